This design comes from an exercise in tuning for small area, a short achievable clock period and few clock cycles on the open sky130 flow, not from production work. RTL that was checked went through simulation tests only; none was proved equivalent to the original. Order is by start time. A run may have started before the one above it ended, and the first run may already hold edits. Not every run is shown, and edits may drop behaviour that the tests do not exercise. Only the layout flow was run in run 3; the RTL was not checked for function there.

===== flow/run.sh =====
#!/bin/bash
# synth_recipe.tcl (not shown) runs the flow's synth.tcl, then flattens the netlist and writes it again
# the make line also repeats each setting of config.mk as NAME=value (left out here)
make -C /OpenROAD-flow-scripts/flow DESIGN_CONFIG=/design/flow/config.mk WORK_HOME=/design/flow/orfs CLKGATE_MAP_FILE= SYNTH_SCRIPT=/design/flow/synth_recipe.tcl finish

===== flow/config.mk =====
export PLATFORM = sky130hd
export DESIGN_NAME = ValuEngine
export DESIGN_NICKNAME = ValuEngine
export VERILOG_FILES = /design/flow/design.v
export SDC_FILE = /design/flow/constraint.sdc
export NUM_CORES = 8
export LEC_CHECK = 0
export CAP_MARGIN = 20
export CORE_MARGIN = 2
export CORE_UTILIZATION = 35
export PLACE_DENSITY = 0.55
export SETUP_SLACK_MARGIN = 0.4
export SLEW_MARGIN = 20

===== flow/constraint.sdc =====
create_clock -name core_clock -period 18.0 [get_ports {clk}]
set_input_delay 3.6000 -clock core_clock [delete_from_list [all_inputs] [get_ports {clk}]]
set_output_delay 3.6000 -clock core_clock [all_outputs]
set_load 0.01 [all_outputs]

===== flow/design.v =====
`timescale 1ns/1ps
module ValuEngine (
  input  wire          io_slots_0_valid,
  input  wire [3:0]    io_slots_0_opcode,
  input  wire [10:0]   io_slots_0_destBase,
  input  wire [10:0]   io_slots_0_src1Base,
  input  wire [10:0]   io_slots_0_src2Base,
  input  wire [10:0]   io_slots_0_src3Base,
  input  wire          io_valid,
  input  wire [31:0]   io_operandA_0_0,
  input  wire [31:0]   io_operandA_0_1,
  input  wire [31:0]   io_operandA_0_2,
  input  wire [31:0]   io_operandA_0_3,
  input  wire [31:0]   io_operandA_0_4,
  input  wire [31:0]   io_operandA_0_5,
  input  wire [31:0]   io_operandA_0_6,
  input  wire [31:0]   io_operandA_0_7,
  input  wire [31:0]   io_operandB_0_0,
  input  wire [31:0]   io_operandB_0_1,
  input  wire [31:0]   io_operandB_0_2,
  input  wire [31:0]   io_operandB_0_3,
  input  wire [31:0]   io_operandB_0_4,
  input  wire [31:0]   io_operandB_0_5,
  input  wire [31:0]   io_operandB_0_6,
  input  wire [31:0]   io_operandB_0_7,
  input  wire [31:0]   io_operandC_0_0,
  input  wire [31:0]   io_operandC_0_1,
  input  wire [31:0]   io_operandC_0_2,
  input  wire [31:0]   io_operandC_0_3,
  input  wire [31:0]   io_operandC_0_4,
  input  wire [31:0]   io_operandC_0_5,
  input  wire [31:0]   io_operandC_0_6,
  input  wire [31:0]   io_operandC_0_7,
  output wire          io_writeReqs_0_0_valid,
  output wire [10:0]   io_writeReqs_0_0_payload_addr,
  output wire [31:0]   io_writeReqs_0_0_payload_data,
  output wire          io_writeReqs_0_1_valid,
  output wire [10:0]   io_writeReqs_0_1_payload_addr,
  output wire [31:0]   io_writeReqs_0_1_payload_data,
  output wire          io_writeReqs_0_2_valid,
  output wire [10:0]   io_writeReqs_0_2_payload_addr,
  output wire [31:0]   io_writeReqs_0_2_payload_data,
  output wire          io_writeReqs_0_3_valid,
  output wire [10:0]   io_writeReqs_0_3_payload_addr,
  output wire [31:0]   io_writeReqs_0_3_payload_data,
  output wire          io_writeReqs_0_4_valid,
  output wire [10:0]   io_writeReqs_0_4_payload_addr,
  output wire [31:0]   io_writeReqs_0_4_payload_data,
  output wire          io_writeReqs_0_5_valid,
  output wire [10:0]   io_writeReqs_0_5_payload_addr,
  output wire [31:0]   io_writeReqs_0_5_payload_data,
  output wire          io_writeReqs_0_6_valid,
  output wire [10:0]   io_writeReqs_0_6_payload_addr,
  output wire [31:0]   io_writeReqs_0_6_payload_data,
  output wire          io_writeReqs_0_7_valid,
  output wire [10:0]   io_writeReqs_0_7_payload_addr,
  output wire [31:0]   io_writeReqs_0_7_payload_data,
  input  wire          clk,
  input  wire          reset
);
  wire                unsignedDivider_9_io_start;
  wire       [31:0]   unsignedDivider_9_io_dividend;
  wire                unsignedDivider_10_io_start;
  wire       [31:0]   unsignedDivider_10_io_dividend;
  wire                unsignedDivider_11_io_start;
  wire       [31:0]   unsignedDivider_11_io_dividend;
  wire                unsignedDivider_12_io_start;
  wire       [31:0]   unsignedDivider_12_io_dividend;
  wire                unsignedDivider_13_io_start;
  wire       [31:0]   unsignedDivider_13_io_dividend;
  wire                unsignedDivider_14_io_start;
  wire       [31:0]   unsignedDivider_14_io_dividend;
  wire                unsignedDivider_15_io_start;
  wire       [31:0]   unsignedDivider_15_io_dividend;
  wire                unsignedDivider_16_io_start;
  wire       [31:0]   unsignedDivider_16_io_dividend;
  wire                unsignedDivider_9_io_done;
  wire                unsignedDivider_9_io_busy;
  wire       [31:0]   unsignedDivider_9_io_quotient;
  wire       [31:0]   unsignedDivider_9_io_remainder;
  wire                unsignedDivider_10_io_done;
  wire                unsignedDivider_10_io_busy;
  wire       [31:0]   unsignedDivider_10_io_quotient;
  wire       [31:0]   unsignedDivider_10_io_remainder;
  wire                unsignedDivider_11_io_done;
  wire                unsignedDivider_11_io_busy;
  wire       [31:0]   unsignedDivider_11_io_quotient;
  wire       [31:0]   unsignedDivider_11_io_remainder;
  wire                unsignedDivider_12_io_done;
  wire                unsignedDivider_12_io_busy;
  wire       [31:0]   unsignedDivider_12_io_quotient;
  wire       [31:0]   unsignedDivider_12_io_remainder;
  wire                unsignedDivider_13_io_done;
  wire                unsignedDivider_13_io_busy;
  wire       [31:0]   unsignedDivider_13_io_quotient;
  wire       [31:0]   unsignedDivider_13_io_remainder;
  wire                unsignedDivider_14_io_done;
  wire                unsignedDivider_14_io_busy;
  wire       [31:0]   unsignedDivider_14_io_quotient;
  wire       [31:0]   unsignedDivider_14_io_remainder;
  wire                unsignedDivider_15_io_done;
  wire                unsignedDivider_15_io_busy;
  wire       [31:0]   unsignedDivider_15_io_quotient;
  wire       [31:0]   unsignedDivider_15_io_remainder;
  wire                unsignedDivider_16_io_done;
  wire                unsignedDivider_16_io_busy;
  wire       [31:0]   unsignedDivider_16_io_quotient;
  wire       [31:0]   unsignedDivider_16_io_remainder;
  wire       [31:0]   _zz_io_dividend;
  wire       [31:0]   _zz_io_dividend_1;
  wire       [63:0]   _zz__zz_io_writeReqs_0_0_payload_data_1;
  wire       [0:0]    _zz__zz_io_writeReqs_0_0_payload_data_1_1;
  wire       [0:0]    _zz__zz_io_writeReqs_0_0_payload_data_1_2;
  wire       [63:0]   _zz__zz_io_writeReqs_0_0_payload_data_1_3;
  wire       [63:0]   _zz__zz_io_writeReqs_0_0_payload_data_1_4;
  wire       [63:0]   _zz__zz_io_writeReqs_0_0_payload_data_1_5;
  wire       [10:0]   _zz_io_writeReqs_0_0_payload_addr_1;
  wire       [31:0]   _zz_io_dividend_2;
  wire       [31:0]   _zz_io_dividend_3;
  wire       [63:0]   _zz__zz_io_writeReqs_0_1_payload_data_1;
  wire       [0:0]    _zz__zz_io_writeReqs_0_1_payload_data_1_1;
  wire       [0:0]    _zz__zz_io_writeReqs_0_1_payload_data_1_2;
  wire       [63:0]   _zz__zz_io_writeReqs_0_1_payload_data_1_3;
  wire       [63:0]   _zz__zz_io_writeReqs_0_1_payload_data_1_4;
  wire       [63:0]   _zz__zz_io_writeReqs_0_1_payload_data_1_5;
  wire       [10:0]   _zz_io_writeReqs_0_1_payload_addr_1;
  wire       [31:0]   _zz_io_dividend_4;
  wire       [31:0]   _zz_io_dividend_5;
  wire       [63:0]   _zz__zz_io_writeReqs_0_2_payload_data_1;
  wire       [0:0]    _zz__zz_io_writeReqs_0_2_payload_data_1_1;
  wire       [0:0]    _zz__zz_io_writeReqs_0_2_payload_data_1_2;
  wire       [63:0]   _zz__zz_io_writeReqs_0_2_payload_data_1_3;
  wire       [63:0]   _zz__zz_io_writeReqs_0_2_payload_data_1_4;
  wire       [63:0]   _zz__zz_io_writeReqs_0_2_payload_data_1_5;
  wire       [10:0]   _zz_io_writeReqs_0_2_payload_addr_1;
  wire       [31:0]   _zz_io_dividend_6;
  wire       [31:0]   _zz_io_dividend_7;
  wire       [63:0]   _zz__zz_io_writeReqs_0_3_payload_data_1;
  wire       [0:0]    _zz__zz_io_writeReqs_0_3_payload_data_1_1;
  wire       [0:0]    _zz__zz_io_writeReqs_0_3_payload_data_1_2;
  wire       [63:0]   _zz__zz_io_writeReqs_0_3_payload_data_1_3;
  wire       [63:0]   _zz__zz_io_writeReqs_0_3_payload_data_1_4;
  wire       [63:0]   _zz__zz_io_writeReqs_0_3_payload_data_1_5;
  wire       [10:0]   _zz_io_writeReqs_0_3_payload_addr_1;
  wire       [31:0]   _zz_io_dividend_8;
  wire       [31:0]   _zz_io_dividend_9;
  wire       [63:0]   _zz__zz_io_writeReqs_0_4_payload_data_1;
  wire       [0:0]    _zz__zz_io_writeReqs_0_4_payload_data_1_1;
  wire       [0:0]    _zz__zz_io_writeReqs_0_4_payload_data_1_2;
  wire       [63:0]   _zz__zz_io_writeReqs_0_4_payload_data_1_3;
  wire       [63:0]   _zz__zz_io_writeReqs_0_4_payload_data_1_4;
  wire       [63:0]   _zz__zz_io_writeReqs_0_4_payload_data_1_5;
  wire       [10:0]   _zz_io_writeReqs_0_4_payload_addr_1;
  wire       [31:0]   _zz_io_dividend_10;
  wire       [31:0]   _zz_io_dividend_11;
  wire       [63:0]   _zz__zz_io_writeReqs_0_5_payload_data_1;
  wire       [0:0]    _zz__zz_io_writeReqs_0_5_payload_data_1_1;
  wire       [0:0]    _zz__zz_io_writeReqs_0_5_payload_data_1_2;
  wire       [63:0]   _zz__zz_io_writeReqs_0_5_payload_data_1_3;
  wire       [63:0]   _zz__zz_io_writeReqs_0_5_payload_data_1_4;
  wire       [63:0]   _zz__zz_io_writeReqs_0_5_payload_data_1_5;
  wire       [10:0]   _zz_io_writeReqs_0_5_payload_addr_1;
  wire       [31:0]   _zz_io_dividend_12;
  wire       [31:0]   _zz_io_dividend_13;
  wire       [63:0]   _zz__zz_io_writeReqs_0_6_payload_data_1;
  wire       [0:0]    _zz__zz_io_writeReqs_0_6_payload_data_1_1;
  wire       [0:0]    _zz__zz_io_writeReqs_0_6_payload_data_1_2;
  wire       [63:0]   _zz__zz_io_writeReqs_0_6_payload_data_1_3;
  wire       [63:0]   _zz__zz_io_writeReqs_0_6_payload_data_1_4;
  wire       [63:0]   _zz__zz_io_writeReqs_0_6_payload_data_1_5;
  wire       [10:0]   _zz_io_writeReqs_0_6_payload_addr_1;
  wire       [31:0]   _zz_io_dividend_14;
  wire       [31:0]   _zz_io_dividend_15;
  wire       [63:0]   _zz__zz_io_writeReqs_0_7_payload_data_1;
  wire       [0:0]    _zz__zz_io_writeReqs_0_7_payload_data_1_1;
  wire       [0:0]    _zz__zz_io_writeReqs_0_7_payload_data_1_2;
  wire       [63:0]   _zz__zz_io_writeReqs_0_7_payload_data_1_3;
  wire       [63:0]   _zz__zz_io_writeReqs_0_7_payload_data_1_4;
  wire       [63:0]   _zz__zz_io_writeReqs_0_7_payload_data_1_5;
  wire       [10:0]   _zz_io_writeReqs_0_7_payload_addr_1;
  wire                _zz_io_writeReqs_0_0_valid;
  reg        [10:0]   _zz_io_writeReqs_0_0_payload_addr;
  reg        [1:0]    _zz_io_writeReqs_0_0_payload_data;
  wire                _zz_io_writeReqs_0_0_valid_1;
  wire                when_ValuEngine_l72;
  wire                when_ValuEngine_l74;
  reg        [31:0]   _zz_io_writeReqs_0_0_payload_data_1;
  reg        [10:0]   _zz_io_writeReqs_0_1_payload_addr;
  reg        [1:0]    _zz_io_writeReqs_0_1_payload_data;
  wire                _zz_io_writeReqs_0_1_valid;
  wire                when_ValuEngine_l72_1;
  wire                when_ValuEngine_l74_1;
  reg        [31:0]   _zz_io_writeReqs_0_1_payload_data_1;
  reg        [10:0]   _zz_io_writeReqs_0_2_payload_addr;
  reg        [1:0]    _zz_io_writeReqs_0_2_payload_data;
  wire                _zz_io_writeReqs_0_2_valid;
  wire                when_ValuEngine_l72_2;
  wire                when_ValuEngine_l74_2;
  reg        [31:0]   _zz_io_writeReqs_0_2_payload_data_1;
  reg        [10:0]   _zz_io_writeReqs_0_3_payload_addr;
  reg        [1:0]    _zz_io_writeReqs_0_3_payload_data;
  wire                _zz_io_writeReqs_0_3_valid;
  wire                when_ValuEngine_l72_3;
  wire                when_ValuEngine_l74_3;
  reg        [31:0]   _zz_io_writeReqs_0_3_payload_data_1;
  reg        [10:0]   _zz_io_writeReqs_0_4_payload_addr;
  reg        [1:0]    _zz_io_writeReqs_0_4_payload_data;
  wire                _zz_io_writeReqs_0_4_valid;
  wire                when_ValuEngine_l72_4;
  wire                when_ValuEngine_l74_4;
  reg        [31:0]   _zz_io_writeReqs_0_4_payload_data_1;
  reg        [10:0]   _zz_io_writeReqs_0_5_payload_addr;
  reg        [1:0]    _zz_io_writeReqs_0_5_payload_data;
  wire                _zz_io_writeReqs_0_5_valid;
  wire                when_ValuEngine_l72_5;
  wire                when_ValuEngine_l74_5;
  reg        [31:0]   _zz_io_writeReqs_0_5_payload_data_1;
  reg        [10:0]   _zz_io_writeReqs_0_6_payload_addr;
  reg        [1:0]    _zz_io_writeReqs_0_6_payload_data;
  wire                _zz_io_writeReqs_0_6_valid;
  wire                when_ValuEngine_l72_6;
  wire                when_ValuEngine_l74_6;
  reg        [31:0]   _zz_io_writeReqs_0_6_payload_data_1;
  reg        [10:0]   _zz_io_writeReqs_0_7_payload_addr;
  reg        [1:0]    _zz_io_writeReqs_0_7_payload_data;
  wire                _zz_io_writeReqs_0_7_valid;
  wire                when_ValuEngine_l72_7;
  wire                when_ValuEngine_l74_7;
  reg        [31:0]   _zz_io_writeReqs_0_7_payload_data_1;
  assign _zz_io_dividend = (_zz_io_dividend_1 - 32'h00000001);
  assign _zz_io_dividend_1 = (io_operandA_0_0 + io_operandB_0_0);
  assign _zz__zz_io_writeReqs_0_0_payload_data_1 = (io_operandA_0_0 * io_operandB_0_0);
  assign _zz__zz_io_writeReqs_0_0_payload_data_1_1 = (io_operandA_0_0 < io_operandB_0_0);
  assign _zz__zz_io_writeReqs_0_0_payload_data_1_2 = (io_operandA_0_0 == io_operandB_0_0);
  assign _zz__zz_io_writeReqs_0_0_payload_data_1_3 = (_zz__zz_io_writeReqs_0_0_payload_data_1_4 + _zz__zz_io_writeReqs_0_0_payload_data_1_5);
  assign _zz__zz_io_writeReqs_0_0_payload_data_1_4 = (io_operandA_0_0 * io_operandB_0_0);
  assign _zz__zz_io_writeReqs_0_0_payload_data_1_5 = {32'd0, io_operandC_0_0};
  assign _zz_io_writeReqs_0_0_payload_addr_1 = (io_slots_0_destBase + 11'h0);
  assign _zz_io_dividend_2 = (_zz_io_dividend_3 - 32'h00000001);
  assign _zz_io_dividend_3 = (io_operandA_0_1 + io_operandB_0_1);
  assign _zz__zz_io_writeReqs_0_1_payload_data_1 = (io_operandA_0_1 * io_operandB_0_1);
  assign _zz__zz_io_writeReqs_0_1_payload_data_1_1 = (io_operandA_0_1 < io_operandB_0_1);
  assign _zz__zz_io_writeReqs_0_1_payload_data_1_2 = (io_operandA_0_1 == io_operandB_0_1);
  assign _zz__zz_io_writeReqs_0_1_payload_data_1_3 = (_zz__zz_io_writeReqs_0_1_payload_data_1_4 + _zz__zz_io_writeReqs_0_1_payload_data_1_5);
  assign _zz__zz_io_writeReqs_0_1_payload_data_1_4 = (io_operandA_0_1 * io_operandB_0_1);
  assign _zz__zz_io_writeReqs_0_1_payload_data_1_5 = {32'd0, io_operandC_0_1};
  assign _zz_io_writeReqs_0_1_payload_addr_1 = (io_slots_0_destBase + 11'h001);
  assign _zz_io_dividend_4 = (_zz_io_dividend_5 - 32'h00000001);
  assign _zz_io_dividend_5 = (io_operandA_0_2 + io_operandB_0_2);
  assign _zz__zz_io_writeReqs_0_2_payload_data_1 = (io_operandA_0_2 * io_operandB_0_2);
  assign _zz__zz_io_writeReqs_0_2_payload_data_1_1 = (io_operandA_0_2 < io_operandB_0_2);
  assign _zz__zz_io_writeReqs_0_2_payload_data_1_2 = (io_operandA_0_2 == io_operandB_0_2);
  assign _zz__zz_io_writeReqs_0_2_payload_data_1_3 = (_zz__zz_io_writeReqs_0_2_payload_data_1_4 + _zz__zz_io_writeReqs_0_2_payload_data_1_5);
  assign _zz__zz_io_writeReqs_0_2_payload_data_1_4 = (io_operandA_0_2 * io_operandB_0_2);
  assign _zz__zz_io_writeReqs_0_2_payload_data_1_5 = {32'd0, io_operandC_0_2};
  assign _zz_io_writeReqs_0_2_payload_addr_1 = (io_slots_0_destBase + 11'h002);
  assign _zz_io_dividend_6 = (_zz_io_dividend_7 - 32'h00000001);
  assign _zz_io_dividend_7 = (io_operandA_0_3 + io_operandB_0_3);
  assign _zz__zz_io_writeReqs_0_3_payload_data_1 = (io_operandA_0_3 * io_operandB_0_3);
  assign _zz__zz_io_writeReqs_0_3_payload_data_1_1 = (io_operandA_0_3 < io_operandB_0_3);
  assign _zz__zz_io_writeReqs_0_3_payload_data_1_2 = (io_operandA_0_3 == io_operandB_0_3);
  assign _zz__zz_io_writeReqs_0_3_payload_data_1_3 = (_zz__zz_io_writeReqs_0_3_payload_data_1_4 + _zz__zz_io_writeReqs_0_3_payload_data_1_5);
  assign _zz__zz_io_writeReqs_0_3_payload_data_1_4 = (io_operandA_0_3 * io_operandB_0_3);
  assign _zz__zz_io_writeReqs_0_3_payload_data_1_5 = {32'd0, io_operandC_0_3};
  assign _zz_io_writeReqs_0_3_payload_addr_1 = (io_slots_0_destBase + 11'h003);
  assign _zz_io_dividend_8 = (_zz_io_dividend_9 - 32'h00000001);
  assign _zz_io_dividend_9 = (io_operandA_0_4 + io_operandB_0_4);
  assign _zz__zz_io_writeReqs_0_4_payload_data_1 = (io_operandA_0_4 * io_operandB_0_4);
  assign _zz__zz_io_writeReqs_0_4_payload_data_1_1 = (io_operandA_0_4 < io_operandB_0_4);
  assign _zz__zz_io_writeReqs_0_4_payload_data_1_2 = (io_operandA_0_4 == io_operandB_0_4);
  assign _zz__zz_io_writeReqs_0_4_payload_data_1_3 = (_zz__zz_io_writeReqs_0_4_payload_data_1_4 + _zz__zz_io_writeReqs_0_4_payload_data_1_5);
  assign _zz__zz_io_writeReqs_0_4_payload_data_1_4 = (io_operandA_0_4 * io_operandB_0_4);
  assign _zz__zz_io_writeReqs_0_4_payload_data_1_5 = {32'd0, io_operandC_0_4};
  assign _zz_io_writeReqs_0_4_payload_addr_1 = (io_slots_0_destBase + 11'h004);
  assign _zz_io_dividend_10 = (_zz_io_dividend_11 - 32'h00000001);
  assign _zz_io_dividend_11 = (io_operandA_0_5 + io_operandB_0_5);
  assign _zz__zz_io_writeReqs_0_5_payload_data_1 = (io_operandA_0_5 * io_operandB_0_5);
  assign _zz__zz_io_writeReqs_0_5_payload_data_1_1 = (io_operandA_0_5 < io_operandB_0_5);
  assign _zz__zz_io_writeReqs_0_5_payload_data_1_2 = (io_operandA_0_5 == io_operandB_0_5);
  assign _zz__zz_io_writeReqs_0_5_payload_data_1_3 = (_zz__zz_io_writeReqs_0_5_payload_data_1_4 + _zz__zz_io_writeReqs_0_5_payload_data_1_5);
  assign _zz__zz_io_writeReqs_0_5_payload_data_1_4 = (io_operandA_0_5 * io_operandB_0_5);
  assign _zz__zz_io_writeReqs_0_5_payload_data_1_5 = {32'd0, io_operandC_0_5};
  assign _zz_io_writeReqs_0_5_payload_addr_1 = (io_slots_0_destBase + 11'h005);
  assign _zz_io_dividend_12 = (_zz_io_dividend_13 - 32'h00000001);
  assign _zz_io_dividend_13 = (io_operandA_0_6 + io_operandB_0_6);
  assign _zz__zz_io_writeReqs_0_6_payload_data_1 = (io_operandA_0_6 * io_operandB_0_6);
  assign _zz__zz_io_writeReqs_0_6_payload_data_1_1 = (io_operandA_0_6 < io_operandB_0_6);
  assign _zz__zz_io_writeReqs_0_6_payload_data_1_2 = (io_operandA_0_6 == io_operandB_0_6);
  assign _zz__zz_io_writeReqs_0_6_payload_data_1_3 = (_zz__zz_io_writeReqs_0_6_payload_data_1_4 + _zz__zz_io_writeReqs_0_6_payload_data_1_5);
  assign _zz__zz_io_writeReqs_0_6_payload_data_1_4 = (io_operandA_0_6 * io_operandB_0_6);
  assign _zz__zz_io_writeReqs_0_6_payload_data_1_5 = {32'd0, io_operandC_0_6};
  assign _zz_io_writeReqs_0_6_payload_addr_1 = (io_slots_0_destBase + 11'h006);
  assign _zz_io_dividend_14 = (_zz_io_dividend_15 - 32'h00000001);
  assign _zz_io_dividend_15 = (io_operandA_0_7 + io_operandB_0_7);
  assign _zz__zz_io_writeReqs_0_7_payload_data_1 = (io_operandA_0_7 * io_operandB_0_7);
  assign _zz__zz_io_writeReqs_0_7_payload_data_1_1 = (io_operandA_0_7 < io_operandB_0_7);
  assign _zz__zz_io_writeReqs_0_7_payload_data_1_2 = (io_operandA_0_7 == io_operandB_0_7);
  assign _zz__zz_io_writeReqs_0_7_payload_data_1_3 = (_zz__zz_io_writeReqs_0_7_payload_data_1_4 + _zz__zz_io_writeReqs_0_7_payload_data_1_5);
  assign _zz__zz_io_writeReqs_0_7_payload_data_1_4 = (io_operandA_0_7 * io_operandB_0_7);
  assign _zz__zz_io_writeReqs_0_7_payload_data_1_5 = {32'd0, io_operandC_0_7};
  assign _zz_io_writeReqs_0_7_payload_addr_1 = (io_slots_0_destBase + 11'h007);
  UnsignedDivider_8 unsignedDivider_9 (
    .io_start     (unsignedDivider_9_io_start          ),  
    .io_dividend  (unsignedDivider_9_io_dividend[31:0] ),  
    .io_divisor   (io_operandB_0_0[31:0]               ),  
    .io_done      (unsignedDivider_9_io_done           ),  
    .io_busy      (unsignedDivider_9_io_busy           ),  
    .io_quotient  (unsignedDivider_9_io_quotient[31:0] ),  
    .io_remainder (unsignedDivider_9_io_remainder[31:0]),  
    .clk          (clk                                 ),  
    .reset        (reset                               )   
  );
  UnsignedDivider_8 unsignedDivider_10 (
    .io_start     (unsignedDivider_10_io_start          ),  
    .io_dividend  (unsignedDivider_10_io_dividend[31:0] ),  
    .io_divisor   (io_operandB_0_1[31:0]                ),  
    .io_done      (unsignedDivider_10_io_done           ),  
    .io_busy      (unsignedDivider_10_io_busy           ),  
    .io_quotient  (unsignedDivider_10_io_quotient[31:0] ),  
    .io_remainder (unsignedDivider_10_io_remainder[31:0]),  
    .clk          (clk                                  ),  
    .reset        (reset                                )   
  );
  UnsignedDivider_8 unsignedDivider_11 (
    .io_start     (unsignedDivider_11_io_start          ),  
    .io_dividend  (unsignedDivider_11_io_dividend[31:0] ),  
    .io_divisor   (io_operandB_0_2[31:0]                ),  
    .io_done      (unsignedDivider_11_io_done           ),  
    .io_busy      (unsignedDivider_11_io_busy           ),  
    .io_quotient  (unsignedDivider_11_io_quotient[31:0] ),  
    .io_remainder (unsignedDivider_11_io_remainder[31:0]),  
    .clk          (clk                                  ),  
    .reset        (reset                                )   
  );
  UnsignedDivider_8 unsignedDivider_12 (
    .io_start     (unsignedDivider_12_io_start          ),  
    .io_dividend  (unsignedDivider_12_io_dividend[31:0] ),  
    .io_divisor   (io_operandB_0_3[31:0]                ),  
    .io_done      (unsignedDivider_12_io_done           ),  
    .io_busy      (unsignedDivider_12_io_busy           ),  
    .io_quotient  (unsignedDivider_12_io_quotient[31:0] ),  
    .io_remainder (unsignedDivider_12_io_remainder[31:0]),  
    .clk          (clk                                  ),  
    .reset        (reset                                )   
  );
  UnsignedDivider_8 unsignedDivider_13 (
    .io_start     (unsignedDivider_13_io_start          ),  
    .io_dividend  (unsignedDivider_13_io_dividend[31:0] ),  
    .io_divisor   (io_operandB_0_4[31:0]                ),  
    .io_done      (unsignedDivider_13_io_done           ),  
    .io_busy      (unsignedDivider_13_io_busy           ),  
    .io_quotient  (unsignedDivider_13_io_quotient[31:0] ),  
    .io_remainder (unsignedDivider_13_io_remainder[31:0]),  
    .clk          (clk                                  ),  
    .reset        (reset                                )   
  );
  UnsignedDivider_8 unsignedDivider_14 (
    .io_start     (unsignedDivider_14_io_start          ),  
    .io_dividend  (unsignedDivider_14_io_dividend[31:0] ),  
    .io_divisor   (io_operandB_0_5[31:0]                ),  
    .io_done      (unsignedDivider_14_io_done           ),  
    .io_busy      (unsignedDivider_14_io_busy           ),  
    .io_quotient  (unsignedDivider_14_io_quotient[31:0] ),  
    .io_remainder (unsignedDivider_14_io_remainder[31:0]),  
    .clk          (clk                                  ),  
    .reset        (reset                                )   
  );
  UnsignedDivider_8 unsignedDivider_15 (
    .io_start     (unsignedDivider_15_io_start          ),  
    .io_dividend  (unsignedDivider_15_io_dividend[31:0] ),  
    .io_divisor   (io_operandB_0_6[31:0]                ),  
    .io_done      (unsignedDivider_15_io_done           ),  
    .io_busy      (unsignedDivider_15_io_busy           ),  
    .io_quotient  (unsignedDivider_15_io_quotient[31:0] ),  
    .io_remainder (unsignedDivider_15_io_remainder[31:0]),  
    .clk          (clk                                  ),  
    .reset        (reset                                )   
  );
  UnsignedDivider_8 unsignedDivider_16 (
    .io_start     (unsignedDivider_16_io_start          ),  
    .io_dividend  (unsignedDivider_16_io_dividend[31:0] ),  
    .io_divisor   (io_operandB_0_7[31:0]                ),  
    .io_done      (unsignedDivider_16_io_done           ),  
    .io_busy      (unsignedDivider_16_io_busy           ),  
    .io_quotient  (unsignedDivider_16_io_quotient[31:0] ),  
    .io_remainder (unsignedDivider_16_io_remainder[31:0]),  
    .clk          (clk                                  ),  
    .reset        (reset                                )   
  );
  assign _zz_io_writeReqs_0_0_valid = (io_slots_0_valid && io_valid);
  assign _zz_io_writeReqs_0_0_valid_1 = (((io_slots_0_opcode == 4'b1010) || (io_slots_0_opcode == 4'b1011)) || (io_slots_0_opcode == 4'b1100));
  assign unsignedDivider_9_io_start = ((_zz_io_writeReqs_0_0_valid && _zz_io_writeReqs_0_0_valid_1) && (! unsignedDivider_9_io_busy));
  assign unsignedDivider_9_io_dividend = ((io_slots_0_opcode == 4'b1100) ? _zz_io_dividend : io_operandA_0_0);
  assign when_ValuEngine_l72 = (io_slots_0_opcode == 4'b1010);
  assign when_ValuEngine_l74 = (io_slots_0_opcode == 4'b1011);
  always @(*) begin
    _zz_io_writeReqs_0_0_payload_data_1 = 32'h0;
    case(io_slots_0_opcode)
      4'b0000 : begin
        _zz_io_writeReqs_0_0_payload_data_1 = (io_operandA_0_0 + io_operandB_0_0);
      end
      4'b0001 : begin
        _zz_io_writeReqs_0_0_payload_data_1 = (io_operandA_0_0 - io_operandB_0_0);
      end
      4'b0010 : begin
        _zz_io_writeReqs_0_0_payload_data_1 = _zz__zz_io_writeReqs_0_0_payload_data_1[31:0];
      end
      4'b0011 : begin
        _zz_io_writeReqs_0_0_payload_data_1 = (io_operandA_0_0 ^ io_operandB_0_0);
      end
      4'b0100 : begin
        _zz_io_writeReqs_0_0_payload_data_1 = (io_operandA_0_0 & io_operandB_0_0);
      end
      4'b0101 : begin
        _zz_io_writeReqs_0_0_payload_data_1 = (io_operandA_0_0 | io_operandB_0_0);
      end
      4'b0110 : begin
        _zz_io_writeReqs_0_0_payload_data_1 = (io_operandA_0_0 <<< io_operandB_0_0[4 : 0]);
      end
      4'b0111 : begin
        _zz_io_writeReqs_0_0_payload_data_1 = (io_operandA_0_0 >>> io_operandB_0_0[4 : 0]);
      end
      4'b1000 : begin
        _zz_io_writeReqs_0_0_payload_data_1 = {31'd0, _zz__zz_io_writeReqs_0_0_payload_data_1_1};
      end
      4'b1001 : begin
        _zz_io_writeReqs_0_0_payload_data_1 = {31'd0, _zz__zz_io_writeReqs_0_0_payload_data_1_2};
      end
      4'b1101 : begin
        _zz_io_writeReqs_0_0_payload_data_1 = io_operandC_0_0;
      end
      4'b1110 : begin
        _zz_io_writeReqs_0_0_payload_data_1 = _zz__zz_io_writeReqs_0_0_payload_data_1_3[31:0];
      end
      default : begin
      end
    endcase
  end
  assign io_writeReqs_0_0_valid = (unsignedDivider_9_io_done || (_zz_io_writeReqs_0_0_valid && (! _zz_io_writeReqs_0_0_valid_1)));
  assign io_writeReqs_0_0_payload_addr = (unsignedDivider_9_io_done ? _zz_io_writeReqs_0_0_payload_addr : _zz_io_writeReqs_0_0_payload_addr_1);
  assign io_writeReqs_0_0_payload_data = (unsignedDivider_9_io_done ? ((_zz_io_writeReqs_0_0_payload_data == 2'b00) ? unsignedDivider_9_io_remainder : unsignedDivider_9_io_quotient) : _zz_io_writeReqs_0_0_payload_data_1);
  assign _zz_io_writeReqs_0_1_valid = (((io_slots_0_opcode == 4'b1010) || (io_slots_0_opcode == 4'b1011)) || (io_slots_0_opcode == 4'b1100));
  assign unsignedDivider_10_io_start = ((_zz_io_writeReqs_0_0_valid && _zz_io_writeReqs_0_1_valid) && (! unsignedDivider_10_io_busy));
  assign unsignedDivider_10_io_dividend = ((io_slots_0_opcode == 4'b1100) ? _zz_io_dividend_2 : io_operandA_0_1);
  assign when_ValuEngine_l72_1 = (io_slots_0_opcode == 4'b1010);
  assign when_ValuEngine_l74_1 = (io_slots_0_opcode == 4'b1011);
  always @(*) begin
    _zz_io_writeReqs_0_1_payload_data_1 = 32'h0;
    case(io_slots_0_opcode)
      4'b0000 : begin
        _zz_io_writeReqs_0_1_payload_data_1 = (io_operandA_0_1 + io_operandB_0_1);
      end
      4'b0001 : begin
        _zz_io_writeReqs_0_1_payload_data_1 = (io_operandA_0_1 - io_operandB_0_1);
      end
      4'b0010 : begin
        _zz_io_writeReqs_0_1_payload_data_1 = _zz__zz_io_writeReqs_0_1_payload_data_1[31:0];
      end
      4'b0011 : begin
        _zz_io_writeReqs_0_1_payload_data_1 = (io_operandA_0_1 ^ io_operandB_0_1);
      end
      4'b0100 : begin
        _zz_io_writeReqs_0_1_payload_data_1 = (io_operandA_0_1 & io_operandB_0_1);
      end
      4'b0101 : begin
        _zz_io_writeReqs_0_1_payload_data_1 = (io_operandA_0_1 | io_operandB_0_1);
      end
      4'b0110 : begin
        _zz_io_writeReqs_0_1_payload_data_1 = (io_operandA_0_1 <<< io_operandB_0_1[4 : 0]);
      end
      4'b0111 : begin
        _zz_io_writeReqs_0_1_payload_data_1 = (io_operandA_0_1 >>> io_operandB_0_1[4 : 0]);
      end
      4'b1000 : begin
        _zz_io_writeReqs_0_1_payload_data_1 = {31'd0, _zz__zz_io_writeReqs_0_1_payload_data_1_1};
      end
      4'b1001 : begin
        _zz_io_writeReqs_0_1_payload_data_1 = {31'd0, _zz__zz_io_writeReqs_0_1_payload_data_1_2};
      end
      4'b1101 : begin
        _zz_io_writeReqs_0_1_payload_data_1 = io_operandC_0_0;
      end
      4'b1110 : begin
        _zz_io_writeReqs_0_1_payload_data_1 = _zz__zz_io_writeReqs_0_1_payload_data_1_3[31:0];
      end
      default : begin
      end
    endcase
  end
  assign io_writeReqs_0_1_valid = (unsignedDivider_10_io_done || (_zz_io_writeReqs_0_0_valid && (! _zz_io_writeReqs_0_1_valid)));
  assign io_writeReqs_0_1_payload_addr = (unsignedDivider_10_io_done ? _zz_io_writeReqs_0_1_payload_addr : _zz_io_writeReqs_0_1_payload_addr_1);
  assign io_writeReqs_0_1_payload_data = (unsignedDivider_10_io_done ? ((_zz_io_writeReqs_0_1_payload_data == 2'b00) ? unsignedDivider_10_io_remainder : unsignedDivider_10_io_quotient) : _zz_io_writeReqs_0_1_payload_data_1);
  assign _zz_io_writeReqs_0_2_valid = (((io_slots_0_opcode == 4'b1010) || (io_slots_0_opcode == 4'b1011)) || (io_slots_0_opcode == 4'b1100));
  assign unsignedDivider_11_io_start = ((_zz_io_writeReqs_0_0_valid && _zz_io_writeReqs_0_2_valid) && (! unsignedDivider_11_io_busy));
  assign unsignedDivider_11_io_dividend = ((io_slots_0_opcode == 4'b1100) ? _zz_io_dividend_4 : io_operandA_0_2);
  assign when_ValuEngine_l72_2 = (io_slots_0_opcode == 4'b1010);
  assign when_ValuEngine_l74_2 = (io_slots_0_opcode == 4'b1011);
  always @(*) begin
    _zz_io_writeReqs_0_2_payload_data_1 = 32'h0;
    case(io_slots_0_opcode)
      4'b0000 : begin
        _zz_io_writeReqs_0_2_payload_data_1 = (io_operandA_0_2 + io_operandB_0_2);
      end
      4'b0001 : begin
        _zz_io_writeReqs_0_2_payload_data_1 = (io_operandA_0_2 - io_operandB_0_2);
      end
      4'b0010 : begin
        _zz_io_writeReqs_0_2_payload_data_1 = _zz__zz_io_writeReqs_0_2_payload_data_1[31:0];
      end
      4'b0011 : begin
        _zz_io_writeReqs_0_2_payload_data_1 = (io_operandA_0_2 ^ io_operandB_0_2);
      end
      4'b0100 : begin
        _zz_io_writeReqs_0_2_payload_data_1 = (io_operandA_0_2 & io_operandB_0_2);
      end
      4'b0101 : begin
        _zz_io_writeReqs_0_2_payload_data_1 = (io_operandA_0_2 | io_operandB_0_2);
      end
      4'b0110 : begin
        _zz_io_writeReqs_0_2_payload_data_1 = (io_operandA_0_2 <<< io_operandB_0_2[4 : 0]);
      end
      4'b0111 : begin
        _zz_io_writeReqs_0_2_payload_data_1 = (io_operandA_0_2 >>> io_operandB_0_2[4 : 0]);
      end
      4'b1000 : begin
        _zz_io_writeReqs_0_2_payload_data_1 = {31'd0, _zz__zz_io_writeReqs_0_2_payload_data_1_1};
      end
      4'b1001 : begin
        _zz_io_writeReqs_0_2_payload_data_1 = {31'd0, _zz__zz_io_writeReqs_0_2_payload_data_1_2};
      end
      4'b1101 : begin
        _zz_io_writeReqs_0_2_payload_data_1 = io_operandC_0_0;
      end
      4'b1110 : begin
        _zz_io_writeReqs_0_2_payload_data_1 = _zz__zz_io_writeReqs_0_2_payload_data_1_3[31:0];
      end
      default : begin
      end
    endcase
  end
  assign io_writeReqs_0_2_valid = (unsignedDivider_11_io_done || (_zz_io_writeReqs_0_0_valid && (! _zz_io_writeReqs_0_2_valid)));
  assign io_writeReqs_0_2_payload_addr = (unsignedDivider_11_io_done ? _zz_io_writeReqs_0_2_payload_addr : _zz_io_writeReqs_0_2_payload_addr_1);
  assign io_writeReqs_0_2_payload_data = (unsignedDivider_11_io_done ? ((_zz_io_writeReqs_0_2_payload_data == 2'b00) ? unsignedDivider_11_io_remainder : unsignedDivider_11_io_quotient) : _zz_io_writeReqs_0_2_payload_data_1);
  assign _zz_io_writeReqs_0_3_valid = (((io_slots_0_opcode == 4'b1010) || (io_slots_0_opcode == 4'b1011)) || (io_slots_0_opcode == 4'b1100));
  assign unsignedDivider_12_io_start = ((_zz_io_writeReqs_0_0_valid && _zz_io_writeReqs_0_3_valid) && (! unsignedDivider_12_io_busy));
  assign unsignedDivider_12_io_dividend = ((io_slots_0_opcode == 4'b1100) ? _zz_io_dividend_6 : io_operandA_0_3);
  assign when_ValuEngine_l72_3 = (io_slots_0_opcode == 4'b1010);
  assign when_ValuEngine_l74_3 = (io_slots_0_opcode == 4'b1011);
  always @(*) begin
    _zz_io_writeReqs_0_3_payload_data_1 = 32'h0;
    case(io_slots_0_opcode)
      4'b0000 : begin
        _zz_io_writeReqs_0_3_payload_data_1 = (io_operandA_0_3 + io_operandB_0_3);
      end
      4'b0001 : begin
        _zz_io_writeReqs_0_3_payload_data_1 = (io_operandA_0_3 - io_operandB_0_3);
      end
      4'b0010 : begin
        _zz_io_writeReqs_0_3_payload_data_1 = _zz__zz_io_writeReqs_0_3_payload_data_1[31:0];
      end
      4'b0011 : begin
        _zz_io_writeReqs_0_3_payload_data_1 = (io_operandA_0_3 ^ io_operandB_0_3);
      end
      4'b0100 : begin
        _zz_io_writeReqs_0_3_payload_data_1 = (io_operandA_0_3 & io_operandB_0_3);
      end
      4'b0101 : begin
        _zz_io_writeReqs_0_3_payload_data_1 = (io_operandA_0_3 | io_operandB_0_3);
      end
      4'b0110 : begin
        _zz_io_writeReqs_0_3_payload_data_1 = (io_operandA_0_3 <<< io_operandB_0_3[4 : 0]);
      end
      4'b0111 : begin
        _zz_io_writeReqs_0_3_payload_data_1 = (io_operandA_0_3 >>> io_operandB_0_3[4 : 0]);
      end
      4'b1000 : begin
        _zz_io_writeReqs_0_3_payload_data_1 = {31'd0, _zz__zz_io_writeReqs_0_3_payload_data_1_1};
      end
      4'b1001 : begin
        _zz_io_writeReqs_0_3_payload_data_1 = {31'd0, _zz__zz_io_writeReqs_0_3_payload_data_1_2};
      end
      4'b1101 : begin
        _zz_io_writeReqs_0_3_payload_data_1 = io_operandC_0_0;
      end
      4'b1110 : begin
        _zz_io_writeReqs_0_3_payload_data_1 = _zz__zz_io_writeReqs_0_3_payload_data_1_3[31:0];
      end
      default : begin
      end
    endcase
  end
  assign io_writeReqs_0_3_valid = (unsignedDivider_12_io_done || (_zz_io_writeReqs_0_0_valid && (! _zz_io_writeReqs_0_3_valid)));
  assign io_writeReqs_0_3_payload_addr = (unsignedDivider_12_io_done ? _zz_io_writeReqs_0_3_payload_addr : _zz_io_writeReqs_0_3_payload_addr_1);
  assign io_writeReqs_0_3_payload_data = (unsignedDivider_12_io_done ? ((_zz_io_writeReqs_0_3_payload_data == 2'b00) ? unsignedDivider_12_io_remainder : unsignedDivider_12_io_quotient) : _zz_io_writeReqs_0_3_payload_data_1);
  assign _zz_io_writeReqs_0_4_valid = (((io_slots_0_opcode == 4'b1010) || (io_slots_0_opcode == 4'b1011)) || (io_slots_0_opcode == 4'b1100));
  assign unsignedDivider_13_io_start = ((_zz_io_writeReqs_0_0_valid && _zz_io_writeReqs_0_4_valid) && (! unsignedDivider_13_io_busy));
  assign unsignedDivider_13_io_dividend = ((io_slots_0_opcode == 4'b1100) ? _zz_io_dividend_8 : io_operandA_0_4);
  assign when_ValuEngine_l72_4 = (io_slots_0_opcode == 4'b1010);
  assign when_ValuEngine_l74_4 = (io_slots_0_opcode == 4'b1011);
  always @(*) begin
    _zz_io_writeReqs_0_4_payload_data_1 = 32'h0;
    case(io_slots_0_opcode)
      4'b0000 : begin
        _zz_io_writeReqs_0_4_payload_data_1 = (io_operandA_0_4 + io_operandB_0_4);
      end
      4'b0001 : begin
        _zz_io_writeReqs_0_4_payload_data_1 = (io_operandA_0_4 - io_operandB_0_4);
      end
      4'b0010 : begin
        _zz_io_writeReqs_0_4_payload_data_1 = _zz__zz_io_writeReqs_0_4_payload_data_1[31:0];
      end
      4'b0011 : begin
        _zz_io_writeReqs_0_4_payload_data_1 = (io_operandA_0_4 ^ io_operandB_0_4);
      end
      4'b0100 : begin
        _zz_io_writeReqs_0_4_payload_data_1 = (io_operandA_0_4 & io_operandB_0_4);
      end
      4'b0101 : begin
        _zz_io_writeReqs_0_4_payload_data_1 = (io_operandA_0_4 | io_operandB_0_4);
      end
      4'b0110 : begin
        _zz_io_writeReqs_0_4_payload_data_1 = (io_operandA_0_4 <<< io_operandB_0_4[4 : 0]);
      end
      4'b0111 : begin
        _zz_io_writeReqs_0_4_payload_data_1 = (io_operandA_0_4 >>> io_operandB_0_4[4 : 0]);
      end
      4'b1000 : begin
        _zz_io_writeReqs_0_4_payload_data_1 = {31'd0, _zz__zz_io_writeReqs_0_4_payload_data_1_1};
      end
      4'b1001 : begin
        _zz_io_writeReqs_0_4_payload_data_1 = {31'd0, _zz__zz_io_writeReqs_0_4_payload_data_1_2};
      end
      4'b1101 : begin
        _zz_io_writeReqs_0_4_payload_data_1 = io_operandC_0_0;
      end
      4'b1110 : begin
        _zz_io_writeReqs_0_4_payload_data_1 = _zz__zz_io_writeReqs_0_4_payload_data_1_3[31:0];
      end
      default : begin
      end
    endcase
  end
  assign io_writeReqs_0_4_valid = (unsignedDivider_13_io_done || (_zz_io_writeReqs_0_0_valid && (! _zz_io_writeReqs_0_4_valid)));
  assign io_writeReqs_0_4_payload_addr = (unsignedDivider_13_io_done ? _zz_io_writeReqs_0_4_payload_addr : _zz_io_writeReqs_0_4_payload_addr_1);
  assign io_writeReqs_0_4_payload_data = (unsignedDivider_13_io_done ? ((_zz_io_writeReqs_0_4_payload_data == 2'b00) ? unsignedDivider_13_io_remainder : unsignedDivider_13_io_quotient) : _zz_io_writeReqs_0_4_payload_data_1);
  assign _zz_io_writeReqs_0_5_valid = (((io_slots_0_opcode == 4'b1010) || (io_slots_0_opcode == 4'b1011)) || (io_slots_0_opcode == 4'b1100));
  assign unsignedDivider_14_io_start = ((_zz_io_writeReqs_0_0_valid && _zz_io_writeReqs_0_5_valid) && (! unsignedDivider_14_io_busy));
  assign unsignedDivider_14_io_dividend = ((io_slots_0_opcode == 4'b1100) ? _zz_io_dividend_10 : io_operandA_0_5);
  assign when_ValuEngine_l72_5 = (io_slots_0_opcode == 4'b1010);
  assign when_ValuEngine_l74_5 = (io_slots_0_opcode == 4'b1011);
  always @(*) begin
    _zz_io_writeReqs_0_5_payload_data_1 = 32'h0;
    case(io_slots_0_opcode)
      4'b0000 : begin
        _zz_io_writeReqs_0_5_payload_data_1 = (io_operandA_0_5 + io_operandB_0_5);
      end
      4'b0001 : begin
        _zz_io_writeReqs_0_5_payload_data_1 = (io_operandA_0_5 - io_operandB_0_5);
      end
      4'b0010 : begin
        _zz_io_writeReqs_0_5_payload_data_1 = _zz__zz_io_writeReqs_0_5_payload_data_1[31:0];
      end
      4'b0011 : begin
        _zz_io_writeReqs_0_5_payload_data_1 = (io_operandA_0_5 ^ io_operandB_0_5);
      end
      4'b0100 : begin
        _zz_io_writeReqs_0_5_payload_data_1 = (io_operandA_0_5 & io_operandB_0_5);
      end
      4'b0101 : begin
        _zz_io_writeReqs_0_5_payload_data_1 = (io_operandA_0_5 | io_operandB_0_5);
      end
      4'b0110 : begin
        _zz_io_writeReqs_0_5_payload_data_1 = (io_operandA_0_5 <<< io_operandB_0_5[4 : 0]);
      end
      4'b0111 : begin
        _zz_io_writeReqs_0_5_payload_data_1 = (io_operandA_0_5 >>> io_operandB_0_5[4 : 0]);
      end
      4'b1000 : begin
        _zz_io_writeReqs_0_5_payload_data_1 = {31'd0, _zz__zz_io_writeReqs_0_5_payload_data_1_1};
      end
      4'b1001 : begin
        _zz_io_writeReqs_0_5_payload_data_1 = {31'd0, _zz__zz_io_writeReqs_0_5_payload_data_1_2};
      end
      4'b1101 : begin
        _zz_io_writeReqs_0_5_payload_data_1 = io_operandC_0_0;
      end
      4'b1110 : begin
        _zz_io_writeReqs_0_5_payload_data_1 = _zz__zz_io_writeReqs_0_5_payload_data_1_3[31:0];
      end
      default : begin
      end
    endcase
  end
  assign io_writeReqs_0_5_valid = (unsignedDivider_14_io_done || (_zz_io_writeReqs_0_0_valid && (! _zz_io_writeReqs_0_5_valid)));
  assign io_writeReqs_0_5_payload_addr = (unsignedDivider_14_io_done ? _zz_io_writeReqs_0_5_payload_addr : _zz_io_writeReqs_0_5_payload_addr_1);
  assign io_writeReqs_0_5_payload_data = (unsignedDivider_14_io_done ? ((_zz_io_writeReqs_0_5_payload_data == 2'b00) ? unsignedDivider_14_io_remainder : unsignedDivider_14_io_quotient) : _zz_io_writeReqs_0_5_payload_data_1);
  assign _zz_io_writeReqs_0_6_valid = (((io_slots_0_opcode == 4'b1010) || (io_slots_0_opcode == 4'b1011)) || (io_slots_0_opcode == 4'b1100));
  assign unsignedDivider_15_io_start = ((_zz_io_writeReqs_0_0_valid && _zz_io_writeReqs_0_6_valid) && (! unsignedDivider_15_io_busy));
  assign unsignedDivider_15_io_dividend = ((io_slots_0_opcode == 4'b1100) ? _zz_io_dividend_12 : io_operandA_0_6);
  assign when_ValuEngine_l72_6 = (io_slots_0_opcode == 4'b1010);
  assign when_ValuEngine_l74_6 = (io_slots_0_opcode == 4'b1011);
  always @(*) begin
    _zz_io_writeReqs_0_6_payload_data_1 = 32'h0;
    case(io_slots_0_opcode)
      4'b0000 : begin
        _zz_io_writeReqs_0_6_payload_data_1 = (io_operandA_0_6 + io_operandB_0_6);
      end
      4'b0001 : begin
        _zz_io_writeReqs_0_6_payload_data_1 = (io_operandA_0_6 - io_operandB_0_6);
      end
      4'b0010 : begin
        _zz_io_writeReqs_0_6_payload_data_1 = _zz__zz_io_writeReqs_0_6_payload_data_1[31:0];
      end
      4'b0011 : begin
        _zz_io_writeReqs_0_6_payload_data_1 = (io_operandA_0_6 ^ io_operandB_0_6);
      end
      4'b0100 : begin
        _zz_io_writeReqs_0_6_payload_data_1 = (io_operandA_0_6 & io_operandB_0_6);
      end
      4'b0101 : begin
        _zz_io_writeReqs_0_6_payload_data_1 = (io_operandA_0_6 | io_operandB_0_6);
      end
      4'b0110 : begin
        _zz_io_writeReqs_0_6_payload_data_1 = (io_operandA_0_6 <<< io_operandB_0_6[4 : 0]);
      end
      4'b0111 : begin
        _zz_io_writeReqs_0_6_payload_data_1 = (io_operandA_0_6 >>> io_operandB_0_6[4 : 0]);
      end
      4'b1000 : begin
        _zz_io_writeReqs_0_6_payload_data_1 = {31'd0, _zz__zz_io_writeReqs_0_6_payload_data_1_1};
      end
      4'b1001 : begin
        _zz_io_writeReqs_0_6_payload_data_1 = {31'd0, _zz__zz_io_writeReqs_0_6_payload_data_1_2};
      end
      4'b1101 : begin
        _zz_io_writeReqs_0_6_payload_data_1 = io_operandC_0_0;
      end
      4'b1110 : begin
        _zz_io_writeReqs_0_6_payload_data_1 = _zz__zz_io_writeReqs_0_6_payload_data_1_3[31:0];
      end
      default : begin
      end
    endcase
  end
  assign io_writeReqs_0_6_valid = (unsignedDivider_15_io_done || (_zz_io_writeReqs_0_0_valid && (! _zz_io_writeReqs_0_6_valid)));
  assign io_writeReqs_0_6_payload_addr = (unsignedDivider_15_io_done ? _zz_io_writeReqs_0_6_payload_addr : _zz_io_writeReqs_0_6_payload_addr_1);
  assign io_writeReqs_0_6_payload_data = (unsignedDivider_15_io_done ? ((_zz_io_writeReqs_0_6_payload_data == 2'b00) ? unsignedDivider_15_io_remainder : unsignedDivider_15_io_quotient) : _zz_io_writeReqs_0_6_payload_data_1);
  assign _zz_io_writeReqs_0_7_valid = (((io_slots_0_opcode == 4'b1010) || (io_slots_0_opcode == 4'b1011)) || (io_slots_0_opcode == 4'b1100));
  assign unsignedDivider_16_io_start = ((_zz_io_writeReqs_0_0_valid && _zz_io_writeReqs_0_7_valid) && (! unsignedDivider_16_io_busy));
  assign unsignedDivider_16_io_dividend = ((io_slots_0_opcode == 4'b1100) ? _zz_io_dividend_14 : io_operandA_0_7);
  assign when_ValuEngine_l72_7 = (io_slots_0_opcode == 4'b1010);
  assign when_ValuEngine_l74_7 = (io_slots_0_opcode == 4'b1011);
  always @(*) begin
    _zz_io_writeReqs_0_7_payload_data_1 = 32'h0;
    case(io_slots_0_opcode)
      4'b0000 : begin
        _zz_io_writeReqs_0_7_payload_data_1 = (io_operandA_0_7 + io_operandB_0_7);
      end
      4'b0001 : begin
        _zz_io_writeReqs_0_7_payload_data_1 = (io_operandA_0_7 - io_operandB_0_7);
      end
      4'b0010 : begin
        _zz_io_writeReqs_0_7_payload_data_1 = _zz__zz_io_writeReqs_0_7_payload_data_1[31:0];
      end
      4'b0011 : begin
        _zz_io_writeReqs_0_7_payload_data_1 = (io_operandA_0_7 ^ io_operandB_0_7);
      end
      4'b0100 : begin
        _zz_io_writeReqs_0_7_payload_data_1 = (io_operandA_0_7 & io_operandB_0_7);
      end
      4'b0101 : begin
        _zz_io_writeReqs_0_7_payload_data_1 = (io_operandA_0_7 | io_operandB_0_7);
      end
      4'b0110 : begin
        _zz_io_writeReqs_0_7_payload_data_1 = (io_operandA_0_7 <<< io_operandB_0_7[4 : 0]);
      end
      4'b0111 : begin
        _zz_io_writeReqs_0_7_payload_data_1 = (io_operandA_0_7 >>> io_operandB_0_7[4 : 0]);
      end
      4'b1000 : begin
        _zz_io_writeReqs_0_7_payload_data_1 = {31'd0, _zz__zz_io_writeReqs_0_7_payload_data_1_1};
      end
      4'b1001 : begin
        _zz_io_writeReqs_0_7_payload_data_1 = {31'd0, _zz__zz_io_writeReqs_0_7_payload_data_1_2};
      end
      4'b1101 : begin
        _zz_io_writeReqs_0_7_payload_data_1 = io_operandC_0_0;
      end
      4'b1110 : begin
        _zz_io_writeReqs_0_7_payload_data_1 = _zz__zz_io_writeReqs_0_7_payload_data_1_3[31:0];
      end
      default : begin
      end
    endcase
  end
  assign io_writeReqs_0_7_valid = (unsignedDivider_16_io_done || (_zz_io_writeReqs_0_0_valid && (! _zz_io_writeReqs_0_7_valid)));
  assign io_writeReqs_0_7_payload_addr = (unsignedDivider_16_io_done ? _zz_io_writeReqs_0_7_payload_addr : _zz_io_writeReqs_0_7_payload_addr_1);
  assign io_writeReqs_0_7_payload_data = (unsignedDivider_16_io_done ? ((_zz_io_writeReqs_0_7_payload_data == 2'b00) ? unsignedDivider_16_io_remainder : unsignedDivider_16_io_quotient) : _zz_io_writeReqs_0_7_payload_data_1);
  always @(posedge clk) begin
    if(reset) begin
      _zz_io_writeReqs_0_0_payload_addr <= 11'h0;
      _zz_io_writeReqs_0_0_payload_data <= 2'b00;
      _zz_io_writeReqs_0_1_payload_addr <= 11'h0;
      _zz_io_writeReqs_0_1_payload_data <= 2'b00;
      _zz_io_writeReqs_0_2_payload_addr <= 11'h0;
      _zz_io_writeReqs_0_2_payload_data <= 2'b00;
      _zz_io_writeReqs_0_3_payload_addr <= 11'h0;
      _zz_io_writeReqs_0_3_payload_data <= 2'b00;
      _zz_io_writeReqs_0_4_payload_addr <= 11'h0;
      _zz_io_writeReqs_0_4_payload_data <= 2'b00;
      _zz_io_writeReqs_0_5_payload_addr <= 11'h0;
      _zz_io_writeReqs_0_5_payload_data <= 2'b00;
      _zz_io_writeReqs_0_6_payload_addr <= 11'h0;
      _zz_io_writeReqs_0_6_payload_data <= 2'b00;
      _zz_io_writeReqs_0_7_payload_addr <= 11'h0;
      _zz_io_writeReqs_0_7_payload_data <= 2'b00;
    end else begin
      if(unsignedDivider_9_io_start) begin
        _zz_io_writeReqs_0_0_payload_addr <= (io_slots_0_destBase + 11'h0);
        if(when_ValuEngine_l72) begin
          _zz_io_writeReqs_0_0_payload_data <= 2'b00;
        end else begin
          if(when_ValuEngine_l74) begin
            _zz_io_writeReqs_0_0_payload_data <= 2'b01;
          end else begin
            _zz_io_writeReqs_0_0_payload_data <= 2'b10;
          end
        end
      end
      if(unsignedDivider_10_io_start) begin
        _zz_io_writeReqs_0_1_payload_addr <= (io_slots_0_destBase + 11'h001);
        if(when_ValuEngine_l72_1) begin
          _zz_io_writeReqs_0_1_payload_data <= 2'b00;
        end else begin
          if(when_ValuEngine_l74_1) begin
            _zz_io_writeReqs_0_1_payload_data <= 2'b01;
          end else begin
            _zz_io_writeReqs_0_1_payload_data <= 2'b10;
          end
        end
      end
      if(unsignedDivider_11_io_start) begin
        _zz_io_writeReqs_0_2_payload_addr <= (io_slots_0_destBase + 11'h002);
        if(when_ValuEngine_l72_2) begin
          _zz_io_writeReqs_0_2_payload_data <= 2'b00;
        end else begin
          if(when_ValuEngine_l74_2) begin
            _zz_io_writeReqs_0_2_payload_data <= 2'b01;
          end else begin
            _zz_io_writeReqs_0_2_payload_data <= 2'b10;
          end
        end
      end
      if(unsignedDivider_12_io_start) begin
        _zz_io_writeReqs_0_3_payload_addr <= (io_slots_0_destBase + 11'h003);
        if(when_ValuEngine_l72_3) begin
          _zz_io_writeReqs_0_3_payload_data <= 2'b00;
        end else begin
          if(when_ValuEngine_l74_3) begin
            _zz_io_writeReqs_0_3_payload_data <= 2'b01;
          end else begin
            _zz_io_writeReqs_0_3_payload_data <= 2'b10;
          end
        end
      end
      if(unsignedDivider_13_io_start) begin
        _zz_io_writeReqs_0_4_payload_addr <= (io_slots_0_destBase + 11'h004);
        if(when_ValuEngine_l72_4) begin
          _zz_io_writeReqs_0_4_payload_data <= 2'b00;
        end else begin
          if(when_ValuEngine_l74_4) begin
            _zz_io_writeReqs_0_4_payload_data <= 2'b01;
          end else begin
            _zz_io_writeReqs_0_4_payload_data <= 2'b10;
          end
        end
      end
      if(unsignedDivider_14_io_start) begin
        _zz_io_writeReqs_0_5_payload_addr <= (io_slots_0_destBase + 11'h005);
        if(when_ValuEngine_l72_5) begin
          _zz_io_writeReqs_0_5_payload_data <= 2'b00;
        end else begin
          if(when_ValuEngine_l74_5) begin
            _zz_io_writeReqs_0_5_payload_data <= 2'b01;
          end else begin
            _zz_io_writeReqs_0_5_payload_data <= 2'b10;
          end
        end
      end
      if(unsignedDivider_15_io_start) begin
        _zz_io_writeReqs_0_6_payload_addr <= (io_slots_0_destBase + 11'h006);
        if(when_ValuEngine_l72_6) begin
          _zz_io_writeReqs_0_6_payload_data <= 2'b00;
        end else begin
          if(when_ValuEngine_l74_6) begin
            _zz_io_writeReqs_0_6_payload_data <= 2'b01;
          end else begin
            _zz_io_writeReqs_0_6_payload_data <= 2'b10;
          end
        end
      end
      if(unsignedDivider_16_io_start) begin
        _zz_io_writeReqs_0_7_payload_addr <= (io_slots_0_destBase + 11'h007);
        if(when_ValuEngine_l72_7) begin
          _zz_io_writeReqs_0_7_payload_data <= 2'b00;
        end else begin
          if(when_ValuEngine_l74_7) begin
            _zz_io_writeReqs_0_7_payload_data <= 2'b01;
          end else begin
            _zz_io_writeReqs_0_7_payload_data <= 2'b10;
          end
        end
      end
    end
  end
endmodule
module UnsignedDivider_8 (
  input  wire          io_start,
  input  wire [31:0]   io_dividend,
  input  wire [31:0]   io_divisor,
  output wire          io_done,
  output wire          io_busy,
  output wire [31:0]   io_quotient,
  output wire [31:0]   io_remainder,
  input  wire          clk,
  input  wire          reset
);
  wire       [33:0]   _zz__zz_r_1;
  wire       [33:0]   _zz__zz_r_1_1;
  reg                 running;
  reg        [5:0]    counter;
  reg                 donePulse;
  reg        [32:0]   r;
  reg        [31:0]   q;
  reg        [32:0]   d;
  wire                when_UnsignedDivider_l58;
  wire       [32:0]   _zz_r;
  wire       [31:0]   _zz_q;
  wire       [33:0]   _zz_r_1;
  wire                when_UnsignedDivider_l77;
  wire                when_UnsignedDivider_l88;
  assign _zz__zz_r_1 = {1'd0, _zz_r};
  assign _zz__zz_r_1_1 = {1'd0, d};
  assign io_busy = running;
  assign io_done = donePulse;
  assign io_quotient = q;
  assign io_remainder = r[31:0];
  assign when_UnsignedDivider_l58 = (io_start && (! running));
  assign _zz_r = {r[31 : 0],q[31]};
  assign _zz_q = {q[30 : 0],1'b0};
  assign _zz_r_1 = (_zz__zz_r_1 - _zz__zz_r_1_1);
  assign when_UnsignedDivider_l77 = (! _zz_r_1[33]);
  assign when_UnsignedDivider_l88 = (counter == 6'h01);
  always @(posedge clk) begin
    if(reset) begin
      running <= 1'b0;
      counter <= 6'h0;
      donePulse <= 1'b0;
      r <= 33'h0;
      q <= 32'h0;
      d <= 33'h0;
    end else begin
      donePulse <= 1'b0;
      if(when_UnsignedDivider_l58) begin
        r <= 33'h0;
        q <= io_dividend;
        d <= {1'd0, io_divisor};
        counter <= 6'h20;
        running <= 1'b1;
      end
      if(running) begin
        if(when_UnsignedDivider_l77) begin
          r <= _zz_r_1[32:0];
          q <= (_zz_q | 32'h00000001);
        end else begin
          r <= _zz_r;
          q <= _zz_q;
        end
        counter <= (counter - 6'h01);
        if(when_UnsignedDivider_l88) begin
          running <= 1'b0;
          donePulse <= 1'b1;
        end
      end
    end
  end
endmodule

==> key figures, run 1 <==
Routing
  • Routed via count: 277k
  • Post-route ant nets: 0
  • First DRT Iteration DRCs: 36.1k
  • Drt total wl: 1590000 µm
  • DR WL/cell: 35.2 µm
  • Via density: 6.13
  • Drt drc: 0
  • Drt pass-1 iters: 9

Worst setup path
  • R2R setup slack: 12100 ps
  • CP max stage delay: 580 ps
  • Setup crit end: io_writeReqs_0_6_payload_data[31]
  • Crit path launch: io_operandA_0_6[7]
  • Most used cell, CP: buf_4
  • Worst EP required: 14400 ps
  • Cell depth of the worst flop-to-flop path: 16
  • RR Startpoint: unsignedDivider_15.q[31]$_SDFFE_PP0P_
  • CP max-delay cell: clkdlybuf4s50_1
  • Crit-path max FO: 13
  • Crit path DAT: 13800 ps
  • Crit Path Class: primary input to primary output
  • Worst R2R End: unsignedDivider_15.r[14]$_SDFFE_PP0P_
  • CP endpoint kind: primary output
  • Setup crit start kind: primary input

Logic synthesis
  • Mapped cell area: 0.259 mm²
  • Primary FF master, synth: dfxtp_1
  • Synth Area in Adders: 36.6%
  • Xor/xnor cell area share of the yosys netlist: 5.84%
  • Largest family of logic cells by synthesized area: adder cells
  • Synth Net Count: 40.6k
  • Sequential area share after synthesis: 7.23%
  • Post-synthesis mux area share: 4.75%
  • Most frequent cell after synthesis: nand2_1
  • Unique masters post-synth: 117
  • Post-synth top cells: nand2_1 (4472), nor2_1 (4401), inv_1 (4337)
  • Synthesized instance count: 34.2k
  • Post-synth EDFFs: 0
  • Share of the synthesized area in the top cell type: 25.5%
  • #FFs+latches synth: 936
  • Post-synth ARST share: 0%
  • Yosys Warn Count: 2
  • Cell taking the most area after synthesis: fa_1
  • Syn avg cell area: 7.57 µm²
  • Synth top area cells: fa_1 (25%), ha_1 (11%), dfxtp_1 (7.2%), nand2_1 (6.5%), nor2_1 (6.4%)
  • Post-synthesis simple-gate area fraction: 17.8%
  • Compound-gate portion of the synthesized area: 18.2%

Timing
  • Max-slew violations: 0
  • Min Tclk post-route: 17400 ps
  • Setup violations, final: 0
  • Clock Skew: 46.2 ps
  • Hold_ws: 447 ps
  • Hold Vio Cnt, Final: 0
  • Slew headroom: 6.37%
  • Final period utilization: 96.7%
  • Max Freq: 57.5 MHz
  • Worst slew pin tran: 1400 ps
  • RSZ-0062 raised after global routing: true

Final layout
  • Layout cell share with drive strength beyond 1: 8.32%
  • Final #Nets: 41.5k
  • Fillcell total: 76.8k
  • P&R area growth vs syn: 14.0%

CTS
  • Hold_buf cts: 0
  • Clock transition at path regs: 50 ps
  • Clk buf depth: 4
  • TritonCTS Sinks: 936
  • CTS tree: yes
  • Clock Latency Late Sink: 920 ps
  • H-tree depth: 4
  • Root Buffer: clkbuf_16
  • CTS buffer count: 139

Floorplanning
  • Core area: 0.739 mm²
  • Die area: 0.747 mm²
  • Row cnt: 316
  • Die W: 864 µm
  • Die Ht: 864 µm
  • Ports: 1172
  • Starting Density: 35.1%

Hold path
  • Worst hold path class: flip-flop to flip-flop

Global routing
  • Grt total ovfl: 0
  • Antenna violations before repair: 200
  • Total Routing Usage GR: 41.0%
  • First-pass GRT wire length: 2170000 µm
  • Number of global-route vias before repair: 268k
  • Pin count of the biggest net entering global routing: 123

Job
  • Maxcap violations: 0

Place
  • Routability cong.: 1.09
  • Placed wire-length estimate: 1270000 µm
  • # port buffers: 1138

Run status
  • Status: timing/DRC/antenna clean
[cell families after synthesis]
| kind of cell | after synthesis |
|---|---|
| compound gates | 7402 |
| xor+xnor | 1722 |
| fa+ha+maj | 5593 |
| buf+inv | 6646 |
| flops | 936 |
| mux | 913 |
| simple gates | 11000 |
[cells in the final DEF, fill, tap and decap left out, types with 157 or more instances in the layout]
cell type | netlist | layout
nand2_1 | 4472 | 4437
nor2_1 | 4401 | 4365
inv_1 | 4337 | 4306
fa_1 | 3296 | 3295
ha_1 | 2297 | 2289
a21oi_1 | 2262 | 2248
buf_4 | 0 | 1759
o21ai_0 | 1727 | 1694
xnor2_1 | 1231 | 1219
clkdlybuf4s50_1 | 0 | 1015
dfxtp_1 | 936 | 920
mux2i_1 | 587 | 585
nor3_1 | 533 | 519
xor2_1 | 487 | 480
a21o_1 | 406 | 405
a211oi_1 | 378 | 375
nand3_1 | 309 | 305
a221oi_1 | 288 | 285
a31oi_1 | 266 | 253
mux4_2 | 244 | 244
o211ai_1 | 238 | 238
nand2b_1 | 222 | 218
nor2b_1 | 203 | 202
o21bai_1 | 199 | 198
diode_2 | 0 | 179
o22ai_1 | 171 | 170
o21a_1 | 157 | 157
[metrics by stage]
| stage | cell area, µm² | utilization (%) | setup WS [ps] | cells | TNS [ps] |
|---|---|---|---|---|---|
| 2_1_floorplan | 259000 | - | 1000 | 34200 | 0 |
| 3_3_place_gp | 288000 | 39.0 | -155 | 44800 | -155 |
| 3_5_place_dp | 289000 | 39.0 | -199 | 44800 | -199 |
| 4_1_cts | 293000 | 39.7 | 349 | 45000 | 0 |
| 5_1_grt | 295000 | 39.9 | 300 | 45100 | 0 |
| 6_report | 295000 | 40.0 | 599 | 45300 | 0 |
[critical path: cells and delay by family]
family,cells,cell delay (ps)
fa+ha+maj,9,3560
compound gates,15,2980
buf+inv,11,2610
xor+xnor,2,580
simple gates,3,440
[final cells by class]
cell class	instances	area [µm²]	share of cell area, %
multi-input combinational	26600	217000	73.3
timing repair buffer	2947	25600	8.66
sequential	936	18800	6.36
inverter	4486	17000	5.75
tap	9858	12300	4.18
clock buffer	186	3930	1.33
clock inverter	58	697	0.236
antenna	179	448	0.152
timing repair inverter	1	5.00	0.00170
[worst min-delay path by stage]
stage | startpoint | cells after the start | slack [ps] | to
after global routing | _zz_io_writeReqs_0_4_payload_addr[9]$_SDFFE_PP0P_ | 2 | 470 | _zz_io_writeReqs_0_4_payload_addr[9]$_SDFFE_PP0P_
after detailed placement | _zz_io_writeReqs_0_4_payload_addr[9]$_SDFFE_PP0P_ | 2 | 450 | _zz_io_writeReqs_0_4_payload_addr[9]$_SDFFE_PP0P_
after CTS | _zz_io_writeReqs_0_4_payload_addr[9]$_SDFFE_PP0P_ | 2 | 450 | _zz_io_writeReqs_0_4_payload_addr[9]$_SDFFE_PP0P_
after floorplan | _zz_io_writeReqs_0_0_payload_addr[10]$_SDFFE_PP0P_ | 2 | 430 | _zz_io_writeReqs_0_0_payload_addr[10]$_SDFFE_PP0P_
final | _zz_io_writeReqs_0_4_payload_addr[9]$_SDFFE_PP0P_ | 2 | 450 | _zz_io_writeReqs_0_4_payload_addr[9]$_SDFFE_PP0P_
after global placement | _zz_io_writeReqs_0_2_payload_addr[4]$_SDFFE_PP0P_ | 2 | 440 | _zz_io_writeReqs_0_2_payload_addr[4]$_SDFFE_PP0P_
[what timing repair did]
item                                    4_1_cts  5_1_grt
pin swaps                                     0       16
gates resized for setup                      27      243
endpoints found under the setup margin       19       63
setup buffers                                 3       66
gates cloned                                  0        1
[metal layers]
metal  GRT usage, %  up-vias  part of all wire, %
met5              0        -                0.049
met4           33.4      114                   10
met1           51.0   138000                   38
met2           57.8    19400                   40
li1               -   115000                    -
met3           13.3     4936                   12
Testbench counts, summed over its fixed seeds: cycles 10,526.
Power of run 1 is not shown: default switching activity piles up to over one toggle a cycle in this logic, so the estimate is an artifact.
--- run 2: outline of the changes from run 1 ---
flow/design.v: 987 -> 3312 lines; modules unchanged: 0
  ValuEngine: edited, 915 -> 148 lines
  ValuLane: new, 113 lines
  mul32lo: new, 3050 lines, shown in part
  removed: UnsignedDivider_8
==> module ValuEngine as of run 2 <==
module ValuEngine (
  input  wire          io_slots_0_valid,
  input  wire [3:0]    io_slots_0_opcode,
  input  wire [10:0]   io_slots_0_destBase,
  input  wire [10:0]   io_slots_0_src1Base,
  input  wire [10:0]   io_slots_0_src2Base,
  input  wire [10:0]   io_slots_0_src3Base,
  input  wire          io_valid,
  input  wire [31:0]   io_operandA_0_0,
  input  wire [31:0]   io_operandA_0_1,
  input  wire [31:0]   io_operandA_0_2,
  input  wire [31:0]   io_operandA_0_3,
  input  wire [31:0]   io_operandA_0_4,
  input  wire [31:0]   io_operandA_0_5,
  input  wire [31:0]   io_operandA_0_6,
  input  wire [31:0]   io_operandA_0_7,
  input  wire [31:0]   io_operandB_0_0,
  input  wire [31:0]   io_operandB_0_1,
  input  wire [31:0]   io_operandB_0_2,
  input  wire [31:0]   io_operandB_0_3,
  input  wire [31:0]   io_operandB_0_4,
  input  wire [31:0]   io_operandB_0_5,
  input  wire [31:0]   io_operandB_0_6,
  input  wire [31:0]   io_operandB_0_7,
  input  wire [31:0]   io_operandC_0_0,
  input  wire [31:0]   io_operandC_0_1,
  input  wire [31:0]   io_operandC_0_2,
  input  wire [31:0]   io_operandC_0_3,
  input  wire [31:0]   io_operandC_0_4,
  input  wire [31:0]   io_operandC_0_5,
  input  wire [31:0]   io_operandC_0_6,
  input  wire [31:0]   io_operandC_0_7,
  output wire          io_writeReqs_0_0_valid,
  output wire [10:0]   io_writeReqs_0_0_payload_addr,
  output wire [31:0]   io_writeReqs_0_0_payload_data,
  output wire          io_writeReqs_0_1_valid,
  output wire [10:0]   io_writeReqs_0_1_payload_addr,
  output wire [31:0]   io_writeReqs_0_1_payload_data,
  output wire          io_writeReqs_0_2_valid,
  output wire [10:0]   io_writeReqs_0_2_payload_addr,
  output wire [31:0]   io_writeReqs_0_2_payload_data,
  output wire          io_writeReqs_0_3_valid,
  output wire [10:0]   io_writeReqs_0_3_payload_addr,
  output wire [31:0]   io_writeReqs_0_3_payload_data,
  output wire          io_writeReqs_0_4_valid,
  output wire [10:0]   io_writeReqs_0_4_payload_addr,
  output wire [31:0]   io_writeReqs_0_4_payload_data,
  output wire          io_writeReqs_0_5_valid,
  output wire [10:0]   io_writeReqs_0_5_payload_addr,
  output wire [31:0]   io_writeReqs_0_5_payload_data,
  output wire          io_writeReqs_0_6_valid,
  output wire [10:0]   io_writeReqs_0_6_payload_addr,
  output wire [31:0]   io_writeReqs_0_6_payload_data,
  output wire          io_writeReqs_0_7_valid,
  output wire [10:0]   io_writeReqs_0_7_payload_addr,
  output wire [31:0]   io_writeReqs_0_7_payload_data,
  input  wire          clk,
  input  wire          reset
);
  wire        issue  = io_valid & io_slots_0_valid;
  wire [3:0]  op     = io_slots_0_opcode;
  wire        is_div = (op == 4'd10) | (op == 4'd11) | (op == 4'd12);
  wire        start  = issue & is_div & ~reset;
  wire        imm    = issue & ~is_div;
  reg  [10:0] base_q;
  reg         mod_q;
  always @(posedge clk) begin
    if (start) begin
      base_q <= io_slots_0_destBase;
      mod_q  <= (op == 4'd10);
    end
  end
  wire [7:0]  busy;
  wire        active = |busy;
  wire [10:0] base   = active ? base_q : io_slots_0_destBase;
  wire        done_0;
  wire [31:0] alu_0, dres_0;
  ValuLane #(.K(4), .LK(2), .N(8), .CW(4)) lane_0 (
    .clk(clk), .reset(reset), .op(op), .start(start), .mod_sel(mod_q),
    .a(io_operandA_0_0), .b(io_operandB_0_0), .c(io_operandC_0_0), .c0(io_operandC_0_0),
    .alu(alu_0), .busy(busy[0]), .done(done_0), .dres(dres_0));
  assign io_writeReqs_0_0_valid        = imm | done_0;
  assign io_writeReqs_0_0_payload_addr = base + 11'd0;
  assign io_writeReqs_0_0_payload_data = active ? dres_0 : alu_0;
  wire        done_1;
  wire [31:0] alu_1, dres_1;
  ValuLane #(.K(4), .LK(2), .N(8), .CW(4)) lane_1 (
    .clk(clk), .reset(reset), .op(op), .start(start), .mod_sel(mod_q),
    .a(io_operandA_0_1), .b(io_operandB_0_1), .c(io_operandC_0_1), .c0(io_operandC_0_0),
    .alu(alu_1), .busy(busy[1]), .done(done_1), .dres(dres_1));
  assign io_writeReqs_0_1_valid        = imm | done_1;
  assign io_writeReqs_0_1_payload_addr = base + 11'd1;
  assign io_writeReqs_0_1_payload_data = active ? dres_1 : alu_1;
  wire        done_2;
  wire [31:0] alu_2, dres_2;
  ValuLane #(.K(4), .LK(2), .N(8), .CW(4)) lane_2 (
    .clk(clk), .reset(reset), .op(op), .start(start), .mod_sel(mod_q),
    .a(io_operandA_0_2), .b(io_operandB_0_2), .c(io_operandC_0_2), .c0(io_operandC_0_0),
    .alu(alu_2), .busy(busy[2]), .done(done_2), .dres(dres_2));
  assign io_writeReqs_0_2_valid        = imm | done_2;
  assign io_writeReqs_0_2_payload_addr = base + 11'd2;
  assign io_writeReqs_0_2_payload_data = active ? dres_2 : alu_2;
  wire        done_3;
  wire [31:0] alu_3, dres_3;
  ValuLane #(.K(4), .LK(2), .N(8), .CW(4)) lane_3 (
    .clk(clk), .reset(reset), .op(op), .start(start), .mod_sel(mod_q),
    .a(io_operandA_0_3), .b(io_operandB_0_3), .c(io_operandC_0_3), .c0(io_operandC_0_0),
    .alu(alu_3), .busy(busy[3]), .done(done_3), .dres(dres_3));
  assign io_writeReqs_0_3_valid        = imm | done_3;
  assign io_writeReqs_0_3_payload_addr = base + 11'd3;
  assign io_writeReqs_0_3_payload_data = active ? dres_3 : alu_3;
  wire        done_4;
  wire [31:0] alu_4, dres_4;
  ValuLane #(.K(4), .LK(2), .N(8), .CW(4)) lane_4 (
    .clk(clk), .reset(reset), .op(op), .start(start), .mod_sel(mod_q),
    .a(io_operandA_0_4), .b(io_operandB_0_4), .c(io_operandC_0_4), .c0(io_operandC_0_0),
    .alu(alu_4), .busy(busy[4]), .done(done_4), .dres(dres_4));
  assign io_writeReqs_0_4_valid        = imm | done_4;
  assign io_writeReqs_0_4_payload_addr = base + 11'd4;
  assign io_writeReqs_0_4_payload_data = active ? dres_4 : alu_4;
  wire        done_5;
  wire [31:0] alu_5, dres_5;
  ValuLane #(.K(4), .LK(2), .N(8), .CW(4)) lane_5 (
    .clk(clk), .reset(reset), .op(op), .start(start), .mod_sel(mod_q),
    .a(io_operandA_0_5), .b(io_operandB_0_5), .c(io_operandC_0_5), .c0(io_operandC_0_0),
    .alu(alu_5), .busy(busy[5]), .done(done_5), .dres(dres_5));
  assign io_writeReqs_0_5_valid        = imm | done_5;
  assign io_writeReqs_0_5_payload_addr = base + 11'd5;
  assign io_writeReqs_0_5_payload_data = active ? dres_5 : alu_5;
  wire        done_6;
  wire [31:0] alu_6, dres_6;
  ValuLane #(.K(4), .LK(2), .N(8), .CW(4)) lane_6 (
    .clk(clk), .reset(reset), .op(op), .start(start), .mod_sel(mod_q),
    .a(io_operandA_0_6), .b(io_operandB_0_6), .c(io_operandC_0_6), .c0(io_operandC_0_0),
    .alu(alu_6), .busy(busy[6]), .done(done_6), .dres(dres_6));
  assign io_writeReqs_0_6_valid        = imm | done_6;
  assign io_writeReqs_0_6_payload_addr = base + 11'd6;
  assign io_writeReqs_0_6_payload_data = active ? dres_6 : alu_6;
  wire        done_7;
  wire [31:0] alu_7, dres_7;
  ValuLane #(.K(4), .LK(2), .N(8), .CW(4)) lane_7 (
    .clk(clk), .reset(reset), .op(op), .start(start), .mod_sel(mod_q),
    .a(io_operandA_0_7), .b(io_operandB_0_7), .c(io_operandC_0_7), .c0(io_operandC_0_0),
    .alu(alu_7), .busy(busy[7]), .done(done_7), .dres(dres_7));
  assign io_writeReqs_0_7_valid        = imm | done_7;
  assign io_writeReqs_0_7_payload_addr = base + 11'd7;
  assign io_writeReqs_0_7_payload_data = active ? dres_7 : alu_7;
endmodule
==> module ValuLane as of run 2 <==
module ValuLane #(parameter K = 4, parameter LK = 2, parameter N = 8, parameter CW = 4) (
  input  wire        clk,
  input  wire        reset,
  input  wire [3:0]  op,
  input  wire        start,
  input  wire        mod_sel,
  input  wire [31:0] a,
  input  wire [31:0] b,
  input  wire [31:0] c,
  input  wire [31:0] c0,
  output reg  [31:0] alu,
  output reg         busy,
  output wire        done,
  output wire [31:0] dres
);
  wire        sub = (op == 4'd1) | (op == 4'd8);
  wire [32:0] as  = {1'b0, a} + {1'b0, b ^ {32{sub}}} + {32'd0, sub};
  wire        lt  = ~as[32];
  wire [31:0] x   = a ^ b;
  wire        eq  = ~|x;
  wire [31:0] arev, shl, shr;
  genvar gi;
  generate for (gi = 0; gi < 32; gi = gi + 1) begin : g_rev
    assign arev[gi] = a[31 - gi];
    assign shr[gi]  = shl[31 - gi];
  end endgenerate
  assign shl = ((op == 4'd7) ? arev : a) << b[4:0];
  wire [31:0] mul;
  mul32lo u_mul (.a(a), .b(b), .c((op == 4'd14) ? c : 32'd0), .y(mul));
  always @(*) begin
    case (op)
      4'd0, 4'd1: alu = as[31:0];
      4'd2, 4'd14: alu = mul;
      4'd3:  alu = x;
      4'd4:  alu = a & b;
      4'd5:  alu = a | b;
      4'd6:  alu = shl;
      4'd7:  alu = shr;
      4'd8:  alu = {31'd0, lt};
      4'd9:  alu = {31'd0, eq};
      4'd13: alu = c0;
      default: alu = 32'd0;
    endcase
  end
  wire [31:0] dv = (op == 4'd12) ? (a + b - 32'd1) : a;
  function [5:0] nbits;
    input [31:0] v;
    integer j;
    begin
      nbits = 6'd0;
      for (j = 0; j < 32; j = j + 1)
        if (v[j]) nbits = j + 1;
    end
  endfunction
  wire [5:0]  nb_dv = nbits(dv);
  wire [5:0]  nb_b  = nbits(b);
  wire        bz    = (b == 32'd0);
  wire [7:0]  diffu = {2'b0, nb_dv} + 8'd32 + K - {2'b0, nb_b};
  wire [7:0]  tq = (diffu - 8'd32) >> LK;
  reg  [CW-1:0] t0;
  always @(*) begin
    if (bz || (diffu >= K * N + 32))
      t0 = N;
    else if (diffu < 2 * K + 32)
      t0 = 1;
    else
      t0 = tq[CW-1:0];
  end
  wire [63:0] init = {32'd0, dv} << (K * (N - t0));
  reg  [31:0] r, q, d;
  reg  [CW-1:0] cnt;
  reg  [31:0] rs [0:K];
  reg  [31:0] qs [0:K];
  reg  [32:0] tt;
  integer s;
  always @(*) begin
    rs[0] = r;
    qs[0] = q;
    for (s = 0; s < K; s = s + 1) begin
      tt = {rs[s], qs[s][31]} - {1'b0, d};
      if (!tt[32]) begin
        rs[s+1] = tt[31:0];
        qs[s+1] = {qs[s][30:0], 1'b1};
      end else begin
        rs[s+1] = {rs[s][30:0], qs[s][31]};
        qs[s+1] = {qs[s][30:0], 1'b0};
      end
    end
  end
  assign done = busy & (cnt == 1);
  assign dres = mod_sel ? rs[K] : qs[K];
  always @(posedge clk) begin
    if (reset) begin
      busy <= 1'b0;
    end else if (start) begin
      busy <= 1'b1;
    end else if (done) begin
      busy <= 1'b0;
    end
  end
  always @(posedge clk) begin
    if (start) begin
      r   <= init[63:32];
      q   <= init[31:0];
      d   <= b;
      cnt <= t0;
    end else if (busy) begin
      r   <= rs[K];
      q   <= qs[K];
      cnt <= cnt - 1'b1;
    end
  end
endmodule
==> module mul32lo as of run 2, first 120 of 3050 lines <==
module mul32lo (
  input  wire [31:0] a,
  input  wire [31:0] b,
  input  wire [31:0] c,
  output wire [31:0] y
);
  wire pp0_0;
  wire pp0_1;
  wire pp0_2;
  wire pp0_3;
  wire pp0_4;
  wire pp0_5;
  wire pp0_6;
  wire pp0_7;
  wire pp0_8;
  wire pp0_9;
  wire pp0_10;
  wire pp0_11;
  wire pp0_12;
  wire pp0_13;
  wire pp0_14;
  wire pp0_15;
  wire pp0_16;
  wire pp0_17;
  wire pp0_18;
  wire pp0_19;
  wire pp0_20;
  wire pp0_21;
  wire pp0_22;
  wire pp0_23;
  wire pp0_24;
  wire pp0_25;
  wire pp0_26;
  wire pp0_27;
  wire pp0_28;
  wire pp0_29;
  wire pp0_30;
  wire pp0_31;
  wire pp1_0;
  wire pp1_1;
  wire pp1_2;
  wire pp1_3;
  wire pp1_4;
  wire pp1_5;
  wire pp1_6;
  wire pp1_7;
  wire pp1_8;
  wire pp1_9;
  wire pp1_10;
  wire pp1_11;
  wire pp1_12;
  wire pp1_13;
  wire pp1_14;
  wire pp1_15;
  wire pp1_16;
  wire pp1_17;
  wire pp1_18;
  wire pp1_19;
  wire pp1_20;
  wire pp1_21;
  wire pp1_22;
  wire pp1_23;
  wire pp1_24;
  wire pp1_25;
  wire pp1_26;
  wire pp1_27;
  wire pp1_28;
  wire pp1_29;
  wire pp1_30;
  wire pp2_0;
  wire pp2_1;
  wire pp2_2;
  wire pp2_3;
  wire pp2_4;
  wire pp2_5;
  wire pp2_6;
  wire pp2_7;
  wire pp2_8;
  wire pp2_9;
  wire pp2_10;
  wire pp2_11;
  wire pp2_12;
  wire pp2_13;
  wire pp2_14;
  wire pp2_15;
  wire pp2_16;
  wire pp2_17;
  wire pp2_18;
  wire pp2_19;
  wire pp2_20;
  wire pp2_21;
  wire pp2_22;
  wire pp2_23;
  wire pp2_24;
  wire pp2_25;
  wire pp2_26;
  wire pp2_27;
  wire pp2_28;
  wire pp2_29;
  wire pp3_0;
  wire pp3_1;
  wire pp3_2;
  wire pp3_3;
  wire pp3_4;
  wire pp3_5;
  wire pp3_6;
  wire pp3_7;
  wire pp3_8;
  wire pp3_9;
  wire pp3_10;
  wire pp3_11;
  wire pp3_12;
  wire pp3_13;
  wire pp3_14;
  wire pp3_15;
  wire pp3_16;
  wire pp3_17;
  wire pp3_18;
  wire pp3_19;
  wire pp3_20;
==> run 2 against run 1 <==
The layout now fails its checks (setup timing). Critical path depth increased by 45. Maximum frequency shrank 14%. Register-to-register slack worse by 10000 ps.
==> key figures, run 2 <==
Final layout
  • Commonest cells after routing, fill and taps aside: buf_4 (5361), inv_1 (5146), nor2_1 (4752), fa_1 (3521), nand2_1 (3497)
  • Most common cell after layout, fill and taps aside: buf_4
  • Post-layout util: 44.0%
  • Layout cell share with drive strength beyond 1: 18.3%
  • Fillcell total: 86.4k
  • P&R area growth vs syn: 25.4%
  • Final #Nets: 50.6k

CTS
  • Clock transition at path regs: 60 ps
  • CTS tree: yes
  • CTS buffer count: 113
  • Clk buf depth: 4
  • TritonCTS Sinks: 820
  • Hold_buf cts: 0
  • Clock Latency Late Sink: 980 ps
  • Root Buffer: clkbuf_16
  • H-tree depth: 3

Routing
  • DR WL/cell: 33.6 µm
  • Drt drc: 0
  • Drt total wl: 1850000 µm
  • Routed via count: 332k
  • First DRT Iteration DRCs: 42.1k
  • Post-route ant nets: 0
  • Via density: 6.02
  • Drt pass-1 iters: 14

Place
  • # port buffers: 1138
  • Placed wire-length estimate: 1450000 µm
  • Placement Setup Slack: -3000 ps
  • Routability cong.: 1.06

Logic synthesis
  • #FFs+latches synth: 820
  • Post-synth EDFFs: 812
  • Unique masters post-synth: 133
  • Synthesized instance count: 38.2k
  • Synth Net Count: 45.4k
  • Cell taking the most area after synthesis: fa_1
  • Mapped cell area: 0.300 mm²
  • Yosys Warn Count: 4
  • Sequential area share after synthesis: 8.17%
  • Share of the synthesized area in the top cell type: 23.6%
  • Post-synth ARST share: 0%
  • Syn avg cell area: 7.86 µm²
  • Primary FF master, synth: edfxtp_1
  • Post-synth top cells: inv_1 (5172), nor2_1 (4798), nand2_1 (3572)
  • Synth top area cells: fa_1 (24%), ha_1 (12%), edfxtp_1 (8.1%), inv_1 (6.5%), nor2_1 (6.0%)
  • Most frequent cell after synthesis: inv_1

Global routing
  • First-pass GRT wire length: 2520000 µm
  • Grt total ovfl: 0
  • Antenna violations before repair: 239
  • Pin count of the biggest net entering global routing: 103
  • Number of global-route vias before repair: 322k
  • Total Routing Usage GR: 41.0%

Worst setup path
  • Top Family by Delay on Critical Path: compound AO/OA/AOI/OAI gates
  • Setup crit start kind: flip-flop
  • Worst EP required: 14400 ps
  • Crit Path Class: flip-flop to primary output
  • CP max stage delay: 530 ps
  • CP bufs+invs: 23
  • Crit-path max FO: 7
  • Most used cell, CP: buf_4
  • CP endpoint kind: primary output
  • CP max-delay cell: or4_4
  • Crit path DAT: 16590 ps

Timing
  • Min Tclk post-route: 20190 ps
  • Max Freq: 49.5 MHz
  • Clock Skew: 120 ps
  • Worst slew pin tran: 1410 ps
  • Final Worst Setup Slack: -2190 ps
  • Setup_tns: -351940 ps
  • Hold Vio Cnt, Final: 0
  • Max-slew violations: 0
  • Slew headroom: 5.77%
  • Setup violations, final: 256
  • RSZ-0062 raised after global routing: true
  • Final period utilization: 112%

Floorplanning
  • Die Ht: 930 µm
  • Row cnt: 340
  • Ports: 1172
  • Core area: 0.856 mm²
  • Die area: 0.866 mm²
  • Starting Density: 35.1%
  • Die W: 930 µm

Run status
  • Status: failed layout checks
  • Violated layout checks: setup timing

Hold path
  • Worst hold path class: flip-flop to flip-flop

Job
  • Maxcap violations: 0
-- run 2: cell types whose count changed after synthesis, moves of 270 or more --
cell      delta
dfxtp_1    -928
nand2_1    -900
xnor2_1    +372
clkbuf_1   -402
mux2_2     +270
edfxtp_1   +812
and2_1     +306
mux2i_1    +299
nor2_1     +397
inv_1      +835
ha_1       +576
-- run 2: path summary, 6_finish.rpt --
path | cells past startpoint | slack [ps] | from | end
worst max-delay path | 85 | -2190 | lane_3.q[31]$_DFFE_PP_ | io_writeReqs_0_3_payload_data[3]
worst min register to register | 2 | 540 | lane_2.busy$_SDFFE_PP0P_ | lane_2.busy$_SDFFE_PP0P_
worst max register to register | 87 | 1930 | lane_3.q[31]$_DFFE_PP_ | lane_3.r[7]$_DFFE_PP_
worst min-delay path | 2 | 540 | lane_2.busy$_SDFFE_PP0P_ | lane_2.busy$_SDFFE_PP0P_
-- run 2: final cells by class --
type | count | area (µm²) | area share, %
multi-input combinational | 30100 | 256000 | 67.9
timing repair buffer | 6898 | 57800 | 15.3
sequential | 820 | 24500 | 6.52
inverter | 5369 | 20200 | 5.36
tap | 11500 | 14300 | 3.81
clock buffer | 127 | 2900 | 0.770
clock inverter | 79 | 773 | 0.205
antenna | 218 | 546 | 0.145
-- run 2: timing repair --
action,in CTS,in global routing
endpoints found under the hold margin,0,0
pin swaps,221,527
setup buffers,144,312
resized for setup,781,1586
setup endpoints to repair,256,256
cloned,3,11
-- run 2: worst reg2reg max path: cells and delay by family, from the launching register on --
family | cells | cell delay [ps]
AOI/OAI and AO/OA | 41 | 8190
xor gates and xnor gates | 4 | 610
buffers and inverters | 25 | 3360
muxes | 2 | 490
DFF | 1 | 380
adders and majority gates | 5 | 1380
and+or+nand+nor | 10 | 1390
-- run 2: kinds of logic (layout without fill, tap and decap cells) --
| group | Yosys count | in the layout | synth area share (%) |
|---|---|---|---|
| buf+inv | 7238 | 12500 | 9.18 |
| xor+xnor | 2191 | 2192 | 6.41 |
| fa+ha+maj | 6417 | 6417 | 35.6 |
| mux | 1309 | 1309 | 4.79 |
| compound gates | 8595 | 8595 | 18.9 |
| flops | 820 | 820 | 8.17 |
| simple gates | 11600 | 11600 | 17.0 |
| other cells | 0 | 218 | 0 |
-- run 2: layer usage --
layer | GRT usage [%] | share of wire [%]
met1 | 52.7 | 39
met2 | 57.4 | 40
met3 | 14.2 | 13
met4 | 28.2 | 8.3
met5 | 0.417 | 0.072
-- run 2: metrics by stage --
stage | hold slack [ps] | instance area [µm²] | std cells
after CTS | 510 | 368000 | 54600
after floorplan | 451 | 301000 | 38200
after global placement | 499 | 361000 | 54200
after detailed placement | 501 | 361000 | 54200
final | 535 | 377000 | 55100
after global routing | 546 | 376000 | 54900
Testbench counts for the RTL of run 2, summed over its fixed seeds: cycles 3,888.
Power of run 2 is left out for the same reason.
## Run 3: large edit since run 2, in outline
flow/design.v: 3312 -> 2690 lines; modules unchanged: 0
  ValuEngine: edited, 148 -> 148 lines
  ValuLane: edited, 113 -> 739 lines, not shown
  mul32lo: edited, 3050 -> 1802 lines, shown in part
==> module ValuEngine, changes in run 3 <==
@@ -77,3 +77,3 @@
   wire [31:0] alu_0, dres_0;
-  ValuLane #(.K(4), .LK(2), .N(8), .CW(4)) lane_0 (
+  ValuLane lane_0 (
     .clk(clk), .reset(reset), .op(op), .start(start), .mod_sel(mod_q),
@@ -86,3 +86,3 @@
   wire [31:0] alu_1, dres_1;
-  ValuLane #(.K(4), .LK(2), .N(8), .CW(4)) lane_1 (
+  ValuLane lane_1 (
     .clk(clk), .reset(reset), .op(op), .start(start), .mod_sel(mod_q),
@@ -95,3 +95,3 @@
   wire [31:0] alu_2, dres_2;
-  ValuLane #(.K(4), .LK(2), .N(8), .CW(4)) lane_2 (
+  ValuLane lane_2 (
     .clk(clk), .reset(reset), .op(op), .start(start), .mod_sel(mod_q),
@@ -104,3 +104,3 @@
   wire [31:0] alu_3, dres_3;
-  ValuLane #(.K(4), .LK(2), .N(8), .CW(4)) lane_3 (
+  ValuLane lane_3 (
     .clk(clk), .reset(reset), .op(op), .start(start), .mod_sel(mod_q),
@@ -113,3 +113,3 @@
   wire [31:0] alu_4, dres_4;
-  ValuLane #(.K(4), .LK(2), .N(8), .CW(4)) lane_4 (
+  ValuLane lane_4 (
     .clk(clk), .reset(reset), .op(op), .start(start), .mod_sel(mod_q),
@@ -122,3 +122,3 @@
   wire [31:0] alu_5, dres_5;
-  ValuLane #(.K(4), .LK(2), .N(8), .CW(4)) lane_5 (
+  ValuLane lane_5 (
     .clk(clk), .reset(reset), .op(op), .start(start), .mod_sel(mod_q),
@@ -131,3 +131,3 @@
   wire [31:0] alu_6, dres_6;
-  ValuLane #(.K(4), .LK(2), .N(8), .CW(4)) lane_6 (
+  ValuLane lane_6 (
     .clk(clk), .reset(reset), .op(op), .start(start), .mod_sel(mod_q),
@@ -140,3 +140,3 @@
   wire [31:0] alu_7, dres_7;
-  ValuLane #(.K(4), .LK(2), .N(8), .CW(4)) lane_7 (
+  ValuLane lane_7 (
     .clk(clk), .reset(reset), .op(op), .start(start), .mod_sel(mod_q),
==> module mul32lo, changes in run 3, first 116 of 3479 lines <==
@@ -6,2 +6,7 @@
 );
+  wire bp1_0;
+  wire bp2_0;
+  wire bm1_0;
+  wire bm2_0;
+  wire bn0;
   wire pp0_0;
@@ -38,2 +43,7 @@
   wire pp0_31;
+  wire bp1_1;
+  wire bp2_1;
+  wire bm1_1;
+  wire bm2_1;
+  wire bn1;
   wire pp1_0;
@@ -68,3 +78,7 @@
   wire pp1_29;
-  wire pp1_30;
+  wire bp1_2;
+  wire bp2_2;
+  wire bm1_2;
+  wire bm2_2;
+  wire bn2;
   wire pp2_0;
@@ -97,4 +111,7 @@
   wire pp2_27;
-  wire pp2_28;
-  wire pp2_29;
+  wire bp1_3;
+  wire bp2_3;
+  wire bm1_3;
+  wire bm2_3;
+  wire bn3;
   wire pp3_0;
@@ -125,5 +142,7 @@
   wire pp3_25;
-  wire pp3_26;
-  wire pp3_27;
-  wire pp3_28;
+  wire bp1_4;
+  wire bp2_4;
+  wire bm1_4;
+  wire bm2_4;
+  wire bn4;
   wire pp4_0;
@@ -152,6 +171,7 @@
   wire pp4_23;
-  wire pp4_24;
-  wire pp4_25;
-  wire pp4_26;
-  wire pp4_27;
+  wire bp1_5;
+  wire bp2_5;
+  wire bm1_5;
+  wire bm2_5;
+  wire bn5;
   wire pp5_0;
@@ -178,7 +198,7 @@
   wire pp5_21;
-  wire pp5_22;
-  wire pp5_23;
-  wire pp5_24;
-  wire pp5_25;
-  wire pp5_26;
+  wire bp1_6;
+  wire bp2_6;
+  wire bm1_6;
+  wire bm2_6;
+  wire bn6;
   wire pp6_0;
@@ -203,8 +223,7 @@
   wire pp6_19;
-  wire pp6_20;
-  wire pp6_21;
-  wire pp6_22;
-  wire pp6_23;
-  wire pp6_24;
-  wire pp6_25;
+  wire bp1_7;
+  wire bp2_7;
+  wire bm1_7;
+  wire bm2_7;
+  wire bn7;
   wire pp7_0;
@@ -227,9 +246,7 @@
   wire pp7_17;
-  wire pp7_18;
-  wire pp7_19;
-  wire pp7_20;
-  wire pp7_21;
-  wire pp7_22;
-  wire pp7_23;
-  wire pp7_24;
+  wire bp1_8;
+  wire bp2_8;
+  wire bm1_8;
+  wire bm2_8;
+  wire bn8;
   wire pp8_0;
@@ -250,10 +267,7 @@
   wire pp8_15;
-  wire pp8_16;
-  wire pp8_17;
-  wire pp8_18;
-  wire pp8_19;
-  wire pp8_20;
-  wire pp8_21;
-  wire pp8_22;
-  wire pp8_23;
+  wire bp1_9;
+  wire bp2_9;
+  wire bm1_9;
+  wire bm2_9;
+  wire bn9;
   wire pp9_0;
--- a/flow/config.mk
+++ b/flow/config.mk
@@ -9,5 +9,6 @@
 export CORE_MARGIN = 2
-export CORE_UTILIZATION = 35
-export PLACE_DENSITY = 0.55
-export SETUP_SLACK_MARGIN = 0.4
+export CORE_UTILIZATION = 55
+export GPL_TIMING_DRIVEN = 0
+export PLACE_DENSITY = 0.7
+export SETUP_SLACK_MARGIN = 3.5
 export SLEW_MARGIN = 20
==> run 3 against run 2 <==
Synthesized area decreased by 4.9%. The run now fails in 5_1_grt. Synthesized cell count is 0.95% lower.
==> key figures, run 3 <==
Global routing
  • Pin count of the biggest net entering global routing: 54
  • Total Routing Usage GR: 93.6%
  • Grt total ovfl: 5422
  • First-pass GRT wire length: 3590000 µm
  • Number of global-route vias before repair: 403k

Logic synthesis
  • Synthesized instance count: 37.8k
  • Most frequent cell after synthesis: inv_1
  • Compound-gate portion of the synthesized area: 31.3%
  • Syn avg cell area: 7.55 µm²
  • Post-synth ARST share: 0%
  • Synth Area in Adders: 25.9%
  • Primary FF master, synth: edfxtp_1
  • Largest family of logic cells by synthesized area: compound AO/OA/AOI/OAI gates
  • Post-synth top cells: inv_1 (3864), a21oi_1 (3610), ha_1 (2785)
  • #FFs+latches synth: 820
  • Sequential area share after synthesis: 8.59%
  • Cell taking the most area after synthesis: fa_1
  • Share of the synthesized area in the top cell type: 13.7%
  • Post-synth EDFFs: 812
  • Post-synthesis mux area share: 5.35%
  • Synth Net Count: 43.4k
  • Synth top area cells: fa_1 (14%), ha_1 (12%), edfxtp_1 (8.5%), a21oi_1 (6.3%), inv_1 (5.1%)
  • Mapped cell area: 0.286 mm²
  • Unique masters post-synth: 110
  • Yosys Warn Count: 4
  • Xor/xnor cell area share of the yosys netlist: 7.00%
  • Post-synthesis simple-gate area fraction: 12.5%

Floorplanning
  • Die Ht: 725 µm
  • Row cnt: 264
  • Starting Density: 55.2%
  • Die W: 725 µm
  • Ports: 1172

Place
  • Placed wire-length estimate: 1830000 µm
  • Placement Setup Slack: -1200 ps
  • # port buffers: 1135
  • Routability cong.: 1.40

Run status
  • Status: stopped before the end
  • Run Error: [ERROR GRT-0116] Global routing finished with congestion. Check the congestion regions in the DRC Viewer.
  • Fail Step: 5_1_grt

CTS
  • H-tree depth: 3
  • Hold_buf cts: 0
  • TritonCTS Sinks: 820
  • Root Buffer: clkbuf_16
  • Clk buf depth: 4
  • CTS buffer count: 109
-- run 3: cell count changes after synthesis, moves of 899 or more --
cell,before,now
nand2_1,3572,2650
a21oi_1,2262,3610
fa_1,3544,1952
nor2_1,4798,2681
inv_1,5172,3864
a221oi_1,282,1181
clkbuf_1,1371,2490
-- run 3: through the flow --
stage / area (µm²) / hold slack, ps / setup TNS (ps) / util [%] / std cells
CTS: 323000 / 530 / 0 / 62.4 / 46500
detailed placement: 316000 / 516 / -20590 / 61.2 / 46300
global placement: 306000 / 472 / -5766710 / 59.1 / 45900
floorplan: 286000 / 457 / 0 / - / 37800
-- run 3: logic make-up after synthesis --
family	count (synthesis)
AO/OA/AOI/OAI	13500
XOR/XNOR	2281
adder cells (fa/ha/maj)	4739
buffers and inverters	7093
flip-flops	820
multiplexers	1438
AND/OR/NAND/NOR	7948
-- run 3: routing by layer --
metal | global-route usage [%] | overflow
met3 | 89.6 | 784
met5 | 76.7 | 99
met4 | 93.8 | 1532
met2 | 99.1 | 2357
met1 | 92.9 | 650
-- run 3: timing repair --
| item | 4_1_cts |
|---|---|
| gates resized for setup | 1142 |
| setup buffers | 19 |
| endpoints found under the hold margin | 0 |
| setup endpoints to repair | 768 |
| pin swaps | 33 |
-- run 3: worst max-delay path by stage --
| stage | start | slack [ps] | depth (start not counted) | end |
|---|---|---|---|---|
| CTS | io_operandA_0_1[18] | 2250 | 25 | io_writeReqs_0_1_payload_data[28] |
| global placement | io_slots_0_opcode[2] | -8910 | 28 | io_writeReqs_0_7_payload_data[31] |
| floorplan | io_operandB_0_0[1] | 3800 | 27 | io_writeReqs_0_0_payload_data[30] |
| detailed placement | io_operandB_0_3[3] | -1200 | 30 | io_writeReqs_0_3_payload_data[27] |
==> run 4: changes to the inputs <==
--- a/flow/design.v
+++ b/flow/design.v
@@ -83,4 +83,4 @@
   assign io_writeReqs_0_0_valid        = imm | done_0;
-  assign io_writeReqs_0_0_payload_addr = base + 11'd0;
-  assign io_writeReqs_0_0_payload_data = active ? dres_0 : alu_0;
+  assign io_writeReqs_0_0_payload_addr = (busy[0] ? base_q : io_slots_0_destBase) + 11'd0;
+  assign io_writeReqs_0_0_payload_data = busy[0] ? dres_0 : alu_0;
   wire        done_1;
@@ -92,4 +92,4 @@
   assign io_writeReqs_0_1_valid        = imm | done_1;
-  assign io_writeReqs_0_1_payload_addr = base + 11'd1;
-  assign io_writeReqs_0_1_payload_data = active ? dres_1 : alu_1;
+  assign io_writeReqs_0_1_payload_addr = (busy[1] ? base_q : io_slots_0_destBase) + 11'd1;
+  assign io_writeReqs_0_1_payload_data = busy[1] ? dres_1 : alu_1;
   wire        done_2;
@@ -101,4 +101,4 @@
   assign io_writeReqs_0_2_valid        = imm | done_2;
-  assign io_writeReqs_0_2_payload_addr = base + 11'd2;
-  assign io_writeReqs_0_2_payload_data = active ? dres_2 : alu_2;
+  assign io_writeReqs_0_2_payload_addr = (busy[2] ? base_q : io_slots_0_destBase) + 11'd2;
+  assign io_writeReqs_0_2_payload_data = busy[2] ? dres_2 : alu_2;
   wire        done_3;
@@ -110,4 +110,4 @@
   assign io_writeReqs_0_3_valid        = imm | done_3;
-  assign io_writeReqs_0_3_payload_addr = base + 11'd3;
-  assign io_writeReqs_0_3_payload_data = active ? dres_3 : alu_3;
+  assign io_writeReqs_0_3_payload_addr = (busy[3] ? base_q : io_slots_0_destBase) + 11'd3;
+  assign io_writeReqs_0_3_payload_data = busy[3] ? dres_3 : alu_3;
   wire        done_4;
@@ -119,4 +119,4 @@
   assign io_writeReqs_0_4_valid        = imm | done_4;
-  assign io_writeReqs_0_4_payload_addr = base + 11'd4;
-  assign io_writeReqs_0_4_payload_data = active ? dres_4 : alu_4;
+  assign io_writeReqs_0_4_payload_addr = (busy[4] ? base_q : io_slots_0_destBase) + 11'd4;
+  assign io_writeReqs_0_4_payload_data = busy[4] ? dres_4 : alu_4;
   wire        done_5;
@@ -128,4 +128,4 @@
   assign io_writeReqs_0_5_valid        = imm | done_5;
-  assign io_writeReqs_0_5_payload_addr = base + 11'd5;
-  assign io_writeReqs_0_5_payload_data = active ? dres_5 : alu_5;
+  assign io_writeReqs_0_5_payload_addr = (busy[5] ? base_q : io_slots_0_destBase) + 11'd5;
+  assign io_writeReqs_0_5_payload_data = busy[5] ? dres_5 : alu_5;
   wire        done_6;
@@ -137,4 +137,4 @@
   assign io_writeReqs_0_6_valid        = imm | done_6;
-  assign io_writeReqs_0_6_payload_addr = base + 11'd6;
-  assign io_writeReqs_0_6_payload_data = active ? dres_6 : alu_6;
+  assign io_writeReqs_0_6_payload_addr = (busy[6] ? base_q : io_slots_0_destBase) + 11'd6;
+  assign io_writeReqs_0_6_payload_data = busy[6] ? dres_6 : alu_6;
   wire        done_7;
@@ -146,4 +146,4 @@
   assign io_writeReqs_0_7_valid        = imm | done_7;
-  assign io_writeReqs_0_7_payload_addr = base + 11'd7;
-  assign io_writeReqs_0_7_payload_data = active ? dres_7 : alu_7;
+  assign io_writeReqs_0_7_payload_addr = (busy[7] ? base_q : io_slots_0_destBase) + 11'd7;
+  assign io_writeReqs_0_7_payload_data = busy[7] ? dres_7 : alu_7;
 endmodule
@@ -876,2 +876,5 @@
   always @(posedge clk) begin
+    if (start) d <= b;
+  end
+  always @(posedge clk) begin
     if (start) begin
@@ -879,5 +882,4 @@
       q   <= q_init;
-      d   <= b;
       cnt <= t0;
-    end else if (busy) begin
+    end else begin
       r   <= rs[3];
==> flow/flow/run.sh (new file) <==
#!/bin/bash
# The standard layout (standard.sh) with two changes to global placement:
#  - synthesis buffers are removed first (flow/pre_global_place.tcl)
#  - the port buffers are buf_4 cells instead of the resizer's default pick
# The full make output goes to standard.log in this folder.
set -o pipefail
HERE=$(cd "$(dirname "$0")" && pwd)
export PRE_GLOBAL_PLACE_TCL="$HERE/pre_global_place.tcl"
export BUFFER_PORTS_ARGS="-buffer_cell sky130_fd_sc_hd__buf_4"
bash standard.sh 2>&1 | tee standard.log
==> flow/flow/pre_global_place.tcl (new file) <==
# Drop the buffers synthesis left in, before the ports are buffered and the
# design is placed; repair_design and repair_timing rebuffer where needed.
remove_buffers
==> flow/standard.sh (new file) <==
#!/bin/bash
# synth_recipe.tcl (not shown) runs the flow's synth.tcl, then flattens the netlist and writes it again
# the make line also repeats each setting of config.mk as NAME=value (left out here)
make -C /OpenROAD-flow-scripts/flow DESIGN_CONFIG=/design/flow/config.mk WORK_HOME=/design/flow/orfs CLKGATE_MAP_FILE= SYNTH_SCRIPT=/design/flow/synth_recipe.tcl "${@:-finish}"
--- a/flow/config.mk
+++ b/flow/config.mk
@@ -7,7 +7,8 @@
 export LEC_CHECK = 0
+export ABC_AREA = 1
 export CAP_MARGIN = 20
 export CORE_MARGIN = 2
-export CORE_UTILIZATION = 55
+export CORE_UTILIZATION = 35
 export GPL_TIMING_DRIVEN = 0
-export PLACE_DENSITY = 0.7
+export PLACE_DENSITY = 0.55
 export SETUP_SLACK_MARGIN = 3.5
removed: flow/run.sh
==> run 4 against run 3 <==
Synthesized cell count grew 14%. Synthesized area is 4.1% lower. The run now finishes clean.
==> key figures, run 4 <==
Run status
  • Status: timing/DRC/antenna clean

Floorplanning
  • Ports: 1172
  • Die W: 889 µm
  • Core area: 0.779 mm²
  • Starting Density: 35.2%
  • Die Ht: 889 µm
  • Row cnt: 324
  • Die area: 0.790 mm²

Timing
  • Final period utilization: 82.6%
  • Worst slew pin tran: 1340 ps
  • Min Tclk post-route: 14860 ps
  • Clock Skew: 66.8 ps
  • Setup violations, final: 0
  • Max Freq: 67.3 MHz
  • Hold Vio Cnt, Final: 0
  • Setup_tns: 0 ps
  • Max-slew violations: 0
  • RSZ-0062 raised after global routing: true
  • Slew headroom: 9.46%

CTS
  • Clk buf depth: 4
  • CTS buffer count: 106
  • TritonCTS Sinks: 820
  • Clock transition at path regs: 70 ps
  • CTS tree: yes
  • Root Buffer: clkbuf_16
  • H-tree depth: 3
  • Clock Latency Late Sink: 960 ps

Place
  • # port buffers: 1138
  • Placed wire-length estimate: 1370000 µm
  • Routability cong.: 1.10

Worst setup path
  • R2R setup slack: 4880 ps
  • CP endpoint kind: primary output
  • Cell depth of the worst flop-to-flop path: 65
  • Setup crit start kind: primary input
  • RR Startpoint: lane_2.d[0]$_DFFE_PP_
  • Crit path launch: io_slots_0_opcode[3]
  • Worst EP required: 14400 ps
  • Crit-path max FO: 101
  • Crit path DAT: 11260 ps
  • Worst R2R End: lane_2.r[22]$_DFF_P_
  • Crit Path Class: primary input to primary output

Global routing
  • First-pass GRT wire length: 2350000 µm
  • Grt total ovfl: 0
  • Pin count of the biggest net entering global routing: 116
  • Total Routing Usage GR: 41.5%
  • Antenna violations before repair: 356
  • Number of global-route vias before repair: 301k

Logic synthesis
  • Sequential area share after synthesis: 6.97%
  • Synthesized instance count: 43.0k
  • Primary FF master, synth: dfxtp_1
  • Synth top area cells: fa_1 (14%), ha_1 (13%), nand2_1 (12%), inv_1 (8.6%), o21ai_0 (8.4%)
  • Syn avg cell area: 6.37 µm²
  • Most frequent cell after synthesis: nand2_1
  • #FFs+latches synth: 820
  • Post-synth top cells: nand2_1 (8694), inv_1 (6298), o21ai_0 (4623)
  • Post-synth ARST share: 0%
  • Cell taking the most area after synthesis: fa_1
  • Yosys Warn Count: 4
  • Unique masters post-synth: 94
  • Share of the synthesized area in the top cell type: 14.3%
  • Mapped cell area: 0.274 mm²
  • Synth Net Count: 48.6k
  • Post-synth EDFFs: 268

Final layout
  • Most common cell after layout, fill and taps aside: nand2_1
  • Final #Nets: 48.2k
  • P&R area growth vs syn: 12.6%
  • Fillcell total: 84.0k
  • Layout cell share with drive strength beyond 1: 9.02%
  • Commonest cells after routing, fill and taps aside: nand2_1 (8535), inv_1 (6031), o21ai_0 (4501), ha_1 (2735), a21oi_1 (2708)

Routing
  • Drt pass-1 iters: 11
  • Via density: 6.23
  • DR WL/cell: 32.4 µm
  • Drt drc: 0
  • Routed via count: 333k
  • First DRT Iteration DRCs: 51.3k
  • Drt total wl: 1730000 µm
  • Post-route ant nets: 0

Hold path
  • Worst hold path class: flip-flop to flip-flop
  • Hold Path Origin: lane_3.q[21]$_DFF_P_
  • Hold endpoint: lane_3.q[24]$_DFF_P_
  • Hold Crit Depth: 2

Job
  • Maxcap violations: 0
==> run 4: layout make-up <==
cell class / count / area [µm²] / area share (%)
multi-input combinational: 33100 / 224000 / 72.8
inverter: 6571 / 25900 / 8.38
timing repair buffer: 1971 / 21000 / 6.82
sequential: 820 / 19100 / 6.20
tap: 10400 / 13100 / 4.23
clock buffer: 139 / 3050 / 0.988
antenna: 292 / 731 / 0.237
clock inverter: 56 / 723 / 0.235
timing repair inverter: 62 / 399 / 0.129
==> run 4: timing repair <==
action | 4_1_cts | 5_1_grt
endpoints found under the setup margin | 166 | 111
buffers inserted | 231 | 190
gates cloned | 51 | 20
resized for setup | 604 | 559
hold buffers | 0 | 0
pin swaps | 37 | 61
==> run 4: cells by family after synthesis <==
group                      share of synthesized area (%)
and+or+nand+nor                                     23.0
AOI/OAI and AO/OA                                   25.5
buffers and inverters                               12.7
muxes                                              0.398
adders and majority gates                           27.0
xor gates and xnor gates                            4.35
DFF                                                 6.97
==> run 4: worst max-delay path by stage <==
| stage | cells after the start | end |
|---|---|---|
| floorplan | 33 | io_writeReqs_0_4_payload_data[31] |
| global placement | 10 | lane_2.r[4]$_DFF_P_ |
| detailed placement | 24 | io_writeReqs_0_4_payload_data[29] |
| CTS | 26 | io_writeReqs_0_4_payload_data[29] |
| global route | 26 | io_writeReqs_0_1_payload_data[27] |
| finish | 24 | io_writeReqs_0_2_payload_data[17] |
==> run 4: layer usage <==
| metal | GRT usage [%] | vias to the layer above | wire length (µm) |
|---|---|---|---|
| met5 | 0.559 | - | 1260 |
| met4 | 25.8 | 128 | 132000 |
| met3 | 16.5 | 4679 | 256000 |
| met2 | 55.8 | 23900 | 658000 |
| met1 | 54.7 | 160000 | 684000 |
| li1 | - | 144000 | - |
==> run 4: critical path, stage by stage <==
cell       delay (ps)
buf_4             130
inv_1             110
nand2_1           220
nor2_4            570
buf_12            270
buf_16            220
buf_12            190
inv_8             150
buf_16            300
buf_16            350
buf_16            310
nand2_1           160
o21ai_1            90
nand2_1           100
o21ai_0           320
mux2i_1           370
mux2i_1           170
o211ai_1          550
o22ai_1           120
a2111oi_0         900
nand2_1           380
o21ai_0           620
o21ai_1           200
buf_4             240
==> run 4: per-stage QoR <==
| stage | hold WS [ps] | utilization, % | setup WS, ps | area (µm²) | instances |
|---|---|---|---|---|---|
| floorplan | 421 | - | 4240 | 274000 | 43000 |
| global placement | 431 | 36.6 | -233980 | 285000 | 52000 |
| detailed placement | 431 | 37.9 | 627 | 295000 | 52400 |
| CTS | 414 | 39.0 | 3310 | 304000 | 52900 |
| global route | 458 | 39.5 | 3330 | 308000 | 53300 |
| finish | 427 | 39.6 | 3140 | 308000 | 53400 |
Testbench counts for the RTL of run 4, summed over its fixed seeds: cycles 4,135.
Power of run 4 is not shown: the default activity estimate is doubtful for this run.
==> run 5: changes to the inputs <==
--- a/flow/design.v
+++ b/flow/design.v
@@ -211,35 +211,33 @@
     case (u)
-      7'd0, 7'd1, 7'd2, 7'd3, 7'd4, 7'd5, 7'd6, 7'd7, 7'd8, 7'd9, 7'd10, 7'd11, 7'd12, 7'd13, 7'd14, 7'd15, 7'd16, 7'd17, 7'd18, 7'd19, 7'd20, 7'd21, 7'd22, 7'd23, 7'd24, 7'd25, 7'd26, 7'd27, 7'd28, 7'd29, 7'd30, 7'd31, 7'd32, 7'd33: begin t0 = 4'd1; x0 = 4'd10; end
-      7'd34, 7'd35, 7'd36: begin t0 = 4'd2; x0 = 4'd9; end
-      7'd37, 7'd38, 7'd39: begin t0 = 4'd3; x0 = 4'd8; end
-      7'd40, 7'd41, 7'd42: begin t0 = 4'd4; x0 = 4'd7; end
-      7'd43, 7'd44, 7'd45: begin t0 = 4'd5; x0 = 4'd6; end
-      7'd46, 7'd47, 7'd48: begin t0 = 4'd6; x0 = 4'd5; end
-      7'd49, 7'd50, 7'd51: begin t0 = 4'd7; x0 = 4'd4; end
-      7'd52, 7'd53, 7'd54: begin t0 = 4'd8; x0 = 4'd3; end
-      7'd55, 7'd56, 7'd57: begin t0 = 4'd9; x0 = 4'd2; end
-      7'd58, 7'd59, 7'd60: begin t0 = 4'd10; x0 = 4'd1; end
-      default: begin t0 = 4'd11; x0 = 4'd0; end
+      7'd0, 7'd1, 7'd2, 7'd3, 7'd4, 7'd5, 7'd6, 7'd7, 7'd8, 7'd9, 7'd10, 7'd11, 7'd12, 7'd13, 7'd14, 7'd15, 7'd16, 7'd17, 7'd18, 7'd19, 7'd20, 7'd21, 7'd22, 7'd23, 7'd24, 7'd25, 7'd26, 7'd27, 7'd28, 7'd29, 7'd30, 7'd31, 7'd32, 7'd33: begin t0 = 4'd1; x0 = 4'd8; end
+      7'd34, 7'd35, 7'd36, 7'd37: begin t0 = 4'd2; x0 = 4'd7; end
+      7'd38, 7'd39, 7'd40, 7'd41: begin t0 = 4'd3; x0 = 4'd6; end
+      7'd42, 7'd43, 7'd44, 7'd45: begin t0 = 4'd4; x0 = 4'd5; end
+      7'd46, 7'd47, 7'd48, 7'd49: begin t0 = 4'd5; x0 = 4'd4; end
+      7'd50, 7'd51, 7'd52, 7'd53: begin t0 = 4'd6; x0 = 4'd3; end
+      7'd54, 7'd55, 7'd56, 7'd57: begin t0 = 4'd7; x0 = 4'd2; end
+      7'd58, 7'd59, 7'd60, 7'd61: begin t0 = 4'd8; x0 = 4'd1; end
+      default: begin t0 = 4'd9; x0 = 4'd0; end
     endcase
-    if (bz) begin t0 = 4'd11; x0 = 4'd0; end
+    if (bz) begin t0 = 4'd9; x0 = 4'd0; end
   end
-  reg  [31:0] rot;
-  reg  [31:0] lowm;
+  reg  [33:0] rot;
+  reg  [33:0] lowm;
   integer lv;
   always @(*) begin
-    rot = dv;
-    if (x0[0]) rot = {rot[28:0], rot[31:29]};
-    if (x0[1]) rot = {rot[25:0], rot[31:26]};
-    if (x0[2]) rot = {rot[19:0], rot[31:20]};
-    if (x0[3]) rot = {rot[7:0], rot[31:8]};
-    for (lv = 0; lv < 32; lv = lv + 1)
-      lowm[lv] = (3 * x0 > lv);
+    rot = {2'd0, dv};
+    if (x0[0]) rot = {rot[29:0], rot[33:30]};
+    if (x0[1]) rot = {rot[25:0], rot[33:26]};
+    if (x0[2]) rot = {rot[17:0], rot[33:18]};
+    if (x0[3]) rot = {rot[1:0], rot[33:2]};
+    for (lv = 0; lv < 34; lv = lv + 1)
+      lowm[lv] = (4 * x0 > lv);
   end
   wire [31:0] r_init = rot[31:0] & lowm[31:0];
-  wire [31:0] q_init = rot & ~lowm;
+  wire [33:0] q_init = rot & ~lowm;
   reg  [31:0] r, d;
-  reg  [31:0] q;
+  reg  [33:0] q;
   reg  [3:0] cnt;
-  reg  [31:0] rs [0:3];
-  reg  [31:0] qs [0:3];
+  reg  [31:0] rs [0:4];
+  reg  [33:0] qs [0:4];
   wire [31:0] nd = ~d;
@@ -249,3 +247,3 @@
   end
-  wire [32:0] xs0 = {rs[0], qs[0][31]};
+  wire [32:0] xs0 = {rs[0], qs[0][33]};
   wire [32:0] gs0 = xs0 & {1'b1, nd};
@@ -452,5 +450,5 @@
     rs[1] = ok0 ? ts0[31:0] : xs0[31:0];
-    qs[1] = {qs[0][30:0], ok0};
+    qs[1] = {qs[0][32:0], ok0};
   end
-  wire [32:0] xs1 = {rs[1], qs[1][31]};
+  wire [32:0] xs1 = {rs[1], qs[1][33]};
   wire [32:0] gs1 = xs1 & {1'b1, nd};
@@ -657,5 +655,5 @@
     rs[2] = ok1 ? ts1[31:0] : xs1[31:0];
-    qs[2] = {qs[1][30:0], ok1};
+    qs[2] = {qs[1][32:0], ok1};
   end
-  wire [32:0] xs2 = {rs[2], qs[2][31]};
+  wire [32:0] xs2 = {rs[2], qs[2][33]};
   wire [32:0] gs2 = xs2 & {1'b1, nd};
@@ -862,3 +860,208 @@
     rs[3] = ok2 ? ts2[31:0] : xs2[31:0];
-    qs[3] = {qs[2][30:0], ok2};
+    qs[3] = {qs[2][32:0], ok2};
+  end
+  wire [32:0] xs3 = {rs[3], qs[3][33]};
+  wire [32:0] gs3 = xs3 & {1'b1, nd};
+  wire [32:0] ps3 = xs3 ^ {1'b1, nd};
+  wire c3_0_0 = gs3[0] | ps3[0];
+  wire c3_1_1 = gs3[1] | (ps3[1] & c3_0_0);
+  wire q3_1_1 = ps3[1] & ps3[0];
+  wire c3_1_3 = gs3[3] | (ps3[3] & gs3[2]);
+  wire q3_1_3 = ps3[3] & ps3[2];
+  wire c3_1_5 = gs3[5] | (ps3[5] & gs3[4]);
+  wire q3_1_5 = ps3[5] & ps3[4];
+  wire c3_1_7 = gs3[7] | (ps3[7] & gs3[6]);
+  wire q3_1_7 = ps3[7] & ps3[6];
+  wire c3_1_9 = gs3[9] | (ps3[9] & gs3[8]);
+  wire q3_1_9 = ps3[9] & ps3[8];
+  wire c3_1_11 = gs3[11] | (ps3[11] & gs3[10]);
+  wire q3_1_11 = ps3[11] & ps3[10];
+  wire c3_1_13 = gs3[13] | (ps3[13] & gs3[12]);
+  wire q3_1_13 = ps3[13] & ps3[12];
+  wire c3_1_15 = gs3[15] | (ps3[15] & gs3[14]);
+  wire q3_1_15 = ps3[15] & ps3[14];
+  wire c3_1_17 = gs3[17] | (ps3[17] & gs3[16]);
+  wire q3_1_17 = ps3[17] & ps3[16];
+  wire c3_1_19 = gs3[19] | (ps3[19] & gs3[18]);
+  wire q3_1_19 = ps3[19] & ps3[18];
+  wire c3_1_21 = gs3[21] | (ps3[21] & gs3[20]);
+  wire q3_1_21 = ps3[21] & ps3[20];
+  wire c3_1_23 = gs3[23] | (ps3[23] & gs3[22]);
+  wire q3_1_23 = ps3[23] & ps3[22];
+  wire c3_1_25 = gs3[25] | (ps3[25] & gs3[24]);
+  wire q3_1_25 = ps3[25] & ps3[24];
+  wire c3_1_27 = gs3[27] | (ps3[27] & gs3[26]);
+  wire q3_1_27 = ps3[27] & ps3[26];
+  wire c3_1_29 = gs3[29] | (ps3[29] & gs3[28]);
+  wire q3_1_29 = ps3[29] & ps3[28];
+  wire c3_1_31 = gs3[31] | (ps3[31] & gs3[30]);
+  wire q3_1_31 = ps3[31] & ps3[30];
+  wire c3_2_2 = gs3[2] | (ps3[2] & c3_1_1);
+  wire q3_2_2 = ps3[2] & q3_1_1;
+  wire c3_2_3 = c3_1_3 | (q3_1_3 & c3_1_1);
+  wire q3_2_3 = q3_1_3 & q3_1_1;
+  wire c3_2_6 = gs3[6] | (ps3[6] & c3_1_5);
+  wire q3_2_6 = ps3[6] & q3_1_5;
+  wire c3_2_7 = c3_1_7 | (q3_1_7 & c3_1_5);
+  wire q3_2_7 = q3_1_7 & q3_1_5;
+  wire c3_2_10 = gs3[10] | (ps3[10] & c3_1_9);
+  wire q3_2_10 = ps3[10] & q3_1_9;
+  wire c3_2_11 = c3_1_11 | (q3_1_11 & c3_1_9);
+  wire q3_2_11 = q3_1_11 & q3_1_9;
+  wire c3_2_14 = gs3[14] | (ps3[14] & c3_1_13);
+  wire q3_2_14 = ps3[14] & q3_1_13;
+  wire c3_2_15 = c3_1_15 | (q3_1_15 & c3_1_13);
+  wire q3_2_15 = q3_1_15 & q3_1_13;
+  wire c3_2_18 = gs3[18] | (ps3[18] & c3_1_17);
+  wire q3_2_18 = ps3[18] & q3_1_17;
+  wire c3_2_19 = c3_1_19 | (q3_1_19 & c3_1_17);
+  wire q3_2_19 = q3_1_19 & q3_1_17;
+  wire c3_2_22 = gs3[22] | (ps3[22] & c3_1_21);
+  wire q3_2_22 = ps3[22] & q3_1_21;
+  wire c3_2_23 = c3_1_23 | (q3_1_23 & c3_1_21);
+  wire q3_2_23 = q3_1_23 & q3_1_21;
+  wire c3_2_26 = gs3[26] | (ps3[26] & c3_1_25);
+  wire q3_2_26 = ps3[26] & q3_1_25;
+  wire c3_2_27 = c3_1_27 | (q3_1_27 & c3_1_25);
+  wire q3_2_27 = q3_1_27 & q3_1_25;
+  wire c3_2_30 = gs3[30] | (ps3[30] & c3_1_29);
+  wire q3_2_30 = ps3[30] & q3_1_29;
+  wire c3_2_31 = c3_1_31 | (q3_1_31 & c3_1_29);
+  wire q3_2_31 = q3_1_31 & q3_1_29;
+  wire c3_3_4 = gs3[4] | (ps3[4] & c3_2_3);
+  wire q3_3_4 = ps3[4] & q3_2_3;
+  wire c3_3_5 = c3_1_5 | (q3_1_5 & c3_2_3);
+  wire q3_3_5 = q3_1_5 & q3_2_3;
+  wire c3_3_6 = c3_2_6 | (q3_2_6 & c3_2_3);
+  wire q3_3_6 = q3_2_6 & q3_2_3;
+  wire c3_3_7 = c3_2_7 | (q3_2_7 & c3_2_3);
+  wire q3_3_7 = q3_2_7 & q3_2_3;
+  wire c3_3_12 = gs3[12] | (ps3[12] & c3_2_11);
+  wire q3_3_12 = ps3[12] & q3_2_11;
+  wire c3_3_13 = c3_1_13 | (q3_1_13 & c3_2_11);
+  wire q3_3_13 = q3_1_13 & q3_2_11;
+  wire c3_3_14 = c3_2_14 | (q3_2_14 & c3_2_11);
+  wire q3_3_14 = q3_2_14 & q3_2_11;
+  wire c3_3_15 = c3_2_15 | (q3_2_15 & c3_2_11);
+  wire q3_3_15 = q3_2_15 & q3_2_11;
+  wire c3_3_20 = gs3[20] | (ps3[20] & c3_2_19);
+  wire q3_3_20 = ps3[20] & q3_2_19;
+  wire c3_3_21 = c3_1_21 | (q3_1_21 & c3_2_19);
+  wire q3_3_21 = q3_1_21 & q3_2_19;
+  wire c3_3_22 = c3_2_22 | (q3_2_22 & c3_2_19);
+  wire q3_3_22 = q3_2_22 & q3_2_19;
+  wire c3_3_23 = c3_2_23 | (q3_2_23 & c3_2_19);
+  wire q3_3_23 = q3_2_23 & q3_2_19;
+  wire c3_3_28 = gs3[28] | (ps3[28] & c3_2_27);
+  wire q3_3_28 = ps3[28] & q3_2_27;
+  wire c3_3_29 = c3_1_29 | (q3_1_29 & c3_2_27);
+  wire q3_3_29 = q3_1_29 & q3_2_27;
+  wire c3_3_30 = c3_2_30 | (q3_2_30 & c3_2_27);
+  wire q3_3_30 = q3_2_30 & q3_2_27;
+  wire c3_3_31 = c3_2_31 | (q3_2_31 & c3_2_27);
+  wire q3_3_31 = q3_2_31 & q3_2_27;
+  wire c3_4_8 = gs3[8] | (ps3[8] & c3_3_7);
+  wire q3_4_8 = ps3[8] & q3_3_7;
+  wire c3_4_9 = c3_1_9 | (q3_1_9 & c3_3_7);
+  wire q3_4_9 = q3_1_9 & q3_3_7;
+  wire c3_4_10 = c3_2_10 | (q3_2_10 & c3_3_7);
+  wire q3_4_10 = q3_2_10 & q3_3_7;
+  wire c3_4_11 = c3_2_11 | (q3_2_11 & c3_3_7);
+  wire q3_4_11 = q3_2_11 & q3_3_7;
+  wire c3_4_12 = c3_3_12 | (q3_3_12 & c3_3_7);
+  wire q3_4_12 = q3_3_12 & q3_3_7;
+  wire c3_4_13 = c3_3_13 | (q3_3_13 & c3_3_7);
+  wire q3_4_13 = q3_3_13 & q3_3_7;
+  wire c3_4_14 = c3_3_14 | (q3_3_14 & c3_3_7);
+  wire q3_4_14 = q3_3_14 & q3_3_7;
+  wire c3_4_15 = c3_3_15 | (q3_3_15 & c3_3_7);
+  wire q3_4_15 = q3_3_15 & q3_3_7;
+  wire c3_4_24 = gs3[24] | (ps3[24] & c3_3_23);
+  wire q3_4_24 = ps3[24] & q3_3_23;
+  wire c3_4_25 = c3_1_25 | (q3_1_25 & c3_3_23);
+  wire q3_4_25 = q3_1_25 & q3_3_23;
+  wire c3_4_26 = c3_2_26 | (q3_2_26 & c3_3_23);
+  wire q3_4_26 = q3_2_26 & q3_3_23;
+  wire c3_4_27 = c3_2_27 | (q3_2_27 & c3_3_23);
+  wire q3_4_27 = q3_2_27 & q3_3_23;
+  wire c3_4_28 = c3_3_28 | (q3_3_28 & c3_3_23);
+  wire q3_4_28 = q3_3_28 & q3_3_23;
+  wire c3_4_29 = c3_3_29 | (q3_3_29 & c3_3_23);
+  wire q3_4_29 = q3_3_29 & q3_3_23;
+  wire c3_4_30 = c3_3_30 | (q3_3_30 & c3_3_23);
+  wire q3_4_30 = q3_3_30 & q3_3_23;
+  wire c3_4_31 = c3_3_31 | (q3_3_31 & c3_3_23);
+  wire q3_4_31 = q3_3_31 & q3_3_23;
+  wire c3_5_16 = gs3[16] | (ps3[16] & c3_4_15);
+  wire q3_5_16 = ps3[16] & q3_4_15;
+  wire c3_5_17 = c3_1_17 | (q3_1_17 & c3_4_15);
+  wire q3_5_17 = q3_1_17 & q3_4_15;
+  wire c3_5_18 = c3_2_18 | (q3_2_18 & c3_4_15);
+  wire q3_5_18 = q3_2_18 & q3_4_15;
+  wire c3_5_19 = c3_2_19 | (q3_2_19 & c3_4_15);
+  wire q3_5_19 = q3_2_19 & q3_4_15;
+  wire c3_5_20 = c3_3_20 | (q3_3_20 & c3_4_15);
+  wire q3_5_20 = q3_3_20 & q3_4_15;
+  wire c3_5_21 = c3_3_21 | (q3_3_21 & c3_4_15);
+  wire q3_5_21 = q3_3_21 & q3_4_15;
+  wire c3_5_22 = c3_3_22 | (q3_3_22 & c3_4_15);
+  wire q3_5_22 = q3_3_22 & q3_4_15;
+  wire c3_5_23 = c3_3_23 | (q3_3_23 & c3_4_15);
+  wire q3_5_23 = q3_3_23 & q3_4_15;
+  wire c3_5_24 = c3_4_24 | (q3_4_24 & c3_4_15);
+  wire q3_5_24 = q3_4_24 & q3_4_15;
+  wire c3_5_25 = c3_4_25 | (q3_4_25 & c3_4_15);
+  wire q3_5_25 = q3_4_25 & q3_4_15;
+  wire c3_5_26 = c3_4_26 | (q3_4_26 & c3_4_15);
+  wire q3_5_26 = q3_4_26 & q3_4_15;
+  wire c3_5_27 = c3_4_27 | (q3_4_27 & c3_4_15);
+  wire q3_5_27 = q3_4_27 & q3_4_15;
+  wire c3_5_28 = c3_4_28 | (q3_4_28 & c3_4_15);
+  wire q3_5_28 = q3_4_28 & q3_4_15;
+  wire c3_5_29 = c3_4_29 | (q3_4_29 & c3_4_15);
+  wire q3_5_29 = q3_4_29 & q3_4_15;
+  wire c3_5_30 = c3_4_30 | (q3_4_30 & c3_4_15);
+  wire q3_5_30 = q3_4_30 & q3_4_15;
+  wire c3_5_31 = c3_4_31 | (q3_4_31 & c3_4_15);
+  wire q3_5_31 = q3_4_31 & q3_4_15;
+  wire c3_6_32 = gs3[32] | (ps3[32] & c3_5_31);
+  wire q3_6_32 = ps3[32] & q3_5_31;
+  wire [32:0] ts3;
+  assign ts3[0] = ~ps3[0];
+  assign ts3[1] = ps3[1] ^ c3_0_0;
+  assign ts3[2] = ps3[2] ^ c3_1_1;
+  assign ts3[3] = ps3[3] ^ c3_2_2;
+  assign ts3[4] = ps3[4] ^ c3_2_3;
+  assign ts3[5] = ps3[5] ^ c3_3_4;
+  assign ts3[6] = ps3[6] ^ c3_3_5;
+  assign ts3[7] = ps3[7] ^ c3_3_6;
+  assign ts3[8] = ps3[8] ^ c3_3_7;
+  assign ts3[9] = ps3[9] ^ c3_4_8;
+  assign ts3[10] = ps3[10] ^ c3_4_9;
+  assign ts3[11] = ps3[11] ^ c3_4_10;
+  assign ts3[12] = ps3[12] ^ c3_4_11;
+  assign ts3[13] = ps3[13] ^ c3_4_12;
+  assign ts3[14] = ps3[14] ^ c3_4_13;
+  assign ts3[15] = ps3[15] ^ c3_4_14;
+  assign ts3[16] = ps3[16] ^ c3_4_15;
+  assign ts3[17] = ps3[17] ^ c3_5_16;
+  assign ts3[18] = ps3[18] ^ c3_5_17;
+  assign ts3[19] = ps3[19] ^ c3_5_18;
+  assign ts3[20] = ps3[20] ^ c3_5_19;
+  assign ts3[21] = ps3[21] ^ c3_5_20;
+  assign ts3[22] = ps3[22] ^ c3_5_21;
+  assign ts3[23] = ps3[23] ^ c3_5_22;
+  assign ts3[24] = ps3[24] ^ c3_5_23;
+  assign ts3[25] = ps3[25] ^ c3_5_24;
+  assign ts3[26] = ps3[26] ^ c3_5_25;
+  assign ts3[27] = ps3[27] ^ c3_5_26;
+  assign ts3[28] = ps3[28] ^ c3_5_27;
+  assign ts3[29] = ps3[29] ^ c3_5_28;
+  assign ts3[30] = ps3[30] ^ c3_5_29;
+  assign ts3[31] = ps3[31] ^ c3_5_30;
+  assign ts3[32] = ps3[32] ^ c3_5_31;
+  wire ok3 = c3_6_32;
+  always @(*) begin
+    rs[4] = ok3 ? ts3[31:0] : xs3[31:0];
+    qs[4] = {qs[3][32:0], ok3};
   end
@@ -884,4 +1087,4 @@
     end else begin
-      r   <= rs[3];
-      q   <= qs[3];
+      r   <= rs[4];
+      q   <= qs[4];
       cnt <= cnt - 1'b1;
--- a/flow/config.mk
+++ b/flow/config.mk
@@ -8,3 +8,3 @@
 export ABC_AREA = 1
-export CAP_MARGIN = 20
+export CAP_MARGIN = 35
 export CORE_MARGIN = 2
@@ -14,2 +14,2 @@
 export SETUP_SLACK_MARGIN = 3.5
-export SLEW_MARGIN = 20
+export SLEW_MARGIN = 25
==> run 5 against run 4 <==
Maximum frequency rose by 0.53%. Via count up 1.8%. Global-route usage down 0.45 points. Synthesized area up 2.6%. Still clean. Critical path depth decreased by 2. Cell count is 2.0% higher. Cell area grew 3.3%. Sequential share of layout area fell by 0.10 points. Core utilization grew 0.18 points. Setup slack improved by 78 ps.
==> key figures, run 5 <==
Run status
  • Status: timing/DRC/antenna clean

Final layout
  • Layout cell share with drive strength beyond 1: 9.63%
  • Most common cell after layout, fill and taps aside: nand2_1
  • FF/Latch Area: 0.0194 mm²
  • Fin area: 0.319 mm²
  • Final #Nets: 49.5k
  • P&R area growth vs syn: 13.3%
  • Commonest cells after routing, fill and taps aside: nand2_1 (8898), inv_1 (5882), o21ai_0 (4571), a21oi_1 (2981), ha_1 (2931)
  • Fillcell total: 85.5k
  • Area of the multi-input gates: 0.233 mm²
  • Non-filler cells, final: 54.5k

Logic synthesis
  • Post-synth ARST share: 0%
  • Synthesized instance count: 43.8k
  • Xor/xnor cell area share of the yosys netlist: 4.68%
  • Cell taking the most area after synthesis: fa_1
  • Syn avg cell area: 6.41 µm²
  • Post-synthesis mux area share: 0.452%
  • Post-synth top cells: nand2_1 (9030), inv_1 (6160), o21ai_0 (4713)
  • Compound-gate portion of the synthesized area: 25.1%
  • Synth Area in Adders: 27.6%
  • Post-synth EDFFs: 268
  • Largest family of logic cells by synthesized area: adder cells
  • Unique masters post-synth: 88
  • Yosys Warn Count: 4
  • Share of the synthesized area in the top cell type: 14.2%
  • Most frequent cell after synthesis: nand2_1
  • Sequential area share after synthesis: 6.91%
  • Mapped cell area: 0.281 mm²
  • Primary FF master, synth: dfxtp_1
  • #FFs+latches synth: 836
  • Post-synthesis simple-gate area fraction: 23.1%
  • Synth Net Count: 49.7k
  • Synth top area cells: fa_1 (14%), ha_1 (13%), nand2_1 (12%), o21ai_0 (8.4%), inv_1 (8.2%)

CTS
  • CTS tree: yes
  • Hold_buf cts: 0
  • Clock Latency Late Sink: 960 ps
  • Clock transition at path regs: 70 ps
  • Clk buf depth: 4
  • H-tree depth: 3
  • Root Buffer: clkbuf_16
  • CTS buffer count: 112
  • TritonCTS Sinks: 836

Floorplanning
  • Die Ht: 900 µm
  • Ports: 1172
  • Row cnt: 329
  • Starting Density: 35.1%
  • Die W: 900 µm
  • Die area: 0.811 mm²
  • Core area: 0.801 mm²

Worst setup path
  • CP endpoint kind: primary output
  • Cell depth of the worst flop-to-flop path: 72
  • CP max stage delay: 840 ps
  • R2R setup slack: 4180 ps
  • Crit Path Class: primary input to primary output
  • Setup crit start kind: primary input
  • Worst EP required: 14400 ps
  • Crit path launch: io_operandB_0_1[5]
  • Most used cell, CP: inv_1
  • Crit path DAT: 11180 ps
  • RR Startpoint: lane_4.d[0]$_DFFE_PP_
  • CP max-delay cell: nor4_2
  • Setup crit end: io_writeReqs_0_1_payload_data[12]
  • CP Cell Sequence: buf_4 > inv_1 > nor3_4 > clkinvlp_2 > o21ai_0 > ha_1 > fa_1 > inv_1 > fa_1 > inv_1 > ha_1 > inv_1 > o21ai_0 > inv_1 > o21a_1 > o21ai_1 > a21oi_1 > o21ai_0 > nand2_1 > nor4_2 > o21ai_0 > buf_4
  • Worst R2R End: lane_4.r[23]$_DFF_P_
  • Crit-path max FO: 11

Timing
  • Setup violations, final: 0
  • Max Freq: 67.6 MHz
  • Final period utilization: 82.1%
  • Setup_tns: 0 ps
  • Slew headroom: 23.3%
  • Max-slew violations: 0
  • Worst slew pin tran: 1120 ps
  • Min Tclk post-route: 14780 ps
  • Clock Skew: 35.5 ps
  • Hold Vio Cnt, Final: 0
  • RSZ-0062 raised after global routing: true

Global routing
  • Antenna violations before repair: 295
  • Grt total ovfl: 0
  • First-pass GRT wire length: 2400000 µm
  • Number of global-route vias before repair: 310k
  • Pin count of the biggest net entering global routing: 123
  • Total Routing Usage GR: 41.0%

Routing
  • Via density: 6.21
  • DR WL/cell: 32.5 µm
  • Post-route ant nets: 0
  • Drt total wl: 1770000 µm
  • Drt pass-1 iters: 13
  • Drt drc: 0
  • First DRT Iteration DRCs: 51.3k
  • Routed via count: 339k

Place
  • Routability cong.: 1.06
  • Placed wire-length estimate: 1390000 µm
  • # port buffers: 1138
  • Placed cell area: 0.304 mm²
  • Post-Place Cells: 53.5k

Job
  • Maxcap violations: 0

Hold path
  • Worst hold path class: flip-flop to flip-flop
## run 5: cell count changes in the layout (fill, tap and decap cells not counted), moves of 100 or more
cell	previous run	this run
xor2_1	881	981
nand4_1	354	240
nand3_1	2452	2787
nor2_1	2357	2100
ha_1	2735	2931
inv_1	6031	5882
a21oi_1	2708	2981
nand2_1	8535	8898
o211ai_1	444	312
## run 5: kinds of logic (layout without fill, tap and decap cells)
| family | count (synthesis) | count (layout) |
|---|---|---|
| multiplexers | 127 | 127 |
| flip-flops | 836 | 836 |
| AO/OA/AOI/OAI | 12000 | 12000 |
| AND/OR/NAND/NOR | 15500 | 15500 |
| adder cells (fa/ha/maj) | 4999 | 4999 |
| XOR/XNOR | 1500 | 1500 |
| other | 0 | 203 |
| buffers and inverters | 8939 | 8784 |
## run 5: layer usage
layer / vias up / GRT usage [%] / share of wire (%)
met1: 162000 / 52.8 / 39
met5: - / 0.0408 / 0.055
met3: 5101 / 14.4 / 14
met4: 130 / 27.8 / 8.4
li1: 148000 / - / -
met2: 23600 / 57.2 / 39
## run 5: timing repair
| item | CTS | global route |
|---|---|---|
| gates cloned | 56 | 25 |
| setup buffers | 218 | 228 |
| pin swaps | 54 | 85 |
| gates resized for setup | 642 | 703 |
| setup endpoints to repair | 412 | 369 |
## run 5: worst min-delay path by stage
stage | slack [ps] | endpoint | from | depth (start not counted)
after floorplan | 420 | lane_1.q[30]$_DFF_P_ | lane_1.q[26]$_DFF_P_ | 2
after global placement | 440 | lane_7.q[9]$_DFF_P_ | lane_7.q[5]$_DFF_P_ | 2
after detailed placement | 440 | lane_7.q[9]$_DFF_P_ | lane_7.q[5]$_DFF_P_ | 2
after CTS | 450 | lane_6.q[12]$_DFF_P_ | lane_6.q[8]$_DFF_P_ | 2
after global routing | 470 | lane_2.q[16]$_DFF_P_ | lane_2.q[12]$_DFF_P_ | 2
final | 450 | lane_7.q[9]$_DFF_P_ | lane_7.q[5]$_DFF_P_ | 2
## run 5: per-stage QoR
step	util [%]	worst slack [ps]	hold WS, ps
2_1_floorplan	-	4070	421
3_3_place_gp	36.5	-42140	436
3_5_place_dp	37.9	31.8	441
4_1_cts	39.0	3350	446
5_1_grt	39.7	3330	471
6_report	39.8	3220	445
## run 5: critical path, delay by kind of cell
family          cells  cell delay, ps
compound gates      7            2440
fa+ha+maj           4            1680
simple gates        3            1460
buf+inv             8            1960
## run 5: layout make-up
type / instances / area share (%)
multi-input cells: 34100 / 73.0
inverters: 6385 / 7.96
repair buffers: 2150 / 7.28
flip-flops and latches: 836 / 6.10
well taps: 10600 / 4.16
clock buffers: 143 / 0.984
clock inverters: 61 / 0.221
diodes: 203 / 0.159
repair inverters: 45 / 0.0911
Testbench counts for the RTL of run 5, summed over its fixed seeds: cycles 3,984.
Power of run 5 is not shown: default switching activity piles up to over one toggle a cycle in this logic, so the estimate is an artifact.
==> run 6: changes to the inputs <==
--- a/flow/config.mk
+++ b/flow/config.mk
@@ -10,5 +10,5 @@
 export CORE_MARGIN = 2
-export CORE_UTILIZATION = 35
+export CORE_UTILIZATION = 45
 export GPL_TIMING_DRIVEN = 0
-export PLACE_DENSITY = 0.55
+export PLACE_DENSITY = 0.65
 export SETUP_SLACK_MARGIN = 3.5
==> run 6 against run 5 <==
Synthesized area stayed put. Via count is 1.5% higher. Setup slack better by 170 ps. Global-route usage is 9.7 points higher. Critical path depth is 4 higher. Non-clock buffer count is 70 lower. Critical path type unchanged. Largest cell class unchanged.
==> key figures, run 6 <==
Global routing
  • First-pass GRT wire length: 2330000 µm
  • Total Routing Usage GR: 50.8%
  • Number of global-route vias before repair: 310k
  • Grt total ovfl: 0
  • Antenna violations before repair: 280
  • Pin count of the biggest net entering global routing: 126

Timing
  • Final Worst Setup Slack: 3390 ps
  • Worst slew pin tran: 1170 ps
  • Setup violations, final: 0
  • Setup_tns: 0 ps
  • Clock Skew: 49.6 ps
  • Final period utilization: 81.2%
  • Min Tclk post-route: 14610 ps
  • Slew headroom: 21.4%
  • RSZ-0062 raised after global routing: true
  • Hold Vio Cnt, Final: 0
  • Max-slew violations: 0
  • Max Freq: 68.4 MHz

Logic synthesis
  • Synthesized instance count: 43.8k
  • Syn avg cell area: 6.41 µm²
  • Most frequent cell after synthesis: nand2_1
  • Primary FF master, synth: dfxtp_1
  • #FFs+latches synth: 836
  • Share of the synthesized area in the top cell type: 14.2%
  • Cell taking the most area after synthesis: fa_1
  • Synth Net Count: 49.7k
  • Unique masters post-synth: 88
  • Sequential area share after synthesis: 6.91%
  • Mapped cell area: 0.281 mm²
  • Post-synth top cells: nand2_1 (9030), inv_1 (6160), o21ai_0 (4713)
  • Synth top area cells: fa_1 (14%), ha_1 (13%), nand2_1 (12%), o21ai_0 (8.4%), inv_1 (8.2%)
  • Yosys Warn Count: 4
  • Post-synth EDFFs: 268
  • Post-synth ARST share: 0%

Worst setup path
  • Setup crit start kind: primary input
  • CP bufs+invs: 7
  • CP endpoint kind: primary output
  • Crit Path Class: primary input to primary output
  • CP max-delay cell: clkinv_2
  • Top Family by Delay on Critical Path: adder cells
  • Worst EP required: 14400 ps
  • Crit-path max FO: 37
  • Most used cell, CP: nand2_1
  • Crit path DAT: 11010 ps
  • CP max stage delay: 710 ps

Final layout
  • P&R area growth vs syn: 11.7%
  • Layout cell share with drive strength beyond 1: 9.22%
  • Final #Nets: 49.4k
  • Most common cell after layout, fill and taps aside: nand2_1
  • Commonest cells after routing, fill and taps aside: nand2_1 (8893), inv_1 (5894), o21ai_0 (4561), a21oi_1 (2992), ha_1 (2952)

Routing
  • First DRT Iteration DRCs: 56.0k
  • Post-route ant nets: 0
  • Drt drc: 0
  • Drt total wl: 1700000 µm
  • Drt pass-1 iters: 16
  • DR WL/cell: 32.5 µm
  • Via density: 6.59
  • Routed via count: 344k

Run status
  • Status: timing/DRC/antenna clean

CTS
  • Clock Latency Late Sink: 940 ps
  • TritonCTS Sinks: 836
  • Root Buffer: clkbuf_16
  • Clk buf depth: 4
  • CTS buffer count: 111
  • Clock transition at path regs: 60 ps
  • H-tree depth: 3
  • CTS tree: yes

Hold path
  • Worst hold path class: flip-flop to flip-flop

Floorplanning
  • Row cnt: 290
  • Ports: 1172
  • Die W: 794 µm
  • Starting Density: 45.1%
  • Die area: 0.631 mm²
  • Die Ht: 794 µm
  • Core area: 0.623 mm²

Place
  • Routability cong.: 1.10
  • Placement Setup Slack: 212 ps
  • # port buffers: 1138
  • Placed wire-length estimate: 1330000 µm

Job
  • Maxcap violations: 0
-- run 6: timing repair --
action / CTS / global route
pin swaps: 42 / 76
gates resized for setup: 623 / 576
gates cloned: 45 / 25
buffers inserted: 196 / 185
endpoints found under the setup margin: 402 / 359
hold buffers: 0 / 0
-- run 6: routing by layer --
| metal | vias up | track usage [%] | wire [µm] | share of wire (%) |
|---|---|---|---|---|
| met4 | 124 | 37.4 | 158000 | 9.3 |
| met2 | 27200 | 67.9 | 640000 | 38 |
| met3 | 6563 | 22.5 | 273000 | 16 |
| li1 | 148000 | - | - | - |
| met5 | - | 0.650 | 1340 | 0.079 |
| met1 | 162000 | 63.7 | 626000 | 37 |
-- run 6: path summary, 6_finish.rpt --
check,from,endpoint,slack [ps],cells after the start
min,lane_1.q[25]$_DFF_P_,lane_1.q[29]$_DFF_P_,450,1
max,io_operandA_0_4[8],io_writeReqs_0_4_payload_data[24],3390,26
max reg2reg,lane_5.d[0]$_DFFE_PP_,lane_5.r[5]$_DFF_P_,3990,76
min reg2reg,lane_1.q[25]$_DFF_P_,lane_1.q[29]$_DFF_P_,450,1
-- run 6: stage by stage --
step / hold WS [ps] / cell area, µm² / utilization [%] / cells
finish: 450 / 314000 / 50.4 / 52200
global route: 449 / 314000 / 50.4 / 52100
CTS: 424 / 309000 / 49.5 / 51700
detailed placement: 439 / 301000 / 48.2 / 51200
global placement: 437 / 290000 / 46.5 / 50800
floorplan: 421 / 281000 / - / 43800
-- run 6: kinds of logic (layout without fill, tap and decap cells) --
logic type      after synthesis  in the layout  share of synthesized area [%]
compound gates            12000          12000                           25.1
xor+xnor                   1500           1500                           4.68
fa+ha+maj                  4999           4999                           27.6
buf+inv                    8939           8709                           12.2
flops                       836            836                           6.91
mux                         127            127                          0.452
other cells                   0            245                              0
simple gates              15500          15500                           23.1
-- run 6: layout make-up --
class	count	area [µm²]
clock inverter	53	518
multi-input combinational	34100	232000
antenna	245	613
fill	64100	309000
timing repair buffer	2080	22200
tap	8322	10400
inverter	6385	25300
clock buffer	149	3230
sequential	836	19400
timing repair inverter	42	268
Power of run 6 is left out for the same reason.

port drivers added, routing unchanged:
The results above use ideal ports. As a check the final layouts listed here were re-extracted and re-timed, cells and wires unchanged. Step 1 (the two cells are an assumption about what drives the block):
set clk [get_ports {clk}]
set_driving_cell -lib_cell sky130_fd_sc_hd__clkbuf_16 $clk
set_driving_cell -lib_cell sky130_fd_sc_hd__buf_2 [delete_from_list [all_inputs] $clk]
Step 2 adds t to the input delays and takes it off the output delays; t is the mean of the earliest and latest rising clock arrival at the registers after step 1. Input paths then give back, and output paths get back, about the clock's delay inside the block. a / b / c = ideal / step 1 / step 2; a / b = the first two.
run | t (ns) | setup WS [ns] | clock arrival spread, ns | slew at the worst register clock pin (ns)
run 1 | 1.034 | 0.599 / 0.574 / 0.574 | 0.051 / 0.052 | 0.07 / 0.07
run 2 | 1.069 | -2.194 / -2.340 / -1.271 | 0.126 / 0.126 | 0.08 / 0.08
run 4 | 1.073 | 3.139 / 2.931 / 2.761 | 0.125 / 0.125 | 0.09 / 0.09
run 5 | 1.077 | 3.217 / 2.846 / 2.846 | 0.038 / 0.039 | 0.08 / 0.08
run 6 | 1.071 | 3.387 / 3.204 / 3.204 | 0.061 / 0.061 | 0.11 / 0.11
For run 4, which loses most, drivers alone change the setup slack by -0.208 ns; drivers and shift together by -0.378 ns.
